From an optimization exercise on the open Yosys and OpenROAD flow, aimed at small area; shortcuts taken in it are not production practice. RTL that was checked went through simulation tests only; none was proved equivalent to the original. The runs stand in the order in which they began. Some may have run side by side, so a run need not build on the results above it, and the first need not be the original design. The series may have gaps, and a smaller design here may also do less where the tests do not look. Function not checked in runs 4 to 7, 10 and 11: the RTL went through the layout flow alone. In runs 7 to 15 the design's own scripts or RTL, not TritonCTS, make the clock network. No driver is modelled on the clock port, so clock power and skew are understated where the tree is cut down; a real chip needs a root buffer or a tree.

$ cat run.sh
#!/bin/bash
# synth_recipe.tcl (not shown) runs the flow's synth.tcl, then flattens the netlist and writes it again
# the make line also repeats each setting of config.mk as NAME=value (left out here)
make -C /OpenROAD-flow-scripts/flow DESIGN_CONFIG=/design/flow/config.mk WORK_HOME=/design/flow/orfs CLKGATE_MAP_FILE= SYNTH_SCRIPT=/design/flow/synth_recipe.tcl finish
$ cat config.mk
export PLATFORM = sky130hd
export DESIGN_NAME = key_xd_seg
export DESIGN_NICKNAME = key_xd_seg
export VERILOG_FILES = /design/flow/design.v
export SDC_FILE = /design/flow/constraint.sdc
export NUM_CORES = 4
export LEC_CHECK = 0
export CAP_MARGIN = 20
export CORE_MARGIN = 2
export CORE_UTILIZATION = 40
export SLEW_MARGIN = 20
$ cat constraint.sdc
create_clock -name core_clock -period 10.0 [get_ports {clk}]
set_input_delay 2.0000 -clock core_clock [delete_from_list [all_inputs] [get_ports {clk}]]
set_output_delay 2.0000 -clock core_clock [all_outputs]
set_load 0.01 [all_outputs]
$ cat design.v
module key_xd(
    clk    ,
    rst_n  ,
    key_in ,
    key_vld 
);
parameter                       	DATA_W 	  = 10          ;
parameter                       	KEY_W 	  = 3           ;
parameter                       	TIME_20MS = 1_000       ;
input               	        	clk                     ;
input               	        	rst_n                   ;
input           [KEY_W-1 :0]		key_in                  ;
output          [KEY_W-1 :0]  	    key_vld                 ;
reg             [KEY_W-1 :0]  	    key_vld                 ;
reg             [DATA_W-1:0]  	    cnt                     ;
wire                            	add_cnt                 ;
wire                            	end_cnt                 ;
reg									flag_add                    ;
reg             [KEY_W-1 :0]        key_in_ff1              ;
reg             [KEY_W-1 :0]        key_in_ff0              ;
always  @(posedge clk or negedge rst_n)begin
    if(rst_n==1'b0)begin
        cnt <= {DATA_W{1'b0}};
    end
    else if(add_cnt)begin
        if(end_cnt)
            cnt <= {DATA_W{1'b0}};
        else
            cnt <= cnt + 1'b1;
    end
    else begin
        cnt <= 0;
    end
end
assign add_cnt = flag_add==1'b0 && (&key_in_ff1==0);
assign end_cnt = add_cnt && cnt == TIME_20MS - 1;
always  @(posedge clk or negedge rst_n)begin
    if(rst_n==1'b0)begin
        flag_add <= 1'b0;
    end
    else if(end_cnt)begin
        flag_add <= 1'b1;
    end
    else if(&key_in_ff1==1)begin
        flag_add <= 1'b0;
    end
end
always  @(posedge clk or negedge rst_n)begin
    if(rst_n==1'b0)begin
        key_in_ff0 <= {{KEY_W}{1'b1}};
        key_in_ff1 <= {{KEY_W}{1'b1}};
    end
    else begin
        key_in_ff0 <= key_in    ;
        key_in_ff1 <= key_in_ff0;
    end
end
always  @(posedge clk or negedge rst_n)begin
    if(rst_n==1'b0)begin
        key_vld <= 0;
    end
    else if(end_cnt)begin
        key_vld <= ~key_in_ff1;
    end
    else begin
        key_vld <= 0;
    end
end
endmodule
module key_xd_seg(
	clk,
	rst_n,
	seg_sel,
	segment,
	key
);
input clk ;
input rst_n ;
input [2:0]key;
output [7:0] seg_sel ;
output [6:0] segment ;
reg [7:0] seg_sel ;
reg [6:0] segment ;
reg [9:0] cnt0;
reg [2:0] cnt1;
wire [2:0]key_out;
wire add_cnt0;
reg key_set1;
reg [2:0] key_set2;
reg key_set3;
wire end_cnt0;
wire add_cnt1;
wire end_cnt1;
 key_xd key_xd(
	.clk(clk),
	.rst_n(rst_n),
	.key_in(key),
	.key_vld(key_out)
	);
always @(posedge clk or negedge rst_n)begin 
 if(!rst_n)begin
 cnt0 <= 0;
 end
 else if(add_cnt0)begin
 if(end_cnt0)
 cnt0 <= 0;
 else
 cnt0 <= cnt0 + 1;
 end
end
assign add_cnt0 = 1 ;
assign end_cnt0 = add_cnt0 && cnt0==1000-1 ;
always @(posedge clk or negedge rst_n)begin 
 if(!rst_n)begin
 cnt1 <= 0;
 end
 else if(add_cnt1)begin
 if(end_cnt1)
 cnt1 <= 0;
 else
 cnt1 <= cnt1 + 1;
 end
end
assign add_cnt1 = end_cnt0;
assign end_cnt1 = add_cnt1 && cnt1==8-1 ;
always @(posedge clk or negedge rst_n) begin
	if (!rst_n) begin
		seg_sel<=8'b11111111;
	end
	else   begin
		case(cnt1)
		0:seg_sel<=8'b11111110;
		1:seg_sel<=8'b11111101;
		2:seg_sel<=8'b11111011;
		3:seg_sel<=8'b11110111;
		4:seg_sel<=8'b11101111;
		5:seg_sel<=8'b11011111;
		6:seg_sel<=8'b10111111;
		7:seg_sel<=8'b01111111;
		default:seg_sel<=seg_sel;
		endcase
	end
end
reg[3:0] sel_data;
always @(posedge clk or negedge rst_n) begin
	if (!rst_n) begin
		segment<=7'h01;
	end
	else begin
		case(sel_data)
		0:segment<=7'h01;
        1:segment<=7'h4f;
        2:segment<=7'h12;
        3:segment<=7'h06;
        4:segment<=7'h4c;
        5:segment<=7'h24;
        6:segment<=7'h20;
        7:segment<=7'h0f;
        8:segment<=7'h00;
        9:segment<=7'h04;
        10:segment<=7'h7f;
		default:segment<=segment;
		endcase
	end
end
reg [3:0] sec_seg_1;
reg [2:0] sec_seg_2;
reg [3:0] min_seg_1;
reg [2:0] min_seg_2;
reg [1:0] hou_seg_1;
reg [1:0] hou_seg_2;
reg [15:0]cnt_1s;
reg [14:0]cnt_0_5s;
wire add_cnt_0_5s;
wire end_cnt_0_5s; 
reg  flash_0_5s;
always @(posedge clk or negedge rst_n)begin  
 if(!rst_n)begin
 cnt_0_5s <= 0;
 end
 else if(add_cnt_0_5s)begin
 if(end_cnt_0_5s)
 cnt_0_5s <= 0;
 else
 cnt_0_5s <= cnt_0_5s + 1;
 end
end
assign add_cnt_0_5s = key_set1; 
assign end_cnt_0_5s = add_cnt_0_5s && cnt_0_5s==2_0000-1 ;
always @(posedge clk or negedge rst_n) begin
	if (!rst_n) begin
		flash_0_5s<=0;
	end
	else if (end_cnt_0_5s) begin
		flash_0_5s<=~flash_0_5s;
	end
end
wire add_cnt_1s;
wire end_cnt_1s; 
always @(posedge clk or negedge rst_n)begin
 if(!rst_n)begin
 cnt_1s <= 0;
 end
 else if(add_cnt_1s)begin
 if(end_cnt_1s)
 cnt_1s <= 0;
 else
 cnt_1s <= cnt_1s + 1;
 end
end
assign add_cnt_1s = key_set1==0; 
assign end_cnt_1s = add_cnt_1s && cnt_1s==50_000-1 ;
wire add_sec_1;
wire end_sec_1;
always @(posedge clk or negedge rst_n) begin
	if (!rst_n) begin
		sec_seg_1<=0;	
	end
	else if (add_sec_1) begin
		if (end_sec_1) begin
			sec_seg_1<=0;
		end
		else begin
			sec_seg_1<=sec_seg_1+1;
		end
	end
end
assign add_sec_1 = end_cnt_1s||((key_set2==0)&& key_set3 &&key_set1) ;
assign end_sec_1 = add_sec_1&& sec_seg_1 == 10-1 ;
wire add_sec_2;
wire end_sec_2;
always @(posedge clk or negedge rst_n) begin
	if (!rst_n) begin
		sec_seg_2<=0;	
	end
	else if (add_sec_2) begin
		if (end_sec_2) begin
			sec_seg_2<=0;
		end
		else begin
			sec_seg_2<=sec_seg_2+1;
		end
	end
end
assign add_sec_2 = end_sec_1 || ((key_set2==1)&& key_set3&&key_set1);
assign end_sec_2 = add_sec_2&& sec_seg_2 == 6-1 ;
wire add_min_1;
wire end_min_1;
always @(posedge clk or negedge rst_n) begin
	if (!rst_n) begin
		min_seg_1<=0;	
	end
	else if (add_min_1) begin
		if (end_min_1) begin
			min_seg_1<=0;
		end
		else begin
			min_seg_1<=min_seg_1+1;
		end
	end
end
assign add_min_1 = end_sec_2 || ((key_set2==2)&& key_set3&&key_set1);
assign end_min_1 = add_min_1 && min_seg_1 == 10-1 ;
wire add_min_2;
wire end_min_2;
always @(posedge clk or negedge rst_n) begin
	if (!rst_n) begin
		min_seg_2<=0;	
	end
	else if (add_min_2) begin
		if (end_min_2) begin
			min_seg_2<=0;
		end
		else begin
			min_seg_2<=min_seg_2+1;
		end
	end
end
assign add_min_2 = end_min_1 || ((key_set2==3)&& key_set3&&key_set1);
assign end_min_2 = add_min_2 && min_seg_2 == 6-1 ;
reg [3:0]x;
wire add_hou_1;
wire end_hou_1;
always @(posedge clk or negedge rst_n) begin
	if (!rst_n) begin
		hou_seg_1<=3;	
	end
	else if (add_hou_1) begin
		if (end_hou_1) begin
			hou_seg_1<=0;
		end
		else begin
			hou_seg_1<=hou_seg_1+1;
		end
	end
end
assign add_hou_1 =  end_min_2 || ((key_set2==4)&& key_set3&&key_set1);
assign end_hou_1 = add_hou_1 && hou_seg_1 == x-1 ;
wire add_hou_2;
wire end_hou_2;
always @(posedge clk or negedge rst_n) begin
	if (!rst_n) begin
		hou_seg_2<=2;	
	end
	else if (add_hou_2) begin
		if (end_hou_2) begin
			hou_seg_2<=0;
		end
		else begin
			hou_seg_2<=hou_seg_2+1;
		end
	end
end
assign add_hou_2 =  end_hou_1 ||((key_set2==5)&& key_set3&&key_set1);
assign end_hou_2 = add_hou_2 && hou_seg_2 == 3-1 ;
always@(*)begin
	if (hou_seg_2 == 2) begin
		x<=4;
	end
	else begin
		x<=10;
	end
end
always@(*)begin
	case(cnt1)
	0:begin
	if (key_set2==5) begin
		if (flash_0_5s) begin
			sel_data<=10;
		end
		else begin
			sel_data<=hou_seg_2;
		end
	end
	else begin
			sel_data<=hou_seg_2;
	end
	end
	1:begin
	if (key_set2==4) begin
		if (flash_0_5s) begin
			sel_data<=10;
		end
		else begin
			sel_data<=hou_seg_1;
		end
	end
	else begin
			sel_data<=hou_seg_1;
	end
	end
	2:begin
	if (key_set2==3) begin
		if (flash_0_5s) begin
			sel_data<=10;
		end
		else begin
			sel_data<=min_seg_2;
		end
	end
	else begin
			sel_data<=min_seg_2;
	end
	end
	3:begin 
	if (key_set2==2) begin
		if (flash_0_5s) begin
			sel_data<=10;
		end
		else begin
			sel_data<=min_seg_1;
		end
	end
	else begin
			sel_data<=min_seg_1;
	end    
	end
	4:begin
	if (key_set2==1) begin
		if (flash_0_5s) begin
			sel_data<=10;
		end
		else begin
			sel_data<=sec_seg_2;
		end
	end
	else begin
			sel_data<=sec_seg_2;
	end    
	end
	5:
	begin
	if (key_set2==0) begin
		if (flash_0_5s) begin
			sel_data<=10;
		end
		else begin
			sel_data<=sec_seg_1;
		end
	end
	else begin
			sel_data<=sec_seg_1;
	end    
	end
	default:sel_data<=0;
	endcase
end
always @(posedge clk or negedge rst_n) begin
	if (!rst_n) begin
		key_set1<=0;
	end
	else if (key_out[0]) begin
		key_set1<=~key_set1;
	end
	else begin
		key_set1<=key_set1;
	end
end
always @(posedge clk or negedge rst_n) begin
	if (!rst_n) begin
		key_set2<=0;
	end
	else if (key_set1) begin
		if (key_set2 >6-1) begin
			key_set2<=0;
		end
		else if (key_out[1])begin
			key_set2<=key_set2+1;
		end
		else begin
			key_set2<=key_set2;
		end
	end
end
always @(posedge clk or negedge rst_n) begin
	if (!rst_n) begin
		key_set3<=0;
	end
	else if (key_out[2]) begin
		key_set3<=1;
	end
	else begin
		key_set3<=0;
	end
end
endmodule
==> flow_summary_export.csv, run 1 <==
group,metric,value,unit
run_status,outcome,"finished clean",
min_path,min_to,"key_set3$_DFF_PN0_",
sta,tightest_slew,0.938,ns
floorplanning,die_w,117,um
job,maxCapViolations,0,
layout,fillers,1190,
place,place.detailed.hpwl,6.37,mm
setup_path,critPathSlowestCell,"dfstp_2",
setup_path,path_buf_inv,1,
sta,min_period,3.39,ns
synthesis,synth_cell_types,72,
cts,clk_pin_slew,0.07,ns
min_path,hold_depth,0,
routing,wl,9.13,mm
setup_path,crit_family,"flip-flops",
layout,layout-drive-gt1-share,0.117,
setup_path,path_class,"reg2out",
sta,timing.final.crit_share,0.339,
cts,ctsHoldBuffers,0,
routing,vias_per_cell,5.11,
global_route,grt_max_degree,77,
global_route,grt.overflow.total,0,
global_route,grt_usage,0.141,
global_route,grt_pass1_wl,16.2,mm
cts,cts.repair.resized,0,
setup_path,endpoint_kind,"output pin",
synthesis,mappedNetlistNets,515,
cts,clock_path_buffers,2,
layout,syn_to_final_growth,13.0,%
synthesis,async_flop_share,1.00,
place,placement.cell_area,5500,um^2
cts,cts.root.buffer_cell,"clkbuf_16",
routing,vias,3510,
floorplanning,die_area,13800,um^2
global_route,antenna_found_initial,0,
sta,rsz0062_at_grt,"no",
place,place_congestion,0.797,
setup_path,reg2regPathDepth,7,
synthesis,synth_edf_count,0,
synthesis,synth_top_area_share,0.414,
synthesis,ys_seq_elements,103,
setup_path,slowest_delay,0.53,ns
layout,finish.net_count,539,
place,port_buffers,19,
setup_path,worstPathRequired,8.00,ns
layout,finalInstanceArea,5810,um^2
routing,first_pass_iters,4,
floorplanning,die_h,117,um
layout,antenna_cells,0,
floorplanning,initial_core_util,0.409,
sta,fin_hold_ws,0.349,ns
synthesis,syn_area_per_cell,10.6,um^2
setup_path,critPathLaunchType,"flop",
floorplanning,rows,41,
sta,setup_viol,0,
sta,maxSlewHeadroom,0.375,
routing,ant_nets,0,
min_path,min_from,"key_xd.key_vld[2]$_DFF_PN0_",
setup_path,r2r-start,"key_set2[2]$_DFFE_PN0P_",
routing,drtIter0Drc,154,
synthesis,ys_seq_area_frac,0.506,
cts,cts_sinks,103,
cts,numCtsBuffers,9,
synthesis,yosys_warnings,2,
setup_path,rrSetupSlack,7.41,ns
sta,finClkSkew,0.00745,ns
setup_path,cp_max_fo,2,
synthesis,syn_area,5140,um^2
cts,cts_tree,"yes",
cts,h-tree-depth,3,
cts,insertion_delay,0.34,ns
routing,drc,0,
sta,finalHoldViolCount,0,
synthesis,synth_common_cells,"dfrtp_1 (85), nand2_1 (49), nor2_1 (49)",
global_route,grt_pass1_vias,3409,
synthesis,yosysMostFrequentCell,"dfrtp_1",
routing,wl_per_cell,13.3,um
setup_path,path_depth,1,
floorplanning,ios,20,
setup_path,r2r-end,"segment[1]$_DFFE_PN0P_",
synthesis,synth_flop_cell,"dfrtp_1",
min_path,min_path_type,"reg2reg",
sta,slew_viol_final,0,
synthesis,synth_area_leader_cell,"dfrtp_1",
sta,max_freq,0.295,GHz
sta,fin_tns_setup,0,ns
setup_path,cp_cell_sequence,"clkdlybuf4s50_1",
setup_path,critPathArrivalTime,1.39,ns
layout,final_util,0.462,
cts,post-cts-setup-buffers,0,
synthesis,synthCells,486,
synthesis,synth_area_leaders,"dfrtp_1 (41%), dfstp_2 (9.2%), ha_1 (5.8%)",
floorplanning,coreArea,12600,um^2
cell families (layout without fill, tap and decap cells):
kind of cell               count (synthesis)  count (layout)  synth area share
AOI/OAI and AO/OA                         75              75             0.105
xor gates and xnor gates                  46              46            0.0784
adders and majority gates                 24              24            0.0584
buffers and inverters                     28              57            0.0251
DFF                                      103             103             0.506
muxes                                      8               8            0.0170
and+or+nand+nor                          202             202             0.210
worst max-delay path by stage:
| stage | slack [ns] | to | start |
|---|---|---|---|
| detailed placement | 6.70 | cnt_0_5s[13]$_DFFE_PN0P_ | rst_n |
| finish | 6.61 | segment[0] | segment[0]$_DFFE_PN1P_ |
| floorplan | 7.47 | segment[0] | segment[0]$_DFFE_PN1P_ |
| global route | 6.56 | seg_sel[6] | seg_sel[6]$_DFF_PN1_ |
| global placement | 6.72 | cnt_0_5s[12]$_DFFE_PN0P_ | rst_n |
| CTS | 6.58 | segment[0] | segment[0]$_DFFE_PN1P_ |
final cells by class:
class	instances	area (um^2)	area share
inverters	21	78.8	0.0136
clock inverters	6	67.6	0.0116
repair buffers	20	195	0.0336
clock buffers	10	239	0.0412
well taps	172	215	0.0371
multi-input cells	355	2410	0.415
flip-flops and latches	103	2600	0.448
sequential cells by signal, summed over array words and instances (netlist names), 2 cells and up:
name	flops
key_set2	3
sec_seg_2	3
key_xd.key_in_ff0	3
hou_seg_2	2
cnt_0_5s	15
key_xd.key_in_ff1	3
hou_seg_1	2
cnt0	10
key_xd.key_vld	3
cnt1	3
cnt_1s	16
seg_sel	8
min_seg_2	3
min_seg_1	4
key_xd.cnt	10
segment	7
sec_seg_1	4
per-stage QoR:
step / cells / setup WS [ns]
2_1_floorplan: 486 / 7.47
5_1_grt: 687 / 6.56
4_1_cts: 687 / 6.58
3_3_place_gp: 671 / 6.72
3_5_place_dp: 671 / 6.70
6_report: 687 / 6.61
worst register-to-register path: cells and delay by family, from the launching register on:
family          cells  cell delay [ns]
compound gates      3             1.17
flops               1             0.62
fa+ha+maj           1             0.29
simple gates        2             0.27
buf+inv             1             0.12
cell usage in the layout (no fill, tap or decap), drive strengths merged, types with 3 or more instances in the layout:
cell type and instances:
clkdlybuf4s50 18, or3 3, ha 24, nor3 10, xor2 21, a21o 3, mux2 6, nor2 50
clkbuf 10, xnor2 25, nand2b 7, and2 4, dfstp 18, o31ai 3, o21ai 19, nand2 50
nor4b 3, inv 22, and4b 3, a211oi 5, and3 10, a22oi 5, nand3b 8, a21oi 15
a31oi 5, dfrtp 85, nand4 11, nand3 24, nor2b 3, a21boi 4, and3b 3
routing by layer:
layer	vias up	track usage	part of all wire
met1	1716	0.192	0.49
met3	11	0.0302	0.032
met2	35	0.222	0.46
li1	1748	-	-
met4	0	0.0497	0.015
met5	-	0	0
Power of run 1 is not shown: the default activity estimate is doubtful for this run.
==> inputs of run 2 (changes only) <==
==> design.v (replaced) <==
module key_xd(
    input            clk,
    input            rst_n,
    input      [2:0] key_in,
    output reg [2:0] key_vld
);
reg  [2:0] key_in_ff0;
reg  [2:0] key_in_ff1;
reg  [9:0] cnt;
reg        flag_add;
wire       add_cnt = !flag_add && !(&key_in_ff1);
wire [10:0] cnt_inc = {1'b0, cnt} + 11'd1;
wire       end_cnt = add_cnt && cnt_inc[10];
always @(posedge clk or negedge rst_n) begin
    if (!rst_n) begin
        key_in_ff0 <= 3'b111;
        key_in_ff1 <= 3'b111;
    end else begin
        key_in_ff0 <= key_in;
        key_in_ff1 <= key_in_ff0;
    end
end
always @(posedge clk or negedge rst_n) begin
    if (!rst_n)
        cnt <= 10'd24;
    else if (add_cnt)
        cnt <= cnt_inc[9:0] | {5'd0, end_cnt, end_cnt, 3'd0};
    else
        cnt <= 10'd24;
end
always @(posedge clk or negedge rst_n) begin
    if (!rst_n)
        flag_add <= 1'b0;
    else if (end_cnt)
        flag_add <= 1'b1;
    else if (&key_in_ff1)
        flag_add <= 1'b0;
end
always @(posedge clk or negedge rst_n) begin
    if (!rst_n)
        key_vld <= 3'b000;
    else
        key_vld <= end_cnt ? ~key_in_ff1 : 3'b000;
end
endmodule
module key_xd_seg(
    input        clk,
    input        rst_n,
    output [7:0] seg_sel,
    output [6:0] segment,
    input  [2:0] key
);
wire [2:0] key_out;
key_xd key_xd(.clk(clk), .rst_n(rst_n), .key_in(key), .key_vld(key_out));
reg  [9:0]  q0;           
reg  [2:0]  q1;
wire [10:0] q0_inc = {1'b0, q0} + 11'd1;
wire        q0_c   = q0_inc[10];
wire [2:0]  q1_n   = q1 + {2'd0, q0_c};
always @(posedge clk or negedge rst_n) begin
    if (!rst_n) begin
        q0 <= 10'd23;
        q1 <= 3'd0;
    end else begin
        q0 <= q0_inc[9:0] | {5'd0, q0_c, q0_c, 3'd0};
        q1 <= q1_n;
    end
end
wire scan_on = |{q0[9:5], q0[3]};
reg       key_set1;
reg [2:0] key_set2;
reg       key_set3;
always @(posedge clk or negedge rst_n) begin
    if (!rst_n) begin
        key_set1 <= 1'b0;
        key_set2 <= 3'd0;
        key_set3 <= 1'b0;
    end else begin
        key_set1 <= key_set1 ^ key_out[0];
        key_set3 <= key_out[2];
        if (key_set1) begin
            if (key_set2 > 3'd5)
                key_set2 <= 3'd0;
            else if (key_out[1])
                key_set2 <= key_set2 + 3'd1;
        end
    end
end
wire set_inc = key_set1 & key_set3;
reg  [15:0] cnt_1s;
wire [16:0] s_inc = {1'b0, cnt_1s} + 17'd1;
wire        tick  = !key_set1 && s_inc[16];
always @(posedge clk or negedge rst_n) begin
    if (!rst_n)
        cnt_1s <= 16'd15536;
    else if (!key_set1)
        cnt_1s <= s_inc[15:0] | (s_inc[16] ? 16'd15536 : 16'd0);
end
reg  [14:0] cnt_b;
reg         flash;
wire [15:0] b_inc = {1'b0, cnt_b} + 16'd1;
always @(posedge clk or negedge rst_n) begin
    if (!rst_n) begin
        cnt_b <= 15'd12768;
        flash <= 1'b0;
    end else if (key_set1) begin
        cnt_b <= b_inc[14:0] | (b_inc[15] ? 15'd12768 : 15'd0);
        flash <= flash ^ b_inc[15];
    end
end
reg [3:0] sec1;
reg [2:0] sec2;
reg [3:0] min1;
reg [2:0] min2;
reg [1:0] hou1;
reg [1:0] hou2;
wire a_s1 = tick || (set_inc && key_set2 == 3'd0);
wire e_s1 = a_s1 && sec1 == 4'd9;
wire a_s2 = e_s1 || (set_inc && key_set2 == 3'd1);
wire e_s2 = a_s2 && sec2 == 3'd5;
wire a_m1 = e_s2 || (set_inc && key_set2 == 3'd2);
wire e_m1 = a_m1 && min1 == 4'd9;
wire a_m2 = e_m1 || (set_inc && key_set2 == 3'd3);
wire e_m2 = a_m2 && min2 == 3'd5;
wire a_h1 = e_m2 || (set_inc && key_set2 == 3'd4);
wire e_h1 = a_h1 && hou2 == 2'd2 && hou1 == 2'd3;
wire a_h2 = e_h1 || (set_inc && key_set2 == 3'd5);
wire e_h2 = a_h2 && hou2 == 2'd2;
always @(posedge clk or negedge rst_n) begin
    if (!rst_n) begin
        sec1 <= 4'd0; sec2 <= 3'd0;
        min1 <= 4'd0; min2 <= 3'd0;
        hou1 <= 2'd3; hou2 <= 2'd2;
    end else begin
        if (a_s1) sec1 <= e_s1 ? 4'd0 : sec1 + 4'd1;
        if (a_s2) sec2 <= e_s2 ? 3'd0 : sec2 + 3'd1;
        if (a_m1) min1 <= e_m1 ? 4'd0 : min1 + 4'd1;
        if (a_m2) min2 <= e_m2 ? 3'd0 : min2 + 3'd1;
        if (a_h1) hou1 <= e_h1 ? 2'd0 : hou1 + 2'd1;
        if (a_h2) hou2 <= e_h2 ? 2'd0 : hou2 + 2'd1;
    end
end
reg [3:0] digit;
always @(*) begin
    case (q1_n)
    3'd0: digit = {2'd0, hou2};
    3'd1: digit = {2'd0, hou1};
    3'd2: digit = {1'd0, min2};
    3'd3: digit = min1;
    3'd4: digit = {1'd0, sec2};
    3'd5: digit = sec1;
    default: digit = 4'd0;
    endcase
end
wire blank = flash && q1_n < 3'd6 && key_set2 == 3'd5 - q1_n;
reg [3:0] sel;
always @(posedge clk or negedge rst_n) begin
    if (!rst_n)
        sel <= 4'd0;
    else
        sel <= blank ? 4'd10 : digit;
end
reg [6:0] seg;
always @(*) begin
    case (sel)
    4'd0: seg = 7'h01;
    4'd1: seg = 7'h4f;
    4'd2: seg = 7'h12;
    4'd3: seg = 7'h06;
    4'd4: seg = 7'h4c;
    4'd5: seg = 7'h24;
    4'd6: seg = 7'h20;
    4'd7: seg = 7'h0f;
    4'd8: seg = 7'h00;
    4'd9: seg = 7'h04;
    default: seg = 7'h7f;
    endcase
end
assign segment = seg;
assign seg_sel = scan_on ? ~(8'd1 << q1) : 8'hff;
endmodule
==> flow_summary_export.csv, run 2 <==
group,metric,value,unit
layout,finish.net_count,511,
layout,final_cell_mix,"dfrtp_1 (64), nand2_1 (60), nor2_1 (31), ha_1 (28), dfstp_2 (28)",
cts,cts.root.buffer_cell,"clkbuf_16",
synthesis,ys_seq_area_frac,0.491,
floorplanning,coreArea,11500,um^2
synthesis,synth_flop_cell,"dfrtp_1",
routing,wl_met2,3.83,mm
setup_path,worstPathRequired,8.00,ns
floorplanning,ios,20,
synthesis,yosys_warnings,2,
place,port_buffers,19,
layout,finalInstanceArea,5380,um^2
place,place.detailed.hpwl,5.87,mm
synthesis,synthCells,455,
setup_path,cp_max_fo,5,
layout,largest_register,"cnt_1s",
sta,setup_viol,0,
cts,insertion_delay,0.34,ns
synthesis,syn_area_per_cell,10.5,um^2
global_route,grt_max_degree,70,
synthesis,synthMuxAreaShare,0.0347,
run_status,outcome,"finished clean",
routing,vias,3260,
layout,ff_latch_area,2340,um^2
layout,layout-drive-gt1-share,0.159,
layout,antenna_cells,0,
sta,finClkSkew,0.00867,ns
routing,vias_per_cell,5.21,
routing,drtIter0Drc,115,
layout,fillers,1075,
cts,numCtsBuffers,9,
routing,wl_per_cell,12.9,um
synthesis,async_flop_share,1.00,
synthesis,synth_xor_area_frac,0.0864,
synthesis,synth_edf_count,0,
cts,cts_sinks,92,
layout,multi_input_area,2310,um^2
routing,wl,8.11,mm
setup_path,endpoint_kind,"output pin",
layout,reg_top3,"cnt_1s x16, cnt_b x15",
synthesis,synth_compound_area_frac,0.0946,
global_route,antenna_found_initial,0,
cts,post-cts-setup-buffers,0,
floorplanning,die_w,113,um
floorplanning,initial_core_util,0.414,
routing,route.met3.wl,209,um
setup_path,critPathLaunchType,"flop",
sta,slew_viol_final,0,
place,placement.cell_area,5100,um^2
cts,h-tree-depth,3,
global_route,grt_usage,0.140,
synthesis,synth_cell_types,57,
synthesis,synth_area_leaders,"dfrtp_1 (34%), dfstp_2 (15%), ha_1 (7.4%)",
layout,syn_to_final_growth,13.0,%
routing,drc,0,
synthesis,synthSimpleGateAreaFrac,0.195,
sta,rsz0062_at_grt,"no",
setup_path,path_class,"reg2out",
synthesis,synth_top_family_by_area,"simple AND/OR/NAND/NOR gates",
min_path,min_path_type,"reg2reg",
synthesis,synth_area_leader_cell,"dfrtp_1",
place,place_congestion,0.822,
sta,maxSlewHeadroom,0.458,
sta,timing.final.crit_share,0.405,
routing,ant_nets,0,
cts,cts_tree,"yes",
global_route,grt_pass1_wl,14.7,mm
cts,clk_pin_slew,0.07,ns
sta,tightest_slew,0.813,ns
floorplanning,rows,39,
setup_path,rrSetupSlack,6.78,ns
setup_path,critPathArrivalTime,2.05,ns
synthesis,mappedNetlistNets,488,
floorplanning,die_h,113,um
floorplanning,die_area,12800,um^2
job,maxCapViolations,0,
cts,clock_path_buffers,2,
cts,cts.repair.resized,0,
global_route,grt.overflow.total,0,
sta,fin_tns_setup,0,ns
layout,largest_register_ffs,16,
synthesis,ys_seq_elements,92,
routing,top_layer,"met4",
synthesis,synthAdderAreaFrac,0.0736,
synthesis,syn_area,4760,um^2
routing,wl_met1,3.89,mm
synthesis,synth_top_area_share,0.336,
layout,layout_commonest_cell,"dfrtp_1",
synthesis,yosysMostFrequentCell,"dfrtp_1",
cts,ctsHoldBuffers,0,
sta,min_period,4.05,ns
sta,max_freq,0.247,GHz
synthesis,synth_common_cells,"dfrtp_1 (64), nand2_1 (60), nor2_1 (31)",
global_route,grt_pass1_vias,3225,
routing,first_pass_iters,15,
sta,finalHoldViolCount,0,
-- run 2: cell count changes after synthesis, sizes merged, moves of 5 or more --
cell / delta
nand2: +11
nor2: -19
dfrtp: -21
mux2: +6
dfstp: +10
a22oi: -5
a31oi: +5
-- run 2: metrics by stage --
stage                util  worst slack [ns]  cells  hold WS, ns
floorplan               -              6.84    455        0.331
finish              0.467              5.95    626        0.340
CTS                 0.467              5.93    626        0.347
detailed placement  0.443              6.31    610        0.335
global placement    0.443              6.35    610        0.338
global route        0.467              5.76    626        0.359
-- run 2: cell type report --
type	instances	share of cell area
Clock buffer	11	0.0451
Tap cell	143	0.0333
Timing Repair Buffer	20	0.0363
Sequential cell	92	0.434
Inverter	22	0.0153
Clock inverter	5	0.00674
Multi-Input combinational cell	333	0.429
-- run 2: worst paths after layout --
check | startpoint | end | cells past startpoint
setup / recovery | sel[1]$_DFF_PN0_ | segment[3] | 6
hold reg to reg | key_xd.key_vld[2]$_DFF_PN0_ | key_set3$_DFF_PN0_ | 0
max in group asynchronous | rst_n | key_xd.cnt[7]$_DFF_PN0_ | 2
setup reg to reg | q0[3]$_DFF_PN0_ | sel[2]$_DFF_PN0_ | 13
hold / removal | key_xd.key_vld[2]$_DFF_PN0_ | key_set3$_DFF_PN0_ | 0
min in group asynchronous | rst_n | cnt_1s[6]$_DFFE_PN0N_ | 1
-- run 2: layer usage --
metal / vias to the layer above / GRT usage
met5: - / 0
met4: 0 / 0.0618
met3: 14 / 0.0225
met2: 49 / 0.235
met1: 1572 / 0.181
li1: 1625 / -
-- run 2: logic make-up after synthesis --
logic type / count (synthesis)
buffers and inverters: 30
adders and majority gates: 28
AOI/OAI and AO/OA: 65
xor gates and xnor gates: 47
and+or+nand+nor: 178
muxes: 15
DFF: 92
-- run 2: worst max-delay path, cell delays in order (launching register included) --
cell	delay, ns
dfrtp_1	0.40
inv_1	0.12
ha_1	0.19
or2_2	0.27
a21oi_1	0.19
a31oi_1	0.06
clkdlybuf4s50_1	0.49
Power of run 2 is not shown: the default activity estimate is doubtful for this run.
==> inputs of run 3 (changes only) <==
==> flow/run.sh (new file) <==
#!/bin/bash
# Own layout flow: the standard flow, with an area-oriented ABC mapping
# (no half-adder extraction), small port buffers and a lighter clock tree.
set -euo pipefail
W=$PWD
F=$W/flow
cat > $W/my_synth.tcl <<EOT
# Same synthesis as synth_recipe.tcl; only the ABC script differs and the
# half/full-adder extraction is skipped, so ABC maps all logic for area.
proc extract_fa {args} { puts "extract_fa skipped" }
proc abc {args} {
  set out {}
  set skip 0
  foreach a \$args {
    if {\$skip} { lappend out $F/area.abc; set skip 0; continue }
    if {\$a eq "-script"} { set skip 1 }
    lappend out \$a
  }
  yosys abc {*}\$out
}
source $W/synth_recipe.tcl
EOT
sed "s#SYNTH_SCRIPT=[^ ]*#SYNTH_SCRIPT=$W/my_synth.tcl#" $W/standard.sh > $W/my_standard.sh
grep -q "my_synth.tcl" $W/my_standard.sh
bash $W/my_standard.sh \
  BUFFER_PORTS_ARGS="-buffer_cell sky130_fd_sc_hd__buf_1" \
  CTS_ARGS="-sink_clustering_enable -repair_clock_nets -dont_use_dummy_load" \
  finish > $W/flow_make.log 2>&1
==> flow/area.abc (new file) <==
strash
&get -n
&st
&dch -f
&nf -R 1000
&put
==> standard.sh (new file) <==
#!/bin/bash
# synth_recipe.tcl (not shown) runs the flow's synth.tcl, then flattens the netlist and writes it again
# the make line also repeats each setting of config.mk as NAME=value (left out here)
make -C /OpenROAD-flow-scripts/flow DESIGN_CONFIG=/design/flow/config.mk WORK_HOME=/design/flow/orfs CLKGATE_MAP_FILE= SYNTH_SCRIPT=/design/flow/synth_recipe.tcl "${@:-finish}"
removed: run.sh
==> flow_summary_export.csv, run 3 <==
group,metric,value,unit
sta,timing.final.crit_share,0.430,
synthesis,mappedNetlistNets,388,
synthesis,synth_area_leader_cell,"dfrtp_1",
place,place_congestion,0.747,
setup_path,worstPathRequired,10.25,ns
sta,finClkSkew,0.0178,ns
cts,post-cts-setup-buffers,0,
synthesis,synthMuxAreaShare,0.00561,
routing,vias_per_cell,5.18,
cts,cts.root.buffer_cell,"clkbuf_8",
synthesis,synthSimpleGateAreaFrac,0.218,
synthesis,synthCells,383,
cts,cts.repair.resized,0,
layout,syn_to_final_growth,9.29,%
layout,final_cell_mix,"dfrtp_1 (64), nand2_1 (53), nor2_1 (41), dfstp_2 (28), xor2_1 (22)",
routing,vias,2821,
synthesis,synth_xor_area_frac,0.0917,
min_path,hold_depth,0,
global_route,grt.overflow.total,0,
routing,wl,6.75,mm
setup_path,critPathLaunchType,"flop",
place,placement.cell_area,4260,um^2
setup_path,rrSetupSlack,5.70,ns
cts,insertion_delay,0.35,ns
cts,cts_tree,"yes",
sta,fin_tns_setup,0,ns
cts,numCtsBuffers,9,
floorplanning,die_h,104,um
routing,drc,0,
global_route,antenna_found_initial,0,
synthesis,ys_seq_elements,92,
setup_path,reg2regPathDepth,14,
synthesis,synth_top_family_by_area,"simple AND/OR/NAND/NOR gates",
routing,first_pass_iters,4,
global_route,grt_usage,0.134,
min_path,min_to,"key_xd.key_in_ff1[1]$_DFF_PN1_",
global_route,grt_pass1_wl,11.9,mm
layout,largest_register_ffs,16,
floorplanning,die_area,10800,um^2
routing,drtIter0Drc,118,
synthesis,yosysMostFrequentCell,"dfrtp_1",
synthesis,ys_seq_area_frac,0.582,
synthesis,synth_edf_count,0,
min_path,min_path_type,"reg2reg",
synthesis,syn_area_per_cell,10.5,um^2
cts,cts_sinks,92,
layout,layout-drive-gt1-share,0.0947,
sta,fin_hold_ws,0.356,ns
setup_path,critPathArrivalTime,4.55,ns
layout,reg_top3,"cnt_1s x16, cnt_b x15",
setup_path,r2r-start,"key_set1$_DFF_PN0_",
layout,finish.net_count,419,
synthesis,synth_top_area_share,0.399,
layout,largest_register,"cnt_1s",
run_status,outcome,"finished clean",
synthesis,synth_common_cells,"dfrtp_1 (64), nand2_1 (53), nor2_1 (41)",
place,place.detailed.hpwl,4.71,mm
cts,clock_path_buffers,2,
synthesis,synth_compound_area_frac,0.0970,
sta,max_freq,0.232,GHz
layout,finalInstanceArea,4390,um^2
floorplanning,rows,36,
sta,maxSlewHeadroom,0.457,
floorplanning,die_w,104,um
synthesis,synth_area_leaders,"dfrtp_1 (40%), dfstp_2 (18%), nand2_1 (5.0%)",
floorplanning,ios,20,
routing,wl_per_cell,12.4,um
setup_path,slowest_delay,0.75,ns
job,maxCapViolations,0,
synthesis,synth_flop_cell,"dfrtp_1",
floorplanning,initial_core_util,0.411,
cts,clk_pin_slew,0.09,ns
global_route,grt_pass1_vias,2707,
synthesis,synthAdderAreaFrac,0,
setup_path,critPathSlowestCell,"dfrtp_1",
min_path,min_from,"key_xd.key_in_ff0[1]$_DFF_PN1_",
layout,layout_commonest_cell,"dfrtp_1",
setup_path,path_class,"reg2reg",
setup_path,cp_max_fo,20,
global_route,grt_max_degree,65,
setup_path,cp_cell_sequence,"nand2_1 > or4_1 > nand2_1 > nor4b_1 > or2_0 > nand4b_1 > a2111oi_0 > o21bai_1 > nand4b_1 > o31ai_1 > nand2_1 > o22ai_1 > o21ai_0 > o21a_1",
cts,ctsHoldBuffers,0,
floorplanning,coreArea,9770,um^2
sta,setup_viol,0,
setup_path,r2r-end,"hou2[0]$_DFFE_PN0P_",
sta,rsz0062_at_grt,"no",
sta,slew_viol_final,0,
setup_path,endpoint_kind,"flop",
place,port_buffers,19,
sta,tightest_slew,0.793,ns
synthesis,synth_cell_types,39,
setup_path,cp_common_cell,"nand2_1",
routing,ant_nets,0,
cts,h-tree-depth,3,
sta,finalHoldViolCount,0,
synthesis,async_flop_share,1.00,
synthesis,syn_area,4010,um^2
layout,antenna_cells,0,
sta,min_period,4.30,ns
synthesis,yosys_warnings,2,
run 3: changes by cell type in the layout (fill, tap and decap cells not counted), sizes merged, moves of 10 or more:
cell	change
mux2	-10
nor2	+10
o21ai	-11
ha	-28
clkdlybuf4s50	-18
buf	+17
inv	-24
run 3: how the worst max path moves through the flow:
stage	start	endpoint
after floorplan	cnt_1s[4]$_DFFE_PN1N_	hou2[0]$_DFFE_PN0P_
after global placement	key_set1$_DFF_PN0_	hou2[0]$_DFFE_PN0P_
after detailed placement	key_set1$_DFF_PN0_	hou2[0]$_DFFE_PN0P_
after CTS	key_set1$_DFF_PN0_	hou2[0]$_DFFE_PN0P_
after global routing	key_set1$_DFF_PN0_	hou2[0]$_DFFE_PN0P_
final	key_set1$_DFF_PN0_	hou2[0]$_DFFE_PN0P_
run 3: worst max-delay path, delay by kind of cell (launching register included):
| family | cells | cell delay [ns] |
|---|---|---|
| DFF | 1 | 0.75 |
| AOI/OAI and AO/OA | 6 | 1.64 |
| and+or+nand+nor | 8 | 1.81 |
run 3: cells by family (layout without fill, tap and decap cells):
logic type / after synthesis / after routing
mux: 2 / 2
buf+inv: 6 / 35
flops: 92 / 92
xor+xnor: 42 / 42
simple gates: 179 / 179
compound gates: 62 / 62
run 3: layout make-up:
type / count / area [um^2]
clock buffer: 9 / 124
fill: 941 / 5390
inverter: 6 / 22.5
multi-input combinational: 285 / 1650
sequential: 92 / 2340
tap: 133 / 166
timing repair buffer: 20 / 82.6
run 3: stage by stage:
| step | cells | util | worst slack [ns] |
|---|---|---|---|
| after detailed placement | 536 | 0.436 | 5.68 |
| after global placement | 536 | 0.436 | 5.89 |
| after floorplan | 383 | - | 6.35 |
| final | 545 | 0.449 | 5.70 |
| after CTS | 545 | 0.449 | 5.68 |
| after global routing | 545 | 0.449 | 5.18 |
run 3: layer usage:
metal / global-route usage / vias to the layer above / part of all wire
li1: - / 1397 / -
met1: 0.165 / 1365 / 0.48
met2: 0.225 / 49 / 0.48
met3: 0.0338 / 10 / 0.031
met4: 0.0550 / 0 / 0.017
met5: 0 / - / 0
Power of run 3 is not shown: the default activity estimate is doubtful for this run.
==> inputs of run 4 (changes only) <==
--- a/design.v
+++ b/design.v
@@ -9,8 +9,8 @@
 reg  [9:0] cnt;
 reg        flag_add;
 wire       add_cnt = !flag_add && !(&key_in_ff1);
-wire [10:0] cnt_inc = {1'b0, cnt} + 11'd1;
-wire       end_cnt = add_cnt && cnt_inc[10];
+wire [9:0] cnt_nxt = {cnt[8:0], cnt[9] ^ cnt[2]};
+wire       end_cnt = add_cnt && ~|{cnt[8:4], cnt[2:0]};
 always @(posedge clk or negedge rst_n) begin
     if (!rst_n) begin
         key_in_ff0 <= 3'b111;
@@ -22,11 +22,11 @@
 end
 always @(posedge clk or negedge rst_n) begin
     if (!rst_n)
-        cnt <= 10'd24;
+        cnt <= 10'd9;
     else if (add_cnt)
-        cnt <= cnt_inc[9:0] | {5'd0, end_cnt, end_cnt, 3'd0};
+        cnt <= cnt_nxt;
     else
-        cnt <= 10'd24;
+        cnt <= 10'd9;
 end
 always @(posedge clk or negedge rst_n) begin
     if (!rst_n)
@@ -52,21 +52,22 @@
 );
 wire [2:0] key_out;
 key_xd key_xd(.clk(clk), .rst_n(rst_n), .key_in(key), .key_vld(key_out));
-reg  [9:0]  q0;           
+reg  [9:0]  q0;
 reg  [2:0]  q1;
-wire [10:0] q0_inc = {1'b0, q0} + 11'd1;
-wire        q0_c   = q0_inc[10];
+wire        q0_z   = ~|{q0[8:4], q0[1:0]};
+wire        q0_c   = q0_z & ~q0[2];       
+wire        scan_on = ~(q0_z & ~q0[3]);   
+wire [9:0]  q0_l   = {q0[8:0], q0[9] ^ q0[2]};
 wire [2:0]  q1_n   = q1 + {2'd0, q0_c};
 always @(posedge clk or negedge rst_n) begin
     if (!rst_n) begin
-        q0 <= 10'd23;
+        q0 <= 10'd4;
         q1 <= 3'd0;
     end else begin
-        q0 <= q0_inc[9:0] | {5'd0, q0_c, q0_c, 3'd0};
+        q0 <= {q0_l[9:5], q0_l[4] & ~q0_c, q0_l[3] | q0_c, q0_l[2:0]};
         q1 <= q1_n;
     end
 end
-wire scan_on = |{q0[9:5], q0[3]};
 reg       key_set1;
 reg [2:0] key_set2;
 reg       key_set3;
--- a/flow/run.sh
+++ b/flow/run.sh
@@ -24,5 +24,5 @@
 grep -q "my_synth.tcl" $W/my_standard.sh
 bash $W/my_standard.sh \
   BUFFER_PORTS_ARGS="-buffer_cell sky130_fd_sc_hd__buf_1" \
-  CTS_ARGS="-sink_clustering_enable -repair_clock_nets -dont_use_dummy_load" \
+  CTS_ARGS="-sink_clustering_enable -repair_clock_nets -dont_use_dummy_load -buf_list sky130_fd_sc_hd__clkbuf_16 -sink_clustering_size 50 -sink_clustering_max_diameter 300" \
   finish > $W/flow_make.log 2>&1
==> flow_summary_export.csv, run 4 <==
group,metric,value,unit
sta,setup_viol,0,
routing,wl_per_cell,12.9,um
sta,max_freq,0.226,GHz
cts,cts.root.buffer_cell,"clkbuf_16",
global_route,antenna_found_initial,0,
cts,cts_sinks,92,
routing,vias_per_cell,5.15,
routing,wl_met1,3.17,mm
layout,layout_commonest_cell,"dfrtp_1",
floorplanning,initial_core_util,0.414,
routing,top_layer,"met4",
floorplanning,coreArea,9280,um^2
setup_path,cp_max_fo,8,
routing,drtIter0Drc,114,
sta,fin_tns_setup,0,ns
layout,finish.net_count,387,
layout,largest_register,"cnt_1s",
synthesis,synth_top_area_share,0.436,
floorplanning,die_area,10400,um^2
cts,clock_path_buffers,2,
synthesis,synth_cell_types,39,
layout,fillers,875,
synthesis,synth_edf_count,0,
sta,maxSlewHeadroom,0.535,
sta,min_period,4.43,ns
floorplanning,rows,35,
setup_path,critPathArrivalTime,4.64,ns
global_route,grt_usage,0.141,
place,port_buffers,19,
floorplanning,ios,20,
layout,syn_to_final_growth,12.9,%
routing,vias,2619,
synthesis,ys_seq_area_frac,0.607,
routing,route.met3.wl,285,um
synthesis,synth_flop_cell,"dfrtp_1",
routing,ant_nets,0,
synthesis,ys_seq_elements,92,
cts,cts.repair.resized,0,
synthesis,synth_common_cells,"dfrtp_1 (67), nand2_1 (42), nor2_1 (29)",
cts,clk_pin_slew,0.06,ns
sta,tightest_slew,0.694,ns
synthesis,syn_area,3840,um^2
setup_path,slowest_delay,0.56,ns
sta,rsz0062_at_grt,"no",
setup_path,endpoint_kind,"flop",
run_status,outcome,"finished clean",
global_route,grt_max_degree,82,
global_route,grt.overflow.total,0,
synthesis,syn_area_per_cell,11.0,um^2
global_route,grt_pass1_wl,11.6,mm
routing,wl,6.54,mm
cts,numCtsBuffers,9,
synthesis,async_flop_share,1.00,
job,maxCapViolations,0,
min_path,min_path_type,"reg2reg",
cts,cts_tree,"yes",
floorplanning,die_h,102,um
layout,ff_latch_area,2330,um^2
floorplanning,die_w,102,um
sta,finClkSkew,0.0155,ns
synthesis,yosys_warnings,2,
routing,wl_met2,2.98,mm
setup_path,cp_common_cell,"o21ai_0",
layout,multi_input_area,1480,um^2
global_route,grt_pass1_vias,2590,
setup_path,cp_cell_sequence,"nand4_1 > nor2_1 > nand4_1 > o41ai_1 > nor4b_1 > a21oi_1 > o21ai_0 > nor4b_1 > o21bai_1 > nand4b_1 > o21ai_0 > nand4_1 > o21ai_0 > o21ai_0 > o21a_1",
layout,final_cell_mix,"dfrtp_1 (67), nand2_1 (42), nor2_1 (29), dfstp_2 (25), xor2_1 (20)",
setup_path,path_class,"reg2reg",
sta,finalHoldViolCount,0,
place,place.detailed.hpwl,4.43,mm
synthesis,synth_area_leader_cell,"dfrtp_1",
setup_path,critPathLaunchType,"flop",
place,place_congestion,0.852,
setup_path,critPathSlowestCell,"dfstp_2",
sta,timing.final.crit_share,0.443,
cts,post-cts-setup-buffers,0,
synthesis,synth_area_leaders,"dfrtp_1 (44%), dfstp_2 (17%), xor2_1 (4.6%)",
synthesis,mappedNetlistNets,355,
cts,h-tree-depth,3,
cts,ctsHoldBuffers,0,
layout,layout-drive-gt1-share,0.0974,
routing,first_pass_iters,4,
routing,drc,0,
layout,largest_register_ffs,16,
synthesis,synthCells,350,
setup_path,worstPathRequired,10.22,ns
cts,insertion_delay,0.34,ns
synthesis,yosysMostFrequentCell,"dfrtp_1",
layout,reg_top3,"cnt_1s x16, cnt_b x15",
sta,slew_viol_final,0,
layout,antenna_cells,0,
-- run 4: per-layer routing --
layer | vias up | track usage
met5 | - | 0
met4 | 0 | 0.0564
met3 | 9 | 0.0390
met2 | 49 | 0.229
met1 | 1264 | 0.181
li1 | 1297 | -
-- run 4: final cells by class --
cell class	count	share of cell area
clock buffer	9	0.0519
inverter	7	0.00606
timing repair buffer	21	0.0254
tap	129	0.0372
sequential	92	0.538
multi-input combinational	251	0.342
-- run 4: worst max-delay path, delay by kind of cell, from the launching register on --
kind	cells	cell delay [ns]
simple gates	7	1.97
compound gates	8	1.76
flops	1	0.56
-- run 4: cells by family after synthesis --
logic type	share of synthesized area
xor gates and xnor gates	0.0707
buffers and inverters	0.00684
muxes	0.00586
and+or+nand+nor	0.216
AOI/OAI and AO/OA	0.0935
DFF	0.607
-- run 4: path summary, 6_finish.rpt --
| check | startpoint | end | slack, ns | cells after the start |
|---|---|---|---|---|
| max | cnt_1s[4]$_DFFE_PN1N_ | hou2[0]$_DFFE_PN0P_ | 5.57 | 15 |
| min | key_xd.key_vld[2]$_DFF_PN0_ | key_set3$_DFF_PN0_ | 0.35 | 0 |
| max reg2reg | cnt_1s[4]$_DFFE_PN1N_ | hou2[0]$_DFFE_PN0P_ | 5.57 | 15 |
| min reg2reg | key_xd.key_vld[2]$_DFF_PN0_ | key_set3$_DFF_PN0_ | 0.35 | 0 |
| max in group asynchronous | rst_n | hou2[1]$_DFFE_PN1P_ | 7.53 | 3 |
| min in group asynchronous | rst_n | key_xd.cnt[5]$_DFF_PN0_ | 1.52 | 1 |
-- run 4: metrics by stage --
step,instances,area (um^2),hold slack (ns),worst slack (ns),utilization
floorplan,350,3840,0.331,6.39,-
global placement,499,4090,0.335,5.92,0.440
detailed placement,499,4090,0.336,5.70,0.440
CTS,508,4310,0.349,5.67,0.464
global route,509,4340,0.351,5.19,0.467
finish,509,4340,0.346,5.57,0.467
Power of run 4 is not shown: the default activity estimate is doubtful for this run.
==> inputs of run 5 (changes only) <==
--- a/flow/run.sh
+++ b/flow/run.sh
@@ -24,5 +24,5 @@
 grep -q "my_synth.tcl" $W/my_standard.sh
 bash $W/my_standard.sh \
   BUFFER_PORTS_ARGS="-buffer_cell sky130_fd_sc_hd__buf_1" \
-  CTS_ARGS="-sink_clustering_enable -repair_clock_nets -dont_use_dummy_load -buf_list sky130_fd_sc_hd__clkbuf_16 -sink_clustering_size 50 -sink_clustering_max_diameter 300" \
+  CTS_ARGS="-sink_clustering_enable -repair_clock_nets -dont_use_dummy_load -buf_list sky130_fd_sc_hd__clkbuf_8 -sink_clustering_size 30 -sink_clustering_max_diameter 200" \
   finish > $W/flow_make.log 2>&1
==> flow_summary_export.csv, run 5 <==
group,metric,value,unit
setup_path,cp_common_cell,"o21ai_0",
sta,rsz0062_at_grt,"no",
cts,insertion_delay,0.36,ns
sta,slew_viol_final,0,
min_path,min_from,"key_xd.key_in_ff0[2]$_DFF_PN1_",
global_route,grt_pass1_vias,2576,
synthesis,syn_area,3840,um^2
floorplanning,die_h,102,um
synthesis,ys_seq_elements,92,
place,place_congestion,0.852,
cts,cts.repair.resized,0,
sta,min_period,4.39,ns
setup_path,cp_max_fo,8,
min_path,min_path_type,"reg2reg",
sta,timing.final.crit_share,0.439,
layout,largest_register_ffs,16,
sta,finalHoldViolCount,0,
cts,h-tree-depth,3,
cts,cts.root.buffer_cell,"clkbuf_8",
synthesis,yosysMostFrequentCell,"dfrtp_1",
synthesis,syn_area_per_cell,11.0,um^2
global_route,grt_max_degree,82,
floorplanning,die_w,102,um
global_route,grt_use_met3,0.0397,
setup_path,critPathSlowestCell,"dfstp_2",
sta,setup_viol,0,
routing,vias,2631,
floorplanning,die_area,10400,um^2
setup_path,endpoint_kind,"flop",
floorplanning,ios,20,
synthesis,synth_area_leaders,"dfrtp_1 (44%), dfstp_2 (17%), xor2_1 (4.6%)",
synthesis,synth_area_leader_cell,"dfrtp_1",
synthesis,synth_top_area_share,0.436,
routing,wl,6.48,mm
cts,numCtsBuffers,9,
place,dp.cells,499,
setup_path,worstPathRequired,10.24,ns
routing,first_pass_iters,4,
layout,finish.net_count,386,
synthesis,synth_common_cells,"dfrtp_1 (67), nand2_1 (42), nor2_1 (29)",
sta,max_freq,0.228,GHz
synthesis,async_flop_share,1.00,
routing,drtIter0Drc,78,
setup_path,r2r-start,"cnt_1s[4]$_DFFE_PN1N_",
sta,finClkSkew,0.0254,ns
cts,cts_sinks,92,
cts,ctsHoldBuffers,0,
setup_path,path_class,"reg2reg",
global_route,use_met1,0.182,
global_route,grt_pass1_wl,11.5,mm
synthesis,mappedNetlistNets,355,
job,maxCapViolations,0,
min_path,hold_depth,0,
floorplanning,coreArea,9280,um^2
synthesis,yosys_warnings,2,
global_route,antenna_found_initial,0,
layout,largest_register,"cnt_1s",
run_status,outcome,"finished clean",
layout,reg_top3,"cnt_1s x16, cnt_b x15",
layout,antenna_cells,0,
cts,cts_tree,"yes",
floorplanning,initial_core_util,0.414,
setup_path,cp_cell_sequence,"nand4_1 > nor2_1 > nand4_1 > o41ai_1 > nor4b_1 > a21oi_1 > o21ai_0 > nor4b_1 > o21bai_1 > nand4b_1 > o21ai_0 > nand4_1 > o21ai_0 > o21ai_0 > o21a_1",
setup_path,critPathLaunchType,"flop",
synthesis,synth_edf_count,0,
routing,vias_per_cell,5.18,
cts,post-cts-setup-buffers,0,
layout,finalInstanceArea,4210,um^2
layout,fin_cells,508,
place,place.detailed.hpwl,4.43,mm
sta,maxSlewHeadroom,0.520,
global_route,top_usage_layer,"met2",
layout,layout_commonest_cell,"dfrtp_1",
layout,syn_to_final_growth,9.67,%
sta,tightest_slew,0.720,ns
setup_path,critPathLaunch,"cnt_1s[4]$_DFFE_PN1N_",
layout,final_cell_mix,"dfrtp_1 (67), nand2_1 (42), nor2_1 (29), dfstp_2 (25), xor2_1 (20)",
global_route,grt.overflow.total,0,
setup_path,reg2regPathDepth,15,
setup_path,critPathArrivalTime,4.63,ns
sta,fin_hold_ws,0.349,ns
synthesis,synth_cell_types,39,
cts,clock_path_buffers,2,
cts,clk_pin_slew,0.08,ns
synthesis,synth_flop_cell,"dfrtp_1",
routing,ant_nets,0,
sta,fin_tns_setup,0,ns
floorplanning,rows,35,
synthesis,ys_seq_area_frac,0.607,
routing,wl_per_cell,12.8,um
synthesis,synthCells,350,
layout,layout-drive-gt1-share,0.0950,
routing,drc,0,
place,port_buffers,19,
global_route,grt_usage,0.140,
setup_path,slowest_delay,0.57,ns
global_route,met2_usage,0.225,
place,placement.cell_area,4090,um^2
run 5: cell count changes in the layout (fill, tap and decap cells not counted), sizes merged:
| cell | delta |
|---|---|
| buf | -1 |
run 5: final timing paths:
check,slack [ns],to
setup / recovery,5.61,hou2[0]$_DFFE_PN0P_
hold / removal,0.35,key_xd.key_in_ff1[2]$_DFF_PN1_
setup reg to reg,5.61,hou2[0]$_DFFE_PN0P_
hold reg to reg,0.35,key_xd.key_in_ff1[2]$_DFF_PN1_
max in group asynchronous,7.57,q1[1]$_DFF_PN0_
min in group asynchronous,1.50,key_xd.cnt[5]$_DFF_PN0_
run 5: final cells by class:
type,instances,area (um^2)
Tap cell,129,161
Sequential cell,92,2330
Multi-Input combinational cell,251,1480
Clock buffer,9,124
Fill cell,891,5070
Timing Repair Buffer,20,86.3
Inverter,7,26.3
run 5: logic make-up after synthesis:
kind of cell	after synthesis	synth area share
AO/OA/AOI/OAI	58	0.0935
XOR/XNOR	31	0.0707
buffers and inverters	7	0.00684
flip-flops	92	0.607
multiplexers	2	0.00586
AND/OR/NAND/NOR	160	0.216
run 5: per-stage QoR:
stage                     utilization  worst slack, ns
after detailed placement        0.440             5.70
final                           0.454             5.61
after CTS                       0.454             5.66
after floorplan                     -             6.39
after global routing            0.454             5.17
after global placement          0.440             5.92
run 5: critical path, delay by kind of cell (launching register included):
family           cells  cell delay, ns
AND/OR/NAND/NOR      7            1.97
AO/OA/AOI/OAI        8            1.71
flip-flops           1            0.57
run 5: metal layers:
metal  vias to the layer above  part of all wire
li1                       1291                 -
met1                      1277              0.48
met2                        53              0.45
met3                        10             0.045
met4                         0             0.017
met5                         -                 0
Power of run 5 is not shown: the default activity estimate is doubtful for this run.
==> inputs of run 6 (changes only) <==
--- a/design.v
+++ b/design.v
@@ -89,24 +89,30 @@
 end
 wire set_inc = key_set1 & key_set3;
 reg  [15:0] cnt_1s;
-wire [16:0] s_inc = {1'b0, cnt_1s} + 17'd1;
-wire        tick  = !key_set1 && s_inc[16];
+wire [15:0] s_l    = {cnt_1s[14:0], cnt_1s[15] ^ cnt_1s[13] ^ cnt_1s[12] ^ cnt_1s[10]};
+wire        s_end  = cnt_1s[15] & ~cnt_1s[14] & ~cnt_1s[13] & ~cnt_1s[12] & cnt_1s[11]
+                   & cnt_1s[10] & cnt_1s[8] & ~cnt_1s[7] & ~cnt_1s[6] & cnt_1s[5]
+                   & cnt_1s[4] & cnt_1s[2] & ~cnt_1s[1] & cnt_1s[0];
+wire        tick   = !key_set1 && s_end;
 always @(posedge clk or negedge rst_n) begin
     if (!rst_n)
-        cnt_1s <= 16'd15536;
+        cnt_1s <= 16'd4714;
     else if (!key_set1)
-        cnt_1s <= s_inc[15:0] | (s_inc[16] ? 16'd15536 : 16'd0);
+        cnt_1s <= {s_l[15:12], s_l[11] & ~s_end, s_l[10:0]};
 end
 reg  [14:0] cnt_b;
 reg         flash;
-wire [15:0] b_inc = {1'b0, cnt_b} + 16'd1;
+wire [14:0] b_l    = {cnt_b[13:0], cnt_b[14] ^ cnt_b[13]};
+wire        b_end  = cnt_b[14] & ~cnt_b[13] & ~cnt_b[11] & ~cnt_b[10] & cnt_b[9]
+                   & cnt_b[8] & cnt_b[7] & ~cnt_b[6] & ~cnt_b[5] & ~cnt_b[4]
+                   & ~cnt_b[3] & ~cnt_b[0];
 always @(posedge clk or negedge rst_n) begin
     if (!rst_n) begin
-        cnt_b <= 15'd12768;
+        cnt_b <= 15'd1795;
         flash <= 1'b0;
     end else if (key_set1) begin
-        cnt_b <= b_inc[14:0] | (b_inc[15] ? 15'd12768 : 15'd0);
-        flash <= flash ^ b_inc[15];
+        cnt_b <= {b_l[14:2], b_l[1] | b_end, b_l[0]};
+        flash <= flash ^ b_end;
     end
 end
 reg [3:0] sec1;
--- a/flow/run.sh
+++ b/flow/run.sh
@@ -24,5 +24,5 @@
 grep -q "my_synth.tcl" $W/my_standard.sh
 bash $W/my_standard.sh \
   BUFFER_PORTS_ARGS="-buffer_cell sky130_fd_sc_hd__buf_1" \
-  CTS_ARGS="-sink_clustering_enable -repair_clock_nets -dont_use_dummy_load -buf_list sky130_fd_sc_hd__clkbuf_8 -sink_clustering_size 30 -sink_clustering_max_diameter 200" \
+  CTS_ARGS="-sink_clustering_enable -repair_clock_nets -dont_use_dummy_load -buf_list \"sky130_fd_sc_hd__clkbuf_4 sky130_fd_sc_hd__clkbuf_8\"" \
   finish > $W/flow_make.log 2>&1
==> flow_summary_export.csv, run 6 <==
group,metric,value,unit
run_status,outcome,"stopped before the end",
run_status,lastStage,"clock tree synthesis",
run_status,stop_error,"[ERROR STA-0564] clock_tree_synthesis positional arguments not supported.",
place,place.detailed.hpwl,3.90,mm
synthesis,synth_xor_area_frac,0.0443,
synthesis,yosys_warnings,2,
synthesis,synth_common_cells,"dfrtp_1 (69), mux2_1 (29), dfstp_2 (23), nand2_1 (23), nor2_1 (23)",
synthesis,syn_area_per_cell,12.2,um^2
floorplanning,initial_core_util,0.410,
floorplanning,rows,35,
floorplanning,die_h,101,um
synthesis,synth_cell_types,35,
place,post-place-ws,5.75,ns
place,place_congestion,0.722,
synthesis,async_flop_share,1.00,
synthesis,syn_area,3750,um^2
floorplanning,die_w,101,um
synthesis,synthSimpleGateAreaFrac,0.162,
synthesis,mappedNetlistNets,313,
synthesis,synth_compound_area_frac,0.0817,
synthesis,synth_area_leader_cell,"dfrtp_1",
synthesis,yosysMostFrequentCell,"dfrtp_1",
synthesis,synthAdderAreaFrac,0,
synthesis,synth_top_family_by_area,"simple AND/OR/NAND/NOR gates",
synthesis,synth_top_area_share,0.460,
synthesis,ys_seq_elements,92,
place,port_buffers,19,
synthesis,ys_seq_area_frac,0.621,
synthesis,synth_flop_cell,"dfrtp_1",
floorplanning,ios,20,
synthesis,synthCells,308,
synthesis,synthMuxAreaShare,0.0870,
synthesis,synth_area_leaders,"dfrtp_1 (46%), dfstp_2 (16%), mux2_1 (8.7%)",
synthesis,synth_edf_count,0,
run 6: changes by cell type after synthesis, sizes merged, moves of 3 or more:
cell / change
nor2b: -3
a22oi: +4
mux2: +27
nand4: -7
and4: -7
nand3: -5
o211ai: -3
nor3: -3
clkinv: -3
xor2: -10
nand4b: +3
nand2: -19
nor2: -6
o21ai: -5
run 6: logic make-up after synthesis:
kind of cell | count (synthesis)
xor gates and xnor gates | 19
buffers and inverters | 4
AOI/OAI and AO/OA | 50
muxes | 29
and+or+nand+nor | 114
DFF | 92
run 6: worst max path at each step:
stage / end / slack, ns / cells after the start
after global placement: hou2[0]$_DFFE_PN0P_ / 5.97 / 15
after detailed placement: hou2[0]$_DFFE_PN0P_ / 5.75 / 15
after floorplan: hou2[0]$_DFFE_PN0P_ / 5.78 / 14
run 6: per-stage QoR:
stage	instance area (um^2)	hold slack, ns	utilization	std cells
floorplan	3750	0.331	-	308
detailed placement	3980	0.340	0.435	440
global placement	3980	0.332	0.435	440
==> inputs of run 7 (changes only) <==
==> flow/run.sh (replaced) <==
#!/bin/bash
# Own layout flow: the standard flow (standard.sh), with
#  - synthesis: the standard flow's script, but ABC maps with an area-oriented script
#    (flow/area.abc) and the half/full-adder extraction is skipped;
#  - port buffers of the smallest buffer (buf_1);
#  - a one-level clock tree (flow/cts_manual.tcl) instead of TritonCTS.
# Every tool's output is in orfs/logs/ and flow_make.log in the work folder.
set -euo pipefail
W=$PWD
F=$W/flow
cat > $W/my_synth.tcl <<EOT
proc extract_fa {args} { puts "extract_fa skipped" }
proc abc {args} {
  set out {}
  set skip 0
  foreach a \$args {
    if {\$skip} { lappend out $F/area.abc; set skip 0; continue }
    if {\$a eq "-script"} { set skip 1 }
    lappend out \$a
  }
  yosys abc {*}\$out
}
source $W/synth_recipe.tcl
EOT
sed "s#SYNTH_SCRIPT=[^ ]*#SYNTH_SCRIPT=$W/my_synth.tcl#" $W/standard.sh > $W/my_standard.sh
grep -q "my_synth.tcl" $W/my_standard.sh
export CTS_LEAVES=${CTS_LEAVES:-4}
export CTS_LEAF_CELL=${CTS_LEAF_CELL:-sky130_fd_sc_hd__clkbuf_16}
bash $W/my_standard.sh \
  BUFFER_PORTS_ARGS="-buffer_cell sky130_fd_sc_hd__buf_1" \
  PRE_CTS_TCL=$F/cts_manual.tcl \
  finish > $W/flow_make.log 2>&1
==> flow/cts_manual.tcl (new file) <==
# Sourced by ORFS's cts.tcl before its clock_tree_synthesis call (PRE_CTS_TCL).
# Replaces TritonCTS with a one-level tree: the flip-flops' clock pins are
# split into CTS_LEAVES groups by position (k-means), and each group gets
# one clock buffer at its centre, driven straight from the clock port.
proc clock_tree_synthesis {args} {
  set nleaf $::env(CTS_LEAVES)
  set cell $::env(CTS_LEAF_CELL)
  set block [ord::get_db_block]
  set net [$block findNet clk]
  set pins {}
  foreach it [$net getITerms] {
    set inst [$it getInst]
    set bb [$inst getBBox]
    set x [expr {([$bb xMin] + [$bb xMax]) / 2.0}]
    set y [expr {([$bb yMin] + [$bb yMax]) / 2.0}]
    lappend pins [list "[$inst getName]/[[$it getMTerm] getName]" $x $y]
  }
  set n [llength $pins]
  puts "manual CTS: $n sinks, $nleaf leaf buffers of $cell"
  # k-means, seeded by sorting on x+y
  set sorted [lsort -real -index 1 $pins]
  set cx {}; set cy {}
  for {set k 0} {$k < $nleaf} {incr k} {
    set p [lindex $sorted [expr {int(($k + 0.5) * $n / $nleaf)}]]
    lappend cx [lindex $p 1]; lappend cy [lindex $p 2]
  }
  set cap [expr {int(ceil(double($n) / $nleaf)) + 1}]
  for {set iter 0} {$iter < 50} {incr iter} {
    # balanced assignment: greedy by distance, each cluster capped
    set cand {}
    set i 0
    foreach p $pins {
      for {set k 0} {$k < $nleaf} {incr k} {
        set d [expr {abs([lindex $p 1] - [lindex $cx $k]) + abs([lindex $p 2] - [lindex $cy $k])}]
        lappend cand [list $d $i $k]
      }
      incr i
    }
    set cand [lsort -real -index 0 $cand]
    array unset asg; array unset cnt
    for {set k 0} {$k < $nleaf} {incr k} { set cnt($k) 0 }
    foreach c $cand {
      lassign $c d i k
      if {[info exists asg($i)] || $cnt($k) >= $cap} continue
      set asg($i) $k; incr cnt($k)
    }
    set ncx {}; set ncy {}
    for {set k 0} {$k < $nleaf} {incr k} {
      set sx 0; set sy 0; set m 0
      for {set i 0} {$i < $n} {incr i} {
        if {$asg($i) == $k} {
          set sx [expr {$sx + [lindex $pins $i 1]}]; set sy [expr {$sy + [lindex $pins $i 2]}]; incr m
        }
      }
      if {$m > 0} { lappend ncx [expr {$sx / $m}]; lappend ncy [expr {$sy / $m}] } else { lappend ncx [lindex $cx $k]; lappend ncy [lindex $cy $k] }
    }
    set cx $ncx; set cy $ncy
  }
  set dbu [$block getDbUnitsPerMicron]
  for {set k 0} {$k < $nleaf} {incr k} {
    set lp {}
    for {set i 0} {$i < $n} {incr i} {
      if {$asg($i) == $k} { lappend lp [get_pins [lindex $pins $i 0]] }
    }
    set x [expr {[lindex $cx $k] / $dbu}]; set y [expr {[lindex $cy $k] / $dbu}]
    puts "manual CTS: leaf $k: [llength $lp] sinks at ($x, $y)"
    insert_buffer -buffer_cell $cell -net clk -load_pins $lp -location [list $x $y] \
      -buffer_name clkbuf_leaf_$k -net_name clknet_leaf_$k
  }
  foreach k [lsort [array names cnt]] { }
  set_propagated_clock [all_clocks]
}
==> flow_summary_export.csv, run 7 <==
group,metric,value,unit
run_status,outcome,"finished clean",
routing,ant_nets,0,
global_route,grt_max_degree,86,
setup_path,cp_max_fo,4,
synthesis,yosys_warnings,2,
cts,post-cts-setup-buffers,0,
layout,layout-drive-gt1-share,0.0901,
sta,slew_viol_final,0,
layout,largest_register,"cnt_1s",
place,place_congestion,0.722,
synthesis,synth_flop_cell,"dfrtp_1",
routing,wl_per_cell,12.8,um
layout,largest_register_ffs,16,
global_route,grt_pass1_wl,9.87,mm
sta,finalHoldViolCount,0,
global_route,grt_usage,0.113,
synthesis,synthCells,308,
layout,layout_commonest_cell,"dfrtp_1",
routing,vias,2294,
sta,min_period,4.23,ns
synthesis,ys_seq_area_frac,0.621,
synthesis,synth_cell_types,35,
global_route,grt_pass1_vias,2204,
cts,insertion_delay,0.16,ns
layout,reg_top3,"cnt_1s x16, cnt_b x15",
floorplanning,initial_core_util,0.410,
layout,finish.net_count,340,
setup_path,path_buf_inv,0,
layout,fillers,834,
synthesis,synth_top_area_share,0.460,
routing,drc,0,
synthesis,mappedNetlistNets,313,
floorplanning,ios,20,
synthesis,yosysMostFrequentCell,"dfrtp_1",
sta,timing.final.crit_share,0.423,
synthesis,async_flop_share,1.00,
floorplanning,die_h,101,um
setup_path,worstPathRequired,10.06,ns
setup_path,critPathLaunchType,"flop",
cts,clk_pin_slew,0.09,ns
synthesis,synth_area_leaders,"dfrtp_1 (46%), dfstp_2 (16%), mux2_1 (8.7%)",
synthesis,syn_area_per_cell,12.2,um^2
sta,fin_tns_setup,0,ns
place,place.detailed.hpwl,3.90,mm
sta,tightest_slew,0.942,ns
cts,ctsHoldBuffers,0,
sta,setup_viol,0,
sta,max_freq,0.236,GHz
synthesis,synth_edf_count,0,
setup_path,endpoint_kind,"flop",
synthesis,synth_common_cells,"dfrtp_1 (69), mux2_1 (29), dfstp_2 (23), nand2_1 (23), nor2_1 (23)",
synthesis,ys_seq_elements,92,
synthesis,synth_area_leader_cell,"dfrtp_1",
floorplanning,die_area,10200,um^2
global_route,antenna_found_initial,0,
routing,vias_per_cell,5.17,
routing,wl,5.67,mm
floorplanning,die_w,101,um
routing,drtIter0Drc,66,
layout,final_cell_mix,"dfrtp_1 (69), mux2_1 (29), nand2_1 (23), nor2_1 (23), dfstp_2 (23)",
setup_path,critPathArrivalTime,4.29,ns
cts,cts.repair.resized,0,
min_path,min_path_type,"reg2reg",
job,maxCapViolations,0,
setup_path,critPathSlowestCell,"a2111oi_0",
floorplanning,rows,35,
sta,finClkSkew,0.0153,ns
global_route,grt.overflow.total,0,
layout,antenna_cells,0,
place,port_buffers,19,
layout,syn_to_final_growth,8.87,%
setup_path,crit_family,"compound AO/OA/AOI/OAI gates",
sta,rsz0062_at_grt,"no",
synthesis,syn_area,3750,um^2
floorplanning,coreArea,9150,um^2
setup_path,path_class,"reg2reg",
setup_path,slowest_delay,0.81,ns
routing,first_pass_iters,4,
sta,maxSlewHeadroom,0.356,
setup_path,cp_cell_sequence,"nand2_1 > nor4_1 > nand4_1 > o21ai_0 > nor4b_1 > or2_0 > nand4b_1 > a2111oi_0 > o21bai_1 > nand4b_1 > o31ai_1 > nand2_1 > o22ai_1 > o21ai_0 > o21a_1",
==> run 7: cell counts after synthesis <==
No cell type changed its count.
==> run 7: layer usage <==
metal	routed length, um	vias to the layer above	track usage
met5	0	-	0
met4	59	0	0.0126
met3	184	5	0.0118
met2	2650	32	0.198
met1	2780	1101	0.158
li1	-	1156	-
==> run 7: area by class of cell, clock buffers not listed <==
class	instances	area, um^2	share of cell area
well taps	111	139	0.0340
inverters	4	15.0	0.00367
flip-flops and latches	92	2330	0.570
repair buffers	21	93.8	0.0230
multi-input cells	212	1410	0.344
==> run 7: cell families (layout without fill, tap and decap cells) <==
| logic type | Yosys count | after routing | synth area share |
|---|---|---|---|
| simple gates | 114 | 114 | 0.162 |
| flops | 92 | 92 | 0.621 |
| compound gates | 50 | 50 | 0.0817 |
| mux | 29 | 29 | 0.0870 |
| xor+xnor | 19 | 19 | 0.0443 |
| buf+inv | 4 | 29 | 0.00400 |
==> run 7: through the flow <==
| stage | hold slack, ns | instances | setup slack (ns) | util | area [um^2] |
|---|---|---|---|---|---|
| after floorplan | 0.331 | 308 | 5.78 | - | 3750 |
| after global placement | 0.332 | 440 | 5.97 | 0.435 | 3980 |
| after detailed placement | 0.340 | 440 | 5.75 | 0.435 | 3980 |
| after CTS | 0.356 | 444 | 5.73 | 0.446 | 4080 |
| after global routing | 0.364 | 444 | 5.32 | 0.446 | 4090 |
| final | 0.354 | 444 | 5.77 | 0.446 | 4090 |
==> run 7: worst reg2reg max path: cells and delay by family, from the launching register on <==
| kind | cells | cell delay, ns |
|---|---|---|
| flops | 1 | 0.54 |
| simple gates | 8 | 1.52 |
| compound gates | 7 | 2.08 |
==> run 7: final timing paths <==
check,startpoint,slack (ns),endpoint,cells after the start
max,cnt_1s[5]$_DFFE_PN1N_,5.77,hou2[0]$_DFFE_PN0P_,15
max reg2reg,cnt_1s[5]$_DFFE_PN1N_,5.77,hou2[0]$_DFFE_PN0P_,15
min in group asynchronous,rst_n,1.68,cnt_1s[0]$_DFFE_PN0N_,1
min reg2reg,key_xd.key_in_ff0[1]$_DFF_PN1_,0.35,key_xd.key_in_ff1[1]$_DFF_PN1_,0
min,key_xd.key_in_ff0[1]$_DFF_PN1_,0.35,key_xd.key_in_ff1[1]$_DFF_PN1_,0
max in group asynchronous,rst_n,7.40,key_set2[0]$_DFFE_PN0P_,2
Power of run 7 is not shown: the default activity estimate is doubtful for this run.
==> inputs of run 8 (changes only) <==
--- a/design.v
+++ b/design.v
@@ -88,31 +88,31 @@
     end
 end
 wire set_inc = key_set1 & key_set3;
-reg  [15:0] cnt_1s;
-wire [15:0] s_l    = {cnt_1s[14:0], cnt_1s[15] ^ cnt_1s[13] ^ cnt_1s[12] ^ cnt_1s[10]};
-wire        s_end  = cnt_1s[15] & ~cnt_1s[14] & ~cnt_1s[13] & ~cnt_1s[12] & cnt_1s[11]
-                   & cnt_1s[10] & cnt_1s[8] & ~cnt_1s[7] & ~cnt_1s[6] & cnt_1s[5]
-                   & cnt_1s[4] & cnt_1s[2] & ~cnt_1s[1] & cnt_1s[0];
-wire        tick   = !key_set1 && s_end;
-always @(posedge clk or negedge rst_n) begin
-    if (!rst_n)
-        cnt_1s <= 16'd4714;
-    else if (!key_set1)
-        cnt_1s <= {s_l[15:12], s_l[11] & ~s_end, s_l[10:0]};
-end
-reg  [14:0] cnt_b;
-reg         flash;
-wire [14:0] b_l    = {cnt_b[13:0], cnt_b[14] ^ cnt_b[13]};
-wire        b_end  = cnt_b[14] & ~cnt_b[13] & ~cnt_b[11] & ~cnt_b[10] & cnt_b[9]
-                   & cnt_b[8] & cnt_b[7] & ~cnt_b[6] & ~cnt_b[5] & ~cnt_b[4]
-                   & ~cnt_b[3] & ~cnt_b[0];
+reg  [9:0] rr;            
+reg  [5:0] s_hi;          
+reg  [4:0] b_hi;          
+reg        flash;
+wire       rr_j   = ~|{rr[8:4], rr[2:0]};                  
+wire [9:0] rr_l   = {rr[8:0], rr[9] ^ rr[2]};
+wire       r_wrap = ~key_set1 & ~rr[0] & rr[1] & ~rr[2] & ~rr[3] & ~rr[4]
+                  & ~rr[5] & ~rr[6] & rr[8] & ~rr[9];        
+wire       tick   = r_wrap && s_hi == 6'd49;
+wire       b_wrap = key_set1 && rr == q0;                    
 always @(posedge clk or negedge rst_n) begin
     if (!rst_n) begin
-        cnt_b <= 15'd1795;
+        rr    <= 10'd772;
+        s_hi  <= 6'd0;
+        b_hi  <= 5'd0;
         flash <= 1'b0;
-    end else if (key_set1) begin
-        cnt_b <= {b_l[14:2], b_l[1] | b_end, b_l[0]};
-        flash <= flash ^ b_end;
+    end else begin
+        if (!key_set1)
+            rr <= {rr_l[9:5], rr_l[4] & ~rr_j, rr_l[3] | rr_j, rr_l[2:0]};
+        if (r_wrap)
+            s_hi <= tick ? 6'd0 : s_hi + 6'd1;
+        if (b_wrap) begin
+            b_hi  <= b_hi == 5'd19 ? 5'd0 : b_hi + 5'd1;
+            flash <= flash ^ (b_hi == 5'd19);
+        end
     end
 end
 reg [3:0] sec1;
==> flow_summary_export.csv, run 8 <==
group,metric,value,unit
setup_path,worstPathRequired,10.03,ns
synthesis,synth_cell_types,33,
sta,tightest_slew,0.715,ns
setup_path,crit_path_end,"hou2[0]$_DFFE_PN0P_",
place,place.detailed.hpwl,4.33,mm
layout,fillers,835,
global_route,grt_pass1_wl,10.6,mm
routing,vias,2377,
setup_path,endpoint_kind,"flop",
layout,antenna_cells,0,
sta,setup_viol,0,
sta,slew_viol_final,0,
layout,finish.net_count,353,
routing,wl_per_cell,13.4,um
setup_path,critPathLaunch,"rr[4]$_DFFE_PN0N_",
sta,rsz0062_at_grt,"no",
cts,clk_pin_slew,0.08,ns
sta,max_freq,0.228,GHz
layout,layout-drive-gt1-share,0.0607,
place,port_buffers,19,
setup_path,r2r-end,"hou2[0]$_DFFE_PN0P_",
setup_path,rrSetupSlack,5.61,ns
cts,post-cts-setup-buffers,0,
global_route,grt_pass1_vias,2256,
floorplanning,initial_core_util,0.409,
setup_path,path_class,"reg2reg",
setup_path,crit_family,"simple AND/OR/NAND/NOR gates",
sta,finalHoldViolCount,0,
floorplanning,die_w,97.9,um
cts,cts.repair.resized,0,
setup_path,path_buf_inv,1,
global_route,antenna_found_initial,0,
synthesis,synth_top_area_share,0.475,
synthesis,async_flop_share,1.00,
synthesis,syn_area,3530,um^2
synthesis,ys_seq_area_frac,0.587,
floorplanning,ios,20,
sta,min_period,4.39,ns
sta,maxSlewHeadroom,0.523,
synthesis,synth_area_leader_cell,"dfrtp_1",
floorplanning,rows,34,
min_path,min_path_type,"reg2reg",
synthesis,yosysMostFrequentCell,"dfrtp_1",
routing,first_pass_iters,6,
synthesis,synthCells,322,
setup_path,path_depth,16,
cts,ctsHoldBuffers,0,
place,placement.cell_area,3750,um^2
layout,syn_to_final_growth,9.11,%
layout,fin_cells,454,
setup_path,cp_cell_sequence,"nor4_1 > and3_1 > clkinv_1 > nor2_1 > a21oi_1 > nor4_1 > a21oi_1 > o21ai_0 > nor4b_1 > o21bai_1 > nand4b_1 > o21ai_0 > nand4_1 > o21ai_0 > o21ai_0 > o21a_1",
synthesis,synth_flop_cell,"dfrtp_1",
setup_path,critPathSlowestCell,"nor4b_1",
layout,final_util,0.446,
place,place_congestion,0.765,
synthesis,mappedNetlistNets,327,
routing,drtIter0Drc,115,
setup_path,cp_common_cell,"o21ai_0",
sta,timing.final.crit_share,0.439,
setup_path,critPathArrivalTime,4.42,ns
cts,insertion_delay,0.15,ns
routing,wl,6.09,mm
synthesis,ys_seq_elements,82,
setup_path,cp_max_fo,7,
sta,fin_tns_setup,0,ns
synthesis,yosys_warnings,2,
place,dp.cells,450,
synthesis,syn_area_per_cell,11.0,um^2
layout,reg_top3,"key_xd.cnt x10, q0 x10, rr x10",
sta,finClkSkew,0.0153,ns
floorplanning,die_area,9590,um^2
run_status,outcome,"finished clean",
synthesis,synth_edf_count,0,
job,maxCapViolations,0,
routing,vias_per_cell,5.24,
setup_path,reg2regPathDepth,16,
layout,layout_commonest_cell,"dfrtp_1",
routing,ant_nets,0,
global_route,grt.overflow.total,0,
layout,finalInstanceArea,3850,um^2
layout,final_cell_mix,"dfrtp_1 (67), nand2_1 (35), nor2_1 (21), xnor2_1 (20), o21ai_0 (19)",
synthesis,synth_area_leaders,"dfrtp_1 (48%), dfstp_2 (11%), xnor2_1 (5.0%)",
global_route,grt_max_degree,83,
routing,drc,0,
setup_path,critPathLaunchType,"flop",
setup_path,r2r-start,"rr[4]$_DFFE_PN0N_",
global_route,grt_usage,0.127,
setup_path,slowest_delay,0.45,ns
synthesis,synth_common_cells,"dfrtp_1 (67), nand2_1 (35), nor2_1 (21)",
floorplanning,coreArea,8640,um^2
floorplanning,die_h,97.9,um
run 8: changes by cell type in the layout (fill, tap and decap cells not counted), sizes merged, moves of 3 or more:
cell   before  now
a21o        0    4
and2       12    9
dfstp      23   15
mux2       29    8
nand2      23   35
nand3       7   10
nand4       3    6
nor2b       4    7
nor3        9   12
o21ai      11   19
xnor2       9   20
xor2       10   15
run 8: worst min path at each step:
stage	start	slack (ns)	endpoint	cells past startpoint
finish	key_xd.key_in_ff0[1]$_DFF_PN1_	0.36	key_xd.key_in_ff1[1]$_DFF_PN1_	0
global route	key_xd.key_in_ff0[2]$_DFF_PN1_	0.36	key_xd.key_in_ff1[2]$_DFF_PN1_	0
CTS	key_xd.key_in_ff0[0]$_DFF_PN1_	0.36	key_xd.key_in_ff1[0]$_DFF_PN1_	0
detailed placement	key_xd.key_in_ff0[0]$_DFF_PN1_	0.35	key_xd.key_in_ff1[0]$_DFF_PN1_	0
global placement	key_xd.key_vld[2]$_DFF_PN0_	0.34	key_set3$_DFF_PN0_	0
floorplan	key_xd.key_vld[2]$_DFF_PN0_	0.33	key_set3$_DFF_PN0_	0
run 8: area by class of cell, clock buffers not listed:
type                            count  area (um^2)  share of cell area
Inverter                            6         22.5             0.00585
Sequential cell                    82         2070               0.538
Tap cell                          108          135              0.0351
Timing Repair Buffer               20         86.3              0.0224
Multi-Input combinational cell    234         1440               0.373
run 8: worst register-to-register path: cells and delay by family, from the launching register on:
family / cells / cell delay (ns)
AND/OR/NAND/NOR: 7 / 2.19
buffers and inverters: 1 / 0.13
flip-flops: 1 / 0.42
AO/OA/AOI/OAI: 8 / 1.54
run 8: kinds of logic (layout without fill, tap and decap cells):
| group | Yosys count | count (layout) | share of synthesized area |
|---|---|---|---|
| multiplexers | 8 | 8 | 0.0255 |
| buffers and inverters | 6 | 30 | 0.00638 |
| XOR/XNOR | 35 | 35 | 0.0869 |
| AND/OR/NAND/NOR | 131 | 131 | 0.192 |
| AO/OA/AOI/OAI | 60 | 60 | 0.102 |
| flip-flops | 82 | 82 | 0.587 |
run 8: per-stage QoR:
| step | hold WS (ns) | worst slack (ns) |
|---|---|---|
| finish | 0.358 | 5.61 |
| detailed placement | 0.347 | 5.59 |
| floorplan | 0.331 | 6.22 |
| CTS | 0.360 | 5.59 |
| global route | 0.362 | 4.92 |
| global placement | 0.338 | 5.79 |
run 8: metal layers:
| layer | up-vias | share of wire | routed length [um] | global-route usage |
|---|---|---|---|---|
| met2 | 33 | 0.47 | 2890 | 0.211 |
| met1 | 1161 | 0.48 | 2950 | 0.189 |
| met3 | 4 | 0.034 | 206 | 0.0107 |
| li1 | 1179 | - | - | - |
| met4 | 0 | 0.0076 | 46 | 0.0160 |
| met5 | - | 0 | 0 | 0 |
Power of run 8 is not shown: the default activity estimate is doubtful for this run.
==> inputs of run 9 (changes only) <==
--- a/flow/run.sh
+++ b/flow/run.sh
@@ -25,7 +25,7 @@
 sed "s#SYNTH_SCRIPT=[^ ]*#SYNTH_SCRIPT=$W/my_synth.tcl#" $W/standard.sh > $W/my_standard.sh
 grep -q "my_synth.tcl" $W/my_standard.sh
 export CTS_LEAVES=${CTS_LEAVES:-4}
-export CTS_LEAF_CELL=${CTS_LEAF_CELL:-sky130_fd_sc_hd__clkbuf_16}
+export CTS_LEAF_CELL=${CTS_LEAF_CELL:-sky130_fd_sc_hd__clkbuf_8}
 bash $W/my_standard.sh \
   BUFFER_PORTS_ARGS="-buffer_cell sky130_fd_sc_hd__buf_1" \
   PRE_CTS_TCL=$F/cts_manual.tcl \
==> flow_summary_export.csv, run 9 <==
group,metric,value,unit
synthesis,mappedNetlistNets,327,
synthesis,synth_flop_cell,"dfrtp_1",
global_route,grt_max_degree,83,
synthesis,yosysMostFrequentCell,"dfrtp_1",
min_path,min_path_type,"reg2reg",
job,maxCapViolations,0,
layout,finish.net_count,353,
routing,wl,6.06,mm
place,place_congestion,0.765,
global_route,use_met1,0.184,
layout,layout_commonest_cell,"dfrtp_1",
synthesis,synth_area_leaders,"dfrtp_1 (48%), dfstp_2 (11%), xnor2_1 (5.0%)",
setup_path,critPathLaunchType,"flop",
routing,drtIter0Drc,117,
setup_path,path_class,"reg2reg",
layout,fillers,846,
synthesis,synth_edf_count,0,
layout,reg_top3,"key_xd.cnt x10, q0 x10, rr x10",
global_route,met2_usage,0.215,
layout,final_cell_mix,"dfrtp_1 (67), nand2_1 (35), nor2_1 (21), xnor2_1 (20), o21ai_0 (19)",
synthesis,async_flop_share,1.00,
routing,vias,2412,
synthesis,syn_area_per_cell,11.0,um^2
synthesis,synth_top_area_share,0.475,
cts,ctsHoldBuffers,0,
layout,layout-drive-gt1-share,0.0607,
synthesis,synth_common_cells,"dfrtp_1 (67), nand2_1 (35), nor2_1 (21)",
place,post-place-ws,5.59,ns
global_route,grt_pass1_vias,2258,
global_route,grt_usage,0.127,
floorplanning,rows,34,
sta,max_freq,0.227,GHz
floorplanning,die_h,97.9,um
sta,fin_hold_ws,0.363,ns
run_status,outcome,"finished clean",
cts,cts.repair.resized,0,
setup_path,worstPathRequired,10.06,ns
layout,antenna_cells,0,
layout,final_util,0.441,
cts,clk_pin_slew,0.11,ns
sta,setup_ws,5.60,ns
setup_path,critPathArrivalTime,4.46,ns
sta,timing.final.crit_share,0.440,
place,place.detailed.hpwl,4.33,mm
layout,syn_to_final_growth,7.83,%
global_route,grt_use_met3,0.0107,
sta,slew_viol_final,0,
sta,finClkSkew,0.0188,ns
routing,drc,0,
cts,insertion_delay,0.18,ns
sta,min_period,4.40,ns
place,port_buffers,19,
routing,first_pass_iters,4,
synthesis,syn_area,3530,um^2
synthesis,ys_seq_area_frac,0.587,
layout,multi_input_area,1440,um^2
synthesis,ys_seq_elements,82,
routing,ant_nets,0,
sta,rsz0062_at_grt,"no",
floorplanning,initial_core_util,0.409,
sta,finalHoldViolCount,0,
floorplanning,ios,20,
global_route,top_usage_layer,"met2",
synthesis,synthCells,322,
setup_path,cp_max_fo,7,
floorplanning,coreArea,8640,um^2
global_route,grt_pass1_wl,10.6,mm
routing,wl_per_cell,13.4,um
sta,setup_viol,0,
synthesis,yosys_warnings,2,
sta,fin_tns_setup,0,ns
global_route,grt.overflow.total,0,
global_route,antenna_found_initial,0,
floorplanning,die_area,9590,um^2
sta,maxSlewHeadroom,0.506,
layout,ff_latch_area,2070,um^2
cts,post-cts-setup-buffers,0,
setup_path,endpoint_kind,"flop",
floorplanning,die_w,97.9,um
routing,vias_per_cell,5.31,
synthesis,synth_cell_types,33,
sta,tightest_slew,0.741,ns
synthesis,synth_area_leader_cell,"dfrtp_1",
-- run 9: area by class of cell, clock buffers not listed --
class,count,share of cell area
inverter,6,0.00592
multi-input combinational,234,0.377
sequential,82,0.544
tap,108,0.0355
timing repair buffer,20,0.0227
-- run 9: logic make-up after synthesis --
| group | after synthesis | share of synthesized area |
|---|---|---|
| multiplexers | 8 | 0.0255 |
| XOR/XNOR | 35 | 0.0869 |
| AND/OR/NAND/NOR | 131 | 0.192 |
| AO/OA/AOI/OAI | 60 | 0.102 |
| flip-flops | 82 | 0.587 |
| buffers and inverters | 6 | 0.00638 |
-- run 9: final timing paths --
kind | start | slack (ns) | end | cells after the start
setup / recovery | rr[4]$_DFFE_PN0N_ | 5.60 | hou2[0]$_DFFE_PN0P_ | 16
hold / removal | key_xd.key_in_ff0[1]$_DFF_PN1_ | 0.36 | key_xd.key_in_ff1[1]$_DFF_PN1_ | 0
setup reg to reg | rr[4]$_DFFE_PN0N_ | 5.60 | hou2[0]$_DFFE_PN0P_ | 16
min in group asynchronous | rst_n | 1.94 | q0[6]$_DFF_PN0_ | 2
max in group asynchronous | rst_n | 7.51 | key_set2[2]$_DFFE_PN0P_ | 2
hold reg to reg | key_xd.key_in_ff0[1]$_DFF_PN1_ | 0.36 | key_xd.key_in_ff1[1]$_DFF_PN1_ | 0
-- run 9: routing by layer --
metal  routed length [um]  up-vias
li1                     -     1180
met1                 2890     1189
met2                 2890       37
met3                  213        6
met4                   74        0
met5                    0        -
-- run 9: metrics by stage --
step,instances,instance area (um^2)
6_report,454,3810
5_1_grt,454,3810
4_1_cts,454,3800
3_5_place_dp,450,3750
3_3_place_gp,450,3750
2_1_floorplan,322,3530
-- run 9: critical path: stages (launching register included) --
cell and delay (ns):
dfrtp_1 0.43, nor4_1 0.41, and3_1 0.38, clkinv_1 0.13, nor2_1 0.26, a21oi_1 0.13, nor4_1 0.43, a21oi_1 0.15
o21ai_0 0.39, nor4b_1 0.45, o21bai_1 0.24, nand4b_1 0.12, o21ai_0 0.17, nand4_1 0.13, o21ai_0 0.18, o21ai_0 0.15
o21a_1 0.13
Power of run 9 is not shown: the default activity estimate is doubtful for this run.
==> inputs of run 10 (changes only) <==
--- a/design.v
+++ b/design.v
@@ -1,16 +1,17 @@
 module key_xd(
-    input            clk,
-    input            rst_n,
-    input      [2:0] key_in,
-    output reg [2:0] key_vld
+    input        clk,
+    input        rst_n,
+    input  [2:0] key_in,
+    output [2:0] key_vld
 );
 reg  [2:0] key_in_ff0;
 reg  [2:0] key_in_ff1;
 reg  [9:0] cnt;
 reg        flag_add;
-wire       add_cnt = !flag_add && !(&key_in_ff1);
-wire [9:0] cnt_nxt = {cnt[8:0], cnt[9] ^ cnt[2]};
-wire       end_cnt = add_cnt && ~|{cnt[8:4], cnt[2:0]};
+wire       released = &key_in_ff1;
+wire       add_cnt  = !flag_add && !released;
+wire [9:0] cnt_nxt  = {cnt[8:0], cnt[9] ^ cnt[2]};
+wire       end_cnt  = add_cnt && ~|{cnt[8:4], cnt[2:0]};
 always @(posedge clk or negedge rst_n) begin
     if (!rst_n) begin
         key_in_ff0 <= 3'b111;
@@ -24,24 +25,19 @@
     if (!rst_n)
         cnt <= 10'd9;
     else if (add_cnt)
-        cnt <= cnt_nxt;
+        cnt <= {cnt_nxt[9:3], end_cnt ? ~key_in_ff1 : cnt_nxt[2:0]};
     else
-        cnt <= 10'd9;
+        cnt <= {7'd1, 2'd0, released};    
 end
 always @(posedge clk or negedge rst_n) begin
     if (!rst_n)
         flag_add <= 1'b0;
     else if (end_cnt)
         flag_add <= 1'b1;
-    else if (&key_in_ff1)
+    else if (released)
         flag_add <= 1'b0;
 end
-always @(posedge clk or negedge rst_n) begin
-    if (!rst_n)
-        key_vld <= 3'b000;
-    else
-        key_vld <= end_cnt ? ~key_in_ff1 : 3'b000;
-end
+assign key_vld = flag_add ? cnt[2:0] : 3'b000;
 endmodule
 module key_xd_seg(
     input        clk,
@@ -69,21 +65,21 @@
     end
 end
 reg       key_set1;
-reg [2:0] key_set2;
+reg [2:0] key_set2;       
 reg       key_set3;
 always @(posedge clk or negedge rst_n) begin
     if (!rst_n) begin
         key_set1 <= 1'b0;
-        key_set2 <= 3'd0;
+        key_set2 <= 3'd5;
         key_set3 <= 1'b0;
     end else begin
         key_set1 <= key_set1 ^ key_out[0];
         key_set3 <= key_out[2];
         if (key_set1) begin
-            if (key_set2 > 3'd5)
-                key_set2 <= 3'd0;
+            if (key_set2 == 3'd7)
+                key_set2 <= 3'd5;
             else if (key_out[1])
-                key_set2 <= key_set2 + 3'd1;
+                key_set2 <= key_set2 - 3'd1;
         end
     end
 end
@@ -121,17 +117,17 @@
 reg [2:0] min2;
 reg [1:0] hou1;
 reg [1:0] hou2;
-wire a_s1 = tick || (set_inc && key_set2 == 3'd0);
+wire a_s1 = tick || (set_inc && key_set2 == 3'd5);
 wire e_s1 = a_s1 && sec1 == 4'd9;
-wire a_s2 = e_s1 || (set_inc && key_set2 == 3'd1);
+wire a_s2 = e_s1 || (set_inc && key_set2 == 3'd4);
 wire e_s2 = a_s2 && sec2 == 3'd5;
-wire a_m1 = e_s2 || (set_inc && key_set2 == 3'd2);
+wire a_m1 = e_s2 || (set_inc && key_set2 == 3'd3);
 wire e_m1 = a_m1 && min1 == 4'd9;
-wire a_m2 = e_m1 || (set_inc && key_set2 == 3'd3);
+wire a_m2 = e_m1 || (set_inc && key_set2 == 3'd2);
 wire e_m2 = a_m2 && min2 == 3'd5;
-wire a_h1 = e_m2 || (set_inc && key_set2 == 3'd4);
+wire a_h1 = e_m2 || (set_inc && key_set2 == 3'd1);
 wire e_h1 = a_h1 && hou2 == 2'd2 && hou1 == 2'd3;
-wire a_h2 = e_h1 || (set_inc && key_set2 == 3'd5);
+wire a_h2 = e_h1 || (set_inc && key_set2 == 3'd0);
 wire e_h2 = a_h2 && hou2 == 2'd2;
 always @(posedge clk or negedge rst_n) begin
     if (!rst_n) begin
@@ -159,7 +155,7 @@
     default: digit = 4'd0;
     endcase
 end
-wire blank = flash && q1_n < 3'd6 && key_set2 == 3'd5 - q1_n;
+wire blank = flash && key_set2 != 3'd7 && key_set2 == q1_n;
 reg [3:0] sel;
 always @(posedge clk or negedge rst_n) begin
     if (!rst_n)
==> flow/area.abc (replaced) <==
strash
&get -n
&deepsyn -T 20
&put
strash
&get -n
&st
&dch -f
&nf -R 1000
&put
strash
&get -n
&st
&dch -f
&nf -R 1000
&put
==> flow_summary_export.csv, run 10 <==
group,metric,value,unit
routing,first_pass_iters,4,
layout,antenna_cells,0,
sta,min_period,4.98,ns
floorplanning,die_w,96.0,um
floorplanning,rows,33,
routing,vias,2448,
setup_path,endpoint_kind,"flop",
synthesis,yosys_warnings,2,
global_route,antenna_found_initial,0,
synthesis,synth_cell_types,40,
synthesis,synth_common_cells,"dfrtp_1 (62), nor2_1 (39), nand2_1 (37)",
layout,finish.net_count,357,
global_route,grt_usage,0.140,
setup_path,cp_common_cell,"nand2_1",
cts,clk_pin_slew,0.11,ns
synthesis,mappedNetlistNets,332,
layout,reg_top3,"key_xd.cnt x10, q0 x10, rr x10",
setup_path,cp_max_fo,23,
routing,drc,0,
layout,syn_to_final_growth,7.73,%
setup_path,critPathArrivalTime,5.09,ns
layout,layout-drive-gt1-share,0.0629,
setup_path,worstPathRequired,10.10,ns
routing,wl_per_cell,13.5,um
sta,slew_viol_final,0,
setup_path,critPathLaunchType,"flop",
sta,fin_hold_ws,0.362,ns
synthesis,synth_flop_cell,"dfrtp_1",
synthesis,ys_seq_area_frac,0.590,
cts,insertion_delay,0.18,ns
synthesis,synth_area_leader_cell,"dfrtp_1",
global_route,grt.overflow.total,0,
sta,finalHoldViolCount,0,
setup_path,path_class,"reg2reg",
synthesis,synth_edf_count,0,
synthesis,synth_top_area_share,0.458,
sta,setup_ws,5.02,ns
sta,tightest_slew,0.959,ns
place,port_buffers,19,
floorplanning,die_area,9210,um^2
synthesis,synth_area_leaders,"dfrtp_1 (46%), dfstp_2 (13%), nor2_1 (4.3%)",
floorplanning,ios,20,
sta,max_freq,0.201,GHz
sta,fin_tns_setup,0,ns
run_status,outcome,"finished clean",
synthesis,synthCells,327,
routing,wl,6.14,mm
synthesis,async_flop_share,1.00,
cts,ctsHoldBuffers,0,
sta,finClkSkew,0.0163,ns
synthesis,yosysMostFrequentCell,"dfrtp_1",
setup_path,path_buf_inv,0,
setup_path,crit_family,"simple AND/OR/NAND/NOR gates",
cts,post-cts-setup-buffers,0,
synthesis,syn_area,3380,um^2
place,post-place-ws,5.06,ns
setup_path,slowest_delay,0.81,ns
global_route,grt_pass1_wl,10.6,mm
routing,drtIter0Drc,146,
global_route,grt_max_degree,80,
sta,setup_viol,0,
floorplanning,die_h,96.0,um
routing,ant_nets,0,
synthesis,ys_seq_elements,79,
place,place.detailed.hpwl,4.42,mm
floorplanning,coreArea,8220,um^2
setup_path,critPathSlowestCell,"dfrtp_1",
synthesis,syn_area_per_cell,10.4,um^2
setup_path,cp_cell_sequence,"nor2_1 > and4_1 > a21oi_1 > nand4_1 > nand2_1 > and2_0 > nand2_1 > o32ai_1 > nand3_1 > nor2_1 > o21a_1 > nand2_1 > o31ai_1 > and2_0 > nand2_1 > o32a_1 > nand3b_1 > a21oi_1 > nor2_1",
floorplanning,initial_core_util,0.412,
job,maxCapViolations,0,
global_route,grt_pass1_vias,2296,
min_path,min_path_type,"reg2reg",
layout,final_util,0.444,
layout,layout_commonest_cell,"dfrtp_1",
sta,maxSlewHeadroom,0.360,
sta,rsz0062_at_grt,"no",
layout,final_cell_mix,"dfrtp_1 (62), nor2_1 (39), nand2_1 (37), a21oi_1 (22), buf_1 (18)",
cts,cts.repair.resized,0,
place,place_congestion,0.824,
routing,vias_per_cell,5.38,
sta,timing.final.crit_share,0.498,
-- run 10: final cells by class, clock buffers not listed --
cell class	instances	area [um^2]
sequential	79	2000
inverter	15	56.3
timing repair buffer	19	75.1
fill	796	4570
multi-input combinational	233	1330
tap	105	131
-- run 10: cell families (layout without fill, tap and decap cells) --
family	count (synthesis)	count (layout)	share of synthesized area
AOI/OAI and AO/OA	75	75	0.144
DFF	79	79	0.590
muxes	1	1	0.00333
buffers and inverters	15	38	0.0166
and+or+nand+nor	137	137	0.194
xor gates and xnor gates	20	20	0.0518
-- run 10: through the flow --
stage | instance area (um^2) | std cells
final | 3650 | 455
after global routing | 3650 | 455
after CTS | 3650 | 455
after detailed placement | 3590 | 451
after global placement | 3590 | 451
after floorplan | 3380 | 327
-- run 10: worst register-to-register path, cell delays in order (launching register included) --
cell and delay, ns:
dfrtp_1 0.81, nor2_1 0.21, and4_1 0.31, a21oi_1 0.24, nand4_1 0.17, nand2_1 0.11
and2_0 0.25, nand2_1 0.10, o32ai_1 0.71, nand3_1 0.19, nor2_1 0.16, o21a_1 0.24
nand2_1 0.10, o31ai_1 0.36, and2_0 0.32, nand2_1 0.09, o32a_1 0.21, nand3b_1 0.16
a21oi_1 0.14, nor2_1 0.05
-- run 10: routing by layer --
| metal | global-route usage | vias up | routed length, um |
|---|---|---|---|
| li1 | - | 1188 | - |
| met1 | 0.209 | 1200 | 3090 |
| met2 | 0.226 | 50 | 2750 |
| met3 | 0.0125 | 10 | 213 |
| met4 | 0.0226 | 0 | 96 |
| met5 | 0 | - | 0 |
-- run 10: final timing paths --
kind	slack [ns]	start	cells past startpoint	endpoint
max	5.02	key_set1$_DFF_PN0_	19	hou2[1]$_DFFE_PN1P_
min	0.36	key_xd.key_in_ff0[2]$_DFF_PN1_	0	key_xd.key_in_ff1[2]$_DFF_PN1_
max reg2reg	5.02	key_set1$_DFF_PN0_	19	hou2[1]$_DFFE_PN1P_
min reg2reg	0.36	key_xd.key_in_ff0[2]$_DFF_PN1_	0	key_xd.key_in_ff1[2]$_DFF_PN1_
max in group asynchronous	7.41	rst_n	1	sel[2]$_DFF_PN0_
min in group asynchronous	1.95	rst_n	1	rr[5]$_DFFE_PN0N_
Power of run 10 is not shown: the default activity estimate is doubtful for this run.
==> inputs of run 11 (changes only) <==
--- a/flow/run.sh
+++ b/flow/run.sh
@@ -3,7 +3,8 @@
 #  - synthesis: the standard flow's script, but ABC maps with an area-oriented script
 #    (flow/area.abc) and the half/full-adder extraction is skipped;
 #  - port buffers of the smallest buffer (buf_1);
-#  - a one-level clock tree (flow/cts_manual.tcl) instead of TritonCTS.
+#  - a one-level clock tree (flow/clock_tree.tcl), built before the main
+#    global placement, instead of TritonCTS.
 # Every tool's output is in orfs/logs/ and flow_make.log in the work folder.
 set -euo pipefail
 W=$PWD
@@ -24,9 +25,11 @@
 EOT
 sed "s#SYNTH_SCRIPT=[^ ]*#SYNTH_SCRIPT=$W/my_synth.tcl#" $W/standard.sh > $W/my_standard.sh
 grep -q "my_synth.tcl" $W/my_standard.sh
+export FLOW_DIR_OWN=$F
 export CTS_LEAVES=${CTS_LEAVES:-4}
 export CTS_LEAF_CELL=${CTS_LEAF_CELL:-sky130_fd_sc_hd__clkbuf_8}
 bash $W/my_standard.sh \
   BUFFER_PORTS_ARGS="-buffer_cell sky130_fd_sc_hd__buf_1" \
-  PRE_CTS_TCL=$F/cts_manual.tcl \
+  PRE_GLOBAL_PLACE_TCL=$F/pre_global_place.tcl \
+  PRE_CTS_TCL=$F/pre_cts.tcl \
   finish > $W/flow_make.log 2>&1
==> flow/clock_tree.tcl (new file) <==
# A one-level clock tree: the flip-flops' clock pins are split into
# CTS_LEAVES groups by position (balanced k-means) and each group gets one
# clock buffer at its centre, driven straight from the clock port.
proc build_clock_tree {} {
  set nleaf $::env(CTS_LEAVES)
  set cell $::env(CTS_LEAF_CELL)
  set block [ord::get_db_block]
  set net [$block findNet clk]
  set pins {}
  foreach it [$net getITerms] {
    set inst [$it getInst]
    set bb [$inst getBBox]
    set x [expr {([$bb xMin] + [$bb xMax]) / 2.0}]
    set y [expr {([$bb yMin] + [$bb yMax]) / 2.0}]
    lappend pins [list "[$inst getName]/[[$it getMTerm] getName]" $x $y]
  }
  set n [llength $pins]
  puts "clock tree: $n sinks, $nleaf leaf buffers of $cell"
  set sorted [lsort -real -index 1 $pins]
  set cx {}; set cy {}
  for {set k 0} {$k < $nleaf} {incr k} {
    set p [lindex $sorted [expr {int(($k + 0.5) * $n / $nleaf)}]]
    lappend cx [lindex $p 1]; lappend cy [lindex $p 2]
  }
  set cap [expr {int(ceil(double($n) / $nleaf))}]
  for {set iter 0} {$iter < 50} {incr iter} {
    set cand {}
    set i 0
    foreach p $pins {
      for {set k 0} {$k < $nleaf} {incr k} {
        set d [expr {abs([lindex $p 1] - [lindex $cx $k]) + abs([lindex $p 2] - [lindex $cy $k])}]
        lappend cand [list $d $i $k]
      }
      incr i
    }
    set cand [lsort -real -index 0 $cand]
    array unset asg; array unset cnt
    for {set k 0} {$k < $nleaf} {incr k} { set cnt($k) 0 }
    foreach c $cand {
      lassign $c d i k
      if {[info exists asg($i)] || $cnt($k) >= $cap} continue
      set asg($i) $k; incr cnt($k)
    }
    set ncx {}; set ncy {}
    for {set k 0} {$k < $nleaf} {incr k} {
      set sx 0; set sy 0; set m 0
      for {set i 0} {$i < $n} {incr i} {
        if {$asg($i) == $k} {
          set sx [expr {$sx + [lindex $pins $i 1]}]; set sy [expr {$sy + [lindex $pins $i 2]}]; incr m
        }
      }
      if {$m > 0} { lappend ncx [expr {$sx / $m}]; lappend ncy [expr {$sy / $m}] } else { lappend ncx [lindex $cx $k]; lappend ncy [lindex $cy $k] }
    }
    set cx $ncx; set cy $ncy
  }
  set dbu [$block getDbUnitsPerMicron]
  for {set k 0} {$k < $nleaf} {incr k} {
    set lp {}
    for {set i 0} {$i < $n} {incr i} {
      if {$asg($i) == $k} { lappend lp [get_pins [lindex $pins $i 0]] }
    }
    set x [expr {[lindex $cx $k] / $dbu}]; set y [expr {[lindex $cy $k] / $dbu}]
    puts "clock tree: leaf $k: [llength $lp] sinks at ($x, $y)"
    insert_buffer -buffer_cell $cell -net clk -load_pins $lp -location [list $x $y] \
      -buffer_name clkbuf_leaf_$k -net_name clknet_leaf_$k
    set_dont_touch [get_cells clkbuf_leaf_$k]
    set_dont_touch [get_nets clknet_leaf_$k]
  }
}
==> flow/pre_cts.tcl (new file) <==
# PRE_CTS_TCL: the clock tree was built before global placement, so
# TritonCTS is not run; the clock is propagated through the leaf buffers.
source $::env(FLOW_DIR_OWN)/clock_tree.tcl
proc clock_tree_synthesis {args} {
  set net [[ord::get_db_block] findNet clk]
  if {[llength [$net getITerms]] > 4} { build_clock_tree }
  set_propagated_clock [all_clocks]
}
==> flow/pre_global_place.tcl (new file) <==
# PRE_GLOBAL_PLACE_TCL: build the clock tree on the first placement, so the
# main global placement pulls each group of flip-flops towards its buffer.
source $::env(FLOW_DIR_OWN)/clock_tree.tcl
build_clock_tree
removed: flow/cts_manual.tcl
==> flow_summary_export.csv, run 11 <==
group,metric,value,unit
sta,min_period,4.96,ns
routing,vias_per_cell,5.20,
synthesis,synth_top_area_share,0.458,
setup_path,critPathLaunchType,"flop",
global_route,grt_pass1_vias,2251,
sta,max_freq,0.202,GHz
layout,final_util,0.447,
synthesis,synth_area_leaders,"dfrtp_1 (46%), dfstp_2 (13%), nor2_1 (4.3%)",
synthesis,async_flop_share,1.00,
synthesis,synth_cell_types,40,
routing,drtIter0Drc,94,
place,place_congestion,0.846,
floorplanning,ios,20,
synthesis,synthCells,327,
layout,ff_latch_area,2000,um^2
cts,clk_pin_slew,0.12,ns
cts,insertion_delay,0.17,ns
floorplanning,die_w,96.0,um
global_route,grt.overflow.total,0,
sta,maxSlewHeadroom,0.448,
synthesis,ys_seq_elements,79,
min_path,min_path_type,"reg2reg",
place,place.detailed.hpwl,4.46,mm
cts,ctsHoldBuffers,0,
synthesis,ys_seq_area_frac,0.590,
setup_path,critPathArrivalTime,5.08,ns
sta,timing.final.crit_share,0.496,
floorplanning,die_area,9210,um^2
synthesis,yosysMostFrequentCell,"dfrtp_1",
routing,wl_per_cell,13.4,um
floorplanning,initial_core_util,0.412,
layout,layout-drive-gt1-share,0.0655,
synthesis,synth_flop_cell,"dfrtp_1",
setup_path,path_class,"reg2reg",
global_route,grt_pass1_wl,10.7,mm
layout,syn_to_final_growth,8.54,%
sta,slew_viol_final,0,
setup_path,endpoint_kind,"flop",
routing,drc,0,
synthesis,mappedNetlistNets,332,
synthesis,synth_common_cells,"dfrtp_1 (62), nor2_1 (39), nand2_1 (37)",
floorplanning,die_h,96.0,um
place,port_buffers,19,
cts,cts.repair.resized,0,
floorplanning,coreArea,8220,um^2
sta,rsz0062_at_grt,"no",
layout,fillers,784,
routing,first_pass_iters,4,
routing,ant_nets,0,
sta,finClkSkew,0.00737,ns
global_route,grt_usage,0.142,
layout,finish.net_count,358,
global_route,antenna_found_initial,0,
layout,multi_input_area,1330,um^2
routing,vias,2369,
job,maxCapViolations,0,
setup_path,critPathLaunch,"key_set1$_DFF_PN0_",
min_path,min_from,"key_xd.key_in_ff0[2]$_DFF_PN1_",
cts,post-cts-setup-buffers,0,
floorplanning,rows,33,
synthesis,synth_area_leader_cell,"dfrtp_1",
setup_path,rrSetupSlack,5.04,ns
sta,fin_tns_setup,0,ns
setup_path,cp_max_fo,23,
layout,final_cell_mix,"dfrtp_1 (62), nor2_1 (39), nand2_1 (37), a21oi_1 (22), buf_1 (18)",
global_route,grt_max_degree,80,
synthesis,syn_area,3380,um^2
sta,setup_viol,0,
run_status,outcome,"finished clean",
setup_path,r2r-start,"key_set1$_DFF_PN0_",
setup_path,worstPathRequired,10.11,ns
layout,antenna_cells,0,
synthesis,yosys_warnings,2,
sta,tightest_slew,0.825,ns
synthesis,synth_edf_count,0,
synthesis,syn_area_per_cell,10.4,um^2
layout,layout_commonest_cell,"dfrtp_1",
sta,finalHoldViolCount,0,
layout,reg_top3,"key_xd.cnt x10, q0 x10, rr x10",
routing,wl,6.10,mm
[run 11: cell counts after synthesis]
No cell type changed its count.
[run 11: cell families (layout without fill, tap and decap cells)]
family	after synthesis	in the layout	synth area share
simple gates	137	137	0.194
compound gates	75	75	0.144
mux	1	1	0.00333
xor+xnor	20	20	0.0518
buf+inv	15	39	0.0166
flops	79	79	0.590
[run 11: cell type report, clock buffers not listed]
type	count	share of cell area
inverters	15	0.0153
multi-input cells	233	0.362
flip-flops and latches	79	0.544
well taps	105	0.0358
repair buffers	20	0.0279
[run 11: through the flow]
step / std cells / hold slack [ns] / cell area, um^2 / worst slack, ns
final: 456 / 0.364 / 3670 / 5.04
after CTS: 455 / 0.365 / 3650 / 5.06
after global routing: 456 / 0.368 / 3670 / 4.45
after floorplan: 327 / 0.345 / 3380 / 5.76
after global placement: 451 / 0.345 / 3590 / 5.33
after detailed placement: 451 / 0.348 / 3590 / 5.09
[run 11: worst paths after layout]
path                                                  endpoint  cells after the start
worst min-delay path            key_xd.key_in_ff1[2]$_DFF_PN1_                      0
worst max register to register             hou2[1]$_DFFE_PN1P_                     19
worst max-delay path                       hou2[1]$_DFFE_PN1P_                     19
min in group asynchronous                    rr[3]$_DFFE_PN0N_                      1
max in group asynchronous              key_set2[2]$_DFFE_PN1P_                      2
worst min register to register  key_xd.key_in_ff1[2]$_DFF_PN1_                      0
[run 11: per-layer routing]
| metal | up-vias | part of all wire | GRT usage |
|---|---|---|---|
| met5 | - | 0 | 0 |
| met4 | 0 | 0.012 | 0.0190 |
| met3 | 6 | 0.031 | 0.0133 |
| met2 | 38 | 0.46 | 0.230 |
| met1 | 1134 | 0.50 | 0.214 |
| li1 | 1191 | - | - |
[run 11: critical path, stage by stage (launching register included)]
cell,delay [ns]
dfrtp_1,0.80
nor2_1,0.20
and4_1,0.31
a21oi_1,0.24
nand4_1,0.17
nand2_1,0.11
and2_0,0.26
nand2_1,0.10
o32ai_1,0.69
nand3_1,0.20
nor2_1,0.17
o21a_1,0.24
nand2_1,0.10
o31ai_1,0.35
and2_0,0.32
nand2_1,0.08
o32a_1,0.21
nand3b_1,0.16
a21oi_1,0.14
nor2_1,0.05
Power of run 11 is not shown: the default activity estimate is doubtful for this run.
==> inputs of run 12 (changes only) <==
--- a/design.v
+++ b/design.v
@@ -76,7 +76,7 @@
         key_set1 <= key_set1 ^ key_out[0];
         key_set3 <= key_out[2];
         if (key_set1) begin
-            if (key_set2 == 3'd7)
+            if (key_set2[2] & key_set2[1])       
                 key_set2 <= 3'd5;
             else if (key_out[1])
                 key_set2 <= key_set2 - 3'd1;
@@ -92,8 +92,9 @@
 wire [9:0] rr_l   = {rr[8:0], rr[9] ^ rr[2]};
 wire       r_wrap = ~key_set1 & ~rr[0] & rr[1] & ~rr[2] & ~rr[3] & ~rr[4]
                   & ~rr[5] & ~rr[6] & rr[8] & ~rr[9];        
-wire       tick   = r_wrap && s_hi == 6'd49;
+wire       tick   = r_wrap && s_hi[5] && s_hi[4] && s_hi[0];    
 wire       b_wrap = key_set1 && rr == q0;                    
+wire       b_end  = b_hi[4] & b_hi[1] & b_hi[0];              
 always @(posedge clk or negedge rst_n) begin
     if (!rst_n) begin
         rr    <= 10'd772;
@@ -106,8 +107,8 @@
         if (r_wrap)
             s_hi <= tick ? 6'd0 : s_hi + 6'd1;
         if (b_wrap) begin
-            b_hi  <= b_hi == 5'd19 ? 5'd0 : b_hi + 5'd1;
-            flash <= flash ^ (b_hi == 5'd19);
+            b_hi  <= b_end ? 5'd0 : b_hi + 5'd1;
+            flash <= flash ^ b_end;
         end
     end
 end
@@ -117,30 +118,41 @@
 reg [2:0] min2;
 reg [1:0] hou1;
 reg [1:0] hou2;
-wire a_s1 = tick || (set_inc && key_set2 == 3'd5);
-wire e_s1 = a_s1 && sec1 == 4'd9;
-wire a_s2 = e_s1 || (set_inc && key_set2 == 3'd4);
-wire e_s2 = a_s2 && sec2 == 3'd5;
-wire a_m1 = e_s2 || (set_inc && key_set2 == 3'd3);
-wire e_m1 = a_m1 && min1 == 4'd9;
-wire a_m2 = e_m1 || (set_inc && key_set2 == 3'd2);
-wire e_m2 = a_m2 && min2 == 3'd5;
-wire a_h1 = e_m2 || (set_inc && key_set2 == 3'd1);
-wire e_h1 = a_h1 && hou2 == 2'd2 && hou1 == 2'd3;
-wire a_h2 = e_h1 || (set_inc && key_set2 == 3'd0);
-wire e_h2 = a_h2 && hou2 == 2'd2;
+wire sel0 = key_set2 == 3'd0;
+wire sel1 = key_set2 == 3'd1;
+wire sel2 = key_set2[1] & ~key_set2[0];             
+wire sel3 = key_set2 == 3'd3;
+wire sel4 = key_set2 == 3'd4;
+wire sel5 = key_set2 == 3'd5;
+wire a_s1 = tick || (set_inc && sel5);
+wire e_s1 = a_s1 && sec1[3] && sec1[0];             
+wire a_s2 = e_s1 || (set_inc && sel4);
+wire e_s2 = a_s2 && sec2[2] && sec2[0];             
+wire a_m1 = e_s2 || (set_inc && sel3);
+wire e_m1 = a_m1 && min1[3] && min1[0];             
+wire a_m2 = e_m1 || (set_inc && sel2);
+wire e_m2 = a_m2 && min2[2] && min2[0];             
+wire a_h1 = e_m2 || (set_inc && sel1);
+wire e_h1 = a_h1 && hou2[1] && hou1[1] && hou1[0];  
+wire a_h2 = e_h1 || (set_inc && sel0);
+wire [3:0] sec1_n = {sec1[3] ^ (sec1[0] & (sec1[3] | (sec1[2] & sec1[1]))), sec1[2] ^ (sec1[1] & sec1[0]),
+                     ~sec1[3] & (sec1[1] ^ sec1[0]), ~sec1[0]};
+wire [3:0] min1_n = {min1[3] ^ (min1[0] & (min1[3] | (min1[2] & min1[1]))), min1[2] ^ (min1[1] & min1[0]),
+                     ~min1[3] & (min1[1] ^ min1[0]), ~min1[0]};
+wire [2:0] sec2_n = {sec2[2] ^ (sec2[0] & (sec2[2] | sec2[1])), ~sec2[2] & (sec2[1] ^ sec2[0]), ~sec2[0]};
+wire [2:0] min2_n = {min2[2] ^ (min2[0] & (min2[2] | min2[1])), ~min2[2] & (min2[1] ^ min2[0]), ~min2[0]};
 always @(posedge clk or negedge rst_n) begin
     if (!rst_n) begin
         sec1 <= 4'd0; sec2 <= 3'd0;
         min1 <= 4'd0; min2 <= 3'd0;
         hou1 <= 2'd3; hou2 <= 2'd2;
     end else begin
-        if (a_s1) sec1 <= e_s1 ? 4'd0 : sec1 + 4'd1;
-        if (a_s2) sec2 <= e_s2 ? 3'd0 : sec2 + 3'd1;
-        if (a_m1) min1 <= e_m1 ? 4'd0 : min1 + 4'd1;
-        if (a_m2) min2 <= e_m2 ? 3'd0 : min2 + 3'd1;
-        if (a_h1) hou1 <= e_h1 ? 2'd0 : hou1 + 2'd1;
-        if (a_h2) hou2 <= e_h2 ? 2'd0 : hou2 + 2'd1;
+        if (a_s1) sec1 <= sec1_n;
+        if (a_s2) sec2 <= sec2_n;
+        if (a_m1) min1 <= min1_n;
+        if (a_m2) min2 <= min2_n;
+        if (a_h1) hou1 <= hou1 + 2'd1;               
+        if (a_h2) hou2 <= {hou2[0], ~hou2[1] & ~hou2[0]};   
     end
 end
 reg [3:0] digit;
@@ -155,30 +167,21 @@
     default: digit = 4'd0;
     endcase
 end
-wire blank = flash && key_set2 != 3'd7 && key_set2 == q1_n;
+wire blank = flash && !(key_set2[2] & key_set2[1]) && key_set2 == q1_n;
 reg [3:0] sel;
 always @(posedge clk or negedge rst_n) begin
     if (!rst_n)
         sel <= 4'd0;
     else
-        sel <= blank ? 4'd10 : digit;
+        sel <= digit | {4{blank}};          
 end
-reg [6:0] seg;
-always @(*) begin
-    case (sel)
-    4'd0: seg = 7'h01;
-    4'd1: seg = 7'h4f;
-    4'd2: seg = 7'h12;
-    4'd3: seg = 7'h06;
-    4'd4: seg = 7'h4c;
-    4'd5: seg = 7'h24;
-    4'd6: seg = 7'h20;
-    4'd7: seg = 7'h0f;
-    4'd8: seg = 7'h00;
-    4'd9: seg = 7'h04;
-    default: seg = 7'h7f;
-    endcase
-end
-assign segment = seg;
+wire [3:0] s = sel;
+assign segment[0] = (~s[3] & ~s[2] & ~s[1]) | (s[2] & s[1] & s[0]);
+assign segment[1] = (~s[3] & ~s[2] & s[0]) | (~s[2] & s[1]) | (s[1] & s[0]);
+assign segment[2] = (s[2] & ~s[1]) | s[0];
+assign segment[3] = (~s[3] & ~s[2] & ~s[1] & s[0]) | (s[2] & ~s[1] & ~s[0]) | (s[2] & s[1] & s[0]);
+assign segment[4] = (s[3] & s[2]) | (~s[2] & s[1] & ~s[0]);
+assign segment[5] = s[2] & ~(~s[3] & s[1] & s[0]) & (s[1] | s[0]);
+assign segment[6] = (~s[3] & ~s[2] & ~s[1] & s[0]) | (s[3] & s[2]) | (s[2] & ~s[1] & ~s[0]);
 assign seg_sel = scan_on ? ~(8'd1 << q1) : 8'hff;
 endmodule
--- a/flow/run.sh
+++ b/flow/run.sh
@@ -3,8 +3,7 @@
 #  - synthesis: the standard flow's script, but ABC maps with an area-oriented script
 #    (flow/area.abc) and the half/full-adder extraction is skipped;
 #  - port buffers of the smallest buffer (buf_1);
-#  - a one-level clock tree (flow/clock_tree.tcl), built before the main
-#    global placement, instead of TritonCTS.
+#  - a one-level clock tree (flow/cts_manual.tcl) instead of TritonCTS.
 # Every tool's output is in orfs/logs/ and flow_make.log in the work folder.
 set -euo pipefail
 W=$PWD
@@ -25,11 +24,9 @@
 EOT
 sed "s#SYNTH_SCRIPT=[^ ]*#SYNTH_SCRIPT=$W/my_synth.tcl#" $W/standard.sh > $W/my_standard.sh
 grep -q "my_synth.tcl" $W/my_standard.sh
-export FLOW_DIR_OWN=$F
 export CTS_LEAVES=${CTS_LEAVES:-4}
 export CTS_LEAF_CELL=${CTS_LEAF_CELL:-sky130_fd_sc_hd__clkbuf_8}
 bash $W/my_standard.sh \
   BUFFER_PORTS_ARGS="-buffer_cell sky130_fd_sc_hd__buf_1" \
-  PRE_GLOBAL_PLACE_TCL=$F/pre_global_place.tcl \
-  PRE_CTS_TCL=$F/pre_cts.tcl \
+  PRE_CTS_TCL=$F/cts_manual.tcl \
   finish > $W/flow_make.log 2>&1
==> flow/cts_manual.tcl: back to that of run 7 <==
--- a/config.mk
+++ b/config.mk
@@ -7,5 +7,6 @@
 export LEC_CHECK = 0
 export CAP_MARGIN = 20
 export CORE_MARGIN = 2
-export CORE_UTILIZATION = 40
+export CORE_UTILIZATION = 70
+export PLACE_DENSITY = 0.85
 export SLEW_MARGIN = 20
removed: flow/clock_tree.tcl
removed: flow/pre_cts.tcl
removed: flow/pre_global_place.tcl
==> flow_summary_export.csv, run 12 <==
group,metric,value,unit
routing,wl,5.95,mm
cts,clk_pin_slew,0.12,ns
place,port_buffers,19,
routing,vias_per_cell,6.02,
layout,syn_to_final_growth,5.92,%
synthesis,synth_top_area_share,0.464,
sta,finClkSkew,0.0155,ns
synthesis,yosys_warnings,2,
layout,layout_commonest_cell,"dfrtp_1",
synthesis,ys_seq_area_frac,0.598,
sta,slew_viol_final,0,
routing,first_pass_iters,4,
cts,ctsHoldBuffers,0,
min_path,hold_depth,0,
synthesis,yosysMostFrequentCell,"dfrtp_1",
synthesis,syn_area_per_cell,10.7,um^2
floorplanning,initial_core_util,0.717,
layout,multi_input_area,1300,um^2
setup_path,path_class,"reg2reg",
place,place_congestion,0.854,
synthesis,synth_common_cells,"dfrtp_1 (62), nor2_1 (38), nand2_1 (29)",
setup_path,critPathArrivalTime,4.08,ns
synthesis,syn_area,3340,um^2
global_route,grt_max_degree,80,
setup_path,reg2regPathDepth,19,
sta,min_period,3.96,ns
job,maxCapViolations,0,
floorplanning,ios,20,
routing,vias,2346,
synthesis,synth_area_leaders,"dfrtp_1 (46%), dfstp_2 (13%), nor2_1 (4.3%)",
floorplanning,die_area,5340,um^2
floorplanning,die_w,73.1,um
layout,finish.net_count,343,
global_route,grt.overflow.total,0,
synthesis,async_flop_share,1.00,
sta,max_freq,0.253,GHz
global_route,grt_pass1_wl,10.1,mm
routing,drc,0,
floorplanning,rows,25,
layout,fillers,294,
synthesis,ys_seq_elements,79,
place,place.detailed.hpwl,4.28,mm
setup_path,slowest_delay,0.40,ns
floorplanning,die_h,73.1,um
run_status,outcome,"finished clean",
setup_path,cp_cell_sequence,"or3_1 > nor3_1 > nand3_1 > nor2_1 > and3_1 > o21bai_1 > nand3_1 > o31ai_1 > and2_0 > nand2_1 > o21ai_0 > a32o_1 > and2_0 > nand2_1 > o31ai_1 > a31oi_1 > o22a_1 > nor2_1 > o22a_1",
layout,final_cell_mix,"dfrtp_1 (62), nor2_1 (38), nand2_1 (29), a21oi_1 (20), buf_1 (18)",
synthesis,mappedNetlistNets,318,
sta,tightest_slew,0.923,ns
global_route,grt_usage,0.238,
setup_path,critPathLaunchType,"flop",
layout,antenna_cells,0,
sta,setup_viol,0,
setup_path,worstPathRequired,10.12,ns
setup_path,critPathSlowestCell,"dfrtp_1",
global_route,antenna_found_initial,0,
synthesis,synth_edf_count,0,
layout,ff_latch_area,2000,um^2
min_path,min_path_type,"reg2reg",
routing,ant_nets,0,
setup_path,path_depth,19,
setup_path,cp_max_fo,6,
setup_path,endpoint_kind,"flop",
setup_path,crit_family,"simple AND/OR/NAND/NOR gates",
layout,layout-drive-gt1-share,0.0655,
sta,finalHoldViolCount,0,
synthesis,synth_flop_cell,"dfrtp_1",
cts,cts.repair.resized,0,
sta,fin_tns_setup,0,ns
synthesis,synth_area_leader_cell,"dfrtp_1",
floorplanning,coreArea,4660,um^2
setup_path,path_buf_inv,0,
routing,wl_per_cell,15.3,um
sta,maxSlewHeadroom,0.384,
layout,reg_top3,"key_xd.cnt x10, q0 x10, rr x10",
sta,timing.final.crit_share,0.396,
cts,insertion_delay,0.17,ns
cts,post-cts-setup-buffers,0,
global_route,grt_pass1_vias,2213,
synthesis,synth_cell_types,38,
routing,drtIter0Drc,248,
synthesis,synthCells,313,
sta,rsz0062_at_grt,"no",
[run 12: final timing paths]
check / end / from / slack, ns
setup / recovery: hou2[0]$_DFFE_PN0P_ / rr[0]$_DFFE_PN0N_ / 6.04
min in group asynchronous: b_hi[4]$_DFFE_PN0P_ / rst_n / 1.96
max in group asynchronous: key_xd.cnt[5]$_DFF_PN0_ / rst_n / 7.45
setup reg to reg: hou2[0]$_DFFE_PN0P_ / rr[0]$_DFFE_PN0N_ / 6.04
hold / removal: key_xd.key_in_ff1[2]$_DFF_PN1_ / key_xd.key_in_ff0[2]$_DFF_PN1_ / 0.36
hold reg to reg: key_xd.key_in_ff1[2]$_DFF_PN1_ / key_xd.key_in_ff0[2]$_DFF_PN1_ / 0.36
[run 12: stage by stage]
step	std cells	hold slack (ns)	cell area [um^2]	setup WS [ns]	util
final	390	0.363	3540	6.04	0.759
after detailed placement	386	0.349	3480	6.06	0.748
after floorplan	313	0.345	3340	6.42	-
after CTS	390	0.365	3540	6.05	0.759
after global placement	386	0.348	3480	6.20	0.748
after global routing	390	0.366	3540	5.50	0.759
[run 12: area by class of cell, clock buffers not listed]
cell class              count  area share
flip-flops and latches     79       0.565
multi-input cells         222       0.367
repair buffers             19      0.0212
well taps                  54      0.0191
inverters                  12      0.0127
[run 12: cell families (layout without fill, tap and decap cells)]
logic type                after synthesis  in the layout  share of synthesized area
DFF                                    79             79                      0.598
xor gates and xnor gates               23             23                     0.0603
and+or+nand+nor                       129            129                      0.185
buffers and inverters                  12             35                     0.0135
AOI/OAI and AO/OA                      69             69                      0.140
muxes                                   1              1                    0.00337
[run 12: metal layers]
metal	wire, um	GRT usage	share of wire	up-vias
met5	0	0	0	-
met4	108	0.0453	0.018	0
met3	222	0.0193	0.037	9
met2	2900	0.410	0.49	57
met1	2720	0.338	0.46	1129
li1	-	-	-	1151
Power of run 12 is not shown: the default activity estimate is doubtful for this run.
==> inputs of run 13 (changes only) <==
==> flow/area.abc (replaced) <==
strash
&get -n
&deepsyn -J 200 -T 300
&put
strash
&get -n
&st
&dch -f
&nf -R 1000
&put
strash
&get -n
&st
&dch -f
&nf -R 1000
&put
==> flow_summary_export.csv, run 13 <==
group,metric,value,unit
global_route,top_usage_layer,"met2",
min_path,min_path_type,"reg2reg",
sta,maxSlewHeadroom,0.373,
layout,multi_input_area,1270,um^2
setup_path,r2r-start,"rr[0]$_DFFE_PN0N_",
floorplanning,ios,20,
min_path,min_from,"key_xd.key_in_ff0[0]$_DFF_PN1_",
global_route,grt.overflow.total,0,
global_route,use_met1,0.334,
min_path,hold_depth,0,
sta,finClkSkew,0.0140,ns
routing,first_pass_iters,5,
synthesis,synth_area_leader_cell,"dfrtp_1",
routing,wl_per_cell,14.7,um
floorplanning,rows,25,
setup_path,reg2regPathDepth,18,
cts,clk_pin_slew,0.12,ns
layout,final_cell_mix,"dfrtp_1 (62), nor2_1 (42), nand2_1 (36), a21oi_1 (21), buf_1 (18)",
global_route,grt_usage,0.230,
cts,post-cts-setup-buffers,0,
synthesis,synth_edf_count,0,
sta,max_freq,0.237,GHz
place,place_congestion,0.867,
synthesis,ys_seq_elements,79,
setup_path,slowest_delay,0.43,ns
cts,ctsHoldBuffers,0,
floorplanning,initial_core_util,0.714,
layout,antenna_cells,0,
run_status,outcome,"finished clean",
setup_path,r2r-end,"hou2[0]$_DFFE_PN0P_",
setup_path,rrSetupSlack,5.77,ns
layout,layout-drive-gt1-share,0.0641,
setup_path,endpoint_kind,"flop",
routing,vias,2404,
layout,fillers,314,
place,port_buffers,19,
layout,ff_latch_area,2000,um^2
place,place.detailed.hpwl,4.27,mm
routing,wl,5.85,mm
sta,finalHoldViolCount,0,
synthesis,synthCells,320,
cts,cts.repair.resized,0,
sta,rsz0062_at_grt,"no",
synthesis,synth_area_leaders,"dfrtp_1 (47%), dfstp_2 (13%), nor2_1 (4.7%)",
floorplanning,die_h,73.0,um
sta,slew_viol_final,0,
floorplanning,coreArea,4660,um^2
sta,setup_viol,0,
global_route,met2_usage,0.393,
routing,vias_per_cell,6.06,
routing,drtIter0Drc,181,
synthesis,mappedNetlistNets,325,
synthesis,yosys_warnings,2,
synthesis,synth_flop_cell,"dfrtp_1",
setup_path,cp_max_fo,6,
layout,syn_to_final_growth,5.94,%
global_route,antenna_found_initial,0,
sta,fin_tns_setup,0,ns
synthesis,syn_area_per_cell,10.4,um^2
sta,tightest_slew,0.941,ns
floorplanning,die_w,73.0,um
synthesis,synth_common_cells,"dfrtp_1 (62), nor2_1 (42), nand2_1 (36)",
setup_path,critPathSlowestCell,"dfrtp_1",
sta,min_period,4.23,ns
layout,finish.net_count,350,
cts,insertion_delay,0.17,ns
layout,layout_commonest_cell,"dfrtp_1",
global_route,grt_pass1_wl,9.85,mm
routing,drc,0,
setup_path,worstPathRequired,10.06,ns
global_route,grt_max_degree,80,
synthesis,synth_top_area_share,0.466,
synthesis,synth_cell_types,39,
min_path,min_to,"key_xd.key_in_ff1[0]$_DFF_PN1_",
global_route,grt_use_met3,0.0124,
sta,timing.final.crit_share,0.423,
synthesis,ys_seq_area_frac,0.600,
routing,ant_nets,0,
synthesis,yosysMostFrequentCell,"dfrtp_1",
setup_path,critPathArrivalTime,4.29,ns
global_route,grt_pass1_vias,2179,
synthesis,syn_area,3330,um^2
layout,reg_top3,"key_xd.cnt x10, q0 x10, rr x10",
setup_path,cp_cell_sequence,"or3_1 > nor3_1 > and4_1 > and3_1 > a41o_1 > nand3_1 > nand2_1 > and2_0 > nand2_1 > o21ai_0 > a32o_1 > and2_0 > nand2_1 > o31ai_1 > and2_0 > a21oi_1 > nor2b_1 > nor2_1",
setup_path,path_class,"reg2reg",
floorplanning,die_area,5320,um^2
setup_path,critPathLaunchType,"flop",
synthesis,async_flop_share,1.00,
job,maxCapViolations,0,
run 13: worst max-delay path: cells and delay by family, from the launching register on:
family	cells	cell delay, ns
flops	1	0.43
compound gates	5	1.04
simple gates	13	2.65
run 13: per-layer routing:
layer / vias up / wire [um] / part of all wire
met3: 10 / 233 / 0.040
met1: 1153 / 2750 / 0.47
met5: - / 0 / 0
li1: 1171 / - / -
met2: 70 / 2760 / 0.47
met4: 0 / 110 / 0.019
run 13: per-stage QoR:
stage / util / instances / setup slack, ns / instance area (um^2) / hold WS [ns]
2_1_floorplan: - / 320 / 6.46 / 3330 / 0.345
3_3_place_gp: 0.745 / 393 / 6.22 / 3470 / 0.349
3_5_place_dp: 0.745 / 393 / 5.87 / 3470 / 0.348
4_1_cts: 0.757 / 397 / 5.81 / 3530 / 0.366
5_1_grt: 0.757 / 397 / 5.35 / 3530 / 0.373
6_report: 0.757 / 397 / 5.77 / 3530 / 0.363
run 13: worst max-delay path by stage:
stage | from | to | depth (start not counted)
after floorplan | rr[0]$_DFFE_PN0N_ | hou2[0]$_DFFE_PN0P_ | 18
after global placement | rr[0]$_DFFE_PN0N_ | hou2[0]$_DFFE_PN0P_ | 18
after detailed placement | rr[0]$_DFFE_PN0N_ | hou2[0]$_DFFE_PN0P_ | 18
after CTS | rr[0]$_DFFE_PN0N_ | hou2[0]$_DFFE_PN0P_ | 18
after global routing | rr[0]$_DFFE_PN0N_ | hou2[0]$_DFFE_PN0P_ | 18
final | rr[0]$_DFFE_PN0N_ | hou2[0]$_DFFE_PN0P_ | 18
run 13: kinds of logic (layout without fill, tap and decap cells):
family,count (synthesis),in the layout,synth area share
compound gates,69,69,0.135
simple gates,138,138,0.196
flops,79,79,0.600
mux,2,2,0.00676
xor+xnor,17,17,0.0447
buf+inv,15,38,0.0169
run 13: layout make-up, clock buffers not listed:
class,instances,area share
tap,54,0.0192
multi-input combinational,226,0.361
inverter,15,0.0160
timing repair buffer,19,0.0213
sequential,79,0.567
Power of run 13 is not shown: the default activity estimate is doubtful for this run.
==> inputs of run 14 (changes only) <==
--- a/flow/run.sh
+++ b/flow/run.sh
@@ -25,7 +25,7 @@
 sed "s#SYNTH_SCRIPT=[^ ]*#SYNTH_SCRIPT=$W/my_synth.tcl#" $W/standard.sh > $W/my_standard.sh
 grep -q "my_synth.tcl" $W/my_standard.sh
 export CTS_LEAVES=${CTS_LEAVES:-4}
-export CTS_LEAF_CELL=${CTS_LEAF_CELL:-sky130_fd_sc_hd__clkbuf_8}
+export CTS_LEAF_CELL=${CTS_LEAF_CELL:-sky130_fd_sc_hd__buf_8}
 bash $W/my_standard.sh \
   BUFFER_PORTS_ARGS="-buffer_cell sky130_fd_sc_hd__buf_1" \
   PRE_CTS_TCL=$F/cts_manual.tcl \
==> flow_summary_export.csv, run 14 <==
group,metric,value,unit
layout,layout_commonest_cell,"dfrtp_1",
global_route,grt_usage,0.229,
global_route,grt_pass1_wl,9.83,mm
sta,finClkSkew,0.0132,ns
synthesis,syn_area_per_cell,10.4,um^2
floorplanning,initial_core_util,0.714,
sta,timing.final.crit_share,0.424,
sta,maxSlewHeadroom,0.381,
setup_path,worstPathRequired,10.02,ns
setup_path,critPathSlowestCell,"dfrtp_1",
floorplanning,rows,25,
sta,slew_viol_final,0,
setup_path,critPathArrivalTime,4.26,ns
setup_path,path_class,"reg2reg",
run_status,outcome,"finished clean",
synthesis,async_flop_share,1.00,
cts,insertion_delay,0.13,ns
setup_path,cp_cell_sequence,"or3_1 > nor3_1 > and4_1 > and3_1 > a41o_1 > nand3_1 > nand2_1 > and2_0 > nand2_1 > o21ai_0 > a32o_1 > and2_0 > nand2_1 > o31ai_1 > and2_0 > a21oi_1 > nor2b_1 > nor2_1",
synthesis,synth_top_area_share,0.466,
global_route,grt_max_degree,80,
synthesis,yosysMostFrequentCell,"dfrtp_1",
routing,drc,0,
synthesis,mappedNetlistNets,325,
layout,final_cell_mix,"dfrtp_1 (62), nor2_1 (42), nand2_1 (36), a21oi_1 (21), buf_1 (18)",
synthesis,synthMuxAreaShare,0.00676,
synthesis,synth_xor_area_frac,0.0447,
synthesis,synthAdderAreaFrac,0,
synthesis,syn_area,3330,um^2
routing,first_pass_iters,6,
cts,clk_pin_slew,0.10,ns
setup_path,endpoint_kind,"flop",
sta,max_freq,0.236,GHz
synthesis,synth_cell_types,39,
floorplanning,ios,20,
layout,syn_to_final_growth,6.09,%
layout,multi_input_area,1270,um^2
synthesis,yosys_warnings,2,
place,port_buffers,19,
layout,finish.net_count,350,
layout,reg_top3,"key_xd.cnt x10, q0 x10, rr x10",
place,place.detailed.hpwl,4.27,mm
min_path,min_path_type,"reg2reg",
routing,ant_nets,0,
place,placement.cell_area,3470,um^2
sta,tightest_slew,0.929,ns
routing,wl_per_cell,14.7,um
synthesis,synth_flop_cell,"dfrtp_1",
setup_path,slowest_delay,0.43,ns
global_route,antenna_found_initial,0,
cts,cts.repair.resized,0,
setup_path,critPathLaunchType,"flop",
routing,vias,2443,
floorplanning,coreArea,4660,um^2
layout,antenna_cells,0,
synthesis,ys_seq_area_frac,0.600,
sta,setup_viol,0,
synthesis,synthSimpleGateAreaFrac,0.196,
layout,fillers,313,
synthesis,synth_compound_area_frac,0.135,
layout,layout-drive-gt1-share,0.0641,
sta,fin_tns_setup,0,ns
layout,ff_latch_area,2000,um^2
global_route,grt_pass1_vias,2167,
layout,final_util,0.758,
cts,ctsHoldBuffers,0,
floorplanning,die_area,5320,um^2
sta,finalHoldViolCount,0,
synthesis,ys_seq_elements,79,
setup_path,cp_max_fo,6,
layout,finalInstanceArea,3530,um^2
routing,drtIter0Drc,198,
global_route,grt.overflow.total,0,
synthesis,synth_top_family_by_area,"simple AND/OR/NAND/NOR gates",
synthesis,synth_area_leaders,"dfrtp_1 (47%), dfstp_2 (13%), nor2_1 (4.7%)",
job,maxCapViolations,0,
routing,vias_per_cell,6.15,
sta,rsz0062_at_grt,"no",
synthesis,synthCells,320,
sta,min_period,4.24,ns
place,place_congestion,0.867,
floorplanning,die_w,73.0,um
floorplanning,die_h,73.0,um
cts,post-cts-setup-buffers,0,
routing,wl,5.83,mm
synthesis,synth_common_cells,"dfrtp_1 (62), nor2_1 (42), nand2_1 (36)",
synthesis,synth_area_leader_cell,"dfrtp_1",
synthesis,synth_edf_count,0,
## run 14: cell counts after synthesis
Identical to the previous run, type by type.
## run 14: metal layers
layer,track usage,wire (um),vias up,part of all wire
li1,-,-,1182,-
met1,0.334,2710,1175,0.46
met2,0.394,2790,76,0.48
met3,0.0124,231,10,0.040
met4,0.0412,95,0,0.016
met5,0,0,-,0
## run 14: final cells by class, clock buffers not listed
| class | instances | share of cell area |
|---|---|---|
| tap | 54 | 0.0191 |
| inverter | 15 | 0.0159 |
| sequential | 79 | 0.566 |
| multi-input combinational | 226 | 0.361 |
| timing repair buffer | 19 | 0.0213 |
## run 14: through the flow
step / instances / hold slack (ns) / setup WS (ns)
2_1_floorplan: 320 / 0.345 / 6.46
3_3_place_gp: 393 / 0.349 / 6.22
3_5_place_dp: 393 / 0.348 / 5.87
4_1_cts: 397 / 0.365 / 5.81
5_1_grt: 397 / 0.370 / 5.35
6_report: 397 / 0.363 / 5.76
## run 14: path summary, 6_finish.rpt
check                                               start                        endpoint  slack [ns]  cells after the start
max                                     rr[0]$_DFFE_PN0N_             hou2[0]$_DFFE_PN0P_        5.76                     18
min                        key_xd.key_in_ff0[0]$_DFF_PN1_  key_xd.key_in_ff1[0]$_DFF_PN1_        0.36                      0
max reg2reg                             rr[0]$_DFFE_PN0N_             hou2[0]$_DFFE_PN0P_        5.76                     18
min reg2reg                key_xd.key_in_ff0[0]$_DFF_PN1_  key_xd.key_in_ff1[0]$_DFF_PN1_        0.36                      0
max in group asynchronous                           rst_n             min2[0]$_DFFE_PN0N_        7.40                      1
min in group asynchronous                           rst_n             b_hi[1]$_DFFE_PN0P_        1.99                      1
## run 14: cell families (layout without fill, tap and decap cells)
| logic type | after synthesis | count (layout) |
|---|---|---|
| AOI/OAI and AO/OA | 69 | 69 |
| xor gates and xnor gates | 17 | 17 |
| buffers and inverters | 15 | 38 |
| DFF | 79 | 79 |
| muxes | 2 | 2 |
| and+or+nand+nor | 138 | 138 |
## run 14: critical path: cells and delay by family, from the launching register on
kind	cells	cell delay [ns]
AOI/OAI and AO/OA	5	1.04
DFF	1	0.43
and+or+nand+nor	13	2.65
Power of run 14 is not shown: the default activity estimate is doubtful for this run.
==> inputs of run 15 (changes only) <==
--- a/design.v
+++ b/design.v
@@ -40,28 +40,25 @@
 assign key_vld = flag_add ? cnt[2:0] : 3'b000;
 endmodule
 module key_xd_seg(
-    input        clk,
-    input        rst_n,
-    output [7:0] seg_sel,
-    output [6:0] segment,
-    input  [2:0] key
+    input            clk,
+    input            rst_n,
+    output reg [7:0] seg_sel,
+    output reg [6:0] segment,
+    input      [2:0] key
 );
 wire [2:0] key_out;
 key_xd key_xd(.clk(clk), .rst_n(rst_n), .key_in(key), .key_vld(key_out));
 reg  [9:0]  q0;
 reg  [2:0]  q1;
-wire        q0_z   = ~|{q0[8:4], q0[1:0]};
-wire        q0_c   = q0_z & ~q0[2];       
-wire        scan_on = ~(q0_z & ~q0[3]);   
+wire        q0_c   = ~|{q0[8:4], q0[2:0]};   
 wire [9:0]  q0_l   = {q0[8:0], q0[9] ^ q0[2]};
-wire [2:0]  q1_n   = q1 + {2'd0, q0_c};
 always @(posedge clk or negedge rst_n) begin
     if (!rst_n) begin
-        q0 <= 10'd4;
+        q0 <= 10'd9;
         q1 <= 3'd0;
     end else begin
         q0 <= {q0_l[9:5], q0_l[4] & ~q0_c, q0_l[3] | q0_c, q0_l[2:0]};
-        q1 <= q1_n;
+        q1 <= q1 + {2'd0, q0_c};
     end
 end
 reg       key_set1;
@@ -90,14 +87,14 @@
 reg        flash;
 wire       rr_j   = ~|{rr[8:4], rr[2:0]};                  
 wire [9:0] rr_l   = {rr[8:0], rr[9] ^ rr[2]};
-wire       r_wrap = ~key_set1 & ~rr[0] & rr[1] & ~rr[2] & ~rr[3] & ~rr[4]
-                  & ~rr[5] & ~rr[6] & rr[8] & ~rr[9];        
+wire       r_wrap = ~key_set1 & ~rr[0] & ~rr[1] & rr[2] & ~rr[3] & ~rr[4]
+                  & ~rr[5] & ~rr[6] & ~rr[7] & rr[9];        
 wire       tick   = r_wrap && s_hi[5] && s_hi[4] && s_hi[0];    
 wire       b_wrap = key_set1 && rr == q0;                    
 wire       b_end  = b_hi[4] & b_hi[1] & b_hi[0];              
 always @(posedge clk or negedge rst_n) begin
     if (!rst_n) begin
-        rr    <= 10'd772;
+        rr    <= 10'd520;
         s_hi  <= 6'd0;
         b_hi  <= 5'd0;
         flash <= 1'b0;
@@ -157,7 +154,7 @@
 end
 reg [3:0] digit;
 always @(*) begin
-    case (q1_n)
+    case (q1)
     3'd0: digit = {2'd0, hou2};
     3'd1: digit = {2'd0, hou1};
     3'd2: digit = {1'd0, min2};
@@ -167,21 +164,23 @@
     default: digit = 4'd0;
     endcase
 end
-wire blank = flash && !(key_set2[2] & key_set2[1]) && key_set2 == q1_n;
-reg [3:0] sel;
+wire blank = flash && !(key_set2[2] & key_set2[1]) && key_set2 == q1;
+wire [3:0] s = digit | {4{blank}};    
+wire [6:0] seg;
+assign seg[0] = (~s[3] & ~s[2] & ~s[1]) | (s[2] & s[1] & s[0]);
+assign seg[1] = (~s[3] & ~s[2] & s[0]) | (~s[2] & s[1]) | (s[1] & s[0]);
+assign seg[2] = (s[2] & ~s[1]) | s[0];
+assign seg[3] = (~s[3] & ~s[2] & ~s[1] & s[0]) | (s[2] & ~s[1] & ~s[0]) | (s[2] & s[1] & s[0]);
+assign seg[4] = (s[3] & s[2]) | (~s[2] & s[1] & ~s[0]);
+assign seg[5] = s[2] & ~(~s[3] & s[1] & s[0]) & (s[1] | s[0]);
+assign seg[6] = (~s[3] & ~s[2] & ~s[1] & s[0]) | (s[3] & s[2]) | (s[2] & ~s[1] & ~s[0]);
 always @(posedge clk or negedge rst_n) begin
-    if (!rst_n)
-        sel <= 4'd0;
-    else
-        sel <= digit | {4{blank}};          
+    if (!rst_n) begin
+        seg_sel <= 8'hff;
+        segment <= 7'h01;
+    end else begin
+        seg_sel <= ~(8'd1 << q1);
+        segment <= seg;
+    end
 end
-wire [3:0] s = sel;
-assign segment[0] = (~s[3] & ~s[2] & ~s[1]) | (s[2] & s[1] & s[0]);
-assign segment[1] = (~s[3] & ~s[2] & s[0]) | (~s[2] & s[1]) | (s[1] & s[0]);
-assign segment[2] = (s[2] & ~s[1]) | s[0];
-assign segment[3] = (~s[3] & ~s[2] & ~s[1] & s[0]) | (s[2] & ~s[1] & ~s[0]) | (s[2] & s[1] & s[0]);
-assign segment[4] = (s[3] & s[2]) | (~s[2] & s[1] & ~s[0]);
-assign segment[5] = s[2] & ~(~s[3] & s[1] & s[0]) & (s[1] | s[0]);
-assign segment[6] = (~s[3] & ~s[2] & ~s[1] & s[0]) | (s[3] & s[2]) | (s[2] & ~s[1] & ~s[0]);
-assign seg_sel = scan_on ? ~(8'd1 << q1) : 8'hff;
 endmodule
==> flow_summary_export.csv, run 15 <==
group,metric,value,unit
floorplanning,initial_core_util,0.714,
setup_path,rrSetupSlack,5.48,ns
routing,ant_nets,0,
floorplanning,ios,20,
setup_path,path_class,"reg2reg",
cts,post-cts-setup-buffers,0,
synthesis,synthSimpleGateAreaFrac,0.167,
layout,fin_cells,407,
routing,top_layer,"met4",
synthesis,synthMuxAreaShare,0.00945,
cts,clk_pin_slew,0.11,ns
routing,wl_met2,2.82,mm
synthesis,synth_compound_area_frac,0.113,
cts,cts.repair.resized,0,
floorplanning,rows,26,
synthesis,synth_cell_types,37,
layout,multi_input_area,1230,um^2
floorplanning,die_w,75.5,um
global_route,grt_pass1_vias,2233,
sta,setup_viol,0,
place,dp.cells,403,
layout,antenna_cells,0,
sta,finalHoldViolCount,0,
routing,first_pass_iters,4,
synthesis,yosysMostFrequentCell,"dfrtp_1",
routing,wl_met1,2.84,mm
min_path,min_path_type,"reg2reg",
place,place_congestion,0.937,
routing,vias,2373,
routing,wl_per_cell,14.8,um
synthesis,async_flop_share,1.00,
cts,ctsHoldBuffers,0,
setup_path,reg2regPathDepth,17,
setup_path,critPathLaunchType,"flop",
setup_path,worstPathRequired,10.08,ns
setup_path,cp_common_cell,"nor2b_1",
synthesis,synth_area_leader_cell,"dfrtp_1",
layout,finish.net_count,344,
setup_path,slowest_delay,0.53,ns
setup_path,path_depth,17,
setup_path,path_buf_inv,0,
sta,maxSlewHeadroom,0.381,
synthesis,synth_flop_cell,"dfrtp_1",
layout,final_cell_mix,"dfrtp_1 (64), nor2_1 (29), nand2_1 (28), dfstp_2 (26)",
synthesis,syn_area,3580,um^2
synthesis,syn_area_per_cell,11.4,um^2
setup_path,cp_max_fo,6,
place,place.detailed.hpwl,4.38,mm
synthesis,ys_seq_area_frac,0.639,
sta,finClkSkew,0.0166,ns
sta,tightest_slew,0.916,ns
synthesis,synth_xor_area_frac,0.0539,
sta,max_freq,0.221,GHz
layout,syn_to_final_growth,6.54,%
floorplanning,coreArea,5010,um^2
global_route,grt_usage,0.223,
setup_path,cp_cell_sequence,"or4_1 > nor3_1 > nand4_1 > o21ai_0 > and2_0 > a32oi_1 > nor2b_1 > a22oi_1 > nor2b_1 > a22oi_1 > nor2b_1 > a22oi_1 > nor2b_1 > a21oi_1 > o22a_1 > nor2_1 > o22a_1",
cts,insertion_delay,0.15,ns
setup_path,endpoint_kind,"flop",
sta,slew_viol_final,0,
job,maxCapViolations,0,
sta,rsz0062_at_grt,"no",
synthesis,synthAdderAreaFrac,0,
floorplanning,die_area,5700,um^2
layout,layout_commonest_cell,"dfrtp_1",
place,port_buffers,19,
run_status,outcome,"finished clean",
synthesis,synth_area_leaders,"dfrtp_1 (45%), dfstp_2 (19%), xnor2_1 (3.4%)",
sta,min_period,4.52,ns
layout,ff_latch_area,2280,um^2
routing,drc,0,
global_route,grt.overflow.total,0,
setup_path,crit_family,"simple AND/OR/NAND/NOR gates",
routing,route.met3.wl,274,um
global_route,grt_pass1_wl,10.0,mm
routing,drtIter0Drc,129,
setup_path,critPathSlowestCell,"or4_1",
layout,layout-drive-gt1-share,0.0950,
synthesis,synthCells,313,
synthesis,synth_top_area_share,0.448,
global_route,grt_max_degree,91,
sta,fin_tns_setup,0,ns
global_route,antenna_found_initial,0,
setup_path,critPathArrivalTime,4.59,ns
min_path,hold_depth,0,
synthesis,synth_common_cells,"dfrtp_1 (64), nor2_1 (29), nand2_1 (28)",
sta,timing.final.crit_share,0.452,
synthesis,synth_top_family_by_area,"simple AND/OR/NAND/NOR gates",
synthesis,yosys_warnings,2,
synthesis,mappedNetlistNets,318,
floorplanning,die_h,75.5,um
synthesis,synth_edf_count,0,
routing,wl,6.02,mm
layout,reg_top3,"key_xd.cnt x10, q0 x10, rr x10",
synthesis,ys_seq_elements,90,
layout,fillers,368,
routing,vias_per_cell,5.83,
-- run 15: final cells by class, clock buffers not listed --
cell class	count	share of cell area
Sequential cell	90	0.600
Tap cell	70	0.0230
Timing Repair Buffer	20	0.0227
Inverter	17	0.0167
Multi-Input combinational cell	206	0.322
-- run 15: per-layer routing --
metal / vias up / track usage
li1: 1135 / -
met1: 1180 / 0.332
met2: 50 / 0.371
met3: 8 / 0.0225
met4: 0 / 0.0351
met5: - / 0
-- run 15: cell families after synthesis --
group                  count (synthesis)
multiplexers                           3
AND/OR/NAND/NOR                      120
AO/OA/AOI/OAI                         61
buffers and inverters                 17
flip-flops                            90
XOR/XNOR                              22
-- run 15: worst paths after layout --
check | from | endpoint
worst max-delay path | rr[0]$_DFFE_PN0N_ | hou2[0]$_DFFE_PN0P_
worst min-delay path | key_xd.key_in_ff0[1]$_DFF_PN1_ | key_xd.key_in_ff1[1]$_DFF_PN1_
worst max register to register | rr[0]$_DFFE_PN0N_ | hou2[0]$_DFFE_PN0P_
worst min register to register | key_xd.key_in_ff0[1]$_DFF_PN1_ | key_xd.key_in_ff1[1]$_DFF_PN1_
max in group asynchronous | rst_n | sec1[3]$_DFFE_PN0N_
min in group asynchronous | rst_n | key_xd.flag_add$_DFFE_PN0P_
-- run 15: worst register-to-register path: cells and delay by family, from the launching register on --
family	cells	cell delay (ns)
AND/OR/NAND/NOR	9	2.55
AO/OA/AOI/OAI	8	1.49
flip-flops	1	0.44
-- run 15: through the flow --
step           setup slack [ns]  utilization  area (um^2)  hold WS (ns)
2_1_floorplan              6.23            -         3580         0.345
3_3_place_gp               5.94        0.748         3750         0.346
3_5_place_dp               5.57        0.748         3750         0.347
4_1_cts                    5.53        0.760         3810         0.364
5_1_grt                    4.99        0.760         3810         0.374
6_report                   5.48        0.760         3810         0.364
Power of run 15 is not shown: the default activity estimate is doubtful for this run.

## re-timing with driven ports
The results above use ideal ports. As a check the final layouts listed here were re-extracted and re-timed, cells and wires unchanged. Step 1 sets driving cells, clkbuf_16 on the clock port and buf_2 on the other inputs (assumed; they add their load-dependent delay and slew). Step 2, shift: input delay + t, output delay - t, t = (earliest + latest rising clock arrival at the registers) / 2. This alone moves slack from input paths to output paths. Three values: no drivers, after step 1, after step 2; two values: the first two.
| run | t, ns | setup WS [ns] | worst hold slack (ns) | slew at the worst register clock pin (ns) | cell pins on the clock port's net |
|---|---|---|---|---|---|
| run 1 | 0.378 | 6.606 / 6.567 / 6.809 | 0.349 / 0.349 / 0.349 | 0.07 / 0.07 | 1 |
| run 2 | 0.374 | 5.948 / 5.913 / 6.287 | 0.340 / 0.340 / 0.340 | 0.07 / 0.07 | 1 |
| run 3 | 0.368 | 5.697 / 5.697 / 5.697 | 0.356 / 0.356 / 0.356 | 0.09 / 0.09 | 1 |
| run 4 | 0.363 | 5.573 / 5.573 / 5.573 | 0.346 / 0.346 / 0.346 | 0.07 / 0.07 | 1 |
| run 5 | 0.378 | 5.607 / 5.607 / 5.607 | 0.349 / 0.349 / 0.349 | 0.09 / 0.09 | 1 |
| run 7 | 0.227 | 5.770 / 5.770 / 5.770 | 0.354 / 0.354 / 0.354 | 0.09 / 0.09 | 4 |
| run 8 | 0.220 | 5.608 / 5.608 / 5.608 | 0.358 / 0.358 / 0.358 | 0.09 / 0.09 | 4 |
| run 9 | 0.225 | 5.597 / 5.597 / 5.597 | 0.363 / 0.363 / 0.363 | 0.12 / 0.12 | 4 |
| run 10 | 0.230 | 5.019 / 5.019 / 5.019 | 0.362 / 0.362 / 0.362 | 0.12 / 0.12 | 4 |
| run 11 | 0.224 | 5.037 / 5.037 / 5.037 | 0.364 / 0.364 / 0.364 | 0.12 / 0.12 | 4 |
| run 12 | 0.221 | 6.044 / 6.044 / 6.044 | 0.363 / 0.363 / 0.363 | 0.12 / 0.12 | 4 |
| run 13 | 0.221 | 5.773 / 5.773 / 5.773 | 0.363 / 0.363 / 0.363 | 0.12 / 0.12 | 4 |
| run 14 | 0.196 | 5.760 / 5.760 / 5.760 | 0.363 / 0.363 / 0.363 | 0.10 / 0.10 | 4 |
| run 15 | 0.212 | 5.484 / 5.484 / 5.484 | 0.364 / 0.364 / 0.364 | 0.12 / 0.12 | 4 |
After both steps setup and hold are still met in every run listed. Setup slack includes reset recovery checks.
